This is an optimization exercise on Yosys and OpenROAD, whose aim is small area, not a production implementation.
Where RTL was checked, it was by simulation tests only, not by an equivalence proof against the original.
Order is by start time. A run may have started before the one above it ended, and the first run may already hold edits.
Not every run is shown, and edits may drop behaviour that the tests do not exercise.
The RTL of runs 2, 3, 5, 11 and 14 was laid out without a check of its function.
No activity file was given, so power comes from the tool's default toggle rates.

==> design/flow/design.v <==
module alu (
    input [63:0] a,
    input [63:0] b,
    input [3:0] operation,
    output reg [63:0] result
);
always @* begin
    case (operation)
        4'h0: begin
            result = a + b;
        end
        4'h1: begin
            result = a - b;
        end
        4'h2: begin
            result = a << b;
        end
        4'h3: begin
            result = a < b;
        end
        4'h4: begin
            result = a ^ b;
        end
        4'h5: begin
            result = a >> b;
        end
        4'h6: begin
            result = a >>> b;
        end
        4'h7: begin
            result = a | b;
        end
        4'h8: begin
            result = a & b;
        end
        4'h9: begin
            result = a == b;
        end
        default: begin
            result = 64'h0;
        end
    endcase
end
endmodule
module riscv_zero_execute(
    input clk,
    input reset,
    input [63:0] pc_in,
    input [6:0] opcode,
    input [31:0] immediate,
    input [4:0]  reg_dest,
    input [63:0] rs1_data,
    input [63:0] rs2_data,
    input [6:0] funct7_out,
    input [2:0] funct3_out,
    input writeback_enable_in,
    input [1:0] writeback_source_in,
    input memory_access_in,
    input mem_wenable_in,
    input jump,
    input branch,
    input ALU_A_mux,
    input ALU_B_mux,
    input [3:0] ALU_op,
    output wire pc_src,
    output wire [63:0] pc_target,
    output reg [63:0] pc_out,
    output reg writeback_enable_out,
    output reg [1:0] writeback_source_out,
    output reg memory_access_out,
    output reg mem_wenable_out,
    output reg [63:0] ALU_out,
    output reg [63:0] mem_write_data
);
wire [63:0] ALU_A_src = ALU_A_mux ? pc_in : rs1_data;
wire [63:0] ALU_B_src = ALU_B_mux ? immediate : rs2_data;
wire [63:0] ALU_result;
assign pc_src = (ALU_result[0] & branch) | jump;
assign pc_target = pc_in + immediate;
alu execute_alu (
    .a(ALU_A_src),
    .b(ALU_B_src),
    .operation(ALU_op),
    .result(ALU_result)
);
always @(posedge clk or posedge reset) begin
    if (reset) begin
        pc_out <= 64'h0;
        ALU_out <= 64'h0;
        writeback_enable_out <= 1'b0;
        writeback_source_out <= 2'b00;
        memory_access_out <= 1'b0;
        mem_wenable_out <= 1'b0;
    end else begin
        pc_out <= pc_in;
        writeback_enable_out <= writeback_enable_in;
        writeback_source_out <= writeback_source_in;
        memory_access_out <= memory_access_in;
        mem_wenable_out <= mem_wenable_in;
        ALU_out <= ALU_result;
    end
end
always @(posedge clk) begin
    mem_write_data <= rs2_data;
end
endmodule
==> design/flow/run.sh <==
#!/bin/bash
# synth_recipe.tcl (not shown) runs the flow's synth.tcl, then flattens the netlist and writes it again
# the make line also repeats each setting of config.mk as NAME=value (left out here)
make -C /OpenROAD-flow-scripts/flow DESIGN_CONFIG=/design/flow/config.mk WORK_HOME=/design/flow/orfs CLKGATE_MAP_FILE= SYNTH_SCRIPT=/design/flow/synth_recipe.tcl finish
==> design/flow/config.mk <==
export PLATFORM = sky130hd
export DESIGN_NAME = riscv_zero_execute
export DESIGN_NICKNAME = riscv_zero_execute
export VERILOG_FILES = /design/flow/design.v
export SDC_FILE = /design/flow/constraint.sdc
export NUM_CORES = 4
export LEC_CHECK = 0
export CAP_MARGIN = 20
export CORE_MARGIN = 2
export CORE_UTILIZATION = 40
export SETUP_SLACK_MARGIN = 0.3
export SLEW_MARGIN = 20
==> design/flow/constraint.sdc <==
create_clock -name core_clock -period 6.5 [get_ports {clk}]
set_input_delay 1.3000 -clock core_clock [delete_from_list [all_inputs] [get_ports {clk}]]
set_output_delay 1.3000 -clock core_clock [all_outputs]
set_load 0.01 [all_outputs]
==> run summary, run 1 <==
Clock network
The number of buffers inserted for hold repair after clock tree synthesis is 0. The maximum clock path buffer count is 2. The number of sinks on the clock net is 197. The library cell used as clock root buffer is sky130_fd_sc_hd__clkbuf_16. The H-tree was split into 4 levels. The TritonCTS buffer count is 17. The TritonCTS clock tree is yes. The clock transition at the registers of the reported paths is 90 ps.

Route
The average via count per standard cell is 6.36. The detail route stage leaves a number of antenna-violating nets equal to 0. After detailed routing, the average wire length per cell comes to 29.1 um. The first TritonRoute pass finished after 7 iterations. For this block, the routed nets add up to 159000 um of wire. For this run, design rule violations remaining after detail routing come to 0. For this block, the initial DRC count from the detailed router was 5128.

The routed layout has 34.8k vias.

Floorplan
The total core area is 67000 um^2. The vertical extent of the die is 264 um. The area enclosed by the die boundary is 69700 um^2. The die is 264 um wide.

523 I/O pins were placed. The starting density of the core is 40.3%. The initialized floorplan defines 95 standard-cell rows.

STA
Setup violations remaining at the end of the flow were counted as 0. The headroom to the max-slew limit is 21.8%. The share of the clock period used by the worst path after layout is 94.9%. The final period demand of the worst path is 6170 ps. The tightest hold path in the finished design has a slack of 979 ps. Setup repair after global routing left no endpoint under its margin. The max-slew violation total from the final report came to 0. The count of final hold-check violations is 0. Based on the critical path, the design can be clocked at up to 162 MHz. For the pin with the worst max-slew slack, the measured transition is 1170 ps.

Power and ir drop
Power spread over the standard cell area amounts to 171 nW/um^2. The internal power is 3.50 mW. The power after layout is 6.44 mW. For this design the total switching power over the nets is 2.94 mW. The largest vdd supply drop is 0.000191 V. Of the total power, registers draw 21.1%. The switching part of the total power is 45.7%. Summed over all cells, the static leakage comes to 16.8 nW. The combinational cell fraction of total power is 60.8%. In this run, the clock network consumes 18.1% of the power.

Run
Across the run, the number of max-cap violations was 0.

Logic synthesis
The post-synthesis net count is 4212. The most common cell in the synthesized netlist is sky130_fd_sc_hd__nor2_1. Counting distinct cell types in the post-synthesis netlist gives 88. The share of flip-flops with an asynchronous set or reset is 67.5%. In the synthesized netlist, the cells that appear most often are 420 x sky130_fd_sc_hd__nor2_1, 368 x sky130_fd_sc_hd__a21oi_1, 318 x sky130_fd_sc_hd__nand2_1. The largest total area in the synthesized netlist belongs to sky130_fd_sc_hd__dfrtp_1. Synthesis inferred 197 register bits. The cell area after synthesis is 27000 um^2. Yosys mapped a number of flops with a built-in enable equal to 0. The area share of the largest cell type after synthesis is 12.3%. The post-synthesis average cell area is 7.26 um^2.

The most used flip-flop cell after synthesis is sky130_fd_sc_hd__dfrtp_1. For this run, the number of Yosys warnings is 2. Synthesis produced a netlist whose cell count is 3724. Sequential cells were found to cover 17.0% of the synthesized design area. After synthesis, the cell types taking the most area are sky130_fd_sc_hd__dfrtp_1 12%, sky130_fd_sc_hd__mux2i_1 11%, sky130_fd_sc_hd__ha_1 10%, sky130_fd_sc_hd__a21oi_1 6.8%, sky130_fd_sc_hd__nor2_1 5.8%.

Status
The flow ran to the end and the layout has no timing, DRC or antenna violations.

Worst setup path
The data arrival at the endpoint of the critical path is 4870 ps. For the worst setup path, the data required time is 5200 ps. STA classifies the critical path endpoint as a primary output.

STA classifies the critical path startpoint as a primary input. The worst-path cell with the longest stage delay is sky130_fd_sc_hd__clkdlybuf4s50_1. The cell occurring most often along the worst timing path is sky130_fd_sc_hd__buf_4. The largest fanout on the critical path is 16.

The largest single stage delay on the critical path is 440 ps. The category of the critical setup timing path is primary input to primary output. Traced cell by cell, the critical path runs through clkdlybuf4s50_1, ha_1, buf_4, o21a_1, nor2_1, buf_4, o31ai_2, a21o_1, a21oi_2, o21ai_2, a221o_1, a31o_2, buf_12, nand4_1, xnor2_1, dlygate4sd2_1.

Global route
The final global-route overflow total is 0. The initial antenna violation count is 15. The pin count of the biggest net entering global routing is 111.

The via count of the first global-routing pass is 32.3k. The first-pass GRT wire length is 225000 um. The total routing resource utilization after global routing is 43.9%.

Finish
The finished cells cover 37700 um^2. The flip-flop and latch area is 4610 um^2. For this run, the number of standard cells in the final layout without fillers is 5473. After the last flow step, the layout net total stands at 5071. Once layout is complete, the utilization of the core stands at 56.2%.

The area growth from synthesis to layout is 39.4%. The share of layout cells above drive strength 1 is 17.4%. The multi-input gate area in the final layout is 20900 um^2. The filler cell count in the final layout is 6583.

Placed design
The count of buffers from port buffering is 500. The final weighted congestion of routability-driven global placement is 1.13. Summed over all nets, the half-perimeter wirelength after detailed placement is 129000 um. Counting tap cells, the placed design contains a total of 5427 instances. In this run the cell area measured after placement is 36800 um^2.

Worst hold path
The worst hold path belongs to the class primary input to flop.
## power by group through the flow
stage / logic, mW / registers (mW) / clock network [mW]
after floorplan: 1.83 / 1.44 / 0
after global placement: 3.71 / 1.38 / 0
after detailed placement: 3.71 / 1.38 / 0
after CTS: 3.75 / 1.36 / 1.20
after global routing: 4.09 / 1.36 / 1.23
final: 3.91 / 1.36 / 1.17
## repair_timing
action / in CTS / in global routing
pin swaps: 17 / 16
cloned: 1 / 1
endpoints found under the setup margin: 41 / 27
resized for setup: 91 / 35
buffers inserted: 4 / 4
## worst paths after layout
check | end | slack [ps] | startpoint | cells past startpoint
worst max-delay path | pc_target[61] | 330 | pc_in[5] | 16
worst min-delay path | mem_write_data[0] | 980 | rs2_data[0] | 1
max in group asynchronous | ALU_out[45] | 4240 | reset | 3
min in group asynchronous | writeback_source_out[1] | 1190 | reset | 2
## kinds of logic (layout without fill, tap and decap cells)
group                    Yosys count  after routing  share of synthesized area (%)
flip-flops                       197            197                           17.0
AND/OR/NAND/NOR                 1173           1173                           19.8
XOR/XNOR                          68             68                           2.20
AO/OA/AOI/OAI                   1229           1229                           29.7
multiplexers                     362            362                           13.8
adder cells (fa/ha/maj)          227            227                           10.6
other                              0              4                              0
buffers and inverters            468           1340                           6.85
## state kept, by name (all words and copies together), names as in the netlist
name,flops
ALU_out,64
mem_wenable_out,1
mem_write_data,64
memory_access_out,1
pc_out,64
writeback_enable_out,1
writeback_source_out,2
## metrics by stage
step / worst slack (ps) / setup TNS [ps]
after CTS: 204 / 0
after global placement: -476 / -7780
after detailed placement: -481 / -7800
after floorplan: 301 / 0
final: 333 / 0
after global routing: 255 / 0
## per-layer routing
metal  routed length, um  share of wire [%]  GRT usage [%]
met4                7350                4.6           18.1
met2               65100                 41           63.2
met5                 139              0.087              0
met3               20700                 13           13.2
met1               66000                 41           60.5
## cell type report
| class | instances | area share (%) |
|---|---|---|
| Antenna cell | 4 | 0.0266 |
| Clock buffer | 20 | 1.24 |
| Clock inverter | 12 | 0.359 |
| Inverter | 211 | 2.13 |
| Multi-Input combinational cell | 3059 | 55.4 |
| Sequential cell | 197 | 12.2 |
| Tap cell | 873 | 2.90 |
| Timing Repair Buffer | 1097 | 25.7 |
## placed cells by master, fill, tap and decap left out, types with 18 or more instances in the layout
master / n
sky130_fd_sc_hd__a211oi_1: 41
sky130_fd_sc_hd__a21o_1: 53
sky130_fd_sc_hd__a21oi_1: 362
sky130_fd_sc_hd__a221oi_1: 40
sky130_fd_sc_hd__a22oi_1: 28
sky130_fd_sc_hd__a31oi_1: 35
sky130_fd_sc_hd__and2_1: 20
sky130_fd_sc_hd__and3_1: 27
sky130_fd_sc_hd__buf_4: 577
sky130_fd_sc_hd__clkbuf_16: 19
sky130_fd_sc_hd__clkdlybuf4s50_1: 460
sky130_fd_sc_hd__dfrtp_1: 133
sky130_fd_sc_hd__dfxtp_1: 64
sky130_fd_sc_hd__dlygate4sd2_1: 21
sky130_fd_sc_hd__ha_1: 222
sky130_fd_sc_hd__inv_1: 202
sky130_fd_sc_hd__mux2_2: 53
sky130_fd_sc_hd__mux2i_1: 295
sky130_fd_sc_hd__nand2_1: 315
sky130_fd_sc_hd__nand2b_1: 38
sky130_fd_sc_hd__nand3_1: 76
sky130_fd_sc_hd__nand4_1: 33
sky130_fd_sc_hd__nor2_1: 418
sky130_fd_sc_hd__nor2b_1: 37
sky130_fd_sc_hd__nor3_1: 86
sky130_fd_sc_hd__nor4_1: 45
sky130_fd_sc_hd__o2111ai_1: 18
sky130_fd_sc_hd__o211ai_1: 59
sky130_fd_sc_hd__o21a_1: 26
sky130_fd_sc_hd__o21ai_0: 230
sky130_fd_sc_hd__o21bai_1: 44
sky130_fd_sc_hd__o221ai_1: 39
sky130_fd_sc_hd__o22ai_1: 50
sky130_fd_sc_hd__o31ai_1: 28
sky130_fd_sc_hd__or3_1: 22
sky130_fd_sc_hd__xnor2_1: 52
## critical path: cells and delay by family
| kind | cells | cell delay (ps) |
|---|---|---|
| buffers and inverters | 5 | 1260 |
| XOR/XNOR | 1 | 130 |
| AO/OA/AOI/OAI | 7 | 1530 |
| AND/OR/NAND/NOR | 2 | 380 |
| adder cells (fa/ha/maj) | 1 | 240 |
==> inputs of run 2 (changes only) <==
--- a/design/flow/design.v
+++ b/design/flow/design.v
@@ -2,45 +2,91 @@
     input [63:0] a,
     input [63:0] b,
     input [3:0] operation,
-    output reg [63:0] result
+    output [63:0] result
 );
-always @* begin
-    case (operation)
-        4'h0: begin
-            result = a + b;
+wire op_add = operation == 4'h0;
+wire op_sub = operation == 4'h1;
+wire op_sll = operation == 4'h2;
+wire op_slt = operation == 4'h3;
+wire op_xor = operation == 4'h4;
+wire op_srl = (operation == 4'h5) | (operation == 4'h6);
+wire op_or  = operation == 4'h7;
+wire op_and = operation == 4'h8;
+wire op_eq  = operation == 4'h9;
+wire sub = op_sub | op_slt;
+wire [63:0] bx = b ^ {64{sub}};
+wire [63:0] p = a ^ bx;
+wire [63:0] g = a & bx;
+wire [63:0] c;    
+bk64 u_bk (.g(g), .p(p), .cin(sub), .c(c));
+wire lt = ~c[63];
+wire eq = ~|p;    
+wire en_p = op_add | op_sub | op_xor | op_or;
+wire en_c = op_add | op_sub;
+wire en_g = op_or | op_and;
+wire [63:0] cin_v = {c[62:0], sub};
+wire [63:0] arith = ({64{en_p}} & p) ^ (({64{en_c}} & cin_v) | ({64{en_g}} & g));
+wire big = |b[63:6];
+wire [63:0] a_rev;
+wire [63:0] sh_rev;
+wire [63:0] sh;
+genvar i;
+generate
+    for (i = 0; i < 64; i = i + 1) begin : g_rev
+        assign a_rev[i] = a[63 - i];
+        assign sh_rev[i] = sh[63 - i];
+    end
+endgenerate
+wire [63:0] sh_in = op_sll ? a_rev : a;
+assign sh = sh_in >> b[5:0];
+wire en_l = op_sll & ~big;
+wire en_r = op_srl & ~big;
+assign result = arith
+              | ({64{en_l}} & sh_rev)
+              | ({64{en_r}} & sh)
+              | {63'b0, (op_slt & lt) | (op_eq & eq)};
+endmodule
+module bk64 (
+    input [63:0] g,
+    input [63:0] p,
+    input cin,
+    output [63:0] c
+);
+wire [63:0] gg [0:6];
+wire [63:0] pp [0:6];
+assign gg[0] = {g[63:1], g[0] | (p[0] & cin)};
+assign pp[0] = p;
+genvar l, i;
+generate
+    for (l = 1; l <= 6; l = l + 1) begin : up
+        for (i = 0; i < 64; i = i + 1) begin : b
+            if ((i % (1 << l)) == (1 << l) - 1) begin : n
+                assign gg[l][i] = gg[l-1][i] | (pp[l-1][i] & gg[l-1][i - (1 << (l-1))]);
+                assign pp[l][i] = pp[l-1][i] & pp[l-1][i - (1 << (l-1))];
+            end else begin : t
+                assign gg[l][i] = gg[l-1][i];
+                assign pp[l][i] = pp[l-1][i];
+            end
         end
-        4'h1: begin
-            result = a - b;
+    end
+endgenerate
+generate
+    for (i = 0; i < 64; i = i + 1) begin : dn
+        if (((i + 1) & i) == 0) begin : whole
+            assign c[i] = gg[tzf(i + 1)][i];
+        end else begin : part
+            assign c[i] = gg[tzf(i + 1)][i] | (pp[tzf(i + 1)][i] & c[i - (1 << tzf(i + 1))]);
         end
-        4'h2: begin
-            result = a << b;
-        end
-        4'h3: begin
-            result = a < b;
-        end
-        4'h4: begin
-            result = a ^ b;
-        end
-        4'h5: begin
-            result = a >> b;
-        end
-        4'h6: begin
-            result = a >>> b;
-        end
-        4'h7: begin
-            result = a | b;
-        end
-        4'h8: begin
-            result = a & b;
-        end
-        4'h9: begin
-            result = a == b;
-        end
-        default: begin
-            result = 64'h0;
-        end
-    endcase
-end
+    end
+endgenerate
+function integer tzf(input integer v);
+    integer k;
+    begin
+        tzf = 0;
+        for (k = 6; k >= 0; k = k - 1)
+            if (v % (1 << k) == 0 && tzf == 0) tzf = k;
+    end
+endfunction
 endmodule
 module riscv_zero_execute(
     input clk,
@@ -73,10 +119,10 @@
     output reg [63:0] mem_write_data
 );
 wire [63:0] ALU_A_src = ALU_A_mux ? pc_in : rs1_data;
-wire [63:0] ALU_B_src = ALU_B_mux ? immediate : rs2_data;
+wire [63:0] ALU_B_src = ALU_B_mux ? {32'b0, immediate} : rs2_data;
 wire [63:0] ALU_result;
 assign pc_src = (ALU_result[0] & branch) | jump;
-assign pc_target = pc_in + immediate;
+assign pc_target = pc_in + {32'b0, immediate};
 alu execute_alu (
     .a(ALU_A_src),
     .b(ALU_B_src),
==> run summary, run 2 <==
Clock network
TritonCTS built the clock tree. The library cell used as clock root buffer is sky130_fd_sc_hd__clkbuf_16. The TritonCTS buffer count came to 17 (unchanged). The maximum clock path buffer count came to 2 (unchanged).

The clock transition at the registers of the reported paths is 80 ps (about the same). The number of sinks on the clock net was 197 (unchanged). The number of H-tree branching levels is 4 (unchanged).

STA
The actual slew at the worst max-slew pin is 1030 ps (-138 ps). The final number of setup-violating endpoints is 0 (unchanged). The count of final hold-check violations is 0 (unchanged). The final period demand of the worst path is 6310 ps (+145 ps). The headroom to the max-slew limit is 30.9% (+9.0 points). The final hold slack is 1220 ps (+245 ps). The post-route setup TNS is 0 ps (unchanged).

Setup repair after global routing could not meet its margin everywhere. The max-slew violation total from the final report is 0 (unchanged). The upper clock frequency limit is 158 MHz (-2.3%). The share of the clock period used by the worst path after layout is 97.1% (+2.2 points). The final worst slack is 188 ps (-145 ps).

Route
The met3 wire length is 13300 um (-36%). The number of design rule violations left after detail routing is 0 (unchanged). The average wire per standard cell came to 30.1 um (+3.3%). The total via count after detailed routing is 24.9k (-29%). Routed signal wires occupy layers up through met5. The routed wire length is 116000 um (-27%). The length of the first detailed-routing pass in iterations is 8 (+1). The count of nets left with antenna violations after detail routing was 0 (unchanged). The detailed-route wire length on metal 1 came to 42600 um (-35%). The detailed route wirelength on metal2 was 51100 um (-21%). The average via count per standard cell was 6.47 (+1.7%).

The count of routing violations after the opening detailed-route iteration is 3563 (-31%).

Finish
The total non-filler cell area in the finished layout is 29500 um^2 (-22%). Leaving out fill and tap cells, the most frequent cell in the layout is sky130_fd_sc_hd__clkdlybuf4s50_1. The largest registers in the layout are ALU_out: 64 flops, mem_write_data: 64 flops, pc_out: 64 flops. The library cells used most frequently in the layout, excluding fill and tap cells, are 478 x sky130_fd_sc_hd__clkdlybuf4s50_1, 463 x sky130_fd_sc_hd__buf_4, 254 x sky130_fd_sc_hd__nand2_1.

The share of layout cells above drive strength 1 is 21.9% (+4.5 points). The area growth from synthesis to layout is 51.2%. The number of nets in the layout came to 3557 (-30%).

Logic synthesis
In the synthesized netlist the dominant register cell turns out to be sky130_fd_sc_hd__dfrtp_1. By instance count, the leading cell after synthesis is sky130_fd_sc_hd__nand2_1. The count of state elements after synthesis was 197 (unchanged). The arithmetic-cell share of the synthesized area counting full adders, half adders and majority gates is 6.25% (-4.3 points). The post-synthesis instance total is 2355 (-37%). The post-synthesis compound-gate area fraction is 23.4% (-6.3 points). The share of flip-flops with an asynchronous set or reset is 67.5% (unchanged). The xor and xnor fraction of the mapped netlist area is 7.39% (+5.2 points). The area fraction in and, or, nand and nor cells after synthesis came to 17.1% (-2.7 points). The number of distinct library cell variants in the gate-level netlist after synthesis is 87 (-1.1%).

The mux contribution to synthesized area is 18.1% (+4.3 points). The total number of yosys warnings is 2 (unchanged). The post-synthesis average cell area is 8.30 um^2 (+14%). The main combinational cell family by area after synthesis is compound AO/OA/AOI/OAI gates. By area the synthesized netlist is led by sky130_fd_sc_hd__dfrtp_1 17%, sky130_fd_sc_hd__mux2i_1 10%, sky130_fd_sc_hd__dfxtp_1 6.6%, sky130_fd_sc_hd__ha_1 6.1%, sky130_fd_sc_hd__xnor2_1 5.6%. The cell area after synthesis is 19500 um^2 (-28%). The area share of the largest cell type after synthesis is 17.0% (+4.7 points). Counting instances in the post-synthesis netlist gives the leading cell types as 254 x sky130_fd_sc_hd__nand2_1, 197 x sky130_fd_sc_hd__mux2i_1, 165 x sky130_fd_sc_hd__nor2_1.

The number of synthesized flops with an enable pin came to 0 (unchanged). The top cell type by total area after synthesis is sky130_fd_sc_hd__dfrtp_1. The share of synthesized area occupied by flip-flops and latches is 23.6% (+6.5 points). The post-synthesis net count is 2713 (-36%).

Power and ir drop
The share of total power in sequential cells is 24.0% (+2.9 points). The combinational cell fraction of total power is 55.3% (-5.5 points). The internal power was 3.23 mW (-7.5%).

The power after layout is 5.64 mW (-12%). The power spent charging and discharging nets came to 2.40 mW (-18%). The switching part of the total power is 42.6% (-3.0 points). The leakage power is 12.7 nW (-24%).

The power density over the cells is 191 nW/um^2 (+12%). The largest vdd supply drop was 0.000164 V (-14%). The clock share of power is 20.7% (+2.6 points).

Placed design
The setup slack after placement is -495 ps (-14.2 ps). The count of buffers from port buffering is 500 (unchanged). The placed wire-length estimate after detailed placement is 95300 um (-26%). The total cell area at the placement stage is 28500 um^2 (-23%). The final weighted congestion of routability-driven global placement is 1.12 (-0.89%).

Run
The number of max-capacitance violations reported came to 0 (unchanged).

Worst setup path
The category of the critical setup timing path is primary input to primary output. The worst setup path is captured at a primary output. The data arrival at the endpoint of the critical path is 5010 ps (+140 ps).

The type of origin of the critical path is a primary input. The largest fanout on the critical path was 26 (+10). The required time of the critical path is 5200 ps (about the same).

Global route
The via count of the first global-routing pass was 23.8k (-26%). The first-pass GRT wire length is 162000 um (-28%). The final global-route overflow total is 0 (unchanged). The initial antenna violation count is 13 (-2).

The total routing resource utilization after global routing was 44.5% (+0.62 points). The pin count of the biggest net entering global routing was 76 (-32%).

Floorplan
The vertical extent of the die was 225 um (-15%). The horizontal die dimension was 225 um (-15%). The placement row count is 81 (-15%). The area enclosed by the die boundary is 50600 um^2 (-27%). The starting density of the core was 40.3% (-0.070 points).

The total core area is 48500 um^2 (-28%). The number of placed I/O pins is 523 (unchanged).

Worst hold path
The min-delay analysis places its worst path in the category primary input to async pin.

Status
The run finished with no timing, DRC or antenna violations.
run 2: cell count changes in the layout (fill, tap and decap cells not counted), sizes merged, moves of 64 or more:
cell	delta
a21oi	-245
mux2i	-106
nand2	-64
nor2	-255
o21ai	-111
xnor2	+72
buf	-126
inv	-168
ha	-128
run 2: critical path, stage by stage:
cell and delay, ps:
sky130_fd_sc_hd__buf_2 100, sky130_fd_sc_hd__buf_12 200, sky130_fd_sc_hd__buf_4 240, sky130_fd_sc_hd__mux2i_1 360, sky130_fd_sc_hd__buf_4 200, sky130_fd_sc_hd__inv_1 60
sky130_fd_sc_hd__buf_4 180, sky130_fd_sc_hd__ha_1 340, sky130_fd_sc_hd__a21o_1 180, sky130_fd_sc_hd__a21o_1 170, sky130_fd_sc_hd__a21oi_1 140, sky130_fd_sc_hd__o221a_2 230
sky130_fd_sc_hd__o221a_2 240, sky130_fd_sc_hd__o41ai_4 100, sky130_fd_sc_hd__o311ai_2 280, sky130_fd_sc_hd__a31oi_1 150, sky130_fd_sc_hd__o21ai_2 120, sky130_fd_sc_hd__buf_4 140
sky130_fd_sc_hd__clkdlybuf4s15_2 240
run 2: per-stage QoR:
step	util, %	instances
global placement	58.6	3795
detailed placement	58.6	3795
finish	60.9	3847
CTS	60.3	3831
global route	60.8	3840
floorplan	-	2355
run 2: per-layer routing:
layer	global-route usage, %	vias up
li1	-	10600
met1	53.8	11900
met2	69.5	1920
met3	12.2	443
met4	28.9	4
met5	0	-
run 2: final timing paths:
path | from | endpoint | slack (ps) | cells past startpoint
worst min-delay path | reset | writeback_source_out[1] | 1220 | 2
min in group core_clock | memory_access_in | memory_access_out | 1220 | 1
max in group asynchronous | reset | ALU_out[31] | 3990 | 3
worst max-delay path | ALU_A_mux | pc_src | 190 | 19
run 2: kinds of logic after synthesis:
kind of cell,Yosys count
AO/OA/AOI/OAI,670
XOR/XNOR,165
multiplexers,319
AND/OR/NAND/NOR,715
flip-flops,197
buffers and inverters,192
adder cells (fa/ha/maj),97
run 2: cell type report:
class | instances | area [um^2]
sequential | 197 | 4610
clock buffer | 17 | 425
tap | 622 | 778
multi-input combinational | 1966 | 14600
inverter | 40 | 155
timing repair buffer | 977 | 8760
fill | 4259 | 19000
antenna | 13 | 32.5
clock inverter | 15 | 200
run 2: timing repair:
item,CTS,global route
pin swaps,3,15
gates resized for setup,51,46
endpoints found under the setup margin,43,33
endpoints found under the hold margin,0,0
hold buffers,0,0
gates cloned,1,0
buffers inserted,3,3
run 2: power groups by stage:
stage | Sequential, mW | Clock (mW) | Combinational (mW)
5_1_grt | 1.36 | 1.23 | 3.22
4_1_cts | 1.35 | 1.19 | 2.98
6_report | 1.35 | 1.17 | 3.12
3_3_place_gp | 1.38 | 0 | 2.91
2_1_floorplan | 1.43 | 0 | 1.31
3_5_place_dp | 1.38 | 0 | 2.94
==> inputs of run 3 (changes only) <==
==> design/flow/flow/run.sh (new file) <==
#!/bin/bash
export BUFFER_PORTS_ARGS="-buffer_cell sky130_fd_sc_hd__buf_1"
bash standard.sh > standard.log 2>&1
==> design/flow/standard.sh (new file) <==
#!/bin/bash
# synth_recipe.tcl (not shown) runs the flow's synth.tcl, then flattens the netlist and writes it again
# the make line also repeats each setting of config.mk as NAME=value (left out here)
make -C /OpenROAD-flow-scripts/flow DESIGN_CONFIG=/design/flow/config.mk WORK_HOME=/design/flow/orfs CLKGATE_MAP_FILE= SYNTH_SCRIPT=/design/flow/synth_recipe.tcl "${@:-finish}"
removed: design/flow/run.sh
==> run summary, run 3 <==
Global route
The first-pass GRT wire length is 155000 um (-4.1%). The pin count of the biggest net entering global routing is 76 (unchanged). The final global-route overflow total is 0 (unchanged).

The via count of the first global-routing pass is 21.7k (-8.8%). The total routing resource utilization after global routing came to 43.0% (-1.5 points). The initial antenna violation count was 3 (-10).

STA
The final period demand of the worst path is 6110 ps (-197 ps). The final hold slack came to 862 ps (-362 ps). The headroom to the max-slew limit came to 27.0% (-3.9 points). The actual slew at the worst max-slew pin is 1100 ps (+61.0 ps).

The final worst slack is 385 ps (+197 ps). The final number of setup-violating endpoints is 0 (unchanged). The max-slew violation total from the final report is 0 (unchanged). The upper clock frequency limit is 164 MHz (+3.2%). The share of the clock period used by the worst path after layout is 94.1% (-3.0 points). Setup repair after global routing left no endpoint under its margin.

The count of final hold-check violations is 0 (unchanged).

Route
The number of design rule violations left after detail routing was 0 (unchanged). The total via count after detailed routing was 23.2k (-6.9%). The routed wire length is 112000 um (-2.8%).

The count of nets left with antenna violations after detail routing came to 0 (unchanged). The count of routing violations after the opening detailed-route iteration is 3150 (-12%). The average wire per standard cell is 31.6 um (+5.2%).

The length of the first detailed-routing pass in iterations is 9 (+1). The average via count per standard cell is 6.52 (+0.80%).

Worst setup path
The cell occurring most often along the worst timing path is sky130_fd_sc_hd__buf_4. The category of cells accounting for the largest share of critical-path delay is compound AO/OA/AOI/OAI gates. The largest fanout on the critical path came to 13 (-50%).

The data arrival at the endpoint of the critical path is 4810 ps (-200 ps). The worst setup path is captured at a primary output. The setup path with the least slack is of type primary input to primary output.

The delay of the slowest critical-path stage is 460 ps (+100 ps). Walking the worst path, the cells encountered are buf_4, buf_4, mux2i_1, buf_4, inv_1, mux2i_2, o22ai_1, o21ai_1, nand4_1, o211ai_1, a221oi_1, buf_4, a221oi_1, o21ai_1, buf_4. The worst-path cell with the longest stage delay is sky130_fd_sc_hd__o21ai_1.

The required time of the critical path is 5200 ps (about the same). The number of buffers and inverters on the critical path is 6 (-2). The worst setup path is launched from a primary input.

Power and ir drop
The power after layout came to 5.03 mW (-11%). The largest vdd supply drop is 0.000158 V (-4.0%). The power density over the cells was 210 nW/um^2 (+10%). The leakage power is 9.83 nW (-23%).

Logic synthesis
Yosys instantiated no cell more often than sky130_fd_sc_hd__nand2_1. The post-synthesis instance total is 2355 (unchanged). The post-synthesis average cell area was 8.30 um^2 (unchanged). The share of flip-flops with an asynchronous set or reset is 67.5% (unchanged).

In the synthesized netlist, the cells that appear most often are 254 x sky130_fd_sc_hd__nand2_1, 197 x sky130_fd_sc_hd__mux2i_1, 165 x sky130_fd_sc_hd__nor2_1. The area share of the largest cell type after synthesis was 17.0% (unchanged). The count of state elements after synthesis was 197 (unchanged). The share of synthesized area occupied by flip-flops and latches was 23.6% (unchanged).

By area the synthesized netlist is led by sky130_fd_sc_hd__dfrtp_1 17%, sky130_fd_sc_hd__mux2i_1 10%, sky130_fd_sc_hd__dfxtp_1 6.6%, sky130_fd_sc_hd__ha_1 6.1%, sky130_fd_sc_hd__xnor2_1 5.6%. The number of synthesized flops with an enable pin is 0 (unchanged). The cell area after synthesis is 19500 um^2 (unchanged). The number of distinct library cell variants in the gate-level netlist after synthesis is 87 (unchanged). The total number of yosys warnings came to 2 (unchanged).

The top cell type by total area after synthesis is sky130_fd_sc_hd__dfrtp_1. The post-synthesis net count is 2713 (unchanged). The most used flip-flop cell after synthesis is sky130_fd_sc_hd__dfrtp_1.

Placed design
The final weighted congestion of routability-driven global placement is 1.03 (-8.2%). The total cell area at the placement stage is 23200 um^2 (-18%). The count of buffers from port buffering came to 500 (unchanged). The setup slack after placement was -50.3 ps (+444 ps). The placed wire-length estimate after detailed placement is 92600 um (-2.9%).

Finish
The library cell used most frequently in the layout, excluding fill and tap cells, is sky130_fd_sc_hd__buf_1. The share of layout cells above drive strength 1 came to 13.4% (-8.5 points). The total non-filler cell area in the finished layout was 24000 um^2 (-19%). The number of nets in the layout is 3273 (-8.0%). The library cells used most frequently in the layout, excluding fill and tap cells, are 496 x sky130_fd_sc_hd__buf_1, 254 x sky130_fd_sc_hd__nand2_1, 189 x sky130_fd_sc_hd__mux2i_1. The area growth from synthesis to layout is 22.6%. In the final layout, the registers with the most flip-flops are ALU_out: 64 flops, mem_write_data: 64 flops, pc_out: 64 flops.

Run
The number of max-capacitance violations reported is 0 (unchanged).

Floorplan
The total core area was 48500 um^2 (unchanged). The horizontal die dimension was 225 um (unchanged). The vertical extent of the die is 225 um (unchanged). The starting density of the core is 40.3% (unchanged). The area enclosed by the die boundary is 50600 um^2 (unchanged).

The number of placed I/O pins is 523 (unchanged). The placement row count is 81 (unchanged).

Clock network
The number of sinks on the clock net is 197 (unchanged). The number of H-tree branching levels came to 4 (unchanged). The number of buffers inserted for hold repair after clock tree synthesis is 0 (unchanged). The TritonCTS buffer count is 17 (unchanged). The maximum clock path buffer count is 2 (unchanged).

TritonCTS built the clock tree. The clock transition at the registers of the reported paths is 70 ps (about the same). The library cell used as clock root buffer is sky130_fd_sc_hd__clkbuf_16.

Worst hold path
The path class of the tightest hold or removal check is primary input to async pin.

Status
The flow ran to the end and the layout has no timing, DRC or antenna violations.
[run 3: kinds of logic after synthesis]
| group | count (synthesis) | share of synthesized area, % |
|---|---|---|
| simple gates | 715 | 17.1 |
| compound gates | 670 | 23.4 |
| mux | 319 | 18.1 |
| flops | 197 | 23.6 |
| buf+inv | 192 | 4.15 |
| xor+xnor | 165 | 7.39 |
| fa+ha+maj | 97 | 6.25 |
[run 3: power by group]
| group | internal (mW) | leakage, nW | switching [mW] |
|---|---|---|---|
| Clock | 0.569 | 0.294 | 0.536 |
| Combinational | 0.861 | 7.35 | 1.71 |
| Sequential | 1.32 | 2.19 | 0.0319 |
[run 3: layer usage]
layer | share of wire [%] | vias up | global-route usage [%]
met1 | 40 | 11300 | 54.5
met5 | 0 | - | 0
li1 | - | 9995 | -
met4 | 6.5 | 0 | 25.6
met3 | 10 | 311 | 10.6
met2 | 44 | 1583 | 66.1
[run 3: final cells by class]
type / instances / area [um^2]
inverter: 40 / 155
tap: 622 / 778
fill: 4838 / 24600
multi-input combinational: 1967 / 14300
antenna: 4 / 10.0
clock inverter: 11 / 116
sequential: 197 / 4610
timing repair buffer: 692 / 3480
clock buffer: 21 / 472
[run 3: per-stage QoR]
step / cells / util (%) / TNS [ps]
after CTS: 3547 / 49.1 / 0
after global routing: 3553 / 49.3 / 0
after floorplan: 2355 / - / 0
after global placement: 3515 / 47.8 / -137
final: 3554 / 49.4 / 0
after detailed placement: 3515 / 47.8 / -50.3
[run 3: final timing paths]
check | from | end | depth (start not counted)
worst max-delay path | ALU_A_mux | pc_src | 15
worst min-delay path | reset | writeback_source_out[1] | 2
max in group asynchronous | reset | ALU_out[43] | 3
min in group core_clock | mem_wenable_in | mem_wenable_out | 1
[run 3: timing repair]
| item | in CTS | in global routing |
|---|---|---|
| endpoints found under the hold margin | 0 | 0 |
| resized for setup | 7 | 24 |
| pin swaps | 0 | 7 |
| buffers inserted | 0 | 1 |
| cloned | 0 | 2 |
| endpoints found under the setup margin | 5 | 8 |
==> inputs of run 4 (changes only) <==
--- a/design/flow/design.v
+++ b/design/flow/design.v
@@ -38,7 +38,17 @@
     end
 endgenerate
 wire [63:0] sh_in = op_sll ? a_rev : a;
-assign sh = sh_in >> b[5:0];
+wire [3:0] d0 = 4'b1 << b[1:0];
+wire [3:0] d1 = 4'b1 << b[3:2];
+wire [3:0] d2 = 4'b1 << b[5:4];
+wire [127:0] x0 = {64'b0, sh_in};
+wire [63:0] s1, s2;
+genvar k;
+for (k = 0; k < 64; k = k + 1) begin : st
+  assign s1[k] = (d2[0] & sh_in[k]) | (d2[1] & (k+16 < 64 ? sh_in[(k+16)%64] : 1'b0)) | (d2[2] & (k+32 < 64 ? sh_in[(k+32)%64] : 1'b0)) | (d2[3] & (k+48 < 64 ? sh_in[(k+48)%64] : 1'b0));
+  assign s2[k] = (d1[0] & s1[k]) | (d1[1] & (k+4 < 64 ? s1[(k+4)%64] : 1'b0)) | (d1[2] & (k+8 < 64 ? s1[(k+8)%64] : 1'b0)) | (d1[3] & (k+12 < 64 ? s1[(k+12)%64] : 1'b0));
+  assign sh[k] = (d0[0] & s2[k]) | (d0[1] & (k+1 < 64 ? s2[(k+1)%64] : 1'b0)) | (d0[2] & (k+2 < 64 ? s2[(k+2)%64] : 1'b0)) | (d0[3] & (k+3 < 64 ? s2[(k+3)%64] : 1'b0));
+end
 wire en_l = op_sll & ~big;
 wire en_r = op_srl & ~big;
 assign result = arith
==> run summary, run 4 <==
Status
The flow ran to the end and the layout has no timing, DRC or antenna violations.

Logic synthesis
The post-synthesis net count is 2479 (-8.6%). The total number of yosys warnings came to 2 (unchanged). The post-synthesis instance total came to 2121 (-9.9%). The most common cell in the synthesized netlist is sky130_fd_sc_hd__nand2_1. The share of flip-flops with an asynchronous set or reset was 67.5% (unchanged). The number of distinct library cell variants in the gate-level netlist after synthesis is 78 (-10%). The area share of the largest cell type after synthesis is 18.6% (+1.5 points). The top cell type by total area after synthesis is sky130_fd_sc_hd__dfrtp_1. The count of state elements after synthesis is 197 (unchanged). In the synthesized netlist the dominant register cell turns out to be sky130_fd_sc_hd__dfrtp_1.

The cell area after synthesis is 17900 um^2 (-8.3%). Yosys attributes the largest share of cell area to sky130_fd_sc_hd__dfrtp_1 19%, sky130_fd_sc_hd__mux2i_1 11%, sky130_fd_sc_hd__dfxtp_1 7.2%, sky130_fd_sc_hd__xnor2_1 6.9%, sky130_fd_sc_hd__ha_1 6.7%. The number of synthesized flops with an enable pin is 0 (unchanged). The post-synthesis average cell area is 8.45 um^2 (+1.8%). The share of synthesized area occupied by flip-flops and latches is 25.7% (+2.1 points). After synthesis, the most frequently instantiated cells are 213 x sky130_fd_sc_hd__nand2_1, 188 x sky130_fd_sc_hd__mux2i_1, 141 x sky130_fd_sc_hd__xnor2_1.

Finish
The multi-input gate area in the final layout was 12700 um^2 (-11%). The filler cell count in the final layout is 4388 (-9.3%). The flip-flop and latch area is 4610 um^2 (unchanged). In the layout the commonest cells are 498 x sky130_fd_sc_hd__buf_1, 212 x sky130_fd_sc_hd__nand2_1, 178 x sky130_fd_sc_hd__mux2i_1. The most frequent standard cell in the layout excluding fill and tap cells is sky130_fd_sc_hd__buf_1.

The share of layout cells above drive strength 1 came to 10.8% (-2.6 points). Compared with the post-synthesis result, the final layout area differs by 22.5%. In the final layout, the registers with the most flip-flops are ALU_out: 64 flops, mem_write_data: 64 flops, pc_out: 64 flops. The total non-filler cell area in the finished layout is 21900 um^2 (-8.4%). The number of nets in the layout is 2994 (-8.5%).

Power and ir drop
The leakage power is 9.01 nW (-8.3%). The power density over the cells is 211 nW/um^2 (+0.38%). The largest vdd supply drop was 0.000185 V (+17%).

Worst setup path
STA classifies the critical path endpoint as a primary output. The largest fanout on the critical path is 11 (-2). The required time of the critical path is 5200 ps (about the same). The type of origin of the critical path is a primary input. The worst setup path is of the primary input to primary output kind. The data arrival at the endpoint of the critical path came to 4800 ps (about the same).

Clock network
The maximum clock path buffer count was 2 (unchanged). CTS placed an instance of sky130_fd_sc_hd__clkbuf_16 at the clock tree root. The number of H-tree branching levels is 4 (unchanged). TritonCTS built the clock tree. The number of sinks on the clock net is 197 (unchanged). The clock transition at the registers of the reported paths was 100 ps (+30 ps). The TritonCTS buffer count is 17 (unchanged). The number of buffers inserted for hold repair after clock tree synthesis is 0 (unchanged).

Route
The count of nets left with antenna violations after detail routing was 0 (unchanged). The count of routing violations after the opening detailed-route iteration is 2516 (-20%). The number of design rule violations left after detail routing came to 0 (unchanged). The length of the first detailed-routing pass in iterations is 9 (unchanged). The total via count after detailed routing is 20.4k (-12%). The average via count per standard cell was 6.28 (-3.6%). The routed wire length is 97400 um (-13%). The average wire per standard cell came to 30.0 um (-5.0%).

STA
The post-route setup TNS was 0 ps (unchanged). The upper clock frequency limit was 164 MHz (+0.30%). The final number of setup-violating endpoints is 0 (unchanged).

The share of the clock period used by the worst path after layout was 93.8% (-0.28 points). The actual slew at the worst max-slew pin is 992 ps (-103 ps). The count of final hold-check violations is 0 (unchanged).

The headroom to the max-slew limit was 32.0% (+5.0 points). The max-slew violation total from the final report is 0 (unchanged). Setup repair after global routing left no endpoint under its margin.

The final period demand of the worst path came to 6100 ps (-18.4 ps).

Global route
The initial antenna violation count is 7 (+4). The pin count of the biggest net entering global routing is 72 (-5.3%). The first-pass GRT wire length came to 136000 um (-12%). The total routing resource utilization after global routing is 40.4% (-2.6 points).

The via count of the first global-routing pass is 19.1k (-12%). The final global-route overflow total is 0 (unchanged).

Floorplan
The vertical extent of the die is 216 um (-4.2%). The placement row count is 77 (-4.9%). The horizontal die dimension is 216 um (-4.2%). The starting density of the core was 40.5% (+0.25 points). The area enclosed by the die boundary was 46500 um^2 (-8.2%).

The number of placed I/O pins is 523 (unchanged). The total core area is 44200 um^2 (-8.9%).

Run
The number of max-capacitance violations reported is 0 (unchanged).

Placed design
The total cell area at the placement stage was 21100 um^2 (-9.0%). The final weighted congestion of routability-driven global placement came to 1.05 (+2.1%). The placed wire-length estimate after detailed placement is 79900 um (-14%). The count of buffers from port buffering is 500 (unchanged).

Worst hold path
The type of the tightest min-delay check is primary input to async pin.
-- run 4: cells by family (layout without fill, tap and decap cells) --
family	count (synthesis)	count (layout)	share of synthesized area [%]
AOI/OAI and AO/OA	585	585	22.7
xor gates and xnor gates	182	182	8.90
adders and majority gates	97	97	6.82
buffers and inverters	201	729	4.41
DFF	197	197	25.7
muxes	269	269	15.7
other	0	2	0
and+or+nand+nor	590	590	15.8
-- run 4: where the power goes --
part | internal, mW | switching, mW
Combinational | 0.735 | 1.44
Clock | 0.527 | 0.576
Sequential | 1.32 | 0.0297
Total | 2.58 | 2.04
-- run 4: worst max path at each step --
stage | start | endpoint | slack (ps) | cells after the start
final | ALU_op[2] | pc_src | 400 | 17
after global routing | pc_in[0] | pc_target[54] | 310 | 18
after CTS | pc_in[0] | pc_target[56] | 280 | 16
after detailed placement | pc_in[0] | pc_target[48] | 110 | 16
after global placement | pc_in[0] | pc_target[56] | 150 | 16
after floorplan | ALU_B_mux | pc_src | 310 | 17
-- run 4: final cells by class --
type                       count  area share (%)
multi-input combinational   1723            58.0
sequential                   197            21.0
timing repair buffer         629            13.7
tap                          592            3.38
clock buffer                  18            2.00
inverter                      68            1.19
clock inverter                14           0.684
antenna                        2          0.0228
-- run 4: worst max-delay path, stage by stage --
cell                       delay, ps
sky130_fd_sc_hd__buf_1           120
sky130_fd_sc_hd__nor3b_4         240
sky130_fd_sc_hd__buf_12          160
sky130_fd_sc_hd__buf_4           120
sky130_fd_sc_hd__buf_6           190
sky130_fd_sc_hd__xnor2_1         120
sky130_fd_sc_hd__ha_1            310
sky130_fd_sc_hd__and4_1          270
sky130_fd_sc_hd__and3_1          220
sky130_fd_sc_hd__nand3_1         140
sky130_fd_sc_hd__or3_1           420
sky130_fd_sc_hd__a311oi_2        290
sky130_fd_sc_hd__nor3_1          120
sky130_fd_sc_hd__o21ai_0         220
sky130_fd_sc_hd__nand3_1         190
sky130_fd_sc_hd__a21o_1          210
sky130_fd_sc_hd__buf_1           120
-- run 4: per-stage QoR --
step | worst slack (ps) | utilization, % | hold slack, ps | cells | power [mW]
after floorplan | 312 | - | 1330 | 2121 | 2.56
after global placement | 149 | 47.8 | 1400 | 3202 | 3.45
after CTS | 278 | 49.2 | 860 | 3234 | 4.56
after global routing | 306 | 49.6 | 883 | 3242 | 4.79
after detailed placement | 105 | 47.8 | 1400 | 3202 | 3.45
final | 404 | 49.6 | 861 | 3243 | 4.62
-- run 4: metal layers --
layer / share of wire [%] / vias up / wire [um] / GRT usage (%)
li1: - / 8929 / - / -
met1: 42 / 9909 / 40700 / 54.3
met4: 5.2 / 10 / 5040 / 18.9
met5: 0.12 / - / 117 / 0
met3: 8.8 / 237 / 8590 / 7.71
met2: 44 / 1287 / 43000 / 62.6
-- run 4: repair_timing --
item | 4_1_cts | 5_1_grt
setup endpoints to repair | 9 | 13
endpoints found under the hold margin | 0 | 0
gates resized for setup | 6 | 21
buffers inserted | 0 | 3
pin swaps | 1 | 5
cloned | 0 | 4
==> inputs of run 5 (changes only) <==
--- a/design/flow/design.v
+++ b/design/flow/design.v
@@ -132,7 +132,8 @@
 wire [63:0] ALU_B_src = ALU_B_mux ? {32'b0, immediate} : rs2_data;
 wire [63:0] ALU_result;
 assign pc_src = (ALU_result[0] & branch) | jump;
-assign pc_target = pc_in + {32'b0, immediate};
+wire [32:0] pt_lo = {1'b0, pc_in[31:0]} + {1'b0, immediate};
+assign pc_target = {pc_in[63:32] + {31'b0, pt_lo[32]}, pt_lo[31:0]};
 alu execute_alu (
     .a(ALU_A_src),
     .b(ALU_B_src),
--- a/design/flow/config.mk
+++ b/design/flow/config.mk
@@ -8,5 +8,6 @@
 export CAP_MARGIN = 20
 export CORE_MARGIN = 2
 export CORE_UTILIZATION = 40
-export SETUP_SLACK_MARGIN = 0.3
+export GPL_TIMING_DRIVEN = 0
+export SETUP_SLACK_MARGIN = 0.2
 export SLEW_MARGIN = 20
==> run summary, run 5 <==
Worst setup path
The required time of the critical path is 5200 ps (about the same). The cell depth of the worst setup path is 25 (+8). The data arrival at the endpoint of the critical path is 5380 ps (+580 ps). The largest fanout on the critical path is 3 (-8).

The delay of the slowest critical-path stage was 350 ps (-70 ps). The type of origin of the critical path is a primary input. The number of buffers and inverters on the critical path is 4 (-1). Grouping stages by cell kind, the critical path spends the most delay in compound AO/OA/AOI/OAI gates.

The category of the critical setup timing path is primary input to primary output. The critical path capture point type is a primary output. Among all stages on the critical path, the largest delay is contributed by sky130_fd_sc_hd__fa_2.

STA
The final worst slack is -182 ps (-586 ps). The final period demand of the worst path is 6680 ps (+586 ps). The count of final hold-check violations came to 0 (unchanged). The final hold slack is 844 ps (-16.9 ps). Setup repair after global routing could not meet its margin everywhere. The headroom to the max-slew limit is 23.1% (-8.9 points). The share of the clock period used by the worst path after layout came to 103% (+9.0 points). The final number of setup-violating endpoints was 8 (+8).

The max-slew violation total from the final report is 0 (unchanged). The upper clock frequency limit came to 150 MHz (-8.8%). The actual slew at the worst max-slew pin is 1150 ps (+161 ps).

Route
The routed wire length came to 101000 um (+3.4%). The average via count per standard cell came to 6.51 (+3.6%). The count of nets left with antenna violations after detail routing was 0 (unchanged).

The count of routing violations after the opening detailed-route iteration is 2831 (+13%). The number of design rule violations left after detail routing was 0 (unchanged). The total via count after detailed routing is 20.2k (-0.80%).

The length of the first detailed-routing pass in iterations is 12 (+3). The average wire per standard cell is 32.5 um (+8.0%).

Power and ir drop
The largest vdd supply drop was 0.000207 V (+12%). The leakage power is 8.70 nW (-3.5%). The power after layout is 4.62 mW (-0.16%). The power density over the cells was 215 nW/um^2 (+2.2%).

Floorplan
The vertical extent of the die is 212 um (-1.8%). The total core area is 42800 um^2 (-3.2%). The placement row count is 76 (-1.3%). The horizontal die dimension is 212 um (-1.8%). The area enclosed by the die boundary is 44800 um^2 (-3.6%). The starting density of the core is 40.3% (-0.20 points).

The number of placed I/O pins was 523 (unchanged).

Clock network
The TritonCTS clock tree is yes. The clock transition at the registers of the reported paths is 80 ps (-20 ps). The TritonCTS buffer count is 17 (unchanged).

The number of sinks on the clock net is 197 (unchanged). The maximum clock path buffer count is 2 (unchanged). The library cell used as clock root buffer is sky130_fd_sc_hd__clkbuf_16. The number of H-tree branching levels is 4 (unchanged).

Status
The layout checks failed on setup timing. The flow ran to the end, but the layout failed its checks.

Global route
The final global-route overflow total is 0 (unchanged). The initial antenna violation count is 10 (+3). The total routing resource utilization after global routing is 44.0% (+3.6 points).

The pin count of the biggest net entering global routing is 70 (-2.8%). The via count of the first global-routing pass is 19.0k (-0.28%). The first-pass GRT wire length is 139000 um (+2.6%).

Logic synthesis
The cell area after synthesis was 17300 um^2 (-3.7%). The area share of the largest cell type after synthesis is 19.3% (+0.71 points). The most used flip-flop cell after synthesis is sky130_fd_sc_hd__dfrtp_1. The post-synthesis average cell area came to 8.66 um^2 (+2.6%). The post-synthesis instance total is 1991 (-6.1%). Among all cell types in the netlist, the one instantiated most often is sky130_fd_sc_hd__nand2_1. The total number of yosys warnings was 2 (unchanged). The number of distinct library cell variants in the gate-level netlist after synthesis is 86 (+10%).

The share of flip-flops with an asynchronous set or reset is 67.5% (unchanged). The top cell type by total area after synthesis is sky130_fd_sc_hd__dfrtp_1. The number of synthesized flops with an enable pin is 0 (unchanged).

The post-synthesis net count is 2351 (-5.2%). After synthesis, the cell types taking the most area are sky130_fd_sc_hd__dfrtp_1 19%, sky130_fd_sc_hd__mux2i_1 10%, sky130_fd_sc_hd__xnor2_1 7.7%, sky130_fd_sc_hd__dfxtp_1 7.4%, sky130_fd_sc_hd__ha_1 7.1%. The share of synthesized area occupied by flip-flops and latches is 26.7% (+0.99 points).

The count of state elements after synthesis is 197 (unchanged). Sorting the synthesized cells by how often they occur yields 201 x sky130_fd_sc_hd__nand2_1, 180 x sky130_fd_sc_hd__mux2i_1, 151 x sky130_fd_sc_hd__xnor2_1.

Finish
The most frequent standard cell in the layout excluding fill and tap cells is sky130_fd_sc_hd__buf_1. The post-layout utilization of the core came to 50.1% (+0.48 points). The multi-input gate area in the final layout is 12400 um^2 (-2.6%).

The final instance count without filler cells is 3105 (-4.3%). Leaving out fill and tap cells, the most frequent cells in the layout are 486 x sky130_fd_sc_hd__buf_1, 197 x sky130_fd_sc_hd__nand2_1, 161 x sky130_fd_sc_hd__mux2i_1. The flip-flop and latch area is 4610 um^2 (unchanged). The largest registers in the layout are ALU_out: 64 flops, mem_write_data: 64 flops, pc_out: 64 flops. The number of nets in the layout came to 2899 (-3.2%). The filler cell count in the final layout is 4169 (-5.0%). The share of layout cells above drive strength 1 came to 12.2% (+1.4 points). The area growth from synthesis to layout is 24.2%.

Placed design
The final weighted congestion of routability-driven global placement was 1.08 (+2.9%). The total placed cells including tap cells was 3033 (-5.3%). The setup slack after placement was -1500 ps (-1610 ps). The placed wire-length estimate after detailed placement is 82500 um (+3.2%). The count of buffers from port buffering is 494 (-1.2%).

Worst hold path
The type of the tightest min-delay check is primary input to async pin.

Run
The number of max-capacitance violations reported was 0 (unchanged).
[run 5: where the power goes]
group,switching (mW),total [mW],leakage (nW),internal [mW]
sequential,0.0287,1.34,2.19,1.32
combinational,1.47,2.17,6.23,0.698
clock,0.557,1.11,0.286,0.548
total,2.05,4.62,8.70,2.56
[run 5: layout make-up]
cell class | count | area share, %
Multi-Input combinational cell | 1625 | 57.8
Inverter | 42 | 0.771
Buffer | 127 | 3.54
Clock inverter | 13 | 0.753
Sequential cell | 197 | 21.5
Tap cell | 546 | 3.19
Antenna cell | 7 | 0.0817
Timing Repair Buffer | 529 | 10.3
Clock buffer | 19 | 2.02
[run 5: path summary, 6_finish.rpt]
| path | start | end |
|---|---|---|
| setup / recovery | immediate[0] | pc_target[60] |
| hold / removal | reset | pc_out[3] |
| max in group asynchronous | reset | ALU_out[32] |
| min in group core_clock | mem_wenable_in | mem_wenable_out |
[run 5: stage by stage]
step	setup TNS [ps]	instance area, um^2
4_1_cts	-100	21100
3_3_place_gp	-25320	19800
2_1_floorplan	0	17300
6_report	-1010	21400
5_1_grt	-2230	21400
3_5_place_dp	-27570	19900
[run 5: kinds of logic after synthesis]
family,Yosys count,synth area share (%)
flops,197,26.7
fa+ha+maj,99,7.22
buf+inv,169,4.46
xor+xnor,179,9.09
mux,256,15.7
compound gates,548,22.1
simple gates,543,14.7
[run 5: layer usage]
layer / GRT usage [%] / wire length [um]
met5: 0 / 13
met4: 25.1 / 6790
met3: 10.6 / 10800
met2: 66.8 / 43300
met1: 57.1 / 39800
[run 5: what timing repair did]
item | CTS | global route
resized for setup | 129 | 77
setup endpoints to repair | 40 | 26
buffers inserted | 19 | 13
gates cloned | 0 | 1
hold buffers | 0 | 0
pin swaps | 27 | 20
==> inputs of run 6 (changes only) <==
--- a/design/flow/design.v
+++ b/design/flow/design.v
@@ -132,8 +132,7 @@
 wire [63:0] ALU_B_src = ALU_B_mux ? {32'b0, immediate} : rs2_data;
 wire [63:0] ALU_result;
 assign pc_src = (ALU_result[0] & branch) | jump;
-wire [32:0] pt_lo = {1'b0, pc_in[31:0]} + {1'b0, immediate};
-assign pc_target = {pc_in[63:32] + {31'b0, pt_lo[32]}, pt_lo[31:0]};
+assign pc_target = pc_in + {32'b0, immediate};
 alu execute_alu (
     .a(ALU_A_src),
     .b(ALU_B_src),
--- a/design/flow/config.mk
+++ b/design/flow/config.mk
@@ -9,5 +9,5 @@
 export CORE_MARGIN = 2
 export CORE_UTILIZATION = 40
 export GPL_TIMING_DRIVEN = 0
-export SETUP_SLACK_MARGIN = 0.2
+export SETUP_SLACK_MARGIN = 0.3
 export SLEW_MARGIN = 20
==> run summary, run 6 <==
Logic synthesis
The total number of yosys warnings is 2 (unchanged). The number of distinct library cell variants in the gate-level netlist after synthesis is 78 (-9.3%). The post-synthesis compound-gate area fraction is 22.7% (+0.61 points). The post-synthesis net count is 2479 (+5.4%). After synthesis, the most frequently instantiated cells are 213 x sky130_fd_sc_hd__nand2_1, 188 x sky130_fd_sc_hd__mux2i_1, 141 x sky130_fd_sc_hd__xnor2_1.

The area fraction in and, or, nand and nor cells after synthesis is 15.8% (+1.1 points). Sorting the synthesized cells by area gives the leading types as sky130_fd_sc_hd__dfrtp_1 19%, sky130_fd_sc_hd__mux2i_1 11%, sky130_fd_sc_hd__dfxtp_1 7.2%, sky130_fd_sc_hd__xnor2_1 6.9%, sky130_fd_sc_hd__ha_1 6.7%. The share of flip-flops with an asynchronous set or reset is 67.5% (unchanged). The count of state elements after synthesis is 197 (unchanged). The number of synthesized flops with an enable pin was 0 (unchanged). The most used flip-flop cell after synthesis is sky130_fd_sc_hd__dfrtp_1.

The share of synthesized area occupied by flip-flops and latches is 25.7% (-0.99 points). The cell area after synthesis is 17900 um^2 (+3.8%). The area share of the largest cell type after synthesis is 18.6% (-0.71 points). sky130_fd_sc_hd__nand2_1 is the most common cell in the netlist. The top cell type by total area after synthesis is sky130_fd_sc_hd__dfrtp_1. The post-synthesis instance total is 2121 (+6.5%). The xor and xnor fraction of the mapped netlist area is 8.90% (-0.19 points). The arithmetic-cell share of the synthesized area counting full adders, half adders and majority gates is 6.82% (-0.41 points).

After synthesis, the largest family of logic cells by area is compound AO/OA/AOI/OAI gates. The mux contribution to synthesized area is 15.7% (-0.029 points). The post-synthesis average cell area was 8.45 um^2 (-2.5%).

Global route
The pin count of the biggest net entering global routing is 72 (+2.9%). The final global-route overflow total is 0 (unchanged). The global-route track usage on met2 is 67.3% (+0.47 points). The layer flagged by global routing as most heavily used is met2.

The via count of the first global-routing pass is 20.4k (+7.5%). The total routing resource utilization after global routing is 44.5% (+0.46 points). The global routing usage on met1 is 57.0% (-0.058 points). The initial antenna violation count is 7 (-3).

The met3 track demand over resource in global routing is 13.3% (+2.7 points). The first-pass GRT wire length is 148000 um (+6.4%).

Finish
The largest registers in the layout are ALU_out: 64 flops, mem_write_data: 64 flops, pc_out: 64 flops. The final instance count without filler cells was 3274 (+5.4%). The multi-input gate area in the final layout is 13100 um^2 (+5.8%).

The share of layout cells above drive strength 1 is 11.4% (-0.83 points). The flip-flop and latch area came to 4610 um^2 (unchanged). The area growth from synthesis to layout is 24.0%. The number of nets in the layout was 3021 (+4.2%). The top cell types in the final layout, fill and taps aside, are 502 x sky130_fd_sc_hd__buf_1, 212 x sky130_fd_sc_hd__nand2_1, 151 x sky130_fd_sc_hd__mux2i_1.

The most frequent standard cell in the layout excluding fill and tap cells is sky130_fd_sc_hd__buf_1. The filler cell count in the final layout is 4380 (+5.1%).

Floorplan
The total core area is 44200 um^2 (+3.3%). The starting density of the core is 40.5% (+0.20 points). The placement row count is 77 (+1.3%). The number of placed I/O pins was 523 (unchanged).

The horizontal die dimension is 216 um (+1.9%). The vertical extent of the die is 216 um (+1.9%). The area enclosed by the die boundary was 46500 um^2 (+3.8%).

Clock network
The number of H-tree branching levels is 4 (unchanged). The number of sinks on the clock net is 197 (unchanged). The maximum clock path buffer count came to 2 (unchanged). The TritonCTS buffer count came to 17 (unchanged). The TritonCTS clock tree is yes. The root buffer cell chosen for the clock tree is sky130_fd_sc_hd__clkbuf_16. The clock transition at the registers of the reported paths was 90 ps (about the same).

Power and ir drop
The internal power is 2.62 mW (+2.1%). The power spent charging and discharging nets is 2.14 mW (+4.2%). The power after layout is 4.76 mW (+3.0%). The share of total power in sequential cells is 28.4% (-0.7 points).

The power density over the cells is 214 nW/um^2 (-0.62%). The combinational cell fraction of total power was 47.8% (+0.9 points). The largest vdd supply drop was 0.000206 V (-0.35%). The switching part of the total power is 45.0% (+0.49 points). The leakage power is 8.86 nW (+1.8%). The clock share of power came to 23.8% (about the same).

Worst setup path
The worst setup path is launched from a primary input. The worst-path cell with the longest stage delay is sky130_fd_sc_hd__mux2i_1. Walking the worst path, the cells encountered are buf_4, clkbuf_8, mux2i_1, inv_1, ha_1, and3_1, nand3_1, or3_4, a311oi_4, nor3_2, o21ai_2, nand3_2, a21o_1, buf_1. The termination of the worst setup path is pc_src. The largest fanout on the critical path is 10 (+7). The category of the critical setup timing path is primary input to primary output. The delay of the slowest critical-path stage was 550 ps (+200 ps).

The number of buffers and inverters on the critical path is 4 (unchanged). The critical path startpoint is ALU_A_mux. The cell depth of the worst setup path is 14 (-44%). The category of cells accounting for the largest share of critical-path delay is simple AND/OR/NAND/NOR gates.

The required time of the critical path is 5200 ps (about the same). The data arrival at the endpoint of the critical path is 4950 ps (-430 ps). The critical path capture point type is a primary output.

STA
The upper clock frequency limit came to 160 MHz (+7.0%). The share of the clock period used by the worst path after layout is 96.1% (-6.7 points). The final hold slack is 836 ps (-7.47 ps).

The final period demand of the worst path came to 6250 ps (-434 ps). The count of final hold-check violations is 0 (unchanged). The actual slew at the worst max-slew pin is 1050 ps (-106 ps).

The max-slew violation total from the final report is 0 (unchanged). The headroom to the max-slew limit came to 28.1% (+5.0 points). Setup repair after global routing could not meet its margin everywhere.

The final number of setup-violating endpoints is 0 (-8).

Placed design
The total placed cells including tap cells is 3209 (+5.8%). The final weighted congestion of routability-driven global placement is 1.06 (-1.7%). The count of buffers from port buffering is 495 (+0.20%). The placed wire-length estimate after detailed placement is 87800 um (+6.5%).

Route
The count of nets left with antenna violations after detail routing came to 0 (unchanged). The number of design rule violations left after detail routing is 0 (unchanged). The total via count after detailed routing is 21.4k (+6.1%). The average via count per standard cell was 6.55 (+0.62%). The routed wire length is 107000 um (+6.0%). The average wire per standard cell came to 32.6 um (+0.50%).

The count of routing violations after the opening detailed-route iteration came to 3106 (+9.7%). The length of the first detailed-routing pass in iterations came to 7 (-5).

Run
The number of max-capacitance violations reported was 0 (unchanged).

Status
The run finished with no timing, DRC or antenna violations.

Worst hold path
The worst hold path belongs to the class primary input to async pin.
==> run 6: cell types whose count changed in the layout (fill, tap and decap cells not counted), moves of 21 or more <==
| cell | change |
|---|---|
| sky130_fd_sc_hd__nor2b_1 | -28 |
| sky130_fd_sc_hd__inv_1 | +24 |
| sky130_fd_sc_hd__o21ai_0 | +21 |
| sky130_fd_sc_hd__o211ai_1 | +27 |
| sky130_fd_sc_hd__o221ai_1 | -24 |
| sky130_fd_sc_hd__nand2b_1 | +33 |
==> run 6: cell type report <==
type                            instances  share of cell area, %
Multi-Input combinational cell       1723                   59.0
Sequential cell                       197                   20.7
Timing Repair Buffer                  523                   9.49
Buffer                                133                   3.38
Tap cell                              592                   3.33
Clock buffer                           17                   1.91
Inverter                               68                   1.18
Clock inverter                         15                  0.873
Antenna cell                            6                 0.0676
==> run 6: worst min path at each step <==
| stage | slack [ps] | endpoint | from |
|---|---|---|---|
| after floorplan | 1330 | mem_write_data[0] | rs2_data[0] |
| after global placement | 1400 | mem_wenable_out | mem_wenable_in |
| after detailed placement | 1390 | pc_out[0] | reset |
| after CTS | 840 | mem_wenable_out | reset |
| after global routing | 880 | mem_wenable_out | reset |
| final | 840 | pc_out[2] | reset |
==> run 6: repair_timing <==
| item | CTS | global route |
|---|---|---|
| endpoints found under the hold margin | 0 | 0 |
| resized for setup | 131 | 100 |
| hold buffers | 0 | 0 |
| setup endpoints to repair | 85 | 22 |
| setup buffers | 10 | 17 |
| pin swaps | 8 | 23 |
==> run 6: cell families (layout without fill, tap and decap cells) <==
kind of cell    count (synthesis)  in the layout
buf+inv                       201            756
simple gates                  590            590
other cells                     0              6
xor+xnor                      182            182
mux                           269            269
flops                         197            197
fa+ha+maj                      97             97
compound gates                585            585
==> run 6: layer usage <==
layer  wire length [um]  vias to the layer above
li1                   -                     9016
met1              41500                    10400
met2              45900                     1657
met3              13000                      339
met4               6340                        4
met5                 30                        -
==> run 6: per-stage QoR <==
stage	instance area [um^2]	TNS, ps	utilization, %	setup WS, ps
floorplan	17900	0	-	312
global placement	20500	-64050	46.4	-2280
detailed placement	20600	-63150	46.5	-2230
CTS	21700	0	49.1	225
global route	22200	0	50.2	259
finish	22200	0	50.3	253
==> run 6: power groups by stage <==
| stage | Sequential [mW] | Combinational [mW] | Clock [mW] |
|---|---|---|---|
| 2_1_floorplan | 1.42 | 1.14 | 0 |
| 3_3_place_gp | 1.37 | 2.06 | 0 |
| 3_5_place_dp | 1.37 | 2.05 | 0 |
| 4_1_cts | 1.35 | 2.11 | 1.15 |
| 5_1_grt | 1.36 | 2.35 | 1.19 |
| 6_report | 1.35 | 2.27 | 1.13 |
==> inputs of run 7 (changes only) <==
==> design/flow/flow/run.sh (replaced) <==
#!/bin/bash
# The standard layout with the smallest buffer on the ports and
# non-critical gates downsized after global routing.
bash standard.sh "BUFFER_PORTS_ARGS=-buffer_cell sky130_fd_sc_hd__buf_1" \
  RECOVER_POWER=100 MATCH_CELL_FOOTPRINT=0 finish > standard.log 2>&1
--- a/design/flow/config.mk
+++ b/design/flow/config.mk
@@ -8,6 +8,5 @@
 export CAP_MARGIN = 20
 export CORE_MARGIN = 2
 export CORE_UTILIZATION = 40
-export GPL_TIMING_DRIVEN = 0
 export SETUP_SLACK_MARGIN = 0.3
 export SLEW_MARGIN = 20
==> run summary, run 7 <==
Status
The flow ran to the end, but the layout failed its checks. The checks that failed: capacitance limit, slew limit.

Floorplan
The starting density of the core was 40.5% (unchanged). The area enclosed by the die boundary came to 46500 um^2 (unchanged). The total core area is 44200 um^2 (unchanged). The placement row count is 77 (unchanged). The horizontal die dimension came to 216 um (unchanged). The vertical extent of the die is 216 um (unchanged).

The number of placed I/O pins is 523 (unchanged).

Finish
The post-layout utilization of the core was 49.8% (-0.46 points). The total non-filler cell area in the finished layout was 22000 um^2 (-0.92%). The number of nets in the layout is 3021 (unchanged). The flip-flop and latch area was 4610 um^2 (unchanged).

Leaving out fill and tap cells, the most frequent cell in the layout is sky130_fd_sc_hd__buf_1. The filler cell count in the final layout is 4448 (+1.6%). In the final layout, the registers with the most flip-flops are ALU_out: 64 flops, mem_write_data: 64 flops, pc_out: 64 flops. The share of layout cells above drive strength 1 is 10.5% (-0.90 points). The multi-input gate area in the final layout came to 12700 um^2 (-3.4%). The top cell types in the final layout, fill and taps aside, are 461 x sky130_fd_sc_hd__buf_1, 211 x sky130_fd_sc_hd__nand2_1, 183 x sky130_fd_sc_hd__mux2i_1. The area growth from synthesis to layout is 22.9%.

STA
The final period demand of the worst path is 6270 ps (+21.8 ps). The count of final hold-check violations is 0 (unchanged). The max-slew violation total from the final report is 136 (+136). The headroom to the max-slew limit was -124% (-150 points). The post-route setup TNS is 0 ps (unchanged). The upper clock frequency limit is 160 MHz (-0.35%). Setup repair after global routing left no endpoint under its margin.

The final hold slack is 879 ps (+42.3 ps). The actual slew at the worst max-slew pin is 3350 ps (+2300 ps). The share of the clock period used by the worst path after layout came to 96.4% (+0.33 points).

The final number of setup-violating endpoints is 0 (unchanged).

Worst setup path
The data arrival at the endpoint of the critical path came to 4970 ps (+20 ps). The number of buffers and inverters on the critical path is 6 (+2). The worst-path cell with the longest stage delay is sky130_fd_sc_hd__nor4b_4. Traced cell by cell, the critical path runs through buf_1, clkbuf_1, nor4b_4, buf_12, buf_4, mux2i_1, o221ai_1, o21a_1, a21oi_1, nand4_1, buf_4, nand2_1, nand3_1, a21o_1, buf_1. The delay of the slowest critical-path stage is 480 ps (-70 ps). The category of cells accounting for the largest share of critical-path delay is buffers and inverters.

The largest fanout on the critical path is 36 (+26). The critical path startpoint is ALU_op[3]. The critical path capture point type is a primary output. The worst setup path is launched from a primary input. The critical path in this run is classified as primary input to primary output. The required time of the critical path is 5200 ps (about the same).

Placed design
The count of buffers from port buffering is 500 (+1.0%). The final weighted congestion of routability-driven global placement is 1.03 (-2.5%). The placed wire-length estimate after detailed placement came to 79900 um (-9.0%). The total cell area at the placement stage is 21300 um^2 (+3.8%).

Logic synthesis
The share of synthesized area occupied by flip-flops and latches is 25.7% (unchanged). The area share of the largest cell type after synthesis is 18.6% (unchanged). The most common cell in the synthesized netlist is sky130_fd_sc_hd__nand2_1. The post-synthesis instance total came to 2121 (unchanged). Yosys attributes the largest share of cell area to sky130_fd_sc_hd__dfrtp_1 19%, sky130_fd_sc_hd__mux2i_1 11%, sky130_fd_sc_hd__dfxtp_1 7.2%, sky130_fd_sc_hd__xnor2_1 6.9%, sky130_fd_sc_hd__ha_1 6.7%. The most used flip-flop cell after synthesis is sky130_fd_sc_hd__dfrtp_1. The post-synthesis average cell area is 8.45 um^2 (unchanged). Summed over all instances, the cell type with the most area after synthesis is sky130_fd_sc_hd__dfrtp_1. The count of state elements after synthesis is 197 (unchanged). After synthesis, the most frequently instantiated cells are 213 x sky130_fd_sc_hd__nand2_1, 188 x sky130_fd_sc_hd__mux2i_1, 141 x sky130_fd_sc_hd__xnor2_1. The cell area after synthesis is 17900 um^2 (unchanged). The share of flip-flops with an asynchronous set or reset came to 67.5% (unchanged). The number of synthesized flops with an enable pin is 0 (unchanged).

The number of distinct library cell variants in the gate-level netlist after synthesis is 78 (unchanged). The total number of yosys warnings is 2 (unchanged). The post-synthesis net count was 2479 (unchanged).

Clock network
The maximum clock path buffer count is 2 (unchanged). The number of sinks on the clock net is 197 (unchanged). The TritonCTS clock tree is yes. The library cell used as clock root buffer is sky130_fd_sc_hd__clkbuf_16. The clock transition at the registers of the reported paths is 80 ps (about the same).

The number of H-tree branching levels is 4 (unchanged). The TritonCTS buffer count is 17 (unchanged).

Power and ir drop
The largest vdd supply drop is 0.000183 V (-11%). The power after layout is 4.70 mW (-1.1%). The power density over the cells is 214 nW/um^2 (-0.20%). The leakage power is 9.08 nW (+2.4%).

Route
The total via count after detailed routing was 20.3k (-5.4%). The count of nets left with antenna violations after detail routing was 0 (unchanged). The average wire per standard cell is 29.4 um (-9.8%).

The length of the first detailed-routing pass in iterations came to 10 (+3). The average via count per standard cell is 6.20 (-5.3%). The count of routing violations after the opening detailed-route iteration is 2806 (-9.7%).

The number of design rule violations left after detail routing came to 0 (unchanged). The routed wire length is 96200 um (-9.9%).

Global route
The pin count of the biggest net entering global routing is 72 (unchanged). The initial antenna violation count is 9 (+2). The via count of the first global-routing pass is 19.2k (-6.2%). The first-pass GRT wire length is 135000 um (-8.8%). The total routing resource utilization after global routing is 40.2% (-4.3 points). The final global-route overflow total is 0 (unchanged).

Worst hold path
In this run the most critical hold path is launched from writeback_enable_in. The type of the tightest min-delay check is primary input to flop.

Run
The number of max-capacitance violations reported was 2 (+2).
run 7: power breakdown:
part / switching, mW / internal [mW] / leakage (nW)
Clock: 0.576 / 0.592 / 0.304
Combinational: 1.44 / 0.742 / 6.58
Sequential: 0.0310 / 1.32 / 2.19
run 7: timing repair:
item	4_1_cts	5_1_grt
endpoints found under the setup margin	9	14
resized for setup	5	23
cloned	0	1
hold buffers	0	0
pin swaps	1	4
setup buffers	0	2
run 7: final timing paths:
check	end	slack, ps	cells past startpoint
min in group asynchronous	ALU_out[2]	1710	2
min	writeback_enable_out	880	1
max	pc_src	230	15
max in group asynchronous	pc_out[29]	2150	3
run 7: logic make-up after synthesis:
logic type	Yosys count	share of synthesized area, %
flip-flops	197	25.7
adder cells (fa/ha/maj)	97	6.82
AO/OA/AOI/OAI	585	22.7
buffers and inverters	201	4.41
AND/OR/NAND/NOR	590	15.8
XOR/XNOR	182	8.90
multiplexers	269	15.7
run 7: cell type report:
cell class                 count  share of cell area, %
antenna                        2                 0.0227
clock buffer                  18                   1.95
clock inverter                14                  0.904
inverter                      68                   1.17
multi-input combinational   1723                   57.5
sequential                   197                   20.9
tap                          592                   3.36
timing repair buffer         656                   14.1
run 7: per-layer routing:
| layer | global-route usage (%) | wire length [um] | up-vias |
|---|---|---|---|
| li1 | - | - | 8992 |
| met3 | 10.6 | 9820 | 214 |
| met2 | 62.3 | 42400 | 1263 |
| met1 | 53.1 | 39700 | 9811 |
| met4 | 16.2 | 4260 | 10 |
| met5 | 0 | 69 | - |
run 7: stage by stage:
stage,instances,setup slack [ps]
2_1_floorplan,2121,312
3_3_place_gp,3233,30.3
3_5_place_dp,3233,101
4_1_cts,3265,304
5_1_grt,3268,170
6_report,3270,231
==> inputs of run 8 (changes only) <==
==> design/flow/flow/run.sh (replaced) <==
#!/bin/bash
# The standard layout with the smallest buffer on the ports.
bash standard.sh "BUFFER_PORTS_ARGS=-buffer_cell sky130_fd_sc_hd__buf_1" finish > standard.log 2>&1
==> design/flow/config.mk (replaced) <==
export PLATFORM = sky130hd
export DESIGN_NAME = riscv_zero_execute
export DESIGN_NICKNAME = riscv_zero_execute
export VERILOG_FILES = /design/flow/design.v
export SDC_FILE = /design/flow/constraint.sdc
export NUM_CORES = 4
export LEC_CHECK = 0
export CAP_MARGIN = 10
export CORE_MARGIN = 2
export CORE_UTILIZATION = 40
export CTS_BUF_LIST = sky130_fd_sc_hd__clkbuf_8 sky130_fd_sc_hd__clkbuf_16
export SETUP_SLACK_MARGIN = 0.15
export SLEW_MARGIN = 10
==> run summary, run 8 <==
Placed design
The setup slack after placement came to 45.8 ps (-54.9 ps). The count of buffers from port buffering is 500 (unchanged). The final weighted congestion of routability-driven global placement came to 1.04 (+0.79%). The placed wire-length estimate after detailed placement was 79500 um (-0.55%). The total cell area at the placement stage was 21100 um^2 (-0.94%).

Global route
The total routing resource utilization after global routing was 40.2% (about the same). The via count of the first global-routing pass is 19.0k (-1.2%). The final global-route overflow total was 0 (unchanged). The pin count of the biggest net entering global routing is 71 (-1.4%). The initial antenna violation count was 6 (-3). The first-pass GRT wire length was 135000 um (-0.14%).

Floorplan
The area enclosed by the die boundary is 46500 um^2 (unchanged). The vertical extent of the die came to 216 um (unchanged). The starting density of the core is 40.5% (unchanged). The number of placed I/O pins is 523 (unchanged). The placement row count is 77 (unchanged). The total core area is 44200 um^2 (unchanged). The horizontal die dimension is 216 um (unchanged).

Clock network
The tree is rooted in a sky130_fd_sc_hd__clkbuf_16. The number of buffers inserted for hold repair after clock tree synthesis is 0 (unchanged). The TritonCTS clock tree is yes. The number of H-tree branching levels was 4 (unchanged). The number of sinks on the clock net is 197 (unchanged). The maximum clock path buffer count is 2 (unchanged).

The clock transition at the registers of the reported paths is 90 ps (about the same). The TritonCTS buffer count is 17 (unchanged).

Logic synthesis
The count of state elements after synthesis is 197 (unchanged). The post-synthesis average cell area is 8.45 um^2 (unchanged). The number of distinct library cell variants in the gate-level netlist after synthesis is 78 (unchanged). The share of synthesized area occupied by flip-flops and latches came to 25.7% (unchanged). The most used flip-flop cell after synthesis is sky130_fd_sc_hd__dfrtp_1.

The total number of yosys warnings was 2 (unchanged). The synthesized design spends more area on one cell type than any other, namely sky130_fd_sc_hd__dfrtp_1. Ranked by instance count, the synthesized netlist is headed by 213 x sky130_fd_sc_hd__nand2_1, 188 x sky130_fd_sc_hd__mux2i_1, 141 x sky130_fd_sc_hd__xnor2_1. The area share of the largest cell type after synthesis came to 18.6% (unchanged). The number of synthesized flops with an enable pin is 0 (unchanged). The post-synthesis instance total was 2121 (unchanged). Sorting the synthesized cells by area gives the leading types as sky130_fd_sc_hd__dfrtp_1 19%, sky130_fd_sc_hd__mux2i_1 11%, sky130_fd_sc_hd__dfxtp_1 7.2%, sky130_fd_sc_hd__xnor2_1 6.9%, sky130_fd_sc_hd__ha_1 6.7%. The share of flip-flops with an asynchronous set or reset came to 67.5% (unchanged). The post-synthesis net count came to 2479 (unchanged). The cell area after synthesis is 17900 um^2 (unchanged).

The most common cell in the synthesized netlist is sky130_fd_sc_hd__nand2_1.

STA
The final number of setup-violating endpoints is 0 (unchanged). The max-slew violation total from the final report is 0 (-100%). The share of the clock period used by the worst path after layout is 96.0% (-0.45 points).

The final period demand of the worst path is 6240 ps (-29.0 ps). The headroom to the max-slew limit was 34.8% (+160 points). The count of final hold-check violations is 0 (unchanged).

Setup repair after global routing left no endpoint under its margin. The post-route setup TNS is 0 ps (unchanged). The actual slew at the worst max-slew pin was 978 ps (-2370 ps). The upper clock frequency limit was 160 MHz (+0.47%). The final worst slack is 260 ps (+29.0 ps).

Status
The run finished with no timing, DRC or antenna violations.

Power and ir drop
The clock share of power is 24.4% (-0.4 points). The leakage power is 9.00 nW (-0.83%). The switching part of the total power is 44.4% (+0.75 points).

The power density over the cells is 212 nW/um^2 (-0.92%). The power spent charging and discharging nets was 2.05 mW (+0.18%). The combinational cell fraction of total power was 46.5% (about the same). The share of total power in sequential cells came to 29.1% (+0.4 points). The largest vdd supply drop is 0.000168 V (-8.5%).

The power after layout is 4.63 mW (-1.5%). The internal power is 2.58 mW (-2.8%).

Route
The average via count per standard cell was 6.29 (+1.3%). The count of routing violations after the opening detailed-route iteration is 2532 (-9.8%). The total via count after detailed routing was 20.4k (+0.57%). The number of design rule violations left after detail routing is 0 (unchanged). The average wire per standard cell is 29.8 um (+1.2%).

The count of nets left with antenna violations after detail routing was 0 (unchanged). The length of the first detailed-routing pass in iterations is 8 (-2). The routed wire length is 96600 um (+0.40%).

Worst setup path
The largest fanout on the critical path came to 13 (-64%). STA classifies the critical path endpoint as a primary output. The required time of the critical path came to 5200 ps (about the same). The data arrival at the endpoint of the critical path is 4940 ps (-30 ps). The type of origin of the critical path is a primary input. The category of the critical setup timing path is primary input to primary output.

Finish
The area growth from synthesis to layout is 22.2%. The most frequent standard cell in the layout excluding fill and tap cells is sky130_fd_sc_hd__buf_1. The share of layout cells above drive strength 1 was 10.6% (+0.061 points). The number of nets in the layout is 2996 (-0.83%). The library cells used most frequently in the layout, excluding fill and tap cells, are 498 x sky130_fd_sc_hd__buf_1, 212 x sky130_fd_sc_hd__nand2_1, 182 x sky130_fd_sc_hd__mux2i_1. The post-layout utilization of the core is 49.5% (-0.30 points). The largest registers in the layout are ALU_out: 64 flops, mem_write_data: 64 flops, pc_out: 64 flops. The total non-filler cell area in the finished layout was 21900 um^2 (-0.60%).

Worst hold path
The tightest min-delay check is of the primary input to async pin type.

Run
The number of max-capacitance violations reported came to 0 (-2).
-- run 8: cell counts after synthesis --
No cell type changed its count.
-- run 8: worst max-delay path by stage --
stage | end | slack (ps) | start | cells past startpoint
3_5_place_dp | pc_src | 50 | ALU_A_mux | 15
4_1_cts | pc_src | 150 | ALU_op[3] | 16
2_1_floorplan | pc_src | 280 | ALU_B_mux | 17
6_report | pc_target[59] | 260 | immediate[7] | 11
3_3_place_gp | pc_src | 40 | ALU_A_mux | 15
5_1_grt | pc_src | 150 | ALU_op[2] | 16
-- run 8: logic make-up after synthesis --
family	after synthesis	synth area share, %
AOI/OAI and AO/OA	585	22.7
xor gates and xnor gates	182	8.90
adders and majority gates	97	6.82
buffers and inverters	201	4.41
DFF	197	25.7
muxes	269	15.7
and+or+nand+nor	590	15.8
-- run 8: area by class of cell --
type / instances / area (um^2)
Tap cell: 592 / 741
Antenna cell: 2 / 5.00
Multi-Input combinational cell: 1723 / 12700
Clock inverter: 15 / 196
Fill cell: 4442 / 22300
Timing Repair Buffer: 631 / 2980
Clock buffer: 17 / 425
Inverter: 68 / 260
Sequential cell: 197 / 4610
-- run 8: worst max-delay path, stage by stage --
cell and delay [ps]:
sky130_fd_sc_hd__buf_1 250, sky130_fd_sc_hd__ha_1 530, sky130_fd_sc_hd__inv_1 200, sky130_fd_sc_hd__o22ai_1 520, sky130_fd_sc_hd__a21oi_1 160, sky130_fd_sc_hd__a211oi_1 480, sky130_fd_sc_hd__o21bai_1 200, sky130_fd_sc_hd__o31a_1 480
sky130_fd_sc_hd__nor4b_1 430, sky130_fd_sc_hd__xor2_1 180, sky130_fd_sc_hd__buf_1 180
-- run 8: power groups by stage --
stage	clock [mW]	sequential [mW]	combinational [mW]
after floorplan	0	1.42	1.14
after global placement	0	1.37	2.08
after detailed placement	0	1.37	2.08
after CTS	1.15	1.35	2.09
after global routing	1.19	1.36	2.27
final	1.13	1.35	2.15
-- run 8: timing repair --
action / CTS / global route
gates cloned: 0 / 2
pin swaps: 0 / 3
buffers inserted: 0 / 4
gates resized for setup: 5 / 11
setup endpoints to repair: 2 / 13
-- run 8: routing by layer --
metal / part of all wire [%] / vias up / global-route usage (%) / wire length (um)
met4: 4.5 / 6 / 18.2 / 4390
met1: 41 / 9965 / 53.3 / 39600
met2: 45 / 1286 / 62.4 / 43100
li1: - / 8956 / - / -
met3: 9.7 / 193 / 8.67 / 9410
met5: 0.036 / - / 0 / 35
-- run 8: stage by stage --
step | std cells | hold WS [ps]
after floorplan | 2121 | 1330
after global placement | 3205 | 1400
after detailed placement | 3205 | 1400
after CTS | 3237 | 845
after global routing | 3243 | 875
final | 3245 | 879
==> inputs of run 9 (changes only) <==
==> design/flow/config.mk (replaced) <==
export PLATFORM = sky130hd
export DESIGN_NAME = riscv_zero_execute
export DESIGN_NICKNAME = riscv_zero_execute
export VERILOG_FILES = /design/flow/design.v
export SDC_FILE = /design/flow/constraint.sdc
export NUM_CORES = 4
export LEC_CHECK = 0
export CAP_MARGIN = 20
export CORE_MARGIN = 2
export CORE_UTILIZATION = 40
export SETUP_SLACK_MARGIN = 0.15
export SLEW_MARGIN = 20
==> run summary, run 9 <==
Logic synthesis
The top cell type by total area after synthesis is sky130_fd_sc_hd__dfrtp_1. The share of flip-flops with an asynchronous set or reset is 67.5% (unchanged). The share of synthesized area occupied by flip-flops and latches is 25.7% (unchanged).

The area share of the largest cell type after synthesis is 18.6% (unchanged). The most common cell in the synthesized netlist is sky130_fd_sc_hd__nand2_1. The post-synthesis instance total was 2121 (unchanged). The post-synthesis net count is 2479 (unchanged). Ranked by total cell area, the synthesized netlist is headed by sky130_fd_sc_hd__dfrtp_1 19%, sky130_fd_sc_hd__mux2i_1 11%, sky130_fd_sc_hd__dfxtp_1 7.2%, sky130_fd_sc_hd__xnor2_1 6.9%, sky130_fd_sc_hd__ha_1 6.7%. The most used flip-flop cell after synthesis is sky130_fd_sc_hd__dfrtp_1.

The count of state elements after synthesis is 197 (unchanged). The post-synthesis average cell area came to 8.45 um^2 (unchanged). Ranked by instance count, the synthesized netlist is headed by 213 x sky130_fd_sc_hd__nand2_1, 188 x sky130_fd_sc_hd__mux2i_1, 141 x sky130_fd_sc_hd__xnor2_1.

The cell area after synthesis was 17900 um^2 (unchanged). The number of synthesized flops with an enable pin is 0 (unchanged). The total number of yosys warnings is 2 (unchanged). The number of distinct library cell variants in the gate-level netlist after synthesis is 78 (unchanged).

Power and ir drop
The power after layout is 4.63 mW (unchanged). The leakage power is 9.00 nW (unchanged). The power density over the cells is 212 nW/um^2 (unchanged). The largest vdd supply drop was 0.000168 V (unchanged).

Global route
The busiest layer in global routing is met2. The initial antenna violation count was 6 (unchanged). The first-pass GRT wire length was 135000 um (unchanged).

The pin count of the biggest net entering global routing is 71 (unchanged). The total routing resource utilization after global routing was 40.2% (unchanged). The met3 track demand over resource in global routing is 8.67% (unchanged). The global routing usage on met1 is 53.3% (unchanged). The global-route track usage on met2 came to 62.4% (unchanged).

The via count of the first global-routing pass is 19.0k (unchanged). The final global-route overflow total is 0 (unchanged).

STA
The count of final hold-check violations is 0 (unchanged). The final hold slack is 879 ps (unchanged). The final period demand of the worst path is 6240 ps (unchanged).

The headroom to the max-slew limit is 34.8% (unchanged). The final number of setup-violating endpoints is 0 (unchanged). The share of the clock period used by the worst path after layout is 96.0% (unchanged).

The actual slew at the worst max-slew pin is 978 ps (unchanged). The post-route setup TNS is 0 ps (unchanged). The upper clock frequency limit is 160 MHz (unchanged).

The max-slew violation total from the final report is 0 (unchanged). Setup repair after global routing left no endpoint under its margin.

Clock network
The clock transition at the registers of the reported paths came to 90 ps (about the same). The number of buffers inserted for hold repair after clock tree synthesis is 0 (unchanged). The TritonCTS buffer count is 17 (unchanged). Clock tree synthesis selected as its root buffer the cell sky130_fd_sc_hd__clkbuf_16. The maximum clock path buffer count is 2 (unchanged). The number of H-tree branching levels was 4 (unchanged). The number of sinks on the clock net is 197 (unchanged).

The TritonCTS clock tree is yes.

Placed design
The placed wire-length estimate after detailed placement is 79500 um (unchanged). The total placed cells including tap cells is 3205 (unchanged). The count of buffers from port buffering is 500 (unchanged).

The final weighted congestion of routability-driven global placement came to 1.04 (unchanged).

Finish
The final instance count without filler cells is 3245 (unchanged). In the layout the commonest cells are 498 x sky130_fd_sc_hd__buf_1, 212 x sky130_fd_sc_hd__nand2_1, 182 x sky130_fd_sc_hd__mux2i_1. The number of nets in the layout was 2996 (unchanged). The area growth from synthesis to layout is 22.2% (unchanged).

The share of layout cells above drive strength 1 was 10.6% (unchanged). The largest registers in the layout are ALU_out: 64 flops, mem_write_data: 64 flops, pc_out: 64 flops. The post-layout utilization of the core is 49.5% (unchanged).

The library cell used most frequently in the layout, excluding fill and tap cells, is sky130_fd_sc_hd__buf_1.

Worst setup path
The category of the critical setup timing path is primary input to primary output. The type of origin of the critical path is a primary input. The cell occurring most often along the worst timing path is sky130_fd_sc_hd__buf_1. The critical path capture point type is a primary output. The largest fanout on the critical path is 13 (unchanged).

The data arrival at the endpoint of the critical path was 4940 ps (about the same). The worst-path cell with the longest stage delay is sky130_fd_sc_hd__ha_1. The required time of the critical path is 5200 ps (about the same).

The critical path goes through buf_1, ha_1, inv_1, o22ai_1, a21oi_1, a211oi_1, o21bai_1, o31a_1, nor4b_1, xor2_1, buf_1. The delay of the slowest critical-path stage is 530 ps (about the same).

Route
The length of the first detailed-routing pass in iterations is 8 (unchanged). The number of design rule violations left after detail routing is 0 (unchanged). The average via count per standard cell is 6.29 (unchanged). The count of nets left with antenna violations after detail routing is 0 (unchanged).

The total via count after detailed routing is 20.4k (unchanged). The average wire per standard cell is 29.8 um (unchanged). The routed wire length is 96600 um (unchanged). The count of routing violations after the opening detailed-route iteration came to 2532 (unchanged).

Floorplan
The vertical extent of the die is 216 um (unchanged). The area enclosed by the die boundary is 46500 um^2 (unchanged). The starting density of the core came to 40.5% (unchanged). The horizontal die dimension is 216 um (unchanged). The number of placed I/O pins is 523 (unchanged). The placement row count is 77 (unchanged). The total core area was 44200 um^2 (unchanged).

Run
The number of max-capacitance violations reported was 0 (unchanged).

Worst hold path
The type of the tightest min-delay check is primary input to async pin.

Status
The flow ran to the end and the layout has no timing, DRC or antenna violations.
[run 9: cell counts after synthesis]
No cell type changed its count.
[run 9: cell type report]
class                      instances  area (um^2)
clock buffer                      17          425
tap                              592          741
inverter                          68          260
fill                            4442        22300
clock inverter                    15          196
multi-input combinational       1723        12700
sequential                       197         4610
antenna                            2         5.00
timing repair buffer             631         2980
[run 9: worst paths after layout]
kind	cells after the start	endpoint	slack, ps	startpoint
setup / recovery	11	pc_target[59]	260	immediate[7]
hold / removal	2	pc_out[3]	880	reset
max in group asynchronous	3	ALU_out[47]	4210	reset
min in group core_clock	1	mem_wenable_out	880	mem_wenable_in
[run 9: power breakdown]
part	internal, mW	switching (mW)
sequential	1.32	0.0304
clock	0.526	0.602
combinational	0.732	1.42
total	2.58	2.05
[run 9: repair_timing]
action / 4_1_cts / 5_1_grt
hold endpoints to repair: 0 / 0
endpoints found under the setup margin: 2 / 13
resized for setup: 5 / 11
cloned: 0 / 2
setup buffers: 0 / 4
pin swaps: 0 / 3
[run 9: per-layer routing]
metal | vias up | wire length (um)
met1 | 9965 | 39600
met5 | - | 35
li1 | 8956 | -
met4 | 6 | 4390
met2 | 1286 | 43100
met3 | 193 | 9410
[run 9: kinds of logic (layout without fill, tap and decap cells)]
kind of cell	Yosys count	count (layout)	share of synthesized area, %
AND/OR/NAND/NOR	590	590	15.8
AO/OA/AOI/OAI	585	585	22.7
multiplexers	269	269	15.7
buffers and inverters	201	731	4.41
flip-flops	197	197	25.7
XOR/XNOR	182	182	8.90
adder cells (fa/ha/maj)	97	97	6.82
other	0	2	0
[run 9: stage by stage]
stage | cell area, um^2 | worst slack [ps]
after detailed placement | 21100 | 45.8
after CTS | 21800 | 149
after floorplan | 17900 | 283
after global routing | 21900 | 149
final | 21900 | 260
after global placement | 21100 | 44.7
[run 9: worst max-delay path, delay by kind of cell]
family	cells	cell delay, ps
AO/OA/AOI/OAI	5	1840
AND/OR/NAND/NOR	1	430
adder cells (fa/ha/maj)	1	530
XOR/XNOR	1	180
buffers and inverters	3	630
==> inputs of run 10 (changes only) <==
==> design/flow/flow/run.sh (replaced) <==
#!/bin/bash
# The standard layout with the smallest buffer on the ports; timing-driven
# global placement only reweights nets and does not keep its trial buffering.
bash standard.sh "BUFFER_PORTS_ARGS=-buffer_cell sky130_fd_sc_hd__buf_1" \
  GPL_KEEP_OVERFLOW=0 finish > standard.log 2>&1
==> run summary, run 10 <==
Floorplan
The number of placed I/O pins is 523 (unchanged). The horizontal die dimension is 216 um (unchanged). The vertical extent of the die was 216 um (unchanged). The area enclosed by the die boundary was 46500 um^2 (unchanged). The total core area is 44200 um^2 (unchanged). The placement row count is 77 (unchanged). The starting density of the core was 40.5% (unchanged).

STA
The final number of setup-violating endpoints is 0 (unchanged). The share of the clock period used by the worst path after layout was 97.0% (+1.0 points). The headroom to the max-slew limit is 20.8% (-14 points).

The actual slew at the worst max-slew pin was 1190 ps (+210 ps). The max-slew violation total from the final report is 0 (unchanged). The final period demand of the worst path is 6310 ps (+66.9 ps).

The upper clock frequency limit is 159 MHz (-1.1%). Setup repair after global routing could not meet its margin everywhere. The count of final hold-check violations is 0 (unchanged).

Logic synthesis
The cell area after synthesis is 17900 um^2 (unchanged). The share of synthesized area occupied by flip-flops and latches is 25.7% (unchanged). The mux contribution to synthesized area is 15.7% (unchanged). The number of synthesized flops with an enable pin is 0 (unchanged). The count of state elements after synthesis came to 197 (unchanged). The xor and xnor fraction of the mapped netlist area came to 8.90% (unchanged). The post-synthesis net count is 2479 (unchanged).

The area share of the largest cell type after synthesis is 18.6% (unchanged). The arithmetic-cell share of the synthesized area counting full adders, half adders and majority gates is 6.82% (unchanged). The post-synthesis instance total is 2121 (unchanged). The number of distinct library cell variants in the gate-level netlist after synthesis came to 78 (unchanged). The post-synthesis average cell area was 8.45 um^2 (unchanged). The share of flip-flops with an asynchronous set or reset is 67.5% (unchanged). The post-synthesis compound-gate area fraction is 22.7% (unchanged).

Ranked by instance count, the synthesized netlist is headed by 213 x sky130_fd_sc_hd__nand2_1, 188 x sky130_fd_sc_hd__mux2i_1, 141 x sky130_fd_sc_hd__xnor2_1. The area fraction in and, or, nand and nor cells after synthesis is 15.8% (unchanged). The most common cell in the synthesized netlist is sky130_fd_sc_hd__nand2_1. The total number of yosys warnings is 2 (unchanged). In the synthesized netlist the dominant register cell turns out to be sky130_fd_sc_hd__dfrtp_1.

Yosys attributes the largest share of cell area to sky130_fd_sc_hd__dfrtp_1 19%, sky130_fd_sc_hd__mux2i_1 11%, sky130_fd_sc_hd__dfxtp_1 7.2%, sky130_fd_sc_hd__xnor2_1 6.9%, sky130_fd_sc_hd__ha_1 6.7%. The main combinational cell family by area after synthesis is compound AO/OA/AOI/OAI gates. The top cell type by total area after synthesis is sky130_fd_sc_hd__dfrtp_1.

Finish
The area growth from synthesis to layout is 21.5%. The number of nets in the layout is 2917 (-2.6%). The share of layout cells above drive strength 1 was 9.14% (-1.4 points).

The most frequent standard cell in the layout excluding fill and tap cells is sky130_fd_sc_hd__buf_1. In the final layout, the registers with the most flip-flops are ALU_out: 64 flops, mem_write_data: 64 flops, pc_out: 64 flops. In the layout the commonest cells are 492 x sky130_fd_sc_hd__buf_1, 211 x sky130_fd_sc_hd__nand2_1, 171 x sky130_fd_sc_hd__mux2i_1.

The total non-filler cell area in the finished layout is 21800 um^2 (-0.57%).

Route
The routed wire length is 93600 um (-3.1%). The average via count per standard cell is 6.27 (-0.33%). The count of nets left with antenna violations after detail routing was 0 (unchanged). The average wire per standard cell came to 29.5 um (-0.76%). The length of the first detailed-routing pass in iterations is 9 (+1).

The count of routing violations after the opening detailed-route iteration is 2620 (+3.5%). The total via count after detailed routing is 19.9k (-2.7%). The number of design rule violations left after detail routing came to 0 (unchanged).

Placed design
The count of buffers from port buffering is 500 (unchanged). The total cell area at the placement stage is 20800 um^2 (-1.8%). The placed wire-length estimate after detailed placement is 76800 um (-3.4%). The final weighted congestion of routability-driven global placement is 0.988 (-5.3%).

Global route
The total routing resource utilization after global routing is 38.9% (-1.3 points). The first-pass GRT wire length is 131000 um (-2.7%). The pin count of the biggest net entering global routing was 72 (+1.4%).

The final global-route overflow total is 0 (unchanged). The initial antenna violation count is 8 (+2). The via count of the first global-routing pass was 18.7k (-1.3%).

Power and ir drop
The largest vdd supply drop is 0.000172 V (+2.7%). The leakage power is 8.76 nW (-2.7%). The power spent charging and discharging nets was 1.97 mW (-4.1%). The power after layout came to 4.62 mW (-0.24%). The combinational cell fraction of total power is 45.7% (-0.8 points). The internal power came to 2.65 mW (+2.9%). The power density over the cells is 212 nW/um^2 (+0.34%). The clock share of power came to 25.1% (+0.7 points). The share of total power in sequential cells was 29.2% (about the same).

The switching part of the total power was 42.6% (-1.7 points).

Worst setup path
The required time of the critical path is 5200 ps (about the same). The critical path goes through buf_6, buf_12, mux2i_1, inv_1, ha_1, nor4_1, nand4_1, or4_1, nor4_1, a21oi_1, o21ai_0, a31oi_1, nand3_2, a21o_1, buf_1. The category of the critical setup timing path is primary input to primary output. The cell occurring most often along the worst timing path is sky130_fd_sc_hd__nor4_1. Among cell families on the critical path, the largest total delay comes from simple AND/OR/NAND/NOR gates. The worst setup path is launched from a primary input.

The number of buffers and inverters on the critical path was 4 (+1). The largest fanout on the critical path is 14 (+1). The delay of the slowest critical-path stage came to 620 ps (+90 ps).

The data arrival at the endpoint of the critical path is 5010 ps (+70 ps). The worst-path cell with the longest stage delay is sky130_fd_sc_hd__nor4_1. The critical path capture point type is a primary output.

Clock network
Clock tree synthesis selected as its root buffer the cell sky130_fd_sc_hd__clkbuf_16. The number of buffers inserted for hold repair after clock tree synthesis is 0 (unchanged). TritonCTS built the clock tree. The maximum clock path buffer count came to 2 (unchanged). The clock transition at the registers of the reported paths is 70 ps (-20 ps). The number of H-tree branching levels is 4 (unchanged). The number of sinks on the clock net is 197 (unchanged).

The TritonCTS buffer count came to 17 (unchanged).

Status
The flow ran to the end and the layout has no timing, DRC or antenna violations.

Worst hold path
The path class of the tightest hold or removal check is primary input to async pin.

Run
The number of max-capacitance violations reported is 0 (unchanged).
## run 10: logic make-up after synthesis
kind of cell,count (synthesis)
adders and majority gates,97
and+or+nand+nor,590
muxes,269
xor gates and xnor gates,182
DFF,197
AOI/OAI and AO/OA,585
buffers and inverters,201
## run 10: final cells by class
class	count	area [um^2]
clock inverter	12	184
tap	592	741
multi-input combinational	1723	12800
inverter	68	263
antenna	5	12.5
sequential	197	4610
fill	4463	22500
timing repair buffer	552	2690
clock buffer	20	437
## run 10: per-layer routing
layer  wire (um)  GRT usage, %  vias to the layer above
met5          17             0                        -
met4        4070          15.7                        2
met3        8780          8.10                      196
met2       41900          61.2                     1220
met1       38800          51.9                     9664
li1            -             -                     8780
## run 10: power by group through the flow
stage / Combinational, mW / Sequential, mW / Clock, mW
after floorplan: 1.14 / 1.42 / 0
after global placement: 1.98 / 1.37 / 0
after detailed placement: 2.00 / 1.37 / 0
after CTS: 2.03 / 1.35 / 1.18
after global routing: 2.21 / 1.36 / 1.23
final: 2.11 / 1.35 / 1.16
## run 10: path summary, 6_finish.rpt
path	cells past startpoint	from	end	slack [ps]
max	15	ALU_A_mux	pc_src	190
min	2	reset	pc_out[0]	860
max in group asynchronous	3	reset	pc_out[23]	4910
min in group core_clock	1	memory_access_in	memory_access_out	890
## run 10: per-stage QoR
step	utilization, %	hold slack [ps]	worst slack (ps)	cells	TNS, ps
5_1_grt	49.2	865	62.8	3167	0
4_1_cts	48.8	844	118	3161	0
3_5_place_dp	46.9	1390	-783	3118	-6390
6_report	49.2	863	193	3169	0
3_3_place_gp	45.2	1400	-5580	3080	-303870
2_1_floorplan	-	1330	283	2121	0
## run 10: timing repair
| item | in CTS | in global routing |
|---|---|---|
| resized for setup | 30 | 28 |
| hold endpoints to repair | 0 | 0 |
| cloned | 1 | 1 |
| pin swaps | 2 | 5 |
| setup endpoints to repair | 16 | 18 |
| buffers inserted | 10 | 2 |
==> inputs of run 11 (changes only) <==
--- a/design/flow/design.v
+++ b/design/flow/design.v
@@ -132,7 +132,40 @@
 wire [63:0] ALU_B_src = ALU_B_mux ? {32'b0, immediate} : rs2_data;
 wire [63:0] ALU_result;
 assign pc_src = (ALU_result[0] & branch) | jump;
-assign pc_target = pc_in + {32'b0, immediate};
+wire [32:0] pt_lo = {1'b0, pc_in[31:0]} + {1'b0, immediate};
+wire [31:0] hi_all;
+wire [31:0] pa [0:5];
+assign pa[0] = pc_in[63:32];
+genvar l, j;
+generate
+    for (l = 1; l <= 5; l = l + 1) begin : g_up
+        for (j = 0; j < 32; j = j + 1) begin : b
+            if ((j % (1 << l)) == (1 << l) - 1) begin : n
+                assign pa[l][j] = pa[l-1][j] & pa[l-1][j - (1 << (l-1))];
+            end else begin : t
+                assign pa[l][j] = pa[l-1][j];
+            end
+        end
+    end
+    wire [31:0] pre;    
+    for (j = 0; j < 32; j = j + 1) begin : g_dn
+        if (((j + 1) & j) == 0) begin : whole
+            assign pre[j] = pa[tzf(j + 1)][j];
+        end else begin : part
+            assign pre[j] = pa[tzf(j + 1)][j] & pre[j - (1 << tzf(j + 1))];
+        end
+    end
+endgenerate
+assign hi_all = {pre[30:0], 1'b1};
+function integer tzf(input integer v);
+    integer k;
+    begin
+        tzf = 0;
+        for (k = 6; k >= 0; k = k - 1)
+            if (v % (1 << k) == 0 && tzf == 0) tzf = k;
+    end
+endfunction
+assign pc_target = {pc_in[63:32] ^ (hi_all & {32{pt_lo[32]}}), pt_lo[31:0]};
 alu execute_alu (
     .a(ALU_A_src),
     .b(ALU_B_src),
==> run summary, run 11 <==
Worst setup path
The largest fanout on the critical path came to 11 (-3). The type of origin of the critical path is a primary input. The critical path capture point type is a primary output.

The critical path startpoint is ALU_op[0]. The data arrival at the endpoint of the critical path was 5210 ps (+200 ps). The required time of the critical path is 5200 ps (about the same). The critical path in this run is classified as primary input to primary output.

STA
The final worst slack is -6.02 ps (-199 ps). The final number of setup-violating endpoints is 1 (+1). The upper clock frequency limit is 154 MHz (-3.1%). The count of final hold-check violations is 0 (unchanged). The share of the clock period used by the worst path after layout is 100% (+3.1 points). Setup repair after global routing could not meet its margin everywhere. The final period demand of the worst path is 6510 ps (+199 ps).

The headroom to the max-slew limit came to 28.1% (+7.3 points). The post-route setup TNS is -6.02 ps (-6.02 ps). The max-slew violation total from the final report is 0 (unchanged). The actual slew at the worst max-slew pin is 1080 ps (-110 ps).

Logic synthesis
The cell area after synthesis came to 17500 um^2 (-2.5%). The number of distinct library cell variants in the gate-level netlist after synthesis came to 78 (unchanged). The post-synthesis net count is 2410 (-2.8%). In the synthesized netlist, the cells that appear most often are 221 x sky130_fd_sc_hd__mux2i_1, 220 x sky130_fd_sc_hd__nand2_1, 148 x sky130_fd_sc_hd__xnor2_1.

The share of flip-flops with an asynchronous set or reset is 67.5% (unchanged). The number of synthesized flops with an enable pin came to 0 (unchanged). The count of state elements after synthesis came to 197 (unchanged). The post-synthesis average cell area came to 8.51 um^2 (+0.81%). The most common cell in the synthesized netlist is sky130_fd_sc_hd__mux2i_1. The post-synthesis instance total is 2051 (-3.3%). The share of synthesized area occupied by flip-flops and latches came to 26.4% (+0.66 points).

After synthesis, the cell types taking the most area are sky130_fd_sc_hd__dfrtp_1 19%, sky130_fd_sc_hd__mux2i_1 13%, sky130_fd_sc_hd__xnor2_1 7.4%, sky130_fd_sc_hd__dfxtp_1 7.3%, sky130_fd_sc_hd__ha_1 6.9%. The area share of the largest cell type after synthesis is 19.1% (+0.48 points). The top cell type by total area after synthesis is sky130_fd_sc_hd__dfrtp_1. The most used flip-flop cell after synthesis is sky130_fd_sc_hd__dfrtp_1.

The total number of yosys warnings is 2 (unchanged).

Global route
The pin count of the biggest net entering global routing came to 68 (-5.6%). The final global-route overflow total is 0 (unchanged). The via count of the first global-routing pass is 18.0k (-3.9%). The global routing usage on met1 is 47.3% (-4.5 points). The global-route track usage on met2 was 58.0% (-3.2 points). The first-pass GRT wire length is 120000 um (-8.9%). The busiest layer in global routing is met2. The initial antenna violation count is 4 (-4). The met3 track demand over resource in global routing came to 6.47% (-1.6 points). The total routing resource utilization after global routing is 36.5% (-2.4 points).

Placed design
The total cell area at the placement stage is 20300 um^2 (-2.2%). The total placed cells including tap cells came to 3048 (-2.2%). The placed wire-length estimate after detailed placement is 69300 um (-9.7%). The count of buffers from port buffering is 500 (unchanged). The final weighted congestion of routability-driven global placement is 0.997 (+0.97%).

Finish
The number of nets in the layout came to 2885 (-1.1%). The share of layout cells above drive strength 1 is 9.96% (+0.83 points). The filler cell count in the final layout came to 4317 (-3.3%). The library cell used most frequently in the layout, excluding fill and tap cells, is sky130_fd_sc_hd__buf_1. The largest registers in the layout are ALU_out: 64 flops, mem_write_data: 64 flops, pc_out: 64 flops. The post-layout utilization of the core came to 50.4% (+1.2 points). The final instance count without filler cells is 3127 (-1.3%).

The total non-filler cell area in the finished layout came to 21700 um^2 (-0.14%). The flip-flop and latch area was 4610 um^2 (unchanged). In the layout the commonest cells are 491 x sky130_fd_sc_hd__buf_1, 220 x sky130_fd_sc_hd__nand2_1, 206 x sky130_fd_sc_hd__mux2i_1. The area growth from synthesis to layout is 24.4%.

The multi-input gate area in the final layout is 12600 um^2 (-2.0%).

Route
The count of nets left with antenna violations after detail routing came to 0 (unchanged). The count of routing violations after the opening detailed-route iteration is 2290 (-13%). The length of the first detailed-routing pass in iterations is 9 (unchanged). The total via count after detailed routing came to 19.1k (-3.7%). The number of design rule violations left after detail routing is 0 (unchanged).

The average via count per standard cell was 6.12 (-2.4%). The average wire per standard cell is 26.9 um (-8.9%). The routed wire length is 84200 um (-10%).

Power and ir drop
The largest vdd supply drop is 0.000175 V (+1.9%). The leakage power is 9.07 nW (+3.5%). The power after layout came to 4.52 mW (-2.2%). The power density over the cells is 208 nW/um^2 (-2.1%).

Floorplan
The area enclosed by the die boundary is 45300 um^2 (-2.5%). The vertical extent of the die is 213 um (-1.2%). The total core area is 43100 um^2 (-2.6%). The number of placed I/O pins is 523 (unchanged). The horizontal die dimension came to 213 um (-1.2%). The starting density of the core is 40.5% (about the same). The placement row count was 76 (-1.3%).

Status
The reasons given for failing layout checks are setup timing. The flow ran to the end, but the layout failed its checks.

Clock network
TritonCTS built the clock tree. The number of buffers inserted for hold repair after clock tree synthesis came to 0 (unchanged). The TritonCTS buffer count was 17 (unchanged). The root buffer cell chosen for the clock tree is sky130_fd_sc_hd__clkbuf_16.

The number of sinks on the clock net is 197 (unchanged). The maximum clock path buffer count is 2 (unchanged). The number of H-tree branching levels is 4 (unchanged). The clock transition at the registers of the reported paths came to 80 ps (about the same).

Run
The number of max-capacitance violations reported is 0 (unchanged).

Worst hold path
The type of the tightest min-delay check is primary input to async pin.
run 11: cell count changes after synthesis, moves of 9 or more:
cell	previous run	this run
sky130_fd_sc_hd__mux2i_1	188	221
sky130_fd_sc_hd__mux2_2	78	50
sky130_fd_sc_hd__o211ai_1	36	10
sky130_fd_sc_hd__o221ai_1	31	54
sky130_fd_sc_hd__a221oi_1	25	8
sky130_fd_sc_hd__clkbuf_1	90	74
sky130_fd_sc_hd__o21ai_0	89	76
sky130_fd_sc_hd__inv_1	68	57
sky130_fd_sc_hd__o22ai_1	23	12
sky130_fd_sc_hd__a31oi_1	18	28
sky130_fd_sc_hd__a22oi_1	27	36
sky130_fd_sc_hd__o21ai_1	0	9
run 11: layout make-up:
| cell class | count | share of cell area, % |
|---|---|---|
| Tap cell | 585 | 3.37 |
| Antenna cell | 3 | 0.0345 |
| Clock inverter | 15 | 0.783 |
| Clock buffer | 17 | 1.96 |
| Inverter | 57 | 1.02 |
| Multi-Input combinational cell | 1668 | 57.8 |
| Timing Repair Buffer | 585 | 13.8 |
| Sequential cell | 197 | 21.2 |
run 11: worst max-delay path, cell delays in order:
cell	delay [ps]
sky130_fd_sc_hd__buf_12	130
sky130_fd_sc_hd__nor3b_4	160
sky130_fd_sc_hd__buf_6	120
sky130_fd_sc_hd__buf_8	110
sky130_fd_sc_hd__buf_8	120
sky130_fd_sc_hd__buf_8	120
sky130_fd_sc_hd__buf_8	120
sky130_fd_sc_hd__buf_12	130
sky130_fd_sc_hd__buf_12	140
sky130_fd_sc_hd__xnor2_1	160
sky130_fd_sc_hd__ha_1	260
sky130_fd_sc_hd__a21o_1	160
sky130_fd_sc_hd__a21o_1	170
sky130_fd_sc_hd__a21oi_2	170
sky130_fd_sc_hd__a2bb2oi_2	170
sky130_fd_sc_hd__o31a_1	230
sky130_fd_sc_hd__o211ai_4	130
sky130_fd_sc_hd__a41oi_4	390
sky130_fd_sc_hd__o21ai_2	130
sky130_fd_sc_hd__a211o_1	310
sky130_fd_sc_hd__a41oi_2	280
sky130_fd_sc_hd__buf_2	180
run 11: worst paths after layout:
kind | endpoint | slack [ps] | cells after the start
min in group core_clock | writeback_source_out[1] | 890 | 1
setup / recovery | pc_src | -6 | 22
hold / removal | writeback_enable_out | 840 | 2
max in group asynchronous | ALU_out[38] | 4940 | 3
run 11: kinds of logic (layout without fill, tap and decap cells):
logic type	Yosys count	after routing	synth area share [%]
AOI/OAI and AO/OA	534	534	21.2
and+or+nand+nor	579	579	15.5
muxes	276	276	16.4
buffers and inverters	186	674	4.39
adders and majority gates	98	98	7.06
xor gates and xnor gates	181	181	9.08
DFF	197	197	26.4
other	0	3	0
run 11: what timing repair did:
action,4_1_cts,5_1_grt
endpoints found under the setup margin,75,16
gates cloned,0,1
setup buffers,30,13
pin swaps,15,21
gates resized for setup,65,38
run 11: power by group:
part	internal, mW	switching, mW
combinational	0.735	1.35
sequential	1.32	0.0320
clock	0.522	0.567
run 11: through the flow:
step / hold WS (ps) / worst slack, ps
floorplan: 1330 / 217
global placement: 1400 / -10590
detailed placement: 1400 / -2400
CTS: 843 / 72.7
global route: 867 / -77.4
finish: 837 / -6.02
run 11: metal layers:
layer	routed length, um	vias to the layer above
met5	8	-
met4	4530	2
met3	6710	183
met2	38400	1112
met1	34500	9272
li1	-	8560
==> inputs of run 12 (changes only) <==
--- a/design/flow/design.v
+++ b/design/flow/design.v
@@ -132,40 +132,7 @@
 wire [63:0] ALU_B_src = ALU_B_mux ? {32'b0, immediate} : rs2_data;
 wire [63:0] ALU_result;
 assign pc_src = (ALU_result[0] & branch) | jump;
-wire [32:0] pt_lo = {1'b0, pc_in[31:0]} + {1'b0, immediate};
-wire [31:0] hi_all;
-wire [31:0] pa [0:5];
-assign pa[0] = pc_in[63:32];
-genvar l, j;
-generate
-    for (l = 1; l <= 5; l = l + 1) begin : g_up
-        for (j = 0; j < 32; j = j + 1) begin : b
-            if ((j % (1 << l)) == (1 << l) - 1) begin : n
-                assign pa[l][j] = pa[l-1][j] & pa[l-1][j - (1 << (l-1))];
-            end else begin : t
-                assign pa[l][j] = pa[l-1][j];
-            end
-        end
-    end
-    wire [31:0] pre;    
-    for (j = 0; j < 32; j = j + 1) begin : g_dn
-        if (((j + 1) & j) == 0) begin : whole
-            assign pre[j] = pa[tzf(j + 1)][j];
-        end else begin : part
-            assign pre[j] = pa[tzf(j + 1)][j] & pre[j - (1 << tzf(j + 1))];
-        end
-    end
-endgenerate
-assign hi_all = {pre[30:0], 1'b1};
-function integer tzf(input integer v);
-    integer k;
-    begin
-        tzf = 0;
-        for (k = 6; k >= 0; k = k - 1)
-            if (v % (1 << k) == 0 && tzf == 0) tzf = k;
-    end
-endfunction
-assign pc_target = {pc_in[63:32] ^ (hi_all & {32{pt_lo[32]}}), pt_lo[31:0]};
+assign pc_target = pc_in + {32'b0, immediate};
 alu execute_alu (
     .a(ALU_A_src),
     .b(ALU_B_src),
--- a/design/flow/config.mk
+++ b/design/flow/config.mk
@@ -8,5 +8,7 @@
 export CAP_MARGIN = 20
 export CORE_MARGIN = 2
 export CORE_UTILIZATION = 40
-export SETUP_SLACK_MARGIN = 0.15
+export CTS_BUF_LIST = sky130_fd_sc_hd__clkbuf_8
+export CTS_CLUSTER_SIZE = 10
+export SETUP_SLACK_MARGIN = 0.1
 export SLEW_MARGIN = 20
==> run summary, run 12 <==
Floorplan
The area enclosed by the die boundary was 46500 um^2 (+2.5%). The total core area was 44200 um^2 (+2.7%). The placement row count is 77 (+1.3%).

The number of placed I/O pins is 523 (unchanged). The starting density of the core came to 40.5% (about the same). The horizontal die dimension is 216 um (+1.3%). The vertical extent of the die was 216 um (+1.3%).

Global route
The final global-route overflow total was 0 (unchanged). The pin count of the biggest net entering global routing is 72 (+5.9%). The total routing resource utilization after global routing is 38.8% (+2.3 points). The via count of the first global-routing pass was 18.6k (+3.6%). The initial antenna violation count is 6 (+2). The first-pass GRT wire length was 131000 um (+9.5%).

Worst setup path
The category of the critical setup timing path is primary input to primary output. The largest fanout on the critical path was 12 (+1). The required time of the critical path is 5200 ps (about the same). The data arrival at the endpoint of the critical path was 5020 ps (-190 ps).

The type of origin of the critical path is a primary input. STA classifies the critical path endpoint as a primary output.

Clock network
The clock transition at the registers of the reported paths is 100 ps (+20 ps). The maximum clock path buffer count is 2 (unchanged). The TritonCTS clock tree is yes. The number of buffers inserted for hold repair after clock tree synthesis was 0 (unchanged). The root buffer cell chosen for the clock tree is sky130_fd_sc_hd__clkbuf_8. The number of sinks on the clock net is 197 (unchanged).

The TritonCTS buffer count is 17 (unchanged). The number of H-tree branching levels is 4 (unchanged).

Finish
In the final layout, the registers with the most flip-flops are ALU_out: 64 flops, mem_write_data: 64 flops, pc_out: 64 flops. The multi-input gate area in the final layout is 12800 um^2 (+2.1%). The filler cell count in the final layout was 4476 (+3.7%). The area growth from synthesis to layout is 20.4%. In the layout the commonest cells are 494 x sky130_fd_sc_hd__buf_1, 211 x sky130_fd_sc_hd__nand2_1, 170 x sky130_fd_sc_hd__mux2i_1. The flip-flop and latch area is 4610 um^2 (unchanged). The number of nets in the layout came to 2917 (+1.1%). The total non-filler cell area in the finished layout came to 21600 um^2 (-0.77%).

The final instance count without filler cells is 3168 (+1.3%). The post-layout utilization of the core came to 48.8% (-1.7 points). The share of layout cells above drive strength 1 came to 9.14% (-0.83 points). Leaving out fill and tap cells, the most frequent cell in the layout is sky130_fd_sc_hd__buf_1.

Logic synthesis
The count of state elements after synthesis was 197 (unchanged). The main combinational cell family by area after synthesis is compound AO/OA/AOI/OAI gates. The share of synthesized area occupied by flip-flops and latches is 25.7% (-0.66 points). The post-synthesis net count is 2479 (+2.9%). The post-synthesis compound-gate area fraction is 22.7% (+1.5 points). The arithmetic-cell share of the synthesized area counting full adders, half adders and majority gates came to 6.82% (-0.25 points). In the synthesized netlist the dominant register cell turns out to be sky130_fd_sc_hd__dfrtp_1. The total number of yosys warnings is 2 (unchanged).

The cell area after synthesis was 17900 um^2 (+2.6%). The xor and xnor fraction of the mapped netlist area is 8.90% (-0.18 points). The commonest cells after synthesis are 213 x sky130_fd_sc_hd__nand2_1, 188 x sky130_fd_sc_hd__mux2i_1, 141 x sky130_fd_sc_hd__xnor2_1. The number of distinct library cell variants in the gate-level netlist after synthesis is 78 (unchanged). The number of synthesized flops with an enable pin came to 0 (unchanged).

The area share of the largest cell type after synthesis is 18.6% (-0.48 points). The post-synthesis average cell area is 8.45 um^2 (-0.81%). The post-synthesis instance total is 2121 (+3.4%). The share of flip-flops with an asynchronous set or reset is 67.5% (unchanged). The top cell type by total area after synthesis is sky130_fd_sc_hd__dfrtp_1. The area fraction in and, or, nand and nor cells after synthesis is 15.8% (+0.27 points). The most common cell in the synthesized netlist is sky130_fd_sc_hd__nand2_1.

The mux contribution to synthesized area is 15.7% (-0.70 points). Yosys attributes the largest share of cell area to sky130_fd_sc_hd__dfrtp_1 19%, sky130_fd_sc_hd__mux2i_1 11%, sky130_fd_sc_hd__dfxtp_1 7.2%, sky130_fd_sc_hd__xnor2_1 6.9%, sky130_fd_sc_hd__ha_1 6.7%.

STA
The max-slew violation total from the final report is 0 (unchanged). Setup repair after global routing could not meet its margin everywhere. The headroom to the max-slew limit is 21.7% (-6.5 points). The upper clock frequency limit is 158 MHz (+2.9%). The final number of setup-violating endpoints was 0 (-1).

The count of final hold-check violations came to 0 (unchanged). The final period demand of the worst path came to 6320 ps (-185 ps). The actual slew at the worst max-slew pin is 1180 ps (+96.9 ps). The share of the clock period used by the worst path after layout came to 97.3% (-2.8 points).

Placed design
The count of buffers from port buffering came to 500 (unchanged). The final weighted congestion of routability-driven global placement came to 0.988 (-0.96%). The total placed cells including tap cells is 3118 (+2.3%). The total cell area at the placement stage came to 20800 um^2 (+2.2%).

The placed wire-length estimate after detailed placement is 76800 um (+11%).

Route
The length of the first detailed-routing pass in iterations was 8 (-1). The total via count after detailed routing is 19.9k (+4.0%). The count of nets left with antenna violations after detail routing is 0 (unchanged).

The average wire per standard cell is 29.5 um (+9.6%). The routed wire length was 93400 um (+11%). The average via count per standard cell is 6.28 (+2.6%). The number of design rule violations left after detail routing is 0 (unchanged). The count of routing violations after the opening detailed-route iteration was 2784 (+22%).

Worst hold path
The type of the tightest min-delay check is primary input to async pin.

Status
The run finished with no timing, DRC or antenna violations.

Power and ir drop
The largest vdd supply drop is 0.000177 V (+0.59%). The power after layout came to 4.36 mW (-3.6%). The leakage power is 8.69 nW (-4.2%). The power density over the cells is 202 nW/um^2 (-2.9%).

Run
The number of max-capacitance violations reported is 0 (unchanged).
[run 12: cell count changes in the layout (fill, tap and decap cells not counted), sizes merged, moves of 11 or more]
cell / change
mux2i: -35
a221oi: +17
buf: -33
o221ai: -25
o22ai: +11
o211ai: +25
mux2: +28
[run 12: final timing paths]
kind / to / cells past startpoint / from
max in group asynchronous: pc_out[23] / 3 / reset
min in group core_clock: writeback_source_out[1] / 1 / writeback_source_in[1]
worst min-delay path: pc_out[0] / 2 / reset
worst max-delay path: pc_src / 16 / ALU_op[3]
[run 12: where the power goes]
part | internal, mW | switching, mW
sequential | 1.32 | 0.0297
clock | 0.391 | 0.505
combinational | 0.710 | 1.40
[run 12: cell families after synthesis]
family                   after synthesis
adder cells (fa/ha/maj)               97
multiplexers                         269
XOR/XNOR                             182
buffers and inverters                201
flip-flops                           197
AO/OA/AOI/OAI                        585
AND/OR/NAND/NOR                      590
[run 12: layer usage]
metal	track usage, %	wire (um)	vias up	part of all wire [%]
met5	1.04	10	-	0.011
met4	16.2	4130	2	4.4
met3	6.82	8560	181	9.2
met2	60.8	41600	1213	45
met1	52.5	39100	9709	42
li1	-	-	8784	-
[run 12: what timing repair did]
action,CTS,global route
resized for setup,23,34
setup buffers,4,8
gates cloned,1,1
endpoints found under the setup margin,16,14
endpoints found under the hold margin,0,0
pin swaps,1,5
[run 12: worst max-delay path: stages]
cell and delay, ps:
sky130_fd_sc_hd__buf_2 200, sky130_fd_sc_hd__nor3b_4 340, sky130_fd_sc_hd__buf_4 190, sky130_fd_sc_hd__buf_6 190, sky130_fd_sc_hd__buf_6 220, sky130_fd_sc_hd__xnor2_1 100, sky130_fd_sc_hd__ha_2 420, sky130_fd_sc_hd__nand4_1 150
sky130_fd_sc_hd__or3_1 420, sky130_fd_sc_hd__or3_1 360, sky130_fd_sc_hd__a311oi_2 350, sky130_fd_sc_hd__nor3_2 110, sky130_fd_sc_hd__o21ai_1 230, sky130_fd_sc_hd__nand3_2 130, sky130_fd_sc_hd__a21o_1 190, sky130_fd_sc_hd__buf_1 120
[run 12: area by class of cell]
class / count / share of cell area, %
clock inverter: 15 / 0.905
inverter: 68 / 1.22
timing repair buffer: 552 / 12.4
antenna: 4 / 0.0464
sequential: 197 / 21.4
clock buffer: 17 / 1.09
tap: 592 / 3.44
multi-input combinational: 1723 / 59.5
[run 12: per-stage QoR]
stage          setup TNS [ps]  worst slack [ps]  hold WS [ps]
2_1_floorplan               0               283          1330
3_3_place_gp          -303870             -5580          1400
3_5_place_dp            -6390              -783          1390
4_1_cts                     0              7.82           734
5_1_grt                     0              63.1           783
6_report                    0               179           770
==> inputs of run 13 (changes only) <==
==> design/flow/flow/run.sh (replaced) <==
#!/bin/bash
# The standard layout with the smallest buffer on the ports; timing-driven
# global placement only reweights nets and does not keep its trial buffering;
# CTS as the standard flow runs it (same buffers and clustering) but without
# dummy loads on the clock tree.
bash standard.sh "BUFFER_PORTS_ARGS=-buffer_cell sky130_fd_sc_hd__buf_1" \
  GPL_KEEP_OVERFLOW=0 \
  "CTS_ARGS=-sink_clustering_enable -repair_clock_nets -sink_clustering_size 10 -buf_list sky130_fd_sc_hd__clkbuf_8 -dont_use_dummy_load" \
  finish > standard.log 2>&1
==> run summary, run 13 <==
Worst hold path
The type of the tightest min-delay check is primary input to async pin.

Floorplan
The vertical extent of the die is 216 um (unchanged). The number of placed I/O pins came to 523 (unchanged). The total core area is 44200 um^2 (unchanged). The starting density of the core came to 40.5% (unchanged). The area enclosed by the die boundary is 46500 um^2 (unchanged). The placement row count is 77 (unchanged). The horizontal die dimension is 216 um (unchanged).

Finish
The share of layout cells above drive strength 1 is 8.80% (-0.34 points). The number of nets in the layout is 2917 (unchanged). The filler cell count in the final layout is 4509 (+0.74%).

The most frequent standard cell in the layout excluding fill and tap cells is sky130_fd_sc_hd__buf_1. In the final layout, the registers with the most flip-flops are ALU_out: 64 flops, mem_write_data: 64 flops, pc_out: 64 flops. The area growth from synthesis to layout is 19.3%. The top cell types in the final layout, fill and taps aside, are 493 x sky130_fd_sc_hd__buf_1, 211 x sky130_fd_sc_hd__nand2_1, 170 x sky130_fd_sc_hd__mux2i_1. The total non-filler cell area in the finished layout is 21400 um^2 (-0.91%). The post-layout utilization of the core is 48.3% (-0.44 points).

Global route
The pin count of the biggest net entering global routing is 72 (unchanged). The total routing resource utilization after global routing is 38.7% (-0.050 points). The via count of the first global-routing pass is 18.6k (-0.064%). The initial antenna violation count is 8 (+2). The first-pass GRT wire length is 131000 um (-0.20%). The final global-route overflow total is 0 (unchanged).

Logic synthesis
The total number of yosys warnings is 2 (unchanged). The post-synthesis net count is 2479 (unchanged). Ranked by instance count, the synthesized netlist is headed by 213 x sky130_fd_sc_hd__nand2_1, 188 x sky130_fd_sc_hd__mux2i_1, 141 x sky130_fd_sc_hd__xnor2_1. The share of flip-flops with an asynchronous set or reset was 67.5% (unchanged). The most used flip-flop cell after synthesis is sky130_fd_sc_hd__dfrtp_1. The largest total area in the synthesized netlist belongs to sky130_fd_sc_hd__dfrtp_1. The area share of the largest cell type after synthesis is 18.6% (unchanged). The count of state elements after synthesis is 197 (unchanged). In the post-synthesis netlist, the biggest area contributors are sky130_fd_sc_hd__dfrtp_1 19%, sky130_fd_sc_hd__mux2i_1 11%, sky130_fd_sc_hd__dfxtp_1 7.2%, sky130_fd_sc_hd__xnor2_1 6.9%, sky130_fd_sc_hd__ha_1 6.7%.

The cell area after synthesis is 17900 um^2 (unchanged). The share of synthesized area occupied by flip-flops and latches is 25.7% (unchanged). Yosys instantiated no cell more often than sky130_fd_sc_hd__nand2_1. The post-synthesis instance total is 2121 (unchanged).

The post-synthesis average cell area is 8.45 um^2 (unchanged). The number of synthesized flops with an enable pin came to 0 (unchanged). The number of distinct library cell variants in the gate-level netlist after synthesis came to 78 (unchanged).

Run
The number of max-capacitance violations reported is 0 (unchanged).

Placed design
The total cell area at the placement stage came to 20800 um^2 (unchanged). The placed wire-length estimate after detailed placement came to 76800 um (unchanged). The final weighted congestion of routability-driven global placement was 0.988 (unchanged).

The setup slack after placement is -783 ps (unchanged). The count of buffers from port buffering is 500 (unchanged).

Power and ir drop
The combinational cell fraction of total power was 51.4% (+2.9 points). The largest vdd supply drop is 0.000137 V (-22%). The power density over the cells is 192 nW/um^2 (-4.9%). The power spent charging and discharging nets is 1.85 mW (-4.6%). The internal power is 2.26 mW (-6.6%). The leakage power is 8.58 nW (-1.2%).

The switching part of the total power was 45.0% (+0.53 points). The clock share of power came to 15.8% (-4.8 points). The share of total power in sequential cells came to 32.8% (+1.9 points).

Clock network
The TritonCTS buffer count is 17 (unchanged). The TritonCTS clock tree is yes. The maximum clock path buffer count is 2 (unchanged). The number of buffers inserted for hold repair after clock tree synthesis is 0 (unchanged). The library cell used as clock root buffer is sky130_fd_sc_hd__clkbuf_8. The number of H-tree branching levels is 4 (unchanged). The number of sinks on the clock net is 197 (unchanged). The clock transition at the registers of the reported paths is 100 ps (about the same).

Worst setup path
The critical path is of the primary input to primary output type. The delay of the slowest critical-path stage is 400 ps (-20 ps). The slowest stage of the critical path is the sky130_fd_sc_hd__fa_1 cell. The worst setup path is captured at a primary output. The required time of the critical path was 5200 ps (about the same).

Traced cell by cell, the critical path runs through buf_1, ha_1, inv_1, fa_1, nor2b_1, o2111ai_1, a31oi_4, o221ai_2, a211oi_2, o2111ai_2, a21oi_4, buf_4, and3_1, and4_1, xor2_1, buf_1. The data arrival at the endpoint of the critical path is 5050 ps (+30 ps). The largest fanout on the critical path came to 5 (-7). The type of origin of the critical path is a primary input. The cell occurring most often along the worst timing path is sky130_fd_sc_hd__buf_1.

Route
The number of design rule violations left after detail routing came to 0 (unchanged). The count of routing violations after the opening detailed-route iteration is 2786 (+0.072%). The average via count per standard cell is 6.31 (+0.49%). The average wire per standard cell is 29.7 um (+0.61%). The count of nets left with antenna violations after detail routing was 0 (unchanged). The routed wire length was 93500 um (about the same). The length of the first detailed-routing pass in iterations is 9 (+1). The total via count after detailed routing was 19.9k (-0.045%).

STA
The share of the clock period used by the worst path after layout is 97.7% (+0.40 points). The max-slew violation total from the final report is 0 (unchanged). The final hold slack is 799 ps (+29.1 ps). The upper clock frequency limit is 158 MHz (-0.41%). The final number of setup-violating endpoints is 0 (unchanged). The final period demand of the worst path is 6350 ps (+26.3 ps). Setup repair after global routing could not meet its margin everywhere.

The count of final hold-check violations is 0 (unchanged). The actual slew at the worst max-slew pin is 1190 ps (+17.3 ps). The headroom to the max-slew limit is 20.5% (-1.2 points). The final worst slack is 152 ps (-26.3 ps).

Status
The flow ran to the end and the layout has no timing, DRC or antenna violations.
## run 13: layout make-up
class	instances	area [um^2]	area share (%)
diodes	2	5.00	0.0234
inverters	68	263	1.23
clock buffers	17	234	1.10
flip-flops and latches	197	4610	21.6
repair buffers	552	2680	12.6
multi-input cells	1723	12800	60.1
well taps	592	741	3.47
## run 13: cell families after synthesis
family	count (synthesis)	synth area share, %
and+or+nand+nor	590	15.8
muxes	269	15.7
buffers and inverters	201	4.41
adders and majority gates	97	6.82
AOI/OAI and AO/OA	585	22.7
DFF	197	25.7
xor gates and xnor gates	182	8.90
## run 13: worst paths after layout
| check | slack (ps) | endpoint | cells after the start | from |
|---|---|---|---|---|
| min | 800 | pc_out[54] | 2 | reset |
| max in group asynchronous | 4980 | ALU_out[47] | 3 | reset |
| min in group core_clock | 810 | writeback_source_out[1] | 1 | writeback_source_in[1] |
| max | 150 | pc_target[54] | 16 | immediate[0] |
## run 13: critical path: cells and delay by family
family	cells	cell delay [ps]
buf+inv	4	640
fa+ha+maj	2	630
xor+xnor	1	160
compound gates	6	1660
simple gates	3	640
## run 13: per-layer routing
metal / GRT usage (%) / part of all wire (%) / vias to the layer above / wire length, um
met2: 60.6 / 45 / 1192 / 41700
met4: 16.8 / 4.8 / 6 / 4440
li1: - / - / 8756 / -
met1: 51.8 / 42 / 9707 / 38900
met3: 7.68 / 9.1 / 219 / 8490
met5: 0 / 0.033 / - / 31
## run 13: stage by stage
stage | total power, mW | TNS [ps] | std cells
2_1_floorplan | 2.56 | 0 | 2121
3_3_place_gp | 3.35 | -303870 | 3080
3_5_place_dp | 3.38 | -6390 | 3118
4_1_cts | 4.04 | 0 | 3140
5_1_grt | 4.28 | 0 | 3150
6_report | 4.11 | 0 | 3151
## run 13: repair_timing
item                                    4_1_cts  5_1_grt
buffers inserted                              4        8
pin swaps                                     1        5
endpoints found under the setup margin       16       13
gates resized for setup                      23       36
gates cloned                                  1        1
## run 13: power by group through the flow
stage / sequential [mW] / combinational [mW] / clock (mW)
final: 1.35 / 2.11 / 0.647
after detailed placement: 1.37 / 2.00 / 0
after global routing: 1.36 / 2.21 / 0.707
after floorplan: 1.42 / 1.14 / 0
after global placement: 1.37 / 1.98 / 0
after CTS: 1.35 / 2.03 / 0.670
==> inputs of run 14 (changes only) <==
--- a/design/flow/design.v
+++ b/design/flow/design.v
@@ -132,7 +132,8 @@
 wire [63:0] ALU_B_src = ALU_B_mux ? {32'b0, immediate} : rs2_data;
 wire [63:0] ALU_result;
 assign pc_src = (ALU_result[0] & branch) | jump;
-assign pc_target = pc_in + {32'b0, immediate};
+wire [32:0] pt_lo = {1'b0, pc_in[31:0]} + {1'b0, immediate};
+assign pc_target = {pc_in[63:32] + {31'b0, pt_lo[32]}, pt_lo[31:0]};
 alu execute_alu (
     .a(ALU_A_src),
     .b(ALU_B_src),
==> run summary, run 14 <==
Floorplan
The total core area is 42800 um^2 (-3.2%). The horizontal die dimension came to 212 um (-1.8%). The starting density of the core was 40.3% (-0.20 points).

The placement row count is 76 (-1.3%). The area enclosed by the die boundary is 44800 um^2 (-3.6%). The number of placed I/O pins is 523 (unchanged). The vertical extent of the die is 212 um (-1.8%).

STA
The share of the clock period used by the worst path after layout is 102% (+4.0 points). The headroom to the max-slew limit is 32.0% (+11 points). The post-route setup TNS is -351 ps (-351 ps).

The final number of setup-violating endpoints is 6 (+6). The max-slew violation total from the final report was 0 (unchanged). Setup repair after global routing could not meet its margin everywhere.

The final hold slack is 745 ps (-53.9 ps). The actual slew at the worst max-slew pin is 1020 ps (-172 ps). The upper clock frequency limit is 151 MHz (-3.9%). The final worst slack came to -105 ps (-257 ps). The final period demand of the worst path came to 6600 ps (+257 ps).

The count of final hold-check violations came to 0 (unchanged).

Logic synthesis
The total number of yosys warnings is 2 (unchanged). The area share of the largest cell type after synthesis is 19.3% (+0.71 points). The post-synthesis average cell area is 8.66 um^2 (+2.6%). The post-synthesis net count is 2351 (-5.2%). The number of distinct library cell variants in the gate-level netlist after synthesis is 86 (+10%). The post-synthesis instance total is 1991 (-6.1%). For this run, the leading register cell type out of synthesis is sky130_fd_sc_hd__dfrtp_1. Counting instances in the post-synthesis netlist gives the leading cell types as 201 x sky130_fd_sc_hd__nand2_1, 180 x sky130_fd_sc_hd__mux2i_1, 151 x sky130_fd_sc_hd__xnor2_1. The share of flip-flops with an asynchronous set or reset is 67.5% (unchanged). In the post-synthesis netlist, the biggest area contributors are sky130_fd_sc_hd__dfrtp_1 19%, sky130_fd_sc_hd__mux2i_1 10%, sky130_fd_sc_hd__xnor2_1 7.7%, sky130_fd_sc_hd__dfxtp_1 7.4%, sky130_fd_sc_hd__ha_1 7.1%. The top cell type by total area after synthesis is sky130_fd_sc_hd__dfrtp_1. The share of synthesized area occupied by flip-flops and latches is 26.7% (+0.99 points).

The count of state elements after synthesis came to 197 (unchanged). The most common cell in the synthesized netlist is sky130_fd_sc_hd__nand2_1. The cell area after synthesis is 17300 um^2 (-3.7%).

The number of synthesized flops with an enable pin is 0 (unchanged).

Clock network
TritonCTS built the clock tree. In this run the clock root is driven by a sky130_fd_sc_hd__clkbuf_8. The TritonCTS buffer count is 17 (unchanged). The number of H-tree branching levels is 4 (unchanged). The maximum clock path buffer count is 2 (unchanged). The number of buffers inserted for hold repair after clock tree synthesis is 0 (unchanged). The clock transition at the registers of the reported paths came to 100 ps (about the same). The number of sinks on the clock net was 197 (unchanged).

Finish
The final instance count without filler cells is 3011 (-4.4%). The total non-filler cell area in the finished layout came to 21100 um^2 (-1.4%). The filler cell count in the final layout is 4273 (-5.2%). In the final layout, the registers with the most flip-flops are ALU_out: 64 flops, mem_write_data: 64 flops, pc_out: 64 flops. The post-layout utilization of the core is 49.3% (+0.93 points). The flip-flop and latch area is 4610 um^2 (unchanged). The number of nets in the layout is 2821 (-3.3%). The area growth from synthesis to layout is 22.2%. The share of layout cells above drive strength 1 is 11.5% (+2.8 points). In the layout the commonest cells are 474 x sky130_fd_sc_hd__buf_1, 198 x sky130_fd_sc_hd__nand2_1, 170 x sky130_fd_sc_hd__mux2i_1.

The multi-input gate area in the final layout is 12400 um^2 (-3.2%). Leaving out fill and tap cells, the most frequent cell in the layout is sky130_fd_sc_hd__buf_1.

Worst setup path
The required time of the critical path is 5200 ps (about the same). The critical path is of the primary input to primary output type. The delay of the slowest critical-path stage is 640 ps (+240 ps). The worst-path cell with the longest stage delay is sky130_fd_sc_hd__nor4_2. Following the worst setup path forward leads to its endpoint at pc_src. The data arrival at the endpoint of the critical path is 5300 ps (+250 ps). The largest fanout on the critical path is 17 (+12).

The critical path capture point type is a primary output. Tracing the worst setup path back leads to its startpoint at ALU_op[3]. The type of origin of the critical path is a primary input. The signal on the critical path passes through buf_2, or3b_4, buf_4, xnor2_1, ha_1, nor4_2, nand4_1, nor4_1, a221oi_1, o21ai_0, nor2_1, o221ai_2, a21o_1, buf_1.

Global route
The total routing resource utilization after global routing came to 38.1% (-0.67 points). The pin count of the biggest net entering global routing was 70 (-2.8%). The via count of the first global-routing pass is 17.7k (-5.2%). The first-pass GRT wire length is 121000 um (-7.2%). The final global-route overflow total is 0 (unchanged). The initial antenna violation count is 11 (+3).

Route
The total via count after detailed routing is 18.6k (-6.2%). The length of the first detailed-routing pass in iterations came to 7 (-2). The average wire per standard cell is 29.1 um (-2.0%). The routed wire length was 87600 um (-6.3%). The count of routing violations after the opening detailed-route iteration was 2071 (-26%). The average via count per standard cell is 6.19 (-1.9%). The number of design rule violations left after detail routing came to 0 (unchanged). The count of nets left with antenna violations after detail routing is 0 (unchanged).

Power and ir drop
The power density over the cells is 192 nW/um^2 (about the same). The largest vdd supply drop is 0.000151 V (+10%). The leakage power came to 8.56 nW (-0.23%).

Run
The number of max-capacitance violations reported is 0 (unchanged).

Placed design
The total cell area at the placement stage is 19900 um^2 (-3.9%). The final weighted congestion of routability-driven global placement is 1.02 (+3.0%). The total placed cells including tap cells came to 2948 (-5.5%). The placed wire-length estimate after detailed placement was 72000 um (-6.3%). The count of buffers from port buffering is 500 (unchanged).

Worst hold path
The type of the tightest min-delay check is primary input to async pin.

Status
A clean result was blocked by setup timing. The run finished, with violations left.
-- run 14: cell type report --
class,instances,area share (%)
clock buffers,17,1.11
diodes,6,0.0712
multi-input cells,1626,58.9
repair buffers,577,14.0
well taps,546,3.24
flip-flops and latches,197,21.9
inverters,42,0.784
-- run 14: layer usage --
layer  global-route usage [%]  vias to the layer above  share of wire (%)
li1                         -                     8338                  -
met1                     49.3                     9087                 41
met4                     17.6                       12                4.8
met3                     8.80                      187                9.1
met2                     60.2                     1014                 45
met5                        0                        -              0.084
-- run 14: what timing repair did --
item,4_1_cts,5_1_grt
gates cloned,2,2
gates resized for setup,100,30
buffers inserted,17,19
pin swaps,25,21
endpoints found under the setup margin,30,18
-- run 14: cell families (layout without fill, tap and decap cells) --
group                      after synthesis  in the layout  share of synthesized area, %
AOI/OAI and AO/OA                      548            548                          22.1
and+or+nand+nor                        543            544                          14.7
muxes                                  256            256                          15.7
DFF                                    197            197                          26.7
xor gates and xnor gates               179            179                          9.09
buffers and inverters                  169            636                          4.46
adders and majority gates               99             99                          7.22
other                                    0              6                             0
-- run 14: how the worst min path moves through the flow --
stage,to,cells past startpoint
CTS,writeback_source_out[1],2
global route,writeback_source_out[1],2
detailed placement,writeback_source_out[1],2
finish,writeback_source_out[1],2
floorplan,mem_write_data[0],0
global placement,memory_access_out,1
-- run 14: worst max-delay path, delay by kind of cell --
kind	cells	cell delay [ps]
compound gates	4	570
xor+xnor	1	390
simple gates	5	2060
buf+inv	3	560
fa+ha+maj	1	390
-- run 14: where the power goes --
part,internal [mW],switching (mW),total (mW)
sequential,1.32,0.0285,1.34
clock,0.231,0.411,0.642
combinational,0.710,1.35,2.06
-- run 14: through the flow --
| step | setup slack [ps] | total power, mW |
|---|---|---|
| 4_1_cts | -106 | 3.99 |
| 6_report | -105 | 4.05 |
| 5_1_grt | -282 | 4.22 |
| 3_5_place_dp | -1410 | 3.29 |
| 2_1_floorplan | 134 | 2.52 |
| 3_3_place_gp | -5780 | 3.26 |
==> inputs of run 15 (changes only) <==
--- a/design/flow/design.v
+++ b/design/flow/design.v
@@ -132,8 +132,7 @@
 wire [63:0] ALU_B_src = ALU_B_mux ? {32'b0, immediate} : rs2_data;
 wire [63:0] ALU_result;
 assign pc_src = (ALU_result[0] & branch) | jump;
-wire [32:0] pt_lo = {1'b0, pc_in[31:0]} + {1'b0, immediate};
-assign pc_target = {pc_in[63:32] + {31'b0, pt_lo[32]}, pt_lo[31:0]};
+assign pc_target = pc_in + {32'b0, immediate};
 alu execute_alu (
     .a(ALU_A_src),
     .b(ALU_B_src),
==> design/flow/config.mk (replaced) <==
export PLATFORM = sky130hd
export DESIGN_NAME = riscv_zero_execute
export DESIGN_NICKNAME = riscv_zero_execute
export VERILOG_FILES = /design/flow/design.v
export SDC_FILE = /design/flow/constraint.sdc
export NUM_CORES = 4
export LEC_CHECK = 0
export CAP_MARGIN = 5
export CORE_MARGIN = 2
export CORE_UTILIZATION = 40
export SETUP_SLACK_MARGIN = 0.1
export SLEW_MARGIN = 5
==> run summary, run 15 <==
Logic synthesis
The cell area after synthesis is 17900 um^2 (+3.8%). The share of flip-flops with an asynchronous set or reset is 67.5% (unchanged). In the synthesized netlist the dominant register cell turns out to be sky130_fd_sc_hd__dfrtp_1. By count the netlist is led by 213 x sky130_fd_sc_hd__nand2_1, 188 x sky130_fd_sc_hd__mux2i_1, 141 x sky130_fd_sc_hd__xnor2_1. The number of distinct library cell variants in the gate-level netlist after synthesis was 78 (-9.3%). The post-synthesis average cell area is 8.45 um^2 (-2.5%). The area share of the largest cell type after synthesis came to 18.6% (-0.71 points). The count of state elements after synthesis came to 197 (unchanged). The number of synthesized flops with an enable pin was 0 (unchanged).

The share of synthesized area occupied by flip-flops and latches was 25.7% (-0.99 points). The synthesized design spends more area on one cell type than any other, namely sky130_fd_sc_hd__dfrtp_1. The most common cell in the synthesized netlist is sky130_fd_sc_hd__nand2_1. The total number of yosys warnings came to 2 (unchanged).

By area the synthesized netlist is led by sky130_fd_sc_hd__dfrtp_1 19%, sky130_fd_sc_hd__mux2i_1 11%, sky130_fd_sc_hd__dfxtp_1 7.2%, sky130_fd_sc_hd__xnor2_1 6.9%, sky130_fd_sc_hd__ha_1 6.7%. The post-synthesis instance total is 2121 (+6.5%). The post-synthesis net count came to 2479 (+5.4%).

Clock network
The number of H-tree branching levels came to 4 (unchanged). The number of sinks on the clock net is 197 (unchanged). The maximum clock path buffer count is 2 (unchanged).

The clock transition at the registers of the reported paths is 90 ps (about the same). The library cell used as clock root buffer is sky130_fd_sc_hd__clkbuf_8. TritonCTS built the clock tree. The TritonCTS buffer count is 17 (unchanged).

Floorplan
The number of placed I/O pins came to 523 (unchanged). The placement row count is 77 (+1.3%). The starting density of the core came to 40.5% (+0.20 points). The area enclosed by the die boundary is 46500 um^2 (+3.8%). The total core area came to 44200 um^2 (+3.3%). The vertical extent of the die is 216 um (+1.9%). The horizontal die dimension is 216 um (+1.9%).

Placed design
The count of buffers from port buffering is 500 (unchanged). The total placed cells including tap cells is 3110 (+5.5%). The setup slack after placement is -843 ps (+567 ps).

The total cell area at the placement stage is 20700 um^2 (+3.8%). The placed wire-length estimate after detailed placement is 76700 um (+6.5%). The final weighted congestion of routability-driven global placement is 0.988 (-2.9%).

STA
Setup repair after global routing could not meet its margin everywhere. The share of the clock period used by the worst path after layout came to 98.3% (-3.3 points). The post-route setup TNS is 0 ps (+351 ps). The headroom to the max-slew limit is 13.0% (-19 points).

The actual slew at the worst max-slew pin was 1310 ps (+285 ps). The final hold slack is 810 ps (+65.2 ps). The max-slew violation total from the final report was 0 (unchanged).

The final worst slack was 108 ps (+212 ps). The final period demand of the worst path is 6390 ps (-212 ps). The count of final hold-check violations is 0 (unchanged). The upper clock frequency limit is 156 MHz (+3.3%). The final number of setup-violating endpoints is 0 (-6).

Route
The routed wire length is 93500 um (+6.8%). The count of routing violations after the opening detailed-route iteration is 2607 (+26%). The average via count per standard cell is 6.35 (+2.7%). The total via count after detailed routing is 20.0k (+7.2%). The length of the first detailed-routing pass in iterations is 14 (+7). The average wire per standard cell is 29.7 um (+2.3%). The number of design rule violations left after detail routing is 0 (unchanged). The count of nets left with antenna violations after detail routing was 0 (unchanged).

Worst setup path
The largest fanout on the critical path was 17 (unchanged). The required time of the critical path was 5200 ps (about the same). The worst setup path is of the primary input to primary output kind. The worst setup path is launched from a primary input. The data arrival at the endpoint of the critical path is 5090 ps (-210 ps).

The critical path capture point type is a primary output.

Global route
The first-pass GRT wire length is 132000 um (+8.3%). The initial antenna violation count is 8 (-3). The total routing resource utilization after global routing is 38.9% (+0.84 points). The via count of the first global-routing pass came to 18.6k (+5.5%). The final global-route overflow total was 0 (unchanged). The pin count of the biggest net entering global routing is 72 (+2.9%).

Status
The flow ran to the end and the layout has no timing, DRC or antenna violations.

Worst hold path
The type of the tightest min-delay check is primary input to async pin.

Power and ir drop
The power after layout is 4.09 mW (+1.2%). The power density over the cells is 193 nW/um^2 (+0.29%). The leakage power came to 8.52 nW (-0.54%).

The largest vdd supply drop was 0.000137 V (-8.9%).

Finish
Leaving out fill and tap cells, the most frequent cell in the layout is sky130_fd_sc_hd__buf_1. The post-layout utilization of the core is 48.1% (-1.2 points). The top cell types in the final layout, fill and taps aside, are 494 x sky130_fd_sc_hd__buf_1, 211 x sky130_fd_sc_hd__nand2_1, 173 x sky130_fd_sc_hd__mux2i_1. The number of nets in the layout is 2906 (+3.0%). The final instance count without filler cells is 3144 (+4.4%).

The share of layout cells above drive strength 1 is 7.97% (-3.6 points). The total non-filler cell area in the finished layout is 21300 um^2 (+0.87%). The area growth from synthesis to layout is 18.7%. The largest registers in the layout are ALU_out: 64 flops, mem_write_data: 64 flops, pc_out: 64 flops.

Run
The number of max-capacitance violations reported was 0 (unchanged).
[run 15: timing repair]
item,in CTS,in global routing
cloned,1,1
gates resized for setup,22,22
hold buffers,0,0
endpoints found under the hold margin,0,0
pin swaps,2,2
setup endpoints to repair,16,17
buffers inserted,6,3
[run 15: kinds of logic after synthesis]
kind of cell / count (synthesis) / share of synthesized area, %
flip-flops: 197 / 25.7
XOR/XNOR: 182 / 8.90
buffers and inverters: 201 / 4.41
adder cells (fa/ha/maj): 97 / 6.82
AO/OA/AOI/OAI: 585 / 22.7
AND/OR/NAND/NOR: 590 / 15.8
multiplexers: 269 / 15.7
[run 15: layout make-up]
cell class,count,area [um^2]
Sequential cell,197,4610
Multi-Input combinational cell,1723,12800
Inverter,68,260
Fill cell,4453,23000
Timing Repair Buffer,541,2610
Tap cell,592,741
Clock buffer,17,234
Antenna cell,6,15.0
[run 15: path summary, 6_finish.rpt]
path	slack, ps	start	endpoint	depth (start not counted)
min in group core_clock	810	memory_access_in	memory_access_out	1
worst max-delay path	110	ALU_A_mux	pc_src	15
max in group asynchronous	4880	reset	ALU_out[47]	3
worst min-delay path	810	reset	pc_out[0]	2
[run 15: per-layer routing]
| metal | vias up | wire (um) | track usage, % |
|---|---|---|---|
| met5 | - | 17 | 0 |
| met4 | 2 | 4470 | 17.0 |
| met3 | 210 | 8530 | 7.78 |
| met2 | 1236 | 41700 | 60.6 |
| met1 | 9779 | 38800 | 52.2 |
| li1 | 8751 | - | - |
[run 15: critical path: stages]
cell and delay, ps:
sky130_fd_sc_hd__buf_4 190, sky130_fd_sc_hd__buf_12 210, sky130_fd_sc_hd__mux2i_1 510, sky130_fd_sc_hd__inv_1 230
sky130_fd_sc_hd__ha_1 450, sky130_fd_sc_hd__nor4_1 500, sky130_fd_sc_hd__nand4_1 170, sky130_fd_sc_hd__or4_1 470
sky130_fd_sc_hd__nor4_1 260, sky130_fd_sc_hd__a21oi_1 70, sky130_fd_sc_hd__o21ai_0 140, sky130_fd_sc_hd__a31oi_1 90
sky130_fd_sc_hd__nand3_1 190, sky130_fd_sc_hd__a21o_1 140, sky130_fd_sc_hd__buf_1 140
[run 15: report_power, final]
group          leakage (nW)  internal (mW)  total (mW)  switching, mW
combinational          6.21          0.702        2.10           1.40
clock                 0.122          0.231       0.643          0.413
sequential             2.19           1.32        1.35         0.0297
total                  8.52           2.25        4.09           1.84

==> port drivers added, routing unchanged <==
The flow's constraints put no driver on any port. The routed layouts listed below were extracted and timed again, unchanged, in two steps.
Step 1 sets driving cells, clkbuf_16 on the clock port and buf_2 on the other inputs (assumed; they add their load-dependent delay and slew).
Step 2 also shifts input and output timing later by t, the mid clock arrival at the registers, as if the neighbouring blocks saw the same clock.
a / b / c = ideal ports / drivers / drivers and shift; a / b = the first two.
run	t (ns)	setup WS [ns]	hold WS [ns]	slew at the worst register clock pin (ns)
run 1	0.579	0.333 / 0.312 / -0.054	0.979 / 0.928 / 1.507	0.09 / 0.09
run 2	0.575	0.188 / 0.130 / 0.130	1.224 / 1.181 / 1.756	0.09 / 0.09
run 3	0.563	0.385 / 0.335 / 0.335	0.862 / 0.823 / 1.386	0.08 / 0.08
run 4	0.551	0.404 / 0.325 / 0.325	0.861 / 0.830 / 1.381	0.10 / 0.10
run 5	0.554	-0.182 / -0.235 / -0.235	0.844 / 0.813 / 1.367	0.08 / 0.08
run 6	0.553	0.253 / 0.218 / 0.115	0.836 / 0.803 / 1.356	0.09 / 0.09
run 7	0.562	0.231 / 0.197 / 0.197	0.879 / 0.849 / 1.412	0.09 / 0.09
run 8	0.556	0.260 / 0.234 / 0.234	0.879 / 0.846 / 1.402	0.09 / 0.09
run 9	0.556	0.260 / 0.234 / 0.234	0.879 / 0.846 / 1.402	0.09 / 0.09
run 10	0.547	0.193 / 0.125 / 0.125	0.863 / 0.828 / 1.375	0.08 / 0.08
run 11	0.546	-0.006 / -0.058 / -0.287	0.837 / 0.804 / 1.351	0.08 / 0.08
run 12	0.618	0.179 / 0.103 / 0.103	0.770 / 0.740 / 1.358	0.12 / 0.12
run 13	0.609	0.152 / 0.120 / 0.120	0.799 / 0.767 / 1.376	0.11 / 0.11
run 14	0.615	-0.105 / -0.137 / -0.137	0.745 / 0.714 / 1.329	0.11 / 0.11
run 15	0.608	0.108 / 0.079 / 0.079	0.810 / 0.779 / 1.387	0.11 / 0.11
With both steps, setup timing fails in run 1, where it was met with ideal ports. For run 1, which loses most, drivers alone change the setup slack by -0.021 ns; drivers and shift together by -0.387 ns.
